What follows belongs to an exercise in optimizing a design on an open flow for small area; a production flow would make more cautious choices.
At most, simulation tests tie the RTL to the original design; equivalence was not proved.
Runs are listed by start time; runs that overlapped did not see each other's results, and the first one shown may already differ from the original design.
Some runs may be left out. An edit can pass the tests and still lose a function that they never use.
Function not checked in runs 1, 8 and 9: the RTL went through the layout flow alone. The flow treats the clock pin as an ideal source, which a real chip does not have.

===== design/flow/config.mk =====
export PLATFORM = sky130hd
export DESIGN_NAME = FanController
export DESIGN_NICKNAME = FanController
export VERILOG_FILES = /design/flow/design.v
export SDC_FILE = /design/flow/constraint.sdc
export NUM_CORES = 4
export LEC_CHECK = 0
export CAP_MARGIN = 20
export CORE_MARGIN = 2
export CORE_UTILIZATION = 40
export PLACE_DENSITY = 0.6
export SLEW_MARGIN = 20

===== design/flow/constraint.sdc =====
create_clock -name core_clock -period 125.0 [get_ports {clk}]
set_input_delay 25.0000 -clock core_clock [delete_from_list [all_inputs] [get_ports {clk}]]
set_output_delay 25.0000 -clock core_clock [all_outputs]
set_load 0.01 [all_outputs]

===== design/flow/design.v =====
module Abs #(parameter WIDTH = 8) (
    input wire [WIDTH-1:0] in,
    output wire [WIDTH-1:0] out
);
    assign out = in[WIDTH-1] ? -in : in;
endmodule
module BetweenChecker #(parameter WIDTH = 8) (
    input wire signed [WIDTH-1:0] a,
    input wire signed [WIDTH-1:0] b,
    input wire signed [WIDTH-1:0] target,
    output wire result
);
    wire signed [WIDTH-1:0] lower = a > b ? b : a;
    wire signed [WIDTH-1:0] upper = a > b ? a : b;
    assign result = target > lower & target < upper;
endmodule
module Mux8To1 #(parameter WIDTH = 8) (
    input wire [WIDTH-1:0] a,
    input wire [WIDTH-1:0] b,
    input wire [WIDTH-1:0] c,
    input wire [WIDTH-1:0] d,
    input wire [WIDTH-1:0] e,
    input wire [WIDTH-1:0] f,
    input wire [WIDTH-1:0] g,
    input wire [WIDTH-1:0] h,
    input wire [2:0] select,
    output reg [WIDTH-1:0] out
);
    always @(*) begin
        case(select)
            3'b000: out = a;
            3'b001: out = b;
            3'b010: out = c;
            3'b011: out = d;
            3'b100: out = e;
            3'b101: out = f;
            3'b110: out = g;
            3'b111: out = h;
        endcase
    end
endmodule
module CounterWithMod #(parameter WIDTH = 8, parameter MOD = 100) (
    input wire clk,
    input wire clear,
    input wire enable,
    input wire mod_enable,
    output reg [WIDTH-1:0] out
);
    always @(posedge clk or posedge clear) begin
        if (clear)
            out <= 0;
        else if (enable) begin
            if (mod_enable)
                out <= (out + 1) % MOD;
            else
                out <= out + 1;
        end
    end
endmodule
module DFFWithLoad #(parameter WIDTH = 8) (
    input wire clk,
    input wire clear,
    input wire sclear,
    input wire load,
    input wire [WIDTH-1:0] in,
    output reg [WIDTH-1:0] out
);
    always @(posedge clk or posedge clear) begin
        if (clear)
            out <= 0;
        else if (sclear)
            out <= 0;
        else if (load)
            out <= in;
    end
endmodule
module SensorSumHolder #(parameter WIDTH = 16) (
    input wire clk,
    input wire reset,
    input wire sclear,  
    input wire enable,  
    input wire sub_sum_not,  
    input wire signed [WIDTH-1:0] in,
    output reg signed [WIDTH-1:0] out
);
    always @(posedge clk or posedge reset) begin
        if (reset)
            out <= 0;
        else if (sclear)
            out <= 0;
        else if (enable) begin
            if (sub_sum_not) begin
                out <= out - in;
            end else begin
                out <= out + in;
            end
        end
    end
endmodule
module FanStatusResultFinder (
    input wire clk,
    input wire reset,
    input wire signed [7:0] sensor1_60_average,
    input wire signed [7:0] sensor2_60_average,
    input wire signed [7:0] set_point,
    output reg [1:0] result
);
    wire [7:0] abs_diff;
    Abs #(8) abs(sensor2_60_average - sensor1_60_average, abs_diff);
    wire set_point_between_averages;
    BetweenChecker #(8) between_checker(sensor1_60_average, sensor2_60_average, set_point, set_point_between_averages);
    reg [1:0] result_held;
    always @(posedge clk or posedge reset) begin
        if (reset)
            result_held <= 0;
        else
            result_held <= result;
    end
    always @(*) begin
        result = result_held;
        if (sensor2_60_average < set_point)
            result = 0;
        else if (sensor2_60_average > set_point & sensor1_60_average > set_point)
            result = 1;
        else if (set_point_between_averages) begin
            if (abs_diff <= 3)
                result = 2;
            else
                result = 3;
        end
    end
endmodule
module Memory (
    input wire clk,
    input wire reset,           
    input wire clear,           
    input wire [7:0] addr,  
    input wire write_enable,
    input wire [7:0] write_data,
    output reg [7:0] read_data
);
    reg [1599:0] mem;  
    genvar i;
    generate
        for (i = 0; i < 200; i = i + 1) begin : word
            always @(posedge clk or posedge reset) begin
                if (reset)
                    mem[8*i +: 8] <= 0;
                else if (clear)
                    mem[8*i +: 8] <= 0;
                else if (write_enable && addr == i)
                    mem[8*i +: 8] <= write_data;
            end
        end
    endgenerate
    always @(posedge clk) begin
        if (!clear && !write_enable)
            read_data <= (addr < 200) ? mem[8*addr +: 8] : 8'd0;
    end
endmodule
module Datapath #(parameter CLOCK_FREQUENCY = 100) (
    input wire clk,
    input wire reset,
    input wire reset_clock_counter,
    input wire reset_sum_registers,
    output wire new_temp_ready,
    input wire [7:0] sensor1_in,
    input wire [7:0] sensor2_in,
    input wire sensor1_last_load,
    input wire sensor2_last_load,
    input wire [2:0] sensor1_average_enable,
    input wire [2:0] sensor2_average_enable,
    input wire [2:0] sensor1_average_mode,
    input wire [2:0] sensor2_average_mode,
    input wire [2:0] average_select,
    output wire signed [7:0] average_output,
    input wire memory_address_count_up,
    input wire memory_select,
    input wire [1:0] memory_old_select,  
    output wire [7:0] memory_address,
    input wire signed [7:0] set_point,
    output wire [1:0] fan_status_result
);
    wire [15:0] sensor1_in_sign_extend = {{8{sensor1_in[7]}}, sensor1_in[7:0]};
    wire [15:0] sensor2_in_sign_extend = {{8{sensor2_in[7]}}, sensor2_in[7:0]};
    wire signed [7:0] sensor1_last_out, sensor2_last_out;
    DFFWithLoad #(.WIDTH(8)) sensor1_last(clk, reset, reset_sum_registers, sensor1_last_load, sensor1_in, sensor1_last_out);
    DFFWithLoad #(.WIDTH(8)) sensor2_last(clk, reset, reset_sum_registers, sensor2_last_load, sensor2_in, sensor2_last_out);
    wire signed [15:0] sensor1_20_out, sensor2_20_out, sensor1_40_out, sensor2_40_out, sensor1_60_out, sensor2_60_out;
    SensorSumHolder #(.WIDTH(16)) sensor1_20(.clk(clk), .reset(reset), .sclear(reset_sum_registers), .enable(sensor1_average_enable[0]), .sub_sum_not(sensor1_average_mode[0]), .in(sensor1_in_sign_extend), .out(sensor1_20_out));
    SensorSumHolder #(.WIDTH(16)) sensor2_20(.clk(clk), .reset(reset), .sclear(reset_sum_registers), .enable(sensor2_average_enable[0]), .sub_sum_not(sensor2_average_mode[0]), .in(sensor2_in_sign_extend), .out(sensor2_20_out));
    SensorSumHolder #(.WIDTH(16)) sensor1_40(.clk(clk), .reset(reset), .sclear(reset_sum_registers), .enable(sensor1_average_enable[1]), .sub_sum_not(sensor1_average_mode[1]), .in(sensor1_in_sign_extend), .out(sensor1_40_out));
    SensorSumHolder #(.WIDTH(16)) sensor2_40(.clk(clk), .reset(reset), .sclear(reset_sum_registers), .enable(sensor2_average_enable[1]), .sub_sum_not(sensor2_average_mode[1]), .in(sensor2_in_sign_extend), .out(sensor2_40_out));
    SensorSumHolder #(.WIDTH(16)) sensor1_60(.clk(clk), .reset(reset), .sclear(reset_sum_registers), .enable(sensor1_average_enable[2]), .sub_sum_not(sensor1_average_mode[2]), .in(sensor1_in_sign_extend), .out(sensor1_60_out));
    SensorSumHolder #(.WIDTH(16)) sensor2_60(.clk(clk), .reset(reset), .sclear(reset_sum_registers), .enable(sensor2_average_enable[2]), .sub_sum_not(sensor2_average_mode[2]), .in(sensor2_in_sign_extend), .out(sensor2_60_out));
    wire signed [7:0] sensor1_20_average = sensor1_20_out / 20;
    wire signed [7:0] sensor2_20_average = sensor2_20_out / 20;
    wire signed [7:0] sensor1_40_average = sensor1_40_out / 40;
    wire signed [7:0] sensor2_40_average = sensor2_40_out / 40;
    wire signed [7:0] sensor1_60_average = sensor1_60_out / 60;
    wire signed [7:0] sensor2_60_average = sensor2_60_out / 60;
    Mux8To1 average_result_mux(
        .a(sensor1_last_out),
        .b(sensor2_last_out),
        .c(sensor1_20_average),
        .d(sensor2_20_average),
        .e(sensor1_40_average),
        .f(sensor2_40_average),
        .g(sensor1_60_average),
        .h(sensor2_60_average),
        .select(average_select),
        .out(average_output)
    );
    wire [31:0] clock_counter;
    CounterWithMod #(.WIDTH(32), .MOD(CLOCK_FREQUENCY)) clock_counter_part(.clk(clk), .clear(reset), .enable(1'b1), .mod_enable(reset_clock_counter), .out(clock_counter));
    assign new_temp_ready = clock_counter >= CLOCK_FREQUENCY;
    wire [7:0] mem_address;
    CounterWithMod #(.WIDTH(8), .MOD(100)) mem_address_counter(.clk(clk), .clear(reset), .enable(memory_address_count_up), .mod_enable(1'b1), .out(mem_address));
    wire [31:0] offset_memory_address = (mem_address + memory_old_select * 80) % 100;
    assign memory_address = memory_select ? offset_memory_address + 100 : offset_memory_address;
    FanStatusResultFinder fan_result_finder(.clk(clk), .reset(reset), .sensor1_60_average(sensor1_60_average), .sensor2_60_average(sensor2_60_average), .set_point(set_point), .result(fan_status_result));
endmodule
module ControlUnit(
    input wire clk,
    input wire reset,
    input wire [3:0] microupcode,
    input wire signed [7:0] sensor1_temp,
    input wire signed [7:0] sensor2_temp,
    output reg [1:0] fan_status,
    output reg cooler_status,
    output reg reset_clock_counter,
    output reg reset_sum_registers,
    input wire new_temp_ready,
    output reg [7:0] sensor1_in,
    output reg [7:0] sensor2_in,
    output reg sensor1_last_load,
    output reg sensor2_last_load,
    output reg [2:0] sensor1_average_enable,
    output reg [2:0] sensor2_average_enable,
    output reg [2:0] sensor1_average_mode,
    output reg [2:0] sensor2_average_mode,
    output reg [2:0] average_select,
    output reg datapath_memory_address_count_up,
    output reg datapath_memory_select,
    output reg [1:0] memory_old_select,
    input wire [1:0] fan_status_result,
    output reg ram_write_enable,
    output reg [7:0] ram_output,
    input wire [7:0] ram_inout,
    output reg ram_reset
);
    localparam [3:0] STATE_START = 0, STATE_STORE_SENSOR1 = 1, STATE_STORE_SENSOR2 = 2,
        STATE_UPDATE_SENSOR1_REG20 = 3, STATE_UPDATE_SENSOR2_REG20 = 4,
        STATE_UPDATE_SENSOR1_REG40 = 5, STATE_UPDATE_SENSOR2_REG40 = 6,
        STATE_UPDATE_SENSOR1_REG60 = 7, STATE_UPDATE_SENSOR2_REG60 = 8,
        STATE_CHECK_UPCODE = 9, STATE_UPDATE_COOLER = 10, STATE_AFTER_SENSOR_UPDATE = 11;
    reg [3:0] state, next_state;
    reg [2:0] average_select_held;
    reg [1:0] fan_status_held;
    reg cooler_status_held;
    always @(*) begin
        reset_clock_counter = 0;
        reset_sum_registers = 0;
        ram_write_enable = 0;
        ram_reset = 0;
        sensor1_last_load = 0;
        sensor2_last_load = 0;
        sensor1_average_enable = 0;
        sensor2_average_enable = 0;
        datapath_memory_address_count_up = 0;
        next_state = state;
        ram_output = 0;
        sensor1_in = 0;
        sensor2_in = 0;
        sensor1_average_mode = 0;
        sensor2_average_mode = 0;
        datapath_memory_select = 0;
        memory_old_select = 0;
        average_select = average_select_held;
        fan_status = fan_status_held;
        cooler_status = cooler_status_held;
        case(state)
            STATE_START: begin
                if (new_temp_ready) begin
                    next_state = STATE_STORE_SENSOR1;
                    reset_clock_counter = 1;
                end else begin
                    next_state = STATE_CHECK_UPCODE;
                end
            end
            STATE_STORE_SENSOR1: begin
                datapath_memory_select = 0;  
                memory_old_select = 0;  
                ram_output = sensor1_temp;  
                sensor1_in = sensor1_temp;
                ram_write_enable = 1;  
                sensor1_last_load = 1;
                sensor1_average_enable = 3'b111;  
                sensor1_average_mode = 3'b000;  
                next_state = STATE_STORE_SENSOR2;
            end
            STATE_STORE_SENSOR2: begin
                datapath_memory_select = 1;  
                memory_old_select = 0;  
                ram_output = sensor2_temp;  
                sensor2_in = sensor2_temp;
                ram_write_enable = 1;  
                sensor2_last_load = 1;
                sensor2_average_enable = 3'b111;  
                sensor2_average_mode = 3'b000;  
                next_state = STATE_UPDATE_SENSOR1_REG20;
            end
            STATE_UPDATE_SENSOR1_REG20: begin
                datapath_memory_select = 0;  
                memory_old_select = 1;  
                next_state = STATE_UPDATE_SENSOR2_REG20;
            end
            STATE_UPDATE_SENSOR2_REG20: begin
                sensor1_average_enable = 3'b001;  
                sensor1_average_mode = 3'b001;  
                sensor1_in = ram_inout;
                datapath_memory_select = 1;  
                memory_old_select = 1;  
                next_state = STATE_UPDATE_SENSOR1_REG40;
            end
            STATE_UPDATE_SENSOR1_REG40: begin
                sensor2_average_enable = 3'b001;  
                sensor2_average_mode = 3'b001;  
                sensor2_in = ram_inout;
                datapath_memory_select = 0;  
                memory_old_select = 2;  
                next_state = STATE_UPDATE_SENSOR2_REG40;
            end
            STATE_UPDATE_SENSOR2_REG40: begin
                sensor1_average_enable = 3'b010;
                sensor1_average_mode = 3'b010;  
                sensor1_in = ram_inout;
                datapath_memory_select = 1;  
                memory_old_select = 2;  
                next_state = STATE_UPDATE_SENSOR1_REG60;
            end
            STATE_UPDATE_SENSOR1_REG60: begin
                sensor2_average_enable = 3'b010;
                sensor2_average_mode = 3'b010;  
                sensor2_in = ram_inout;
                datapath_memory_select = 0;  
                memory_old_select = 3;  
                next_state = STATE_UPDATE_SENSOR2_REG60;
            end
            STATE_UPDATE_SENSOR2_REG60: begin
                sensor1_average_enable = 3'b100;
                sensor1_average_mode = 3'b100;  
                sensor1_in = ram_inout;
                datapath_memory_select = 1;  
                memory_old_select = 3;  
                next_state = STATE_AFTER_SENSOR_UPDATE;
            end
            STATE_AFTER_SENSOR_UPDATE: begin
                sensor2_average_enable = 3'b100;
                sensor2_average_mode = 3'b100;  
                sensor2_in = ram_inout;
                datapath_memory_address_count_up = 1;  
                next_state = STATE_CHECK_UPCODE;
            end
            STATE_CHECK_UPCODE: begin
                case (microupcode)
                4'b0000: begin
                    reset_sum_registers = 1;
                    ram_reset = 1;
                end
                4'b1000: average_select = 0;
                4'b1100: average_select = 1;
                4'b1001: average_select = 2;
                4'b1010: average_select = 4;
                4'b1011: average_select = 6;
                4'b1101: average_select = 3;
                4'b1110: average_select = 5;
                4'b1111: average_select = 7;
                endcase
                next_state = microupcode == 0 ? STATE_START : STATE_UPDATE_COOLER;
            end
            STATE_UPDATE_COOLER: begin
                case (fan_status_result)
                2'b00: begin
                    fan_status = 0;
                    cooler_status = 0;
                end
                2'b01: begin
                    fan_status = 2;
                    cooler_status = 1;
                end
                2'b10: begin
                    fan_status = 1;
                    cooler_status = 0;
                end
                2'b11: begin
                    fan_status = 2;
                    cooler_status = 0;
                end
                endcase
                next_state = STATE_START;
            end
        endcase
    end
    always @(posedge clk or posedge reset) begin
        if (reset) begin
            state <= STATE_START;
            average_select_held <= 0;
            fan_status_held <= 0;
            cooler_status_held <= 0;
        end else begin
            state <= next_state;
            average_select_held <= average_select;
            fan_status_held <= fan_status;
            cooler_status_held <= cooler_status;
        end
    end
endmodule
module FanController #(parameter CLOCK_FREQUENCY = 100) (
    input wire clk,
    input wire reset,
    input wire [3:0] microupcode,
    input wire signed [7:0] set_point,
    input wire signed [7:0] sensor1_temp,
    input wire signed [7:0] sensor2_temp,
    output wire [1:0] fan_status,
    output wire cooler_status,
    output wire [7:0] user_output
);
    wire [7:0] mem_address, mem_write_data, mem_read_data;
    wire mem_wire_enable, mem_reset;
    Memory ram (.clk(clk), .reset(reset), .clear(mem_reset), .addr(mem_address), .write_enable(mem_wire_enable), .write_data(mem_write_data), .read_data(mem_read_data));
    wire reset_clock_counter, reset_sum_registers, new_temp_ready, sensor1_last_load, sensor2_last_load, memory_address_count_up, memory_select;
    wire [7:0] sensor1_in, sensor2_in;
    wire [2:0] sensor1_average_enable, sensor2_average_enable, sensor1_average_mode, sensor2_average_mode, average_select;
    wire [1:0] fan_status_result, memory_old_select;
    Datapath #(CLOCK_FREQUENCY) datapath(
        .clk(clk),
        .reset(reset),
        .reset_clock_counter(reset_clock_counter),
        .reset_sum_registers(reset_sum_registers),
        .new_temp_ready(new_temp_ready),
        .sensor1_in(sensor1_in),
        .sensor2_in(sensor2_in),
        .sensor1_last_load(sensor1_last_load),
        .sensor2_last_load(sensor2_last_load),
        .sensor1_average_enable(sensor1_average_enable),
        .sensor2_average_enable(sensor2_average_enable),
        .sensor1_average_mode(sensor1_average_mode),
        .sensor2_average_mode(sensor2_average_mode),
        .average_select(average_select),
        .average_output(user_output),
        .memory_address_count_up(memory_address_count_up),
        .memory_select(memory_select),
        .memory_old_select(memory_old_select),
        .memory_address(mem_address),
        .set_point(set_point),
        .fan_status_result(fan_status_result)
    );
    ControlUnit cu(
        .clk(clk),
        .reset(reset),
        .microupcode(microupcode),
        .sensor1_temp(sensor1_temp),
        .sensor2_temp(sensor2_temp),
        .fan_status(fan_status),
        .cooler_status(cooler_status),
        .reset_clock_counter(reset_clock_counter),
        .reset_sum_registers(reset_sum_registers),
        .new_temp_ready(new_temp_ready),
        .sensor1_in(sensor1_in),
        .sensor2_in(sensor2_in),
        .sensor1_last_load(sensor1_last_load),
        .sensor2_last_load(sensor2_last_load),
        .sensor1_average_enable(sensor1_average_enable),
        .sensor2_average_enable(sensor2_average_enable),
        .sensor1_average_mode(sensor1_average_mode),
        .sensor2_average_mode(sensor2_average_mode),
        .average_select(average_select),
        .datapath_memory_address_count_up(memory_address_count_up),
        .datapath_memory_select(memory_select),
        .memory_old_select(memory_old_select),
        .fan_status_result(fan_status_result),
        .ram_write_enable(mem_wire_enable),
        .ram_output(mem_write_data),
        .ram_inout(mem_read_data),
        .ram_reset(mem_reset)
    );
endmodule

===== design/flow/run.sh =====
#!/bin/bash
# synth_recipe.tcl (not shown) runs the flow's synth.tcl, then flattens the netlist and writes it again
# the make line also repeats each setting of config.mk as NAME=value (left out here)
make -C /OpenROAD-flow-scripts/flow DESIGN_CONFIG=/design/flow/config.mk WORK_HOME=/design/flow/orfs CLKGATE_MAP_FILE= SYNTH_SCRIPT=/design/flow/synth_recipe.tcl finish

==> metrics.yaml, run 1 <==
hold_start: "datapath.sensor2_20.out[0]"
seq_area_frac_synth: 0.4554
wl_met1_mm: 127.6
firstDrtPassIters: 6
drive_gt1_frac: 0.1094
worstSkewPairLatency_ns: 0.88
crit_top_cell: "o21ai_0"
drcViolationCount: 0
cp.arrival_ns: 35.76
path_buf_inv: 5
routed.top_layer: "met4"
synthArstFlopShare: 0.9955
outcome: "timing/DRC/antenna clean"
fin_nets: 9787
antenna_found_initial: 1
drt-wirelength-per-cell_um: 22.10
start_util: 0.4014
r2r_end: "datapath.clock_counter_part.out[3]"
fp.dieH_um: 497.6
drtIter0Drc: 7373
max_freq_ghz: 0.01646
finalSetupViolations: 0
relSlewSlack: 0.1927
ys_ff_latch: 1772
place_congestion: 0.8693
yosysUniqueCellTypes: 154
timing.final.crit_period_ns: 60.76
post_cts_resized: 0
track_usage: 0.2270
hpwlAfterDp_mm: 175.6
crit_type: "input pin to primary output"
overflow: 0
start_kind: "input pin"
fin_skew_ns: 0.08385
netlist_area_um2: 97450
grt_max_degree: 249
synth_area_per_cell_um2: 9.643
rr_worst_depth: 65
min_path_cells: 2
cp_max_fo: 23
cts_tree: "built"
hold_viol_final: 0
die_area_um2: 247600
numCtsBuffers: 189
routed_wl_mm: 286.2
reg2reg_from: "datapath.clock_counter_part.out[4]"
max_slew.worst_pin.slew_ns: 1.211
syn-num-nets: 10300
vias_per_cell: 6.032
grt_pass1_wl_mm: 451.2
required_ns: 100.00
crit_slowest_cell: "mux2i_4"
die-width_um: 497.6
min_delay_worst_endpoint: "datapath.sensor2_20.out[0]"
ys.flop_type: "dfrtp_1"
vias: 78090
syn_inst: 10110
rsz0062_at_grt: "false"
timing.max_cap.violations: 0
ctsHoldBuffers: 0
synth_edf_count: 8
tns_ns: 0
clock-sinks: 1772
area_growth_pct: 9.284
cts.reportedPaths.clkPinSlew_ns: 0.06
final_max_slew_viol_count: 0
pin_count: 41
cts-root-buf: "clkbuf_16"
htree_levels: 4
cp_top_family: "compound AO/OA/AOI/OAI gates"
period_share: 0.4861
cp-end-kind: "primary output"
ff2ff_setup_slack_ns: 103.71
port_buffers: 40
hold_class: "register to register"
yosys_warnings: 8
final_antenna_net_count: 0
postCtsSetupBuffers: 0
max_stage_delay_ns: 0.64
wl_met2_mm: 133.5
grt_pass1_vias: 75840
final_util: 0.4387
cts_buffer_depth: 3
core_area_um2: 242800
rows: 181
met3_length_mm: 16.72
## worst register-to-register path, delay by kind of cell (launching register included)
family                   cells  cell delay (ns)
AO/OA/AOI/OAI               40            12.44
XOR/XNOR                     5             1.16
adder cells (fa/ha/maj)      4             1.52
flip-flops                   1             0.48
multiplexers                 4             1.47
AND/OR/NAND/NOR             12             4.07
## per-layer routing
metal,track usage,vias up
met5,0,-
met4,0.06780,0
met3,0.03629,451
met2,0.3622,2248
met1,0.3184,39300
li1,-,36090
## final cells by class
type                       count  area, µm²
fill                       23190     136300
multi-input combinational   7364      49560
sequential                  1772      44390
clock buffer                 259       5383
tap                         3202       4006
timing repair buffer         164       1685
clock inverter                81       1075
inverter                     103      394.1
antenna                        2      5.005
## worst max-delay path by stage
stage | startpoint | to | slack [ns] | depth (start not counted)
6_report | microupcode[3] | user_output[7] | 64.24 | 41
3_3_place_gp | microupcode[3] | user_output[7] | 64.06 | 41
5_1_grt | microupcode[3] | user_output[7] | 63.10 | 40
3_5_place_dp | microupcode[3] | user_output[7] | 63.82 | 42
4_1_cts | microupcode[3] | user_output[7] | 63.80 | 40
2_1_floorplan | reset | cu.average_select_held[0] | 50.20 | 1
## logic make-up (layout without fill, tap and decap cells)
logic type,count (synthesis),in the layout,synth area share
simple gates,3498,3498,0.1715
buf+inv,970,607,0.03893
fa+ha+maj,189,189,0.02427
mux,511,511,0.1049
compound gates,2821,2821,0.1730
xor+xnor,345,345,0.03200
other cells,0,2,0
flops,1772,1772,0.4554
## sequential cells by signal (all words and copies together), names as in the netlist
name	count
cu.state	4
datapath.clock_counter_part.out	32
datapath.sensor2_last.out	8
datapath.sensor1_40.out	16
datapath.sensor2_40.out	16
datapath.sensor1_last.out	8
datapath.fan_result_finder.result_held	2
datapath.sensor1_20.out	16
cu.average_select_held	3
cu.fan_status_held	2
cu.cooler_status_held	1
datapath.sensor1_60.out	16
datapath.mem_address_counter.out	8
datapath.sensor2_20.out	16
datapath.sensor2_60.out	16
ram.read_data	8
ram.mem	1600
## cells in the mapped netlist, types with 79 or more instances
cell,number,share of area
nand3_1,1809,0.093
o21ai_0,1775,0.091
dfrtp_1,1764,0.45
nand2_1,913,0.035
clkbuf_1,712,0.027
mux4_2,404,0.093
nor2_1,315,0.012
a21oi_1,236,0.012
xnor2_1,188,0.017
a21o_1,157,0.012
ha_1,155,0.020
xor2_1,148,0.013
buf_1,116,0.0045
inv_1,99,0.0038
nor3_1,86,0.0044
mux2i_1,85,0.0087
a22o_1,79,0.0071
## through the flow
| stage | cell area [µm²] | cells | hold slack, ns | setup WS [ns] |
|---|---|---|---|---|
| after detailed placement | 99950 | 12600 | 0.4677 | 63.82 |
| after floorplan | 97450 | 10110 | 0.4485 | 50.20 |
| after global placement | 99870 | 12600 | 0.4611 | 64.06 |
| final | 106500 | 12950 | 0.4799 | 64.24 |
| after global routing | 106500 | 12950 | 0.5117 | 63.10 |
| after CTS | 106400 | 12940 | 0.4812 | 63.80 |
## cell usage in the layout (no fill, tap or decap), drive strengths merged, types with 47 or more instances in the layout
| cell type | n |
|---|---|
| nand3 | 1810 |
| o21ai | 1806 |
| dfrtp | 1764 |
| nand2 | 917 |
| mux4 | 404 |
| nor2 | 321 |
| clkbuf | 259 |
| a21oi | 243 |
| xnor2 | 194 |
| a21o | 158 |
| ha | 155 |
| xor2 | 150 |
| buf | 124 |
| inv | 108 |
| mux2i | 89 |
| nor3 | 89 |
| and3 | 81 |
| a22o | 79 |
| a31oi | 76 |
| clkinv | 56 |
| a311oi | 55 |
| o31ai | 47 |
Power of run 1 is left out: the tool's default activity adds up to more than one toggle a clock period on the data nets, which glitch-free logic cannot reach.
==> run 2, diff against run 1 <==
==> design/flow/design.v (replaced) <==
module FanController #(parameter CLOCK_FREQUENCY = 100) (
    input wire clk,
    input wire reset,
    input wire [3:0] microupcode,
    input wire signed [7:0] set_point,
    input wire signed [7:0] sensor1_temp,
    input wire signed [7:0] sensor2_temp,
    output wire [1:0] fan_status,
    output wire cooler_status,
    output wire [7:0] user_output
);
    localparam [3:0] ST_START = 0, ST_S1 = 1, ST_S2 = 2, ST_P3 = 3, ST_P4 = 4, ST_P5 = 5,
        ST_P6 = 6, ST_P7 = 7, ST_P8 = 8, ST_P9 = 11, ST_CHECK = 9, ST_COOL = 10;
    localparam CW = 7;  
    localparam [CW-1:0] FM1 = CLOCK_FREQUENCY - 1;
    reg [3:0] state;
    reg [CW-1:0] ccnt;
    wire ready = ccnt >= CLOCK_FREQUENCY;
    wire take = (state == ST_START) && ready;
    wire op_zero = (microupcode == 4'b0000);
    wire clr = (state == ST_CHECK) && op_zero;
    wire st_s1 = (state == ST_S1), st_s2 = (state == ST_S2);
    wire [CW-1:0] ccnt_inc;
    Inc #(CW) ccnt_adder (.a(ccnt), .s(ccnt_inc));
    wire [CW-1:0] ccnt_wrap;
    AddC #(CW) ccnt_sub (.a(ccnt), .b(~FM1), .cin(1'b1), .s(ccnt_wrap));  
    always @(posedge clk or posedge reset) begin
        if (reset) begin
            state <= ST_START;
            ccnt <= 0;
        end else begin
            ccnt <= take ? ccnt_wrap : ccnt_inc;
            case (state)
                ST_START: state <= ready ? ST_S1 : ST_CHECK;
                ST_S1: state <= ST_S2;
                ST_S2: state <= ST_P3;
                ST_P3: state <= ST_P4;
                ST_P4: state <= ST_P5;
                ST_P5: state <= ST_P6;
                ST_P6: state <= ST_P7;
                ST_P7: state <= ST_P8;
                ST_P8: state <= ST_P9;
                ST_P9: state <= ST_CHECK;
                ST_CHECK: state <= op_zero ? ST_START : ST_COOL;
                default: state <= ST_START;
            endcase
        end
    end
    reg [8*61-1:0] h1, h2;
    always @(posedge clk) begin
        if (st_s1) h1 <= {h1[8*60-1:0], sensor1_temp};
        if (st_s2) h2 <= {h2[8*60-1:0], sensor2_temp};
    end
    reg [5:0] vcnt;
    wire [5:0] vcnt_inc;
    Inc #(6) vcnt_adder (.a(vcnt), .s(vcnt_inc));
    always @(posedge clk or posedge reset) begin
        if (reset) vcnt <= 0;
        else if (clr) vcnt <= 0;
        else if (st_s2 && vcnt != 61) vcnt <= vcnt_inc;
    end
    wire v20 = vcnt >= 21, v40 = vcnt >= 41, v60 = vcnt == 61;
    wire l1_valid = (vcnt != 0) || st_s2;
    wire l2_valid = (vcnt != 0);
    reg [7:0] opnd;
    reg sub, ss;
    always @(*) begin
        sub = 1'b1;
        ss = 1'b0;
        case (state)
            ST_S1: begin opnd = sensor1_temp; sub = 1'b0; end
            ST_S2: begin opnd = sensor2_temp; sub = 1'b0; ss = 1'b1; end
            ST_P4: opnd = ~h1[8*20 +: 8];
            ST_P5: begin opnd = ~h2[8*20 +: 8]; ss = 1'b1; end
            ST_P6: opnd = ~h1[8*40 +: 8];
            ST_P7: begin opnd = ~h2[8*40 +: 8]; ss = 1'b1; end
            ST_P8: opnd = ~h1[8*60 +: 8];
            default: begin opnd = ~h2[8*60 +: 8]; ss = 1'b1; end
        endcase
    end
    wire [8:0] y = {opnd[7], opnd};
    reg [8:0] q1_20, q2_20, q1_40, q2_40, q1_60, q2_60;
    reg [4:0] r1_20, r2_20;
    reg [5:0] r1_40, r2_40, r1_60, r2_60;
    wire [8:0] n_q20, n_q40, n_q60;
    wire [4:0] n_r20;
    wire [5:0] n_r40, n_r60;
    Upd20 u20 (.q(ss ? q2_20 : q1_20), .r(ss ? r2_20 : r1_20), .y(y), .cin(sub), .qn(n_q20), .rn(n_r20));
    Upd40 u40 (.q(ss ? q2_40 : q1_40), .r(ss ? r2_40 : r1_40), .y(y), .cin(sub), .qn(n_q40), .rn(n_r40));
    Upd60 u60 (.q(ss ? q2_60 : q1_60), .r(ss ? r2_60 : r1_60), .y(y), .cin(sub), .qn(n_q60), .rn(n_r60));
    wire ld1_20 = st_s1 || (state == ST_P4 && v20);
    wire ld2_20 = st_s2 || (state == ST_P5 && v20);
    wire ld1_40 = st_s1 || (state == ST_P6 && v40);
    wire ld2_40 = st_s2 || (state == ST_P7 && v40);
    wire ld1_60 = st_s1 || (state == ST_P8 && v60);
    wire ld2_60 = st_s2 || (state == ST_P9 && v60);
    always @(posedge clk or posedge reset) begin
        if (reset) begin
            q1_20 <= 0; q2_20 <= 0; q1_40 <= 0; q2_40 <= 0; q1_60 <= 0; q2_60 <= 0;
            r1_20 <= 0; r2_20 <= 0; r1_40 <= 0; r2_40 <= 0; r1_60 <= 0; r2_60 <= 0;
        end else if (clr) begin
            q1_20 <= 0; q2_20 <= 0; q1_40 <= 0; q2_40 <= 0; q1_60 <= 0; q2_60 <= 0;
            r1_20 <= 0; r2_20 <= 0; r1_40 <= 0; r2_40 <= 0; r1_60 <= 0; r2_60 <= 0;
        end else begin
            if (ld1_20) begin q1_20 <= n_q20; r1_20 <= n_r20; end
            if (ld2_20) begin q2_20 <= n_q20; r2_20 <= n_r20; end
            if (ld1_40) begin q1_40 <= n_q40; r1_40 <= n_r40; end
            if (ld2_40) begin q2_40 <= n_q40; r2_40 <= n_r40; end
            if (ld1_60) begin q1_60 <= n_q60; r1_60 <= n_r60; end
            if (ld2_60) begin q2_60 <= n_q60; r2_60 <= n_r60; end
        end
    end
    wire signed [7:0] a1, a2;
    Inc8If a1_inc (.a(q1_60[7:0]), .c(q1_60[8] && r1_60 != 0), .s(a1));
    Inc8If a2_inc (.a(q2_60[7:0]), .c(q2_60[8] && r2_60 != 0), .s(a2));
    reg [2:0] sel_held;
    wire [2:0] sel = (state == ST_CHECK && microupcode[3]) ? {microupcode[1:0], microupcode[2]} : sel_held;
    reg [7:0] dq;
    reg dc;
    always @(*) begin
        case (sel[1:0])
            2'd0: begin dq = q1_40[7:0]; dc = q1_40[8] && r1_40 != 0; end
            2'd1: begin dq = q2_40[7:0]; dc = q2_40[8] && r2_40 != 0; end
            2'd2: begin dq = q1_20[7:0]; dc = q1_20[8] && r1_20 != 0; end
            default: begin dq = q2_20[7:0]; dc = q2_20[8] && r2_20 != 0; end
        endcase
    end
    wire [7:0] avg_mid;
    Inc8If mid_inc (.a(dq), .c(dc), .s(avg_mid));
    reg [7:0] uo;
    always @(*) begin
        case (sel)
            3'd0: uo = l1_valid ? h1[7:0] : 8'd0;
            3'd1: uo = l2_valid ? h2[7:0] : 8'd0;
            3'd6: uo = a1;
            3'd7: uo = a2;
            default: uo = avg_mid;
        endcase
    end
    assign user_output = uo;
    wire a2_lt_s = SLt8(a2, set_point);
    wire a2_gt_s = SLt8(set_point, a2);
    wire a1_lt_s = SLt8(a1, set_point);
    wire a1_gt_s = SLt8(set_point, a1);
    wire [7:0] d;
    AddC #(8) dsub (.a(a2), .b(~a1), .cin(1'b1), .s(d));
    wire close = (d[7:2] == 6'b000000) || (d[7:2] == 6'b111111 && d[1:0] != 2'b00);
    reg [1:0] res_held;
    reg [1:0] res;
    always @(*) begin
        res = res_held;
        if (a2_lt_s) res = 0;
        else if (a2_gt_s && a1_gt_s) res = 1;
        else if (a2_gt_s && a1_lt_s) res = close ? 2 : 3;
    end
    reg [1:0] fan_held;
    reg cool_held;
    wire cool_state = (state == ST_COOL);
    assign fan_status = cool_state ? {res != 2'd2 && res != 2'd0, res == 2'd2} : fan_held;
    assign cooler_status = cool_state ? (res == 2'd1) : cool_held;
    always @(posedge clk or posedge reset) begin
        if (reset) begin
            sel_held <= 0; res_held <= 0; fan_held <= 0; cool_held <= 0;
        end else begin
            sel_held <= sel; res_held <= res; fan_held <= fan_status; cool_held <= cooler_status;
        end
    end
    function SLt8(input [7:0] a, input [7:0] b);
        integer i;
        reg c;
        begin
            c = 1'b1;
            for (i = 0; i < 7; i = i + 1)
                c = (a[i] & ~b[i]) | (a[i] & c) | (~b[i] & c);
            c = (~a[7] & b[7]) | (~a[7] & c) | (b[7] & c);
            SLt8 = ~c;
        end
    endfunction
endmodule
module AddC #(parameter W = 8) (
    input wire [W-1:0] a,
    input wire [W-1:0] b,
    input wire cin,
    output wire [W-1:0] s
);
    wire [W:0] c;
    assign c[0] = cin;
    genvar i;
    generate
        for (i = 0; i < W; i = i + 1) begin : bit_
            assign s[i] = a[i] ^ b[i] ^ c[i];
            assign c[i+1] = (a[i] & b[i]) | (c[i] & (a[i] ^ b[i]));
        end
    endgenerate
endmodule
module Inc #(parameter W = 8) (
    input wire [W-1:0] a,
    output wire [W-1:0] s
);
    wire [W:0] c;
    assign c[0] = 1'b1;
    genvar i;
    generate
        for (i = 0; i < W; i = i + 1) begin : bit_
            assign s[i] = a[i] ^ c[i];
            assign c[i+1] = a[i] & c[i];
        end
    endgenerate
endmodule
module Inc8If (
    input wire [7:0] a,
    input wire c,
    output wire [7:0] s
);
    wire [8:0] k;
    assign k[0] = c;
    genvar i;
    generate
        for (i = 0; i < 8; i = i + 1) begin : bit_
            assign s[i] = a[i] ^ k[i];
            assign k[i+1] = a[i] & k[i];
        end
    endgenerate
endmodule
module Upd20 (
    input wire [8:0] q,
    input wire [4:0] r,
    input wire [8:0] y,
    input wire cin,
    output wire [8:0] qn,
    output wire [4:0] rn
);
    wire [8:0] t;
    AddC #(9) add_r (.a({4'b0, r}), .b(y), .cin(cin), .s(t));
    wire signed [6:0] u = t[8:2];
    reg signed [3:0] k;
    reg [2:0] m;
    always @(*) begin
        if (u >= 35) begin k = 7; m = u - 35; end
        else if (u >= 30) begin k = 6; m = u - 30; end
        else if (u >= 25) begin k = 5; m = u - 25; end
        else if (u >= 20) begin k = 4; m = u - 20; end
        else if (u >= 15) begin k = 3; m = u - 15; end
        else if (u >= 10) begin k = 2; m = u - 10; end
        else if (u >= 5) begin k = 1; m = u - 5; end
        else if (u >= 0) begin k = 0; m = u; end
        else if (u >= -5) begin k = -1; m = u + 5; end
        else if (u >= -10) begin k = -2; m = u + 10; end
        else if (u >= -15) begin k = -3; m = u + 15; end
        else if (u >= -20) begin k = -4; m = u + 20; end
        else if (u >= -25) begin k = -5; m = u + 25; end
        else if (u >= -30) begin k = -6; m = u + 30; end
        else begin k = -7; m = u + 35; end
    end
    assign rn = {m, t[1:0]};
    AddC #(9) add_q (.a(q), .b({{5{k[3]}}, k}), .cin(1'b0), .s(qn));
endmodule
module Upd40 (
    input wire [8:0] q,
    input wire [5:0] r,
    input wire [8:0] y,
    input wire cin,
    output wire [8:0] qn,
    output wire [5:0] rn
);
    wire [8:0] t;
    AddC #(9) add_r (.a({3'b0, r}), .b(y), .cin(cin), .s(t));
    wire signed [5:0] u = t[8:3];
    reg signed [3:0] k;
    reg [2:0] m;
    always @(*) begin
        if (u >= 20) begin k = 4; m = u - 20; end
        else if (u >= 15) begin k = 3; m = u - 15; end
        else if (u >= 10) begin k = 2; m = u - 10; end
        else if (u >= 5) begin k = 1; m = u - 5; end
        else if (u >= 0) begin k = 0; m = u; end
        else if (u >= -5) begin k = -1; m = u + 5; end
        else if (u >= -10) begin k = -2; m = u + 10; end
        else if (u >= -15) begin k = -3; m = u + 15; end
        else begin k = -4; m = u + 20; end
    end
    assign rn = {m, t[2:0]};
    AddC #(9) add_q (.a(q), .b({{5{k[3]}}, k}), .cin(1'b0), .s(qn));
endmodule
module Upd60 (
    input wire [8:0] q,
    input wire [5:0] r,
    input wire [8:0] y,
    input wire cin,
    output wire [8:0] qn,
    output wire [5:0] rn
);
    wire [8:0] t;
    AddC #(9) add_r (.a({3'b0, r}), .b(y), .cin(cin), .s(t));
    wire signed [6:0] u = t[8:2];
    reg signed [3:0] k;
    reg [3:0] m;
    always @(*) begin
        if (u >= 45) begin k = 3; m = u - 45; end
        else if (u >= 30) begin k = 2; m = u - 30; end
        else if (u >= 15) begin k = 1; m = u - 15; end
        else if (u >= 0) begin k = 0; m = u; end
        else if (u >= -15) begin k = -1; m = u + 15; end
        else if (u >= -30) begin k = -2; m = u + 30; end
        else begin k = -3; m = u + 45; end
    end
    assign rn = {m, t[1:0]};
    AddC #(9) add_q (.a(q), .b({{5{k[3]}}, k}), .cin(1'b0), .s(qn));
endmodule
--- a/design/flow/config.mk
+++ b/design/flow/config.mk
@@ -6,7 +6,8 @@
 export NUM_CORES = 4
 export LEC_CHECK = 0
+export ABC_AREA = 1
 export CAP_MARGIN = 20
 export CORE_MARGIN = 2
-export CORE_UTILIZATION = 40
-export PLACE_DENSITY = 0.6
+export CORE_UTILIZATION = 60
+export PLACE_DENSITY = 0.7
 export SLEW_MARGIN = 20
==> metrics.yaml, run 2 <==
outcome: "timing/DRC/antenna clean"
ff2ff_setup_slack_ns: 114.20  # +10.49 ns
fin_nets: 2756  # -72%
netlist_area_um2: 39930  # -59%
grt_max_degree: 210  # -16%
min_path_cells: 0  # -2
clock-sinks: 1089  # -39%
cts-root-buf: "clkbuf_16"
rr_worst_depth: 42  # -35%
fin_ws_ns: 71.13  # +6.895 ns
syn-num-nets: 2635  # -74%
vias: 19520  # -75%
max_slew.worst_pin.slew_ns: 1.142  # -0.06878 ns
drcViolationCount: 0  # unchanged
yosys_warnings: 4  # -4
syn_inst: 2485  # -75%
cp-end-kind: "primary output"
antennaDiodeCount: 0  # -2
timing.final.crit_period_ns: 53.87  # -6.895 ns
max_freq_ghz: 0.01856  # +13%
drive_gt1_frac: 0.08773  # -0.02168
worstSkewPairLatency_ns: 0.67  # -0.21 ns
reg2reg_from: "state[3]"
place_congestion: 0.9614  # +11%
routed_wl_mm: 71.34  # -75%
yosys.area.top_type_share: 0.7339  # +0.2810
rows: 94  # -48%
postCtsSetupBuffers: 0  # unchanged
synth.most_common_cell: "edfxtp_1"
pin_count: 41  # unchanged
cts.reportedPaths.clkPinSlew_ns: 0.06  # about the same
period_share: 0.4309  # -0.05516
cp_max_fo: 10  # -57%
fin_skew_ns: 0.02987  # -0.05398 ns
overflow: 0  # unchanged
finalSetupViolations: 0  # unchanged
yosysUniqueCellTypes: 61  # -60%
place_ws_ns: 71.22  # +7.398 ns
synth_common_cells: "edfxtp_1, nand2_1, inv_1"
firstDrtPassIters: 5  # -1
vias_per_cell: 5.491  # -9.0%
min_delay_worst_endpoint: "h2[18]"
htree_levels: 3  # -1
post_cts_resized: 0  # unchanged
cts_buffer_depth: 3  # unchanged
final_antenna_net_count: 0  # unchanged
hpwlAfterDp_mm: 41.70  # -76%
antenna_found_initial: 0  # -1
seq_area_frac_synth: 0.8047  # +0.3493
start_kind: "input pin"
ys_ff_latch: 1089  # -39%
die-width_um: 262.0  # -47%
hold_class: "register to register"
ys_top_cells_by_area: "edfxtp_1, dfrtp_1, nand2_1"
cts_tree: "built"
cp.arrival_ns: 28.87  # -6.89 ns
final_max_slew_viol_count: 0  # unchanged
r2r_end: "q1_20[7]"
fp.dieH_um: 262.0  # -47%
hold_start: "h2[10]"
numCtsBuffers: 101  # -47%
core_area_um2: 65860  # -73%
layout_commonest_cell: "edfxtp_1"
port_buffers: 40  # unchanged
mostFrequentLayoutCells: "edfxtp_1, nand2_1, inv_1"
timing.max_cap.violations: 0  # unchanged
drt-wirelength-per-cell_um: 20.07  # -9.2%
crit_type: "input pin to primary output"
top_regs: "h1 x488, h2 x488"
synthArstFlopShare: 0.1038  # -0.8917
start_util: 0.6063  # +0.2049
tns_ns: 0  # unchanged
synth_area_per_cell_um2: 16.07  # +67%
yosysTopAreaCell: "edfxtp_1"
synth_edf_count: 976  # +968
required_ns: 100.00  # about the same
grt_pass1_wl_mm: 110.2  # -76%
fillCellCount: 4267  # -82%
hold_viol_final: 0  # unchanged
area_growth_pct: 11.97
ys.flop_type: "edfxtp_1"
die_area_um2: 68640  # -72%
drtIter0Drc: 2037  # -72%
ctsHoldBuffers: 0  # unchanged
rsz0062_at_grt: "false"
relSlewSlack: 0.2385  # +0.04585
track_usage: 0.2126  # -0.01438
grt_pass1_vias: 19310  # -75%
[run 2: worst max-delay path by stage]
| stage | startpoint | endpoint | cells after the start |
|---|---|---|---|
| floorplan | microupcode[3] | user_output[7] | 19 |
| global placement | microupcode[3] | user_output[7] | 21 |
| detailed placement | microupcode[3] | user_output[7] | 21 |
| CTS | microupcode[3] | user_output[7] | 21 |
| global route | microupcode[3] | user_output[7] | 20 |
| finish | microupcode[3] | user_output[7] | 20 |
[run 2: per-stage QoR]
step                utilization  cell area (µm²)  std cells  hold WS (ns)
CTS                      0.6787            44700       3554        0.3989
floorplan                     -            39930       2485        0.4003
global placement         0.6283            41380       3367        0.4003
global route             0.6789            44710       3554        0.4010
detailed placement       0.6283            41380       3367        0.4045
finish                   0.6789            44710       3554        0.3986
[run 2: layout make-up]
type	count	area, µm²	share of cell area
tap	864	1081	0.02418
clock inverter	68	681.9	0.01525
sequential	1089	32140	0.7187
inverter	261	996.0	0.02228
multi-input combinational	1096	6615	0.1480
timing repair buffer	57	564.3	0.01262
clock buffer	119	2638	0.05899
[run 2: layer usage]
metal	wire (µm)	track usage	up-vias
li1	-	-	9142
met5	0	0	-
met4	1706	0.06136	0
met2	33300	0.3294	578
met1	32790	0.3156	9675
met3	3548	0.03829	120
[run 2: logic make-up after synthesis]
| family | synth area share |
|---|---|
| buffers and inverters | 0.02998 |
| and+or+nand+nor | 0.06527 |
| AOI/OAI and AO/OA | 0.04954 |
| DFF | 0.8047 |
| xor gates and xnor gates | 0.003290 |
| muxes | 0.001316 |
| adders and majority gates | 0.04587 |
[run 2: critical path: stages]
cell             delay (ns)
clkdlybuf4s50_1        0.53
nand2_4                0.10
o21ai_4                0.25
inv_2                  0.14
nor2_1                 0.33
inv_1                  0.18
o221ai_1               0.20
o21ai_0                0.13
inv_1                  0.07
ha_1                   0.15
ha_1                   0.15
ha_1                   0.14
ha_1                   0.14
ha_1                   0.14
ha_1                   0.14
ha_1                   0.15
xor2_1                 0.16
nand2_1                0.08
o2111ai_1              0.10
clkdlybuf4s50_1        0.58
Power of run 2 is left out for the same reason.
==> run 3, diff against run 2 <==
--- a/design/flow/design.v
+++ b/design/flow/design.v
@@ -47,35 +47,64 @@
         end
     end
-    reg [8*61-1:0] h1, h2;
-    always @(posedge clk) begin
-        if (st_s1) h1 <= {h1[8*60-1:0], sensor1_temp};
-        if (st_s2) h2 <= {h2[8*60-1:0], sensor2_temp};
-    end
-    reg [5:0] vcnt;
-    wire [5:0] vcnt_inc;
-    Inc #(6) vcnt_adder (.a(vcnt), .s(vcnt_inc));
+    reg [7:0] l1, l2;
     always @(posedge clk or posedge reset) begin
-        if (reset) vcnt <= 0;
-        else if (clr) vcnt <= 0;
-        else if (st_s2 && vcnt != 61) vcnt <= vcnt_inc;
-    end
-    wire v20 = vcnt >= 21, v40 = vcnt >= 41, v60 = vcnt == 61;
-    wire l1_valid = (vcnt != 0) || st_s2;
-    wire l2_valid = (vcnt != 0);
+        if (reset) begin
+            l1 <= 0; l2 <= 0;
+        end else if (clr) begin
+            l1 <= 0; l2 <= 0;
+        end else begin
+            if (st_s1) l1 <= sensor1_temp;
+            if (st_s2) l2 <= sensor2_temp;
+        end
+    end
+    reg [8*122-1:0] ring;
+    wire wr1 = (ccnt == 50), wr2 = (ccnt == 51);
+    always @(posedge clk)
+        ring <= {ring[8*121-1:0], wr1 ? l1 : wr2 ? l2 : ring[8*121 +: 8]};
+    reg [5:0] wcnt;
+    wire [5:0] wcnt_inc;
+    Inc #(6) wcnt_adder (.a(wcnt), .s(wcnt_inc));
+    always @(posedge clk or posedge reset) begin
+        if (reset) wcnt <= 0;
+        else if (clr) wcnt <= 0;
+        else if (wr1 && wcnt != 60) wcnt <= wcnt_inc;
+    end
+    wire v20 = wcnt >= 20, v40 = wcnt >= 40, v60 = wcnt == 60;
     reg [7:0] opnd;
     reg sub, ss;
+    reg [1:0] grp, koff;
     always @(*) begin
         sub = 1'b1;
         ss = 1'b0;
+        grp = 2'd0;
+        koff = 2'd0;
         case (state)
-            ST_S1: begin opnd = sensor1_temp; sub = 1'b0; end
-            ST_S2: begin opnd = sensor2_temp; sub = 1'b0; ss = 1'b1; end
-            ST_P4: opnd = ~h1[8*20 +: 8];
-            ST_P5: begin opnd = ~h2[8*20 +: 8]; ss = 1'b1; end
-            ST_P6: opnd = ~h1[8*40 +: 8];
-            ST_P7: begin opnd = ~h2[8*40 +: 8]; ss = 1'b1; end
-            ST_P8: opnd = ~h1[8*60 +: 8];
-            default: begin opnd = ~h2[8*60 +: 8]; ss = 1'b1; end
+            ST_S1: sub = 1'b0;
+            ST_S2: begin sub = 1'b0; ss = 1'b1; end
+            ST_P4: begin grp = 2'd0; koff = 2'd0; end
+            ST_P5: begin grp = 2'd0; koff = 2'd1; ss = 1'b1; end
+            ST_P6: begin grp = 2'd1; koff = 2'd2; end
+            ST_P7: begin grp = 2'd1; koff = 2'd3; ss = 1'b1; end
+            ST_P8: begin grp = 2'd2; koff = 2'd0; end
+            default: begin grp = 2'd2; koff = 2'd1; ss = 1'b1; end
+        endcase
+    end
+    wire [1:0] jit = ccnt[1:0] - koff;
+    reg [7:0] tap;
+    always @(*) begin
+        case ({grp, jit})
+            4'b0000: tap = ring[8*1 +: 8];
+            4'b0001: tap = ring[8*2 +: 8];
+            4'b0010: tap = ring[8*3 +: 8];
+            4'b0100: tap = ring[8*51 +: 8];
+            4'b0101: tap = ring[8*52 +: 8];
+            4'b0110: tap = ring[8*53 +: 8];
+            4'b1000: tap = ring[8*101 +: 8];
+            4'b1001: tap = ring[8*102 +: 8];
+            default: tap = ring[8*103 +: 8];
         endcase
+        if (state == ST_S1) opnd = sensor1_temp;
+        else if (state == ST_S2) opnd = sensor2_temp;
+        else opnd = ~tap;
     end
     wire [8:0] y = {opnd[7], opnd};
@@ -131,6 +160,6 @@
     always @(*) begin
         case (sel)
-            3'd0: uo = l1_valid ? h1[7:0] : 8'd0;
-            3'd1: uo = l2_valid ? h2[7:0] : 8'd0;
+            3'd0: uo = l1;
+            3'd1: uo = l2;
             3'd6: uo = a1;
             3'd7: uo = a2;
==> metrics.yaml, run 3 <==
firstDrtPassIters: 5  # unchanged
ctsHoldBuffers: 0  # unchanged
drt-wirelength-per-cell_um: 18.16  # -9.6%
largest_reg_flops: 976
worstSetupStartpoint: "microupcode[3]"
cts-root-buf: "clkbuf_16"
drive_gt1_frac: 0.09260  # +0.004867
start_util: 0.6042  # -0.002082
placed_cell_area_um2: 31930  # -23%
final_util: 0.6927  # +0.01383
pin_count: 41  # unchanged
syn_inst: 2500  # +0.60%
track_usage: 0.2365  # +0.02387
period_share: 0.4288  # -0.002160
hpwlAfterDp_mm: 36.23  # -13%
relSlewSlack: 0.3148  # +0.07625
grt_pass1_vias: 17870  # -7.4%
synthArstFlopShare: 0.1167  # +0.01298
layout_commonest_cell: "dfxtp_1"
rows: 83  # -12%
finalSetupViolations: 0  # unchanged
core_area_um2: 50990  # -23%
r2r_end: "q1_20[7]"
cts.reportedPaths.clkPinSlew_ns: 0.07  # about the same
max_slew.worst_pin.slew_ns: 1.018  # -0.1238 ns
yosys_warnings: 4  # unchanged
worstSkewPairLatency_ns: 0.64  # -0.03 ns
grt_pass1_wl_mm: 98.37  # -11%
syn-num-nets: 2650  # +0.57%
synth_common_cells: "dfxtp_1, nand2_1, inv_1"
crit_end: "user_output[7]"
overflow: 0  # unchanged
place_ws_ns: 71.42  # +0.2064 ns
drcViolationCount: 0  # unchanged
fp.dieH_um: 230.6  # -12%
regMostFlops: "ring"
ys_top_cells_by_area: "dfxtp_1, dfrtp_1, nand2_1"
vias_per_cell: 5.123  # -6.7%
grt_max_degree: 78  # -63%
reg2reg_from: "state[0]"
fin_nets: 2758  # +0.073%
synth_area_per_cell_um2: 12.32  # -23%
max_freq_ghz: 0.01866  # +0.50%
netlist_area_um2: 30810  # -23%
ys_ff_latch: 1105  # +1.5%
drtIter0Drc: 1321  # -35%
timing.max_cap.violations: 0  # unchanged
yosys.area.top_type_share: 0.6342  # -0.09975
die-width_um: 230.6  # -12%
numCtsBuffers: 98  # -3.0%
cts_tree: "built"
final_cell_area_um2: 35320  # -21%
cts_buffer_depth: 3  # unchanged
cp.arrival_ns: 28.60  # -0.27 ns
rr_worst_depth: 44  # +4.8%
hold_class: "register to register"
ff2ff_setup_slack_ns: 113.21  # -0.99 ns
vias: 17260  # -12%
ys.flop_type: "dfxtp_1"
final_antenna_net_count: 0  # unchanged
cp_max_fo: 10  # unchanged
area_growth_pct: 14.64
yosysUniqueCellTypes: 56  # -8.2%
rsz0062_at_grt: "false"
antenna_found_initial: 2  # +2
die_area_um2: 53180  # -23%
synth.most_common_cell: "dfxtp_1"
post_cts_resized: 0  # unchanged
crit_type: "input pin to primary output"
cp-end-kind: "primary output"
clock-sinks: 1105  # +1.5%
postCtsSetupBuffers: 0  # unchanged
final_max_slew_viol_count: 0  # unchanged
hold_viol_final: 0  # unchanged
htree_levels: 3  # unchanged
seq_area_frac_synth: 0.7390  # -0.06578
fin_ws_ns: 71.40  # +0.2700 ns
port_buffers: 40  # unchanged
place_congestion: 0.9549  # -0.68%
timing.final.crit_period_ns: 53.60  # -0.2700 ns
routed_wl_mm: 61.18  # -14%
required_ns: 100.00  # about the same
fillCellCount: 3434  # -20%
mostFrequentLayoutCells: "dfxtp_1, nand2_1, inv_1"
start_kind: "input pin"
yosysTopAreaCell: "dfxtp_1"
tns_ns: 0  # unchanged
fin_skew_ns: 0.02292  # -0.006953 ns
outcome: "timing/DRC/antenna clean"
synth_edf_count: 0  # -100%
run 3: cell count changes after synthesis, sizes merged, moves of 15 or more:
cell,previous run,this run
dfxtp,0,976
edfxtp,976,0
nor2,161,117
inv,258,228
a221oi,7,24
dfrtp,113,129
nand3,63,78
run 3: final cells by class:
class,count,area [µm²],area share
Tap cell,680,850.8,0.02409
Clock buffer,146,2885,0.08169
Timing Repair Buffer,47,473.0,0.01339
Antenna cell,1,2.502,0.00007085
Sequential cell,1105,22770,0.6446
Clock inverter,35,467.9,0.01325
Inverter,230,865.8,0.02451
Multi-Input combinational cell,1126,7008,0.1984
run 3: metal layers:
layer | vias to the layer above | global-route usage | wire (µm)
li1 | 8318 | - | -
met1 | 8306 | 0.3232 | 27600
met2 | 511 | 0.3769 | 28430
met3 | 124 | 0.04335 | 3335
met4 | 4 | 0.09335 | 1792
met5 | - | 0 | 24
run 3: kinds of logic (layout without fill, tap and decap cells):
logic type | after synthesis | count (layout) | synth area share
and+or+nand+nor | 590 | 590 | 0.08142
xor gates and xnor gates | 19 | 19 | 0.005401
adders and majority gates | 120 | 120 | 0.05945
muxes | 25 | 25 | 0.008691
buffers and inverters | 269 | 458 | 0.03383
AOI/OAI and AO/OA | 372 | 372 | 0.07225
DFF | 1105 | 1105 | 0.7390
other | 0 | 1 | 0
run 3: how the worst min path moves through the flow:
stage | start | to | cells after the start
after floorplan | ring[92] | ring[100] | 0
after global placement | ring[930] | ring[938] | 0
after detailed placement | ring[145] | ring[153] | 0
after CTS | ring[399] | ring[407] | 0
after global routing | ring[845] | ring[853] | 0
final | ring[917] | ring[925] | 0
run 3: critical path, cell delays in order:
cell             delay, ns
clkdlybuf4s50_1       0.50
nand2_2               0.11
nand2_1               0.10
o21ai_2               0.09
inv_2                 0.18
nor2_1                0.14
o311ai_0              0.11
o2111ai_1             0.21
ha_1                  0.23
ha_1                  0.18
ha_1                  0.18
ha_1                  0.19
ha_1                  0.19
ha_1                  0.18
ha_1                  0.19
xor2_1                0.15
nand2_1               0.07
nand2_1               0.07
clkdlybuf4s50_1       0.53
run 3: through the flow:
step | instances | hold WS [ns]
finish | 3370 | 0.3143
global placement | 3187 | 0.3095
detailed placement | 3187 | 0.3121
floorplan | 2500 | 0.3096
global route | 3369 | 0.3226
CTS | 3368 | 0.3114
Power of run 3 is left out for the same reason.
==> run 4, diff against run 3 <==
--- a/design/flow/design.v
+++ b/design/flow/design.v
@@ -109,13 +109,11 @@
     end
     wire [8:0] y = {opnd[7], opnd};
-    reg [8:0] q1_20, q2_20, q1_40, q2_40, q1_60, q2_60;
-    reg [4:0] r1_20, r2_20;
-    reg [5:0] r1_40, r2_40, r1_60, r2_60;
-    wire [8:0] n_q20, n_q40, n_q60;
-    wire [4:0] n_r20;
-    wire [5:0] n_r40, n_r60;
-    Upd20 u20 (.q(ss ? q2_20 : q1_20), .r(ss ? r2_20 : r1_20), .y(y), .cin(sub), .qn(n_q20), .rn(n_r20));
-    Upd40 u40 (.q(ss ? q2_40 : q1_40), .r(ss ? r2_40 : r1_40), .y(y), .cin(sub), .qn(n_q40), .rn(n_r40));
-    Upd60 u60 (.q(ss ? q2_60 : q1_60), .r(ss ? r2_60 : r1_60), .y(y), .cin(sub), .qn(n_q60), .rn(n_r60));
+    reg [7:0] q1_20, q2_20, q1_40, q2_40, q1_60, q2_60;
+    reg [6:0] r1_20, r2_20, r1_40, r2_40, r1_60, r2_60;
+    wire [7:0] n_q20, n_q40, n_q60;
+    wire [6:0] n_r20, n_r40, n_r60;
+    Upd120 u20 (.q(ss ? q2_20 : q1_20), .r(ss ? r2_20 : r1_20), .y(y), .cin(sub), .qn(n_q20), .rn(n_r20));
+    Upd120 u40 (.q(ss ? q2_40 : q1_40), .r(ss ? r2_40 : r1_40), .y(y), .cin(sub), .qn(n_q40), .rn(n_r40));
+    Upd120 u60 (.q(ss ? q2_60 : q1_60), .r(ss ? r2_60 : r1_60), .y(y), .cin(sub), .qn(n_q60), .rn(n_r60));
     wire ld1_20 = st_s1 || (state == ST_P4 && v20);
     wire ld2_20 = st_s2 || (state == ST_P5 && v20);
@@ -141,20 +139,34 @@
     end
     wire signed [7:0] a1, a2;
-    Inc8If a1_inc (.a(q1_60[7:0]), .c(q1_60[8] && r1_60 != 0), .s(a1));
-    Inc8If a2_inc (.a(q2_60[7:0]), .c(q2_60[8] && r2_60 != 0), .s(a2));
+    Inc8If a1_inc (.a({q1_60[6:0], r1_60 >= 7'd60}), .c(q1_60[7] && r1_60 != 7'd0 && r1_60 != 7'd60), .s(a1));
+    Inc8If a2_inc (.a({q2_60[6:0], r2_60 >= 7'd60}), .c(q2_60[7] && r2_60 != 7'd0 && r2_60 != 7'd60), .s(a2));
     reg [2:0] sel_held;
     wire [2:0] sel = (state == ST_CHECK && microupcode[3]) ? {microupcode[1:0], microupcode[2]} : sel_held;
     reg [7:0] dq;
-    reg dc;
+    reg [6:0] dr;
     always @(*) begin
         case (sel[1:0])
-            2'd0: begin dq = q1_40[7:0]; dc = q1_40[8] && r1_40 != 0; end
-            2'd1: begin dq = q2_40[7:0]; dc = q2_40[8] && r2_40 != 0; end
-            2'd2: begin dq = q1_20[7:0]; dc = q1_20[8] && r1_20 != 0; end
-            default: begin dq = q2_20[7:0]; dc = q2_20[8] && r2_20 != 0; end
+            2'd0: begin dq = q1_40; dr = r1_40; end
+            2'd1: begin dq = q2_40; dr = r2_40; end
+            2'd2: begin dq = q1_20; dr = r1_20; end
+            default: begin dq = q2_20; dr = r2_20; end
         endcase
     end
+    wire is20 = sel[1];
+    reg [2:0] df;
+    reg dnz;
+    always @(*) begin
+        if (is20) begin
+            df = (dr >= 100) ? 3'd5 : (dr >= 80) ? 3'd4 : (dr >= 60) ? 3'd3 : (dr >= 40) ? 3'd2 : (dr >= 20) ? 3'd1 : 3'd0;
+            dnz = !(dr == 0 || dr == 20 || dr == 40 || dr == 60 || dr == 80 || dr == 100);
+        end else begin
+            df = (dr >= 80) ? 3'd2 : (dr >= 40) ? 3'd1 : 3'd0;
+            dnz = !(dr == 0 || dr == 40 || dr == 80);
+        end
+    end
+    wire [7:0] dq3;
+    AddC #(8) dq3_add (.a(dq), .b({dq[6:0], 1'b0}), .cin(1'b0), .s(dq3));
     wire [7:0] avg_mid;
-    Inc8If mid_inc (.a(dq), .c(dc), .s(avg_mid));
+    AddC #(8) mid_add (.a(is20 ? {dq3[6:0], 1'b0} : dq3), .b({5'd0, df}), .cin(dq[7] && dnz), .s(avg_mid));
     reg [7:0] uo;
     always @(*) begin
@@ -252,87 +264,29 @@
     endgenerate
 endmodule
-module Upd20 (
-    input wire [8:0] q,
-    input wire [4:0] r,
-    input wire [8:0] y,
-    input wire cin,
-    output wire [8:0] qn,
-    output wire [4:0] rn
-);
-    wire [8:0] t;
-    AddC #(9) add_r (.a({4'b0, r}), .b(y), .cin(cin), .s(t));
-    wire signed [6:0] u = t[8:2];
-    reg signed [3:0] k;
-    reg [2:0] m;
-    always @(*) begin
-        if (u >= 35) begin k = 7; m = u - 35; end
-        else if (u >= 30) begin k = 6; m = u - 30; end
-        else if (u >= 25) begin k = 5; m = u - 25; end
-        else if (u >= 20) begin k = 4; m = u - 20; end
-        else if (u >= 15) begin k = 3; m = u - 15; end
-        else if (u >= 10) begin k = 2; m = u - 10; end
-        else if (u >= 5) begin k = 1; m = u - 5; end
-        else if (u >= 0) begin k = 0; m = u; end
-        else if (u >= -5) begin k = -1; m = u + 5; end
-        else if (u >= -10) begin k = -2; m = u + 10; end
-        else if (u >= -15) begin k = -3; m = u + 15; end
-        else if (u >= -20) begin k = -4; m = u + 20; end
-        else if (u >= -25) begin k = -5; m = u + 25; end
-        else if (u >= -30) begin k = -6; m = u + 30; end
-        else begin k = -7; m = u + 35; end
-    end
-    assign rn = {m, t[1:0]};
-    AddC #(9) add_q (.a(q), .b({{5{k[3]}}, k}), .cin(1'b0), .s(qn));
-endmodule
-module Upd40 (
-    input wire [8:0] q,
-    input wire [5:0] r,
+module Upd120 (
+    input wire [7:0] q,
+    input wire [6:0] r,
     input wire [8:0] y,
     input wire cin,
-    output wire [8:0] qn,
-    output wire [5:0] rn
+    output wire [7:0] qn,
+    output wire [6:0] rn
 );
     wire [8:0] t;
-    AddC #(9) add_r (.a({3'b0, r}), .b(y), .cin(cin), .s(t));
-    wire signed [5:0] u = t[8:3];
-    reg signed [3:0] k;
-    reg [2:0] m;
-    always @(*) begin
-        if (u >= 20) begin k = 4; m = u - 20; end
-        else if (u >= 15) begin k = 3; m = u - 15; end
-        else if (u >= 10) begin k = 2; m = u - 10; end
-        else if (u >= 5) begin k = 1; m = u - 5; end
-        else if (u >= 0) begin k = 0; m = u; end
-        else if (u >= -5) begin k = -1; m = u + 5; end
-        else if (u >= -10) begin k = -2; m = u + 10; end
-        else if (u >= -15) begin k = -3; m = u + 15; end
-        else begin k = -4; m = u + 20; end
-    end
-    assign rn = {m, t[2:0]};
-    AddC #(9) add_q (.a(q), .b({{5{k[3]}}, k}), .cin(1'b0), .s(qn));
-endmodule
-module Upd60 (
-    input wire [8:0] q,
-    input wire [5:0] r,
-    input wire [8:0] y,
-    input wire cin,
-    output wire [8:0] qn,
-    output wire [5:0] rn
-);
-    wire [8:0] t;
-    AddC #(9) add_r (.a({3'b0, r}), .b(y), .cin(cin), .s(t));
-    wire signed [6:0] u = t[8:2];
-    reg signed [3:0] k;
-    reg [3:0] m;
-    always @(*) begin
-        if (u >= 45) begin k = 3; m = u - 45; end
-        else if (u >= 30) begin k = 2; m = u - 30; end
-        else if (u >= 15) begin k = 1; m = u - 15; end
-        else if (u >= 0) begin k = 0; m = u; end
-        else if (u >= -15) begin k = -1; m = u + 15; end
-        else if (u >= -30) begin k = -2; m = u + 30; end
-        else begin k = -3; m = u + 45; end
-    end
-    assign rn = {m, t[1:0]};
-    AddC #(9) add_q (.a(q), .b({{5{k[3]}}, k}), .cin(1'b0), .s(qn));
+    AddC #(9) add_r (.a({2'b0, r}), .b(y), .cin(cin), .s(t));
+    wire neg = t[8];
+    wire lt_m120 = (t[8:3] == 6'b110000);              
+    wire ge_120 = !neg && (t[7] || t[6:3] == 4'b1111);  
+    wire ge_240 = !neg && (t[7:4] == 4'b1111);          
+    reg [2:0] k;
+    always @(*) begin
+        if (lt_m120) k = 3'b110;
+        else if (neg) k = 3'b111;
+        else if (ge_240) k = 3'b010;
+        else if (ge_120) k = 3'b001;
+        else k = 3'b000;
+    end
+    wire [3:0] rh;
+    AddC #(4) add_rh (.a(t[6:3]), .b({k[2], k}), .cin(1'b0), .s(rh));
+    assign rn = {rh, t[2:0]};
+    AddC #(8) add_q (.a(q), .b({{5{k[2]}}, k}), .cin(1'b0), .s(qn));
 endmodule
--- a/design/flow/config.mk
+++ b/design/flow/config.mk
@@ -10,4 +10,7 @@
 export CORE_MARGIN = 2
 export CORE_UTILIZATION = 60
+export CTS_BUF_LIST = sky130_fd_sc_hd__clkbuf_16
+export CTS_CLUSTER_DIAMETER = 50
+export CTS_CLUSTER_SIZE = 30
 export PLACE_DENSITY = 0.7
 export SLEW_MARGIN = 20
==> metrics.yaml, run 4 <==
outcome: "timing/DRC/antenna clean"
final_max_slew_viol_count: 0  # unchanged
syn-num-nets: 2498  # -5.7%
seq_area_frac_synth: 0.7556  # +0.01669
synth.most_common_cell: "dfxtp_1"
drcViolationCount: 0  # unchanged
mostFrequentLayoutCells: "dfxtp_1, nand2_1, inv_1"
start_kind: "input pin"
yosysUniqueCellTypes: 57  # +1.8%
min_delay_worst_endpoint: "ring[470]"
vias_per_cell: 4.934  # -3.7%
numCtsBuffers: 60  # -39%
timing.max_cap.violations: 0  # unchanged
r2r_end: "q2_20[7]"
cp_max_fo: 27  # +17
max_freq_ghz: 0.01807  # -3.1%
largest_reg_flops: 976  # unchanged
cts.reportedPaths.clkPinSlew_ns: 0.10  # +0.03 ns
grt_pass1_vias: 15550  # -13%
layout_commonest_cell: "dfxtp_1"
drive_gt1_frac: 0.08205  # -0.01055
grt_pass1_wl_mm: 85.10  # -13%
synthArstFlopShare: 0.1183  # +0.001596
final_antenna_net_count: 0  # unchanged
synth_area_per_cell_um2: 12.76  # +3.5%
synth_edf_count: 0  # unchanged
ctsHoldBuffers: 0  # unchanged
required_ns: 100.00  # about the same
relSlewSlack: 0.3963  # +0.08155
path_buf_inv: 6  # +3
regMostFlops: "ring"
cts-root-buf: "clkbuf_16"
cp_cell_sequence: "clkdlybuf4s50_1 > nand3_2 > nand2_1 > nand2_4 > nand2_4 > inv_4 > nand2_1 > o2111ai_1 > ha_1 > fa_1 > inv_1 > fa_1 > inv_1 > fa_1 > fa_1 > fa_1 > inv_1 > o21ai_0 > ha_1 > nand3_1 > nand2_1 > nand2_1 > nand2_1 > clkdlybuf4s50_1"
grt_max_degree: 70  # -10%
start_util: 0.6043  # about the same
ys_top_cells_by_area: "dfxtp_1, dfrtp_1, nand2_1"
track_usage: 0.2082  # -0.02827
overflow: 0  # unchanged
yosys.area.top_type_share: 0.6471  # +0.01290
routed_wl_mm: 52.30  # -15%
synth_common_cells: "dfxtp_1, nand2_1, inv_1"
place_congestion: 0.8985  # -5.9%
port_buffers: 40  # unchanged
ff2ff_setup_slack_ns: 114.73  # +1.52 ns
cp-end-kind: "primary output"
hold_class: "register to register"
max_stage_delay_ns: 0.63  # +0.10 ns
crit_type: "input pin to primary output"
pin_count: 41  # unchanged
drt-wirelength-per-cell_um: 16.62  # -8.4%
htree_levels: 2  # -1
timing.final.crit_period_ns: 55.33  # +1.729 ns
area_growth_pct: 10.90
drtIter0Drc: 1089  # -18%
firstDrtPassIters: 6  # +1
fillCellCount: 3569  # +3.9%
post_cts_resized: 0  # unchanged
cp.arrival_ns: 30.33  # +1.73 ns
hpwlAfterDp_mm: 34.61  # -4.5%
min_path_cells: 0  # unchanged
hold_viol_final: 0  # unchanged
reg2reg_from: "state[0]"
regArea_um2: 22820  # +0.22%
crit_slowest_cell: "clkdlybuf4s50_1"
vias: 15520  # -10%
multi_input_area_um2: 6340  # -9.5%
postCtsSetupBuffers: 0  # unchanged
tns_ns: 0  # unchanged
cts_tree: "built"
fin_nets: 2561  # -7.1%
netlist_area_um2: 30200  # -2.0%
syn_inst: 2367  # -5.3%
antenna_found_initial: 0  # -2
die_area_um2: 52140  # -2.0%
antennaDiodeCount: 0  # -1
hold_start: "ring[462]"
rows: 82  # -1.2%
period_share: 0.4426  # +0.01383
rsz0062_at_grt: "false"
clock-sinks: 1107  # +0.18%
rr_worst_depth: 46  # +4.5%
ys.flop_type: "dfxtp_1"
ys_ff_latch: 1107  # +0.18%
die-width_um: 228.3  # -0.98%
cp_top_family: "adder cells"
yosysTopAreaCell: "dfxtp_1"
worstSkewPairLatency_ns: 0.66  # +0.02 ns
finalSetupViolations: 0  # unchanged
fp.dieH_um: 228.3  # -0.98%
max_slew.worst_pin.slew_ns: 0.9055  # -0.1129 ns
cts_buffer_depth: 3  # unchanged
fin_skew_ns: 0.03933  # +0.01641 ns
core_area_um2: 49970  # -2.0%
yosys_warnings: 2  # -2
-- run 4: final cells by class --
cell class,instances,share of cell area
sequential,1107,0.6814
multi-input combinational,1001,0.1893
clock buffer,60,0.04484
tap,672,0.02511
inverter,217,0.02455
clock inverter,46,0.02219
timing repair buffer,43,0.01263
-- run 4: worst max path at each step --
stage,startpoint,end,slack (ns),depth (start not counted)
final,microupcode[3],user_output[7],69.67,24
after global routing,microupcode[3],user_output[7],69.28,29
after CTS,microupcode[3],user_output[7],69.64,24
after detailed placement,microupcode[3],user_output[7],69.65,24
after global placement,microupcode[3],user_output[7],69.74,24
after floorplan,microupcode[3],user_output[7],71.22,23
-- run 4: through the flow --
step | instances | hold WS [ns] | worst slack [ns] | instance area (µm²) | utilization
after floorplan | 2367 | 0.3096 | 71.22 | 30200 | -
after global placement | 3040 | 0.3095 | 69.74 | 31240 | 0.6253
after detailed placement | 3040 | 0.3121 | 69.65 | 31240 | 0.6253
after CTS | 3146 | 0.3193 | 69.64 | 33490 | 0.6702
after global routing | 3146 | 0.3269 | 69.28 | 33490 | 0.6702
final | 3146 | 0.3229 | 69.67 | 33490 | 0.6702
-- run 4: cell families (layout without fill, tap and decap cells) --
group,count (synthesis),in the layout,synth area share
buffers and inverters,259,366,0.03448
and+or+nand+nor,594,594,0.08847
muxes,26,26,0.009365
DFF,1107,1107,0.7556
AOI/OAI and AO/OA,266,266,0.05146
adders and majority gates,101,101,0.05652
xor gates and xnor gates,14,14,0.004061
-- run 4: worst reg2reg max path, delay by kind of cell, from the launching register on --
family | cells | cell delay (ns)
flip-flops | 1 | 0.63
AO/OA/AOI/OAI | 4 | 0.71
XOR/XNOR | 2 | 0.35
buffers and inverters | 9 | 1.00
AND/OR/NAND/NOR | 15 | 2.11
adder cells (fa/ha/maj) | 16 | 5.27
-- run 4: layer usage --
layer / track usage / wire length, µm / up-vias / part of all wire
met4: 0.08190 / 1955 / 0 / 0.037
li1: - / - / 7635 / -
met3: 0.04454 / 3060 / 104 / 0.059
met5: 0 / 0 / - / 0
met2: 0.3146 / 22810 / 400 / 0.44
met1: 0.2968 / 24480 / 7383 / 0.47
Power of run 4 is not shown: the default activity estimate is doubtful for this run.
==> run 5, diff against run 4 <==
--- a/design/flow/config.mk
+++ b/design/flow/config.mk
@@ -11,6 +11,6 @@
 export CORE_UTILIZATION = 60
 export CTS_BUF_LIST = sky130_fd_sc_hd__clkbuf_16
-export CTS_CLUSTER_DIAMETER = 50
-export CTS_CLUSTER_SIZE = 30
+export CTS_CLUSTER_DIAMETER = 40
+export CTS_CLUSTER_SIZE = 22
 export PLACE_DENSITY = 0.7
 export SLEW_MARGIN = 20
==> metrics.yaml, run 5 <==
syn-num-nets: 2498  # unchanged
layout_commonest_cell: "dfxtp_1"
routed_wl_mm: 56.75  # +8.5%
synthSimpleGateAreaFrac: 0.08847  # unchanged
antenna_found_initial: 3  # +3
relSlewSlack: 0.3801  # -0.01618
area_growth_pct: 15.63
postCtsSetupBuffers: 0  # unchanged
vias: 15940  # +2.7%
ys.flop_type: "dfxtp_1"
synth_edf_count: 0  # unchanged
numCtsBuffers: 99  # +65%
synth_compound_area_frac: 0.05146  # unchanged
synth_common_cells: "dfxtp_1, nand2_1, inv_1"
port_buffers: 40  # unchanged
yosysUniqueCellTypes: 57  # unchanged
yosys_warnings: 2  # unchanged
synthArstFlopShare: 0.1183  # unchanged
die-width_um: 228.3  # unchanged
cts_tree: "built"
timing.final.crit_period_ns: 55.35  # +0.02460 ns
pin_count: 41  # unchanged
required_ns: 100.00  # about the same
cp.arrival_ns: 30.35  # +0.02 ns
timing.hold.ws_ns: 0.3131  # -0.009804 ns
synth_area_per_cell_um2: 12.76  # unchanged
synthXorXnorAreaFrac: 0.004061  # unchanged
fin_nets: 2600  # +1.5%
cts-root-buf: "clkbuf_16"
vias_per_cell: 4.938  # about the same
start_kind: "input pin"
rsz0062_at_grt: "false"
htree_levels: 3  # +1
drtIter0Drc: 1109  # +1.8%
seq_area_frac_synth: 0.7556  # unchanged
max_freq_ghz: 0.01807  # about the same
placed_cell_area_um2: 31240  # unchanged
cp-end-kind: "primary output"
final_max_slew_viol_count: 0  # unchanged
finalSetupViolations: 0  # unchanged
worstSkewPairLatency_ns: 0.65  # about the same
hold_class: "register to register"
yosys.area.top_type_share: 0.6471  # unchanged
outcome: "timing/DRC/antenna clean"
grt_pass1_vias: 16630  # +6.9%
rows: 82  # unchanged
fin_skew_ns: 0.02799  # -0.01134 ns
largest_reg_flops: 976  # unchanged
clock-sinks: 1107  # unchanged
start_util: 0.6043  # unchanged
grt_max_degree: 70  # unchanged
core_area_um2: 49970  # unchanged
drive_gt1_frac: 0.1095  # +0.02749
netlist_area_um2: 30200  # unchanged
mostFrequentLayoutCells: "dfxtp_1, nand2_1, inv_1"
place_congestion: 0.8985  # unchanged
final_cell_area_um2: 34920  # +4.3%
post_cts_resized: 0  # unchanged
ys_top_cells_by_area: "dfxtp_1, dfrtp_1, nand2_1"
synthMuxAreaShare: 0.009365  # unchanged
ctsHoldBuffers: 0  # unchanged
drcViolationCount: 0  # unchanged
hpwlAfterDp_mm: 34.61  # unchanged
die_area_um2: 52140  # unchanged
synth.most_common_cell: "dfxtp_1"
ys_ff_latch: 1107  # unchanged
track_usage: 0.2273  # +0.01904
antennaDiodeCount: 0  # unchanged
final_antenna_net_count: 0  # unchanged
cp_max_fo: 27  # unchanged
regMostFlops: "ring"
fillCellCount: 3363  # -5.8%
overflow: 0  # unchanged
grt_pass1_wl_mm: 92.02  # +8.1%
synth_top_family_by_area: "simple AND/OR/NAND/NOR gates"
period_share: 0.4428  # about the same
cts_buffer_depth: 3  # unchanged
max_slew.worst_pin.slew_ns: 0.9298  # +0.02427 ns
cts.reportedPaths.clkPinSlew_ns: 0.07  # -0.03 ns
crit_type: "input pin to primary output"
yosysTopAreaCell: "dfxtp_1"
synth_adder_area_share: 0.05652  # unchanged
timing.max_cap.violations: 0  # unchanged
fp.dieH_um: 228.3  # unchanged
tns_ns: 0  # unchanged
hold_viol_final: 0  # unchanged
drt-wirelength-per-cell_um: 17.58  # +5.7%
firstDrtPassIters: 5  # -1
syn_inst: 2367  # unchanged
==> run 5: cell types whose count changed in the layout (fill, tap and decap cells not counted), moves of 3 or more <==
cell	change
clkinv_4	+5
clkinvlp_4	+4
bufinv_16	+4
inv_6	+11
clkinv_1	+3
clkbuf_16	+43
clkinv_16	-7
inv_12	+8
inv_8	+6
==> run 5: logic make-up after synthesis <==
logic type	count (synthesis)
flip-flops	1107
AND/OR/NAND/NOR	594
AO/OA/AOI/OAI	266
buffers and inverters	259
adder cells (fa/ha/maj)	101
multiplexers	26
XOR/XNOR	14
==> run 5: per-stage QoR <==
stage	worst slack, ns	instances	util
2_1_floorplan	71.22	2367	-
3_3_place_gp	69.74	3040	0.6253
3_5_place_dp	69.65	3040	0.6253
4_1_cts	69.64	3228	0.6988
5_1_grt	69.28	3228	0.6988
6_report	69.65	3228	0.6988
==> run 5: worst paths after layout <==
check | start | end | slack (ns) | depth (start not counted)
worst max-delay path | microupcode[3] | user_output[7] | 69.65 | 24
min in group asynchronous | reset | r1_60[1] | 24.88 | 2
worst min-delay path | ring[444] | ring[452] | 0.31 | 0
max in group asynchronous | reset | r2_20[2] | 98.64 | 3
worst min register to register | ring[444] | ring[452] | 0.31 | 0
worst max register to register | state[0] | q2_20[7] | 114.76 | 46
==> run 5: cell type report <==
type | count | area, µm² | area share
sequential | 1107 | 22820 | 0.6535
inverter | 217 | 822.0 | 0.02354
clock buffer | 103 | 2577 | 0.07382
timing repair buffer | 43 | 422.9 | 0.01211
tap | 672 | 840.8 | 0.02408
multi-input combinational | 1001 | 6340 | 0.1816
clock inverter | 85 | 1096 | 0.03139
==> run 5: critical path: stages <==
cell,delay [ns]
clkdlybuf4s50_1,0.62
nand3_2,0.17
nand2_1,0.15
nand2_4,0.21
nand2_4,0.21
inv_4,0.08
nand2_1,0.06
o2111ai_1,0.16
ha_1,0.27
fa_1,0.41
inv_1,0.09
fa_1,0.17
inv_1,0.05
fa_1,0.44
fa_1,0.46
fa_1,0.55
inv_1,0.06
o21ai_0,0.17
ha_1,0.20
nand3_1,0.08
nand2_1,0.07
nand2_1,0.04
nand2_1,0.08
clkdlybuf4s50_1,0.54
==> run 5: metal layers <==
| metal | GRT usage | part of all wire | vias up |
|---|---|---|---|
| met5 | 0 | 0.00023 | - |
| li1 | - | - | 7768 |
| met3 | 0.05788 | 0.064 | 106 |
| met2 | 0.3645 | 0.47 | 453 |
| met4 | 0.08211 | 0.028 | 2 |
| met1 | 0.3017 | 0.44 | 7610 |
Power of run 5 is not shown: the default activity estimate is doubtful for this run.
==> run 6, diff against run 5 <==
--- a/design/flow/config.mk
+++ b/design/flow/config.mk
@@ -11,6 +11,6 @@
 export CORE_UTILIZATION = 60
 export CTS_BUF_LIST = sky130_fd_sc_hd__clkbuf_16
-export CTS_CLUSTER_DIAMETER = 40
-export CTS_CLUSTER_SIZE = 22
+export CTS_CLUSTER_DIAMETER = 100
+export CTS_CLUSTER_SIZE = 30
 export PLACE_DENSITY = 0.7
 export SLEW_MARGIN = 20
==> metrics.yaml, run 6 <==
rsz0062_at_grt: "false"
yosysUniqueCellTypes: 57  # unchanged
postCtsSetupBuffers: 0  # unchanged
cts-root-buf: "clkbuf_16"
tns_ns: 0  # unchanged
fp.dieH_um: 228.3  # unchanged
ys_top_cells_by_area: "dfxtp_1, dfrtp_1, nand2_1"
outcome: "timing/DRC/antenna clean"
synthArstFlopShare: 0.1183  # unchanged
place_congestion: 0.8985  # unchanged
yosys.area.top_type_share: 0.6471  # unchanged
mostFrequentLayoutCells: "dfxtp_1, nand2_1, inv_1"
cts_buffer_depth: 3  # unchanged
syn_inst: 2367  # unchanged
cp_max_fo: 27  # unchanged
ys_ff_latch: 1107  # unchanged
overflow: 0  # unchanged
vias: 15310  # -4.0%
period_share: 0.4426  # about the same
regArea_um2: 22820  # unchanged
wl_met2_mm: 22.40  # -16%
track_usage: 0.2042  # -0.02308
hpwlAfterDp_mm: 34.61  # unchanged
port_buffers: 40  # unchanged
grt_pass1_wl_mm: 83.59  # -9.2%
clock-sinks: 1107  # unchanged
cp.arrival_ns: 30.33  # -0.02 ns
core_area_um2: 49970  # unchanged
area_growth_pct: 7.380
start_kind: "input pin"
relSlewSlack: 0.3905  # +0.01040
cp_cell_sequence: "clkdlybuf4s50_1 > nand3_2 > nand2_1 > nand2_4 > nand2_4 > inv_4 > nand2_1 > o2111ai_1 > ha_1 > fa_1 > inv_1 > fa_1 > inv_1 > fa_1 > fa_1 > fa_1 > inv_1 > o21ai_0 > ha_1 > nand3_1 > nand2_1 > nand2_1 > nand2_1 > clkdlybuf4s50_1"
grt_max_degree: 70  # unchanged
seq_area_frac_synth: 0.7556  # unchanged
worstSkewPairLatency_ns: 0.62  # -0.03 ns
max_slew.worst_pin.slew_ns: 0.9142  # -0.01560 ns
vias_per_cell: 4.940  # about the same
required_ns: 100.00  # about the same
met3_length_mm: 2.925  # -19%
worstSetupStartpoint: "microupcode[3]"
ctsHoldBuffers: 0  # unchanged
max_stage_delay_ns: 0.63  # about the same
antennaDiodeCount: 0  # unchanged
antenna_found_initial: 1  # -2
netlist_area_um2: 30200  # unchanged
routed.top_layer: "met4"
final_antenna_net_count: 0  # unchanged
crit_slowest_cell: "clkdlybuf4s50_1"
hold_viol_final: 0  # unchanged
numCtsBuffers: 43  # -57%
drive_gt1_frac: 0.06224  # -0.04730
fin_nets: 2544  # -2.2%
crit_type: "input pin to primary output"
post_cts_resized: 0  # unchanged
cts_tree: "built"
pin_count: 41  # unchanged
final_max_slew_viol_count: 0  # unchanged
multi_input_area_um2: 6340  # unchanged
routed_wl_mm: 51.51  # -9.2%
yosys_warnings: 2  # unchanged
ys.flop_type: "dfxtp_1"
cp-end-kind: "primary output"
final_util: 0.6489  # -0.04988
reg2reg_from: "state[0]"
drt-wirelength-per-cell_um: 16.63  # -5.4%
htree_levels: 2  # -1
wl_met1_mm: 24.23  # -3.0%
cts.reportedPaths.clkPinSlew_ns: 0.11  # +0.04 ns
hold_class: "register to register"
die_area_um2: 52140  # unchanged
layout_commonest_cell: "dfxtp_1"
synth.most_common_cell: "dfxtp_1"
rows: 82  # unchanged
synth_edf_count: 0  # unchanged
fin_skew_ns: 0.03571  # +0.007716 ns
start_util: 0.6043  # unchanged
synth_common_cells: "dfxtp_1, nand2_1, inv_1"
hold_start: "ring[836]"
largest_reg_flops: 976  # unchanged
fillCellCount: 3712  # +10%
timing.final.crit_period_ns: 55.33  # -0.02290 ns
max_freq_ghz: 0.01807  # about the same
timing.max_cap.violations: 0  # unchanged
syn-num-nets: 2498  # unchanged
drtIter0Drc: 1076  # -3.0%
finalSetupViolations: 0  # unchanged
die-width_um: 228.3  # unchanged
regMostFlops: "ring"
grt_pass1_vias: 15230  # -8.5%
synth_area_per_cell_um2: 12.76  # unchanged
yosysTopAreaCell: "dfxtp_1"
firstDrtPassIters: 6  # +1
drcViolationCount: 0  # unchanged
[run 6: cell families (layout without fill, tap and decap cells)]
group	Yosys count	in the layout	synth area share
multiplexers	26	26	0.009365
buffers and inverters	259	318	0.03448
flip-flops	1107	1107	0.7556
AO/OA/AOI/OAI	266	266	0.05146
XOR/XNOR	14	14	0.004061
adder cells (fa/ha/maj)	101	101	0.05652
AND/OR/NAND/NOR	594	594	0.08847
[run 6: path summary, 6_finish.rpt]
kind / depth (start not counted) / slack [ns] / to
max: 24 / 69.67 / user_output[7]
max in group asynchronous: 3 / 98.64 / q2_20[0]
min in group asynchronous: 2 / 24.89 / r1_60[1]
min reg2reg: 0 / 0.31 / ring[844]
max reg2reg: 46 / 114.76 / q2_20[7]
min: 0 / 0.31 / ring[844]
[run 6: metrics by stage]
step / std cells / hold WS, ns / worst slack, ns / instance area (µm²)
3_3_place_gp: 3040 / 0.3095 / 69.74 / 31240
2_1_floorplan: 2367 / 0.3096 / 71.22 / 30200
4_1_cts: 3098 / 0.3241 / 69.64 / 32420
6_report: 3098 / 0.3148 / 69.67 / 32420
3_5_place_dp: 3040 / 0.3121 / 69.65 / 31240
5_1_grt: 3098 / 0.3294 / 69.27 / 32420
[run 6: final cells by class]
type / instances / share of cell area
well taps: 672 / 0.02593
inverters: 217 / 0.02535
clock inverters: 15 / 0.003241
repair buffers: 43 / 0.01304
flip-flops and latches: 1107 / 0.7037
multi-input cells: 1001 / 0.1955
clock buffers: 43 / 0.03319
[run 6: critical path, delay by kind of cell]
kind	cells	cell delay [ns]
adders and majority gates	7	2.49
buffers and inverters	6	1.43
and+or+nand+nor	9	1.08
AOI/OAI and AO/OA	2	0.32
[run 6: routing by layer]
layer	vias to the layer above	global-route usage
met5	-	0
li1	7555	-
met2	364	0.3086
met1	7273	0.2943
met4	0	0.07435
met3	113	0.04204
Power of run 6 is not shown: the default activity estimate is doubtful for this run.
==> run 7, diff against run 6 <==
==> design/flow/flow/run.sh (new file) <==
#!/bin/bash
# Own flow: the standard layout, except that Yosys's technology mapping step runs ABC
# with an area-oriented script (flow/abc_area.script: dc2, dch, amap) in place of ORFS's
# abc_area.script. Everything else, including the registers, is the standard synthesis.
set -euo pipefail
W=$PWD

# Synthesis script: synth_recipe.tcl sourcing a copy of ORFS's synth.tcl whose abc call uses
# our ABC script
sed 's|^  log_cmd abc {\*}\$abc_args$|  set abc_args [lreplace $abc_args 1 1 '"$W"'/flow/abc_area.script]\n  log_cmd abc {*}$abc_args|' \
    "$FLOW_HOME/scripts/synth.tcl" > "$W/abc_synth.tcl"
grep -q 'flow/abc_area.script' "$W/abc_synth.tcl"
sed 's|^source \$::env(SCRIPTS_DIR)/synth.tcl$|source '"$W"'/abc_synth.tcl|' "$W/synth_recipe.tcl" > "$W/own_synth.tcl"
grep -q 'abc_synth.tcl' "$W/own_synth.tcl"
sed "s|SYNTH_SCRIPT=[^ ]*|SYNTH_SCRIPT=$W/own_synth.tcl|" "$W/standard.sh" > "$W/own_standard.sh"
grep -q 'own_synth.tcl' "$W/own_standard.sh"

bash "$W/own_standard.sh" synth > "$W/synth.log" 2>&1
bash "$W/standard.sh" > "$W/layout.log" 2>&1
test -f "$W/out/final.def"
==> design/flow/flow/abc_area.script (new file) <==
strash
dc2
dch -f
amap
topo
dnsize -c
==> design/flow/standard.sh (new file) <==
#!/bin/bash
# synth_recipe.tcl (not shown) runs the flow's synth.tcl, then flattens the netlist and writes it again
# the make line also repeats each setting of config.mk as NAME=value (left out here)
make -C /OpenROAD-flow-scripts/flow DESIGN_CONFIG=/design/flow/config.mk WORK_HOME=/design/flow/orfs CLKGATE_MAP_FILE= SYNTH_SCRIPT=/design/flow/synth_recipe.tcl "${@:-finish}"
removed: design/flow/run.sh
==> metrics.yaml, run 7 <==
outcome: "timing/DRC/antenna clean"
required_ns: 100.00  # about the same
ctsHoldBuffers: 0  # unchanged
ff2ff_setup_slack_ns: 113.64  # -1.12 ns
seq_area_frac_synth: 0.7880  # +0.03232
grt_pass1_vias: 14780  # -2.9%
hold_class: "register to register"
die_area_um2: 50040  # -4.0%
final_max_slew_viol_count: 0  # unchanged
cp.arrival_ns: 32.16  # +1.83 ns
final_antenna_net_count: 0  # unchanged
syn-num-nets: 2188  # -12%
port_buffers: 40  # unchanged
regMostFlops: "ring"
cp-end-kind: "primary output"
hold_viol_final: 0  # unchanged
track_usage: 0.2113  # +0.007059
cp_max_fo: 21  # -22%
max_freq_ghz: 0.01749  # -3.2%
ys_ff_latch: 1107  # unchanged
routed_wl_mm: 51.46  # about the same
antenna_found_initial: 1  # unchanged
finalSetupViolations: 0  # unchanged
period_share: 0.4573  # +0.01465
rr_worst_depth: 41  # -11%
relSlewSlack: 0.2508  # -0.1397
reg2reg_from: "state[3]"
fin_skew_ns: 0.04010  # +0.004395 ns
crit_type: "input pin to primary output"
cts-root-buf: "clkbuf_16"
drive_gt1_frac: 0.03407  # -0.02817
r2r_end: "q1_20[7]"
crit_slowest_cell: "nor2_1"
antennaDiodeCount: 0  # unchanged
ys_top_cells_by_area: "dfxtp_1, dfrtp_1, fa_1"
yosysUniqueCellTypes: 44  # -23%
mostFrequentLayoutCells: "dfxtp_1, clkinv_1, o22ai_1"
hpwlAfterDp_mm: 33.73  # -2.5%
drcViolationCount: 0  # unchanged
grt_pass1_wl_mm: 82.26  # -1.6%
htree_levels: 2  # unchanged
layout_commonest_cell: "dfxtp_1"
overflow: 0  # unchanged
start_util: 0.6077  # +0.003425
numCtsBuffers: 43  # unchanged
vias_per_cell: 5.275  # +6.8%
post_cts_resized: 0  # unchanged
timing.final.crit_period_ns: 57.16  # +1.831 ns
drtIter0Drc: 1005  # -6.6%
synth.most_common_cell: "dfxtp_1"
min_delay_worst_endpoint: "ring[928]"
cts.reportedPaths.clkPinSlew_ns: 0.11  # about the same
synth_common_cells: "dfxtp_1, clkinv_1, o22ai_1"
cts_buffer_depth: 3  # unchanged
hold_start: "ring[920]"
core_area_um2: 47650  # -4.6%
area_growth_pct: 8.767
tns_ns: 0  # unchanged
vias: 14700  # -3.9%
max_stage_delay_ns: 0.72  # +0.09 ns
yosysTopAreaCell: "dfxtp_1"
firstDrtPassIters: 5  # -1
start_kind: "input pin"
fin_nets: 2290  # -10%
cts_tree: "built"
cp_top_family: "buffers and inverters"
grt_max_degree: 75  # +7.1%
netlist_area_um2: 28960  # -4.1%
worstSkewPairLatency_ns: 0.61  # about the same
yosys.area.top_type_share: 0.6748  # +0.02768
drt-wirelength-per-cell_um: 18.46  # +11%
min_path_cells: 0  # unchanged
pin_count: 41  # unchanged
die-width_um: 223.7  # -2.0%
max_slew.worst_pin.slew_ns: 1.113  # +0.1993 ns
fp.dieH_um: 223.7  # -2.0%
rsz0062_at_grt: "false"
postCtsSetupBuffers: 0  # unchanged
synth_area_per_cell_um2: 14.08  # +10%
synth_edf_count: 0  # unchanged
syn_inst: 2057  # -13%
timing.max_cap.violations: 0  # unchanged
clock-sinks: 1107  # unchanged
rows: 80  # -2.4%
synthArstFlopShare: 0.1183  # unchanged
yosys_warnings: 2  # unchanged
place_congestion: 0.9137  # +1.7%
largest_reg_flops: 976  # unchanged
ys.flop_type: "dfxtp_1"
path_buf_inv: 7  # +1
## run 7: cell types whose count changed after synthesis, sizes merged, moves of 17 or more
| cell | previous run | this run |
|---|---|---|
| a22oi | 5 | 22 |
| buf | 23 | 3 |
| clkbuf | 19 | 0 |
| clkinv | 2 | 183 |
| inv | 215 | 0 |
| mux2 | 18 | 0 |
| nand2 | 375 | 88 |
| nand3 | 76 | 13 |
| o21ai | 162 | 76 |
| o22ai | 8 | 144 |
## run 7: worst max path at each step
stage	from	endpoint	slack [ns]	depth (start not counted)
floorplan	microupcode[3]	user_output[7]	69.20	24
global placement	microupcode[3]	user_output[7]	68.22	27
detailed placement	microupcode[3]	user_output[7]	67.94	27
CTS	microupcode[3]	user_output[7]	67.92	27
global route	microupcode[3]	user_output[7]	67.24	27
finish	microupcode[3]	user_output[7]	67.84	27
## run 7: logic make-up (layout without fill, tap and decap cells)
kind of cell | after synthesis | after routing | synth area share
AO/OA/AOI/OAI | 385 | 385 | 0.08612
XOR/XNOR | 1 | 1 | 0.0003025
adder cells (fa/ha/maj) | 101 | 101 | 0.05894
buffers and inverters | 186 | 301 | 0.02411
flip-flops | 1107 | 1107 | 0.7880
AND/OR/NAND/NOR | 277 | 277 | 0.04256
## run 7: per-stage QoR
| step | utilization | cell area (µm²) | setup WS [ns] | std cells | hold WS [ns] |
|---|---|---|---|---|---|
| 2_1_floorplan | - | 28960 | 69.20 | 2057 | 0.3096 |
| 3_3_place_gp | 0.6357 | 30290 | 68.22 | 2729 | 0.3099 |
| 3_5_place_dp | 0.6357 | 30290 | 67.94 | 2729 | 0.3121 |
| 4_1_cts | 0.6609 | 31490 | 67.92 | 2787 | 0.3172 |
| 5_1_grt | 0.6610 | 31500 | 67.24 | 2787 | 0.3287 |
| 6_report | 0.6610 | 31500 | 67.84 | 2787 | 0.3123 |
## run 7: per-layer routing
metal | vias up | part of all wire | global-route usage
li1 | 7090 | - | -
met1 | 7101 | 0.45 | 0.2942
met2 | 413 | 0.46 | 0.3357
met3 | 98 | 0.055 | 0.03686
met4 | 0 | 0.035 | 0.07849
met5 | - | 0 | 0
## run 7: layout make-up
class,instances,area (µm²)
Fill cell,3448,16150
Tap cell,615,769.5
Clock inverter,14,101.3
Timing Repair Buffer,60,550.5
Sequential cell,1107,22820
Inverter,183,689.4
Clock buffer,44,1101
Multi-Input combinational cell,764,5466
Power of run 7 is not shown: default switching activity piles up to over one toggle a cycle in this logic, so the estimate is an artifact.
==> run 8, diff against run 7 <==
--- a/design/flow/design.v
+++ b/design/flow/design.v
@@ -109,11 +109,15 @@
     end
     wire [8:0] y = {opnd[7], opnd};
-    reg [7:0] q1_20, q2_20, q1_40, q2_40, q1_60, q2_60;
+    reg [5:0] q1_20, q2_20;
+    reg [6:0] q1_40, q2_40;
+    reg [7:0] q1_60, q2_60;
     reg [6:0] r1_20, r2_20, r1_40, r2_40, r1_60, r2_60;
-    wire [7:0] n_q20, n_q40, n_q60;
+    wire [5:0] n_q20;
+    wire [6:0] n_q40;
+    wire [7:0] n_q60;
     wire [6:0] n_r20, n_r40, n_r60;
-    Upd120 u20 (.q(ss ? q2_20 : q1_20), .r(ss ? r2_20 : r1_20), .y(y), .cin(sub), .qn(n_q20), .rn(n_r20));
-    Upd120 u40 (.q(ss ? q2_40 : q1_40), .r(ss ? r2_40 : r1_40), .y(y), .cin(sub), .qn(n_q40), .rn(n_r40));
-    Upd120 u60 (.q(ss ? q2_60 : q1_60), .r(ss ? r2_60 : r1_60), .y(y), .cin(sub), .qn(n_q60), .rn(n_r60));
+    Upd120 #(6) u20 (.q(ss ? q2_20 : q1_20), .r(ss ? r2_20 : r1_20), .y(y), .cin(sub), .qn(n_q20), .rn(n_r20));
+    Upd120 #(7) u40 (.q(ss ? q2_40 : q1_40), .r(ss ? r2_40 : r1_40), .y(y), .cin(sub), .qn(n_q40), .rn(n_r40));
+    Upd120 #(8) u60 (.q(ss ? q2_60 : q1_60), .r(ss ? r2_60 : r1_60), .y(y), .cin(sub), .qn(n_q60), .rn(n_r60));
     wire ld1_20 = st_s1 || (state == ST_P4 && v20);
     wire ld2_20 = st_s2 || (state == ST_P5 && v20);
@@ -147,8 +151,8 @@
     always @(*) begin
         case (sel[1:0])
-            2'd0: begin dq = q1_40; dr = r1_40; end
-            2'd1: begin dq = q2_40; dr = r2_40; end
-            2'd2: begin dq = q1_20; dr = r1_20; end
-            default: begin dq = q2_20; dr = r2_20; end
+            2'd0: begin dq = {q1_40[6], q1_40}; dr = r1_40; end
+            2'd1: begin dq = {q2_40[6], q2_40}; dr = r2_40; end
+            2'd2: begin dq = {{2{q1_20[5]}}, q1_20}; dr = r1_20; end
+            default: begin dq = {{2{q2_20[5]}}, q2_20}; dr = r2_20; end
         endcase
     end
@@ -264,10 +268,10 @@
     endgenerate
 endmodule
-module Upd120 (
-    input wire [7:0] q,
+module Upd120 #(parameter QW = 8) (
+    input wire [QW-1:0] q,
     input wire [6:0] r,
     input wire [8:0] y,
     input wire cin,
-    output wire [7:0] qn,
+    output wire [QW-1:0] qn,
     output wire [6:0] rn
 );
@@ -289,4 +293,4 @@
     AddC #(4) add_rh (.a(t[6:3]), .b({k[2], k}), .cin(1'b0), .s(rh));
     assign rn = {rh, t[2:0]};
-    AddC #(8) add_q (.a(q), .b({{5{k[2]}}, k}), .cin(1'b0), .s(qn));
-endmodule
+    AddC #(QW) add_q (.a(q), .b({{(QW-3){k[2]}}, k}), .cin(1'b0), .s(qn));
+endmodule
--- a/design/flow/flow/run.sh
+++ b/design/flow/flow/run.sh
@@ -17,4 +17,5 @@
 
 bash "$W/own_standard.sh" synth > "$W/synth.log" 2>&1
+export CTS_ARGS="-sink_clustering_enable -repair_clock_nets -buf_list sky130_fd_sc_hd__clkbuf_16 -sink_clustering_size 30 -sink_clustering_max_diameter 100 -dont_use_dummy_load"
 bash "$W/standard.sh" > "$W/layout.log" 2>&1
 test -f "$W/out/final.def"
==> design/flow/flow/abc_area.script (replaced) <==
strash
dc2
dch -f
amap -F 20 -A 20
topo
dnsize -c
==> metrics.yaml, run 8 <==
start_kind: "input pin"
routed_wl_mm: 51.24  # -0.42%
syn_inst: 2027  # -1.5%
relSlewSlack: 0.3285  # +0.07769
worstSetupStartpoint: "microupcode[3]"
required_ns: 100.00  # about the same
period_share: 0.4600  # +0.002707
rows: 80  # unchanged
dp_cells: 2697  # -1.2%
hold_class: "register to register"
use_met1: 0.3154  # +0.02116
yosysTopAreaCell: "dfxtp_1"
synthArstFlopShare: 0.1135  # -0.004805
seq_area_frac_synth: 0.7923  # +0.004367
die-width_um: 222.4  # -0.59%
drive_gt1_frac: 0.02963  # -0.004437
vias_per_cell: 5.267  # -0.16%
cp.arrival_ns: 32.50  # +0.34 ns
timing.max_cap.violations: 0  # unchanged
overflow: 0  # unchanged
yosysUniqueCellTypes: 43  # -2.3%
ff2ff_setup_slack_ns: 114.05  # +0.41 ns
place_congestion: 0.9093  # -0.48%
rsz0062_at_grt: "false"
core_area_um2: 47450  # -0.42%
drt-wirelength-per-cell_um: 18.68  # +1.2%
cp-end-kind: "primary output"
cts_buffer_depth: 3  # unchanged
area_growth_pct: 8.371
min_path_cells: 0  # unchanged
netlist_area_um2: 28610  # -1.2%
fin_skew_ns: 0.07299  # +0.03289 ns
use_met2: 0.3026  # -0.03319
ys.flop_type: "dfxtp_1"
antenna_found_initial: 3  # +2
pin_count: 41  # unchanged
port_buffers: 40  # unchanged
cts-root-buf: "clkbuf_16"
ys_ff_latch: 1101  # -0.54%
regMostFlops: "ring"
met3_usage: 0.04324  # +0.006385
yosys_warnings: 4  # +2
synth_edf_count: 0  # unchanged
drtIter0Drc: 1448  # +44%
largest_reg_flops: 976  # unchanged
timing.final.crit_period_ns: 57.50  # +0.3384 ns
grt_pass1_vias: 14230  # -3.7%
final_cells: 2743  # -1.6%
synth_area_per_cell_um2: 14.11  # +0.26%
outcome: "timing/DRC/antenna clean"
min_delay_worst_endpoint: "ring[868]"
cts_tree: "built"
finalSetupViolations: 0  # unchanged
hold_start: "ring[860]"
tns_ns: 0  # unchanged
drcViolationCount: 0  # unchanged
clock-sinks: 1101  # -0.54%
grt_pass1_wl_mm: 79.64  # -3.2%
syn-num-nets: 2156  # -1.5%
post_cts_resized: 0  # unchanged
synth.most_common_cell: "dfxtp_1"
yosys.area.top_type_share: 0.6830  # +0.008234
ctsHoldBuffers: 0  # unchanged
rr_worst_depth: 44  # +7.3%
cp_max_fo: 19  # -9.5%
fp.dieH_um: 222.4  # -0.59%
start_util: 0.6030  # -0.004793
firstDrtPassIters: 6  # +1
track_usage: 0.2092  # -0.002051
layout_commonest_cell: "dfxtp_1"
max_slew.worst_pin.slew_ns: 1.007  # -0.1063 ns
die_area_um2: 49440  # -1.2%
fin_nets: 2257  # -1.4%
cts.reportedPaths.clkPinSlew_ns: 0.10  # about the same
crit_type: "input pin to primary output"
vias: 14450  # -1.7%
reg2reg_from: "state[0]"
postCtsSetupBuffers: 0  # unchanged
mostFrequentLayoutCells: "dfxtp_1, clkinv_1, o22ai_1"
final_max_slew_viol_count: 0  # unchanged
numCtsBuffers: 43  # unchanged
htree_levels: 2  # unchanged
grt_busiest_layer: "met1"
ys_top_cells_by_area: "dfxtp_1, dfrtp_1, fa_1"
hold_viol_final: 0  # unchanged
final_antenna_net_count: 0  # unchanged
synth_common_cells: "dfxtp_1, clkinv_1, o22ai_1"
max_freq_ghz: 0.01739  # -0.59%
grt_max_degree: 71  # -5.3%
hpwlAfterDp_mm: 33.79  # +0.20%
r2r_end: "q1_60[7]"
worstSkewPairLatency_ns: 0.60  # about the same
run 8: cell types whose count changed in the layout (fill, tap and decap cells not counted), sizes merged, moves of 8 or more:
cell,delta
nor3,-11
a21oi,+8
nor2,-8
inv,-11
clkinv,+11
a211oi,-8
o21ai,+10
a222oi,+11
o21a,-8
run 8: layout make-up:
type,count,area (µm²)
Sequential cell,1101,22670
Tap cell,615,769.5
Timing Repair Buffer,58,543.0
Multi-Input combinational cell,727,5200
Clock buffer,43,1076
Inverter,197,742.0
Antenna cell,2,5.005
Fill cell,3456,16440
run 8: kinds of logic (layout without fill, tap and decap cells):
| family | Yosys count | count (layout) | synth area share |
|---|---|---|---|
| buffers and inverters | 199 | 298 | 0.02611 |
| and+or+nand+nor | 247 | 247 | 0.03735 |
| adders and majority gates | 99 | 99 | 0.05800 |
| xor gates and xnor gates | 1 | 1 | 0.0003062 |
| other | 0 | 2 | 0 |
| AOI/OAI and AO/OA | 380 | 380 | 0.08590 |
| DFF | 1101 | 1101 | 0.7923 |
run 8: worst max-delay path by stage:
stage,to,slack (ns),cells past startpoint
after detailed placement,user_output[7],67.58,24
after global placement,user_output[7],67.68,24
after floorplan,user_output[6],69.04,21
final,user_output[7],67.50,24
after global routing,user_output[7],66.99,24
after CTS,user_output[7],67.54,24
run 8: metrics by stage:
stage,util,setup slack (ns),hold slack (ns),instance area (µm²)
global route,0.6533,66.99,0.2924,31000
finish,0.6534,67.50,0.2956,31000
detailed placement,0.6303,67.58,0.3121,29910
global placement,0.6303,67.68,0.3097,29910
floorplan,-,69.04,0.3096,28610
CTS,0.6530,67.54,0.2897,30980
run 8: critical path, stage by stage:
cell,delay (ns)
clkdlybuf4s50_1,0.47
nor2b_1,0.26
clkinv_1,0.16
o22ai_1,0.14
buf_4,0.27
clkinv_1,0.43
nor2_1,0.59
a222oi_1,0.20
o22ai_1,0.54
clkinv_1,0.29
nor4_1,0.60
a311oi_1,0.17
o21ai_0,0.20
a31oi_1,0.09
fa_1,0.48
fa_1,0.47
fa_1,0.43
ha_1,0.21
ha_1,0.20
ha_1,0.19
ha_1,0.21
xnor2_1,0.14
o221ai_1,0.17
clkdlybuf4s50_1,0.59
run 8: metal layers:
metal | share of wire | vias to the layer above
li1 | - | 6970
met1 | 0.49 | 6939
met2 | 0.41 | 458
met3 | 0.070 | 80
met4 | 0.029 | 0
met5 | 0 | -
Power of run 8 is left out for the same reason.
==> run 9, diff against run 8 <==
--- a/design/flow/flow/run.sh
+++ b/design/flow/flow/run.sh
@@ -17,5 +17,4 @@
 
 bash "$W/own_standard.sh" synth > "$W/synth.log" 2>&1
-export CTS_ARGS="-sink_clustering_enable -repair_clock_nets -buf_list sky130_fd_sc_hd__clkbuf_16 -sink_clustering_size 30 -sink_clustering_max_diameter 100 -dont_use_dummy_load"
 bash "$W/standard.sh" > "$W/layout.log" 2>&1
 test -f "$W/out/final.def"
==> metrics.yaml, run 9 <==
cp-end-kind: "primary output"
cts.reportedPaths.clkPinSlew_ns: 0.10  # about the same
ys.flop_type: "dfxtp_1"
final_antenna_net_count: 0  # unchanged
yosysTopAreaCell: "dfxtp_1"
wl_met1_mm: 25.20  # +0.93%
overflow: 0  # unchanged
place_congestion: 0.9093  # unchanged
finalSetupViolations: 0  # unchanged
tns_ns: 0  # unchanged
seq_area_frac_synth: 0.7923  # unchanged
grt_max_degree: 71  # unchanged
drtIter0Drc: 1564  # +8.0%
outcome: "timing/DRC/antenna clean"
ctsHoldBuffers: 0  # unchanged
final_max_slew_viol_count: 0  # unchanged
start_util: 0.6030  # unchanged
fillCellCount: 3440  # -0.46%
drcViolationCount: 0  # unchanged
core_area_um2: 47450  # unchanged
place_ws_ns: 67.58  # unchanged
hpwlAfterDp_mm: 33.79  # unchanged
syn_inst: 2027  # unchanged
synth_top_family_by_area: "compound AO/OA/AOI/OAI gates"
vias: 14390  # -0.40%
ff2ff_setup_slack_ns: 114.07  # +0.02 ns
routed_wl_mm: 51.39  # +0.29%
max_slew.worst_pin.slew_ns: 1.027  # +0.02001 ns
synth_common_cells: "dfxtp_1, clkinv_1, o22ai_1"
period_share: 0.4598  # about the same
mostFrequentLayoutCells: "dfxtp_1, clkinv_1, o22ai_1"
die_area_um2: 49440  # unchanged
port_buffers: 40  # unchanged
synth_area_per_cell_um2: 14.11  # unchanged
pin_count: 41  # unchanged
synthArstFlopShare: 0.1135  # unchanged
rr_worst_depth: 44  # unchanged
r2r_end: "q1_60[7]"
synthSimpleGateAreaFrac: 0.03735  # unchanged
grt_pass1_vias: 14280  # +0.36%
yosys.area.top_type_share: 0.6830  # unchanged
ys_top_cells_by_area: "dfxtp_1, dfrtp_1, fa_1"
timing.final.crit_period_ns: 57.48  # -0.02220 ns
worstSkewPairLatency_ns: 0.61  # about the same
drt-wirelength-per-cell_um: 18.65  # -0.18%
fin_ws_ns: 67.52  # +0.02220 ns
ys_ff_latch: 1101  # unchanged
synthMuxAreaShare: 0  # unchanged
post_cts_resized: 0  # unchanged
area_growth_pct: 8.857
netlist_area_um2: 28610  # unchanged
reg2reg_from: "state[0]"
cts_tree: "built"
fin_skew_ns: 0.02131  # -0.05168 ns
synth_edf_count: 0  # unchanged
antenna_found_initial: 3  # unchanged
fp.dieH_um: 222.4  # unchanged
synthXorXnorAreaFrac: 0.0003062  # unchanged
synth_adder_area_share: 0.05800  # unchanged
rows: 80  # unchanged
min_delay_worst_endpoint: "ring[491]"
synth.most_common_cell: "dfxtp_1"
hold_class: "register to register"
fin_nets: 2257  # unchanged
firstDrtPassIters: 6  # unchanged
synth_compound_area_frac: 0.08590  # unchanged
drive_gt1_frac: 0.03226  # +0.002625
cp.arrival_ns: 32.48  # -0.02 ns
htree_levels: 2  # unchanged
die-width_um: 222.4  # unchanged
cp_max_fo: 19  # unchanged
layout_commonest_cell: "dfxtp_1"
rsz0062_at_grt: "false"
postCtsSetupBuffers: 0  # unchanged
min_path_cells: 0  # unchanged
wl_met2_mm: 21.56  # +1.5%
regMostFlops: "ring"
syn-num-nets: 2156  # unchanged
largest_reg_flops: 976  # unchanged
yosysUniqueCellTypes: 43  # unchanged
met3_length_mm: 3.253  # -8.7%
hold_viol_final: 0  # unchanged
crit_type: "input pin to primary output"
routed.top_layer: "met4"
yosys_warnings: 4  # unchanged
clock-sinks: 1101  # unchanged
track_usage: 0.2102  # +0.001036
required_ns: 100.00  # about the same
grt_pass1_wl_mm: 80.00  # +0.45%
cts_buffer_depth: 3  # unchanged
cts-root-buf: "clkbuf_16"
relSlewSlack: 0.3152  # -0.01334
timing.max_cap.violations: 0  # unchanged
max_freq_ghz: 0.01740  # about the same
start_kind: "input pin"
hold_start: "ring[483]"
vias_per_cell: 5.221  # -0.87%
numCtsBuffers: 43  # unchanged
run 9: layer usage:
metal,global-route usage,vias to the layer above
met5,0,-
met4,0.07058,0
met3,0.04192,80
met2,0.3073,414
met1,0.3164,6908
li1,-,6987
run 9: layout make-up:
cell class                 count  area, µm²  share of cell area
antenna                        2      5.005           0.0001607
sequential                  1101      22670              0.7279
tap                          615      769.5             0.02471
clock buffer                  44       1101             0.03536
clock inverter                12      101.3            0.003254
inverter                     197      742.0             0.02383
multi-input combinational    727       5200              0.1670
timing repair buffer          58      555.5             0.01784
run 9: worst max-delay path: stages:
cell             delay [ns]
clkdlybuf4s50_1        0.47
nor2b_1                0.26
clkinv_1               0.16
o22ai_1                0.14
buf_4                  0.27
clkinv_1               0.43
nor2_1                 0.60
a222oi_1               0.21
o22ai_1                0.52
clkinv_1               0.28
nor4_1                 0.58
a311oi_1               0.16
o21ai_0                0.20
a31oi_1                0.09
fa_1                   0.48
fa_1                   0.47
fa_1                   0.43
ha_1                   0.21
ha_1                   0.20
ha_1                   0.19
ha_1                   0.21
xnor2_1                0.14
o221ai_1               0.17
clkdlybuf4s50_1        0.59
run 9: worst max-delay path by stage:
stage                         from              to  slack, ns  cells after the start
floorplan           microupcode[3]  user_output[6]      69.04                     21
global route        microupcode[3]  user_output[7]      66.99                     24
global placement    microupcode[3]  user_output[7]      67.68                     24
detailed placement  microupcode[3]  user_output[7]      67.58                     24
CTS                 microupcode[3]  user_output[7]      67.54                     24
finish              microupcode[3]  user_output[7]      67.52                     24
run 9: cells by family (layout without fill, tap and decap cells):
family | count (synthesis) | after routing
AOI/OAI and AO/OA | 380 | 380
buffers and inverters | 199 | 311
and+or+nand+nor | 247 | 247
xor gates and xnor gates | 1 | 1
other | 0 | 2
adders and majority gates | 99 | 99
DFF | 1101 | 1101
run 9: stage by stage:
stage          instance area [µm²]    util  hold WS (ns)  instances
5_1_grt                      31140  0.6563        0.3304       2754
3_5_place_dp                 29910  0.6303        0.3121       2697
3_3_place_gp                 29910  0.6303        0.3097       2697
6_report                     31140  0.6564        0.3250       2756
2_1_floorplan                28610       -        0.3096       2027
4_1_cts                      31110  0.6557        0.3260       2753
Power of run 9 is left out for the same reason.
==> run 10, diff against run 9 <==
--- a/design/flow/design.v
+++ b/design/flow/design.v
@@ -11,5 +11,5 @@
 );
     localparam [3:0] ST_START = 0, ST_S1 = 1, ST_S2 = 2, ST_P3 = 3, ST_P4 = 4, ST_P5 = 5,
-        ST_P6 = 6, ST_P7 = 7, ST_P8 = 8, ST_P9 = 11, ST_CHECK = 9, ST_COOL = 10;
+        ST_P6 = 6, ST_P7 = 7, ST_P8 = 8, ST_P9 = 9, ST_CHECK = 10, ST_COOL = 11;
     localparam CW = 7;  
     localparam [CW-1:0] FM1 = CLOCK_FREQUENCY - 1;
--- a/design/flow/flow/run.sh
+++ b/design/flow/flow/run.sh
@@ -3,4 +3,5 @@
 # with an area-oriented script (flow/abc_area.script: dc2, dch, amap) in place of ORFS's
 # abc_area.script. Everything else, including the registers, is the standard synthesis.
+# Clock tree synthesis takes the same settings as config.mk gives it, without dummy loads.
 set -euo pipefail
 W=$PWD
@@ -17,4 +18,5 @@
 
 bash "$W/own_standard.sh" synth > "$W/synth.log" 2>&1
+export CTS_ARGS="-sink_clustering_enable -repair_clock_nets -buf_list sky130_fd_sc_hd__clkbuf_16 -sink_clustering_size 30 -sink_clustering_max_diameter 100 -dont_use_dummy_load"
 bash "$W/standard.sh" > "$W/layout.log" 2>&1
 test -f "$W/out/final.def"
==> metrics.yaml, run 10 <==
start_util: 0.6117  # +0.008709
ys_ff_latch: 1101  # unchanged
worstSkewPairLatency_ns: 0.63  # +0.02 ns
clock-sinks: 1101  # unchanged
core_area_um2: 46750  # -1.5%
fillCellCount: 3326  # -3.3%
htree_levels: 2  # unchanged
synth_area_per_cell_um2: 14.17  # +0.41%
worstSetupStartpoint: "microupcode[3]"
seq_area_frac_synth: 0.7926  # about the same
numCtsBuffers: 43  # unchanged
hold_viol_final: 0  # unchanged
grt_max_degree: 83  # +17%
vias_per_cell: 5.292  # +1.4%
rows: 79  # -1.3%
crit_end: "user_output[6]"
final_antenna_net_count: 0  # unchanged
grt_pass1_vias: 14630  # +2.4%
cp.arrival_ns: 32.10  # -0.38 ns
firstDrtPassIters: 7  # +1
netlist_area_um2: 28600  # about the same
timing.max_cap.violations: 0  # unchanged
postCtsSetupBuffers: 0  # unchanged
hold_class: "register to register"
drtIter0Drc: 992  # -37%
fin_nets: 2249  # -0.35%
cts.reportedPaths.clkPinSlew_ns: 0.10  # about the same
timing.final.crit_period_ns: 57.10  # -0.3719 ns
drcViolationCount: 0  # unchanged
track_usage: 0.2152  # +0.004940
die_area_um2: 49420  # about the same
post_cts_resized: 0  # unchanged
relSlewSlack: 0.3867  # +0.07147
die-width_um: 222.3  # about the same
fp.dieH_um: 222.3  # about the same
max_slew.worst_pin.slew_ns: 0.9200  # -0.1072 ns
drt-wirelength-per-cell_um: 19.08  # +2.3%
yosys.area.top_type_share: 0.6832  # about the same
finalSetupViolations: 0  # unchanged
crit_type: "input pin to primary output"
cts_tree: "built"
routed_wl_mm: 51.98  # +1.1%
max_freq_ghz: 0.01751  # +0.65%
grt_pass1_wl_mm: 82.53  # +3.2%
synth_common_cells: "dfxtp_1, clkinv_1, o22ai_1"
place_congestion: 0.8984  # -1.2%
hpwlAfterDp_mm: 34.35  # +1.6%
area_growth_pct: 8.313
synth.most_common_cell: "dfxtp_1"
vias: 14420  # +0.22%
required_ns: 100.00  # about the same
syn_inst: 2018  # -0.44%
synthArstFlopShare: 0.1135  # unchanged
ys.flop_type: "dfxtp_1"
drive_gt1_frac: 0.02975  # -0.002513
final_max_slew_viol_count: 0  # unchanged
reg2reg_from: "state[1]"
antenna_found_initial: 2  # -1
yosysTopAreaCell: "dfxtp_1"
start_kind: "input pin"
fin_skew_ns: 0.08320  # +0.06189 ns
regMostFlops: "ring"
overflow: 0  # unchanged
synth_edf_count: 0  # unchanged
ff2ff_setup_slack_ns: 113.28  # -0.79 ns
outcome: "timing/DRC/antenna clean"
pin_count: 41  # unchanged
r2r_end: "q2_60[7]"
period_share: 0.4568  # -0.002975
cp-end-kind: "primary output"
rr_worst_depth: 43  # -2.3%
yosysUniqueCellTypes: 41  # -4.7%
syn-num-nets: 2147  # -0.42%
antennaDiodeCount: 0  # -2
yosys_warnings: 4  # unchanged
cts-root-buf: "clkbuf_16"
cts_buffer_depth: 3  # unchanged
port_buffers: 40  # unchanged
tns_ns: 0  # unchanged
min_path_cells: 0  # unchanged
largest_reg_flops: 976  # unchanged
cp_max_fo: 19  # unchanged
ctsHoldBuffers: 0  # unchanged
ys_top_cells_by_area: "dfxtp_1, dfrtp_1, fa_1"
rsz0062_at_grt: "false"
mostFrequentLayoutCells: "dfxtp_1, clkinv_1, o22ai_1"
layout_commonest_cell: "dfxtp_1"
[run 10: layout make-up]
cell class              instances  area (µm²)  share of cell area
well taps                     607       759.5             0.02452
multi-input cells             721        5195              0.1677
inverters                     194       730.7             0.02359
clock buffers                  43        1076             0.03474
flip-flops and latches       1101       22670              0.7318
repair buffers                 59       546.8             0.01765
[run 10: routing by layer]
layer  wire length [µm]  part of all wire  global-route usage
met1              24790              0.48              0.3169
met2              23240              0.45              0.3326
met3               2526             0.049             0.03028
met4               1431             0.028             0.06866
met5                  0                 0                   0
[run 10: cell families after synthesis]
family	count (synthesis)	share of synthesized area
buffers and inverters	196	0.02573
adders and majority gates	99	0.05802
DFF	1101	0.7926
and+or+nand+nor	249	0.03798
AOI/OAI and AO/OA	373	0.08567
[run 10: per-stage QoR]
stage / setup WS, ns / util / instances / instance area, µm² / hold slack [ns]
6_report: 67.90 / 0.6625 / 2725 / 30970 / 0.2589
5_1_grt: 67.39 / 0.6625 / 2725 / 30970 / 0.2555
2_1_floorplan: 69.42 / - / 2018 / 28600 / 0.3096
3_3_place_gp: 68.01 / 0.6394 / 2682 / 29890 / 0.3095
3_5_place_dp: 67.87 / 0.6394 / 2682 / 29890 / 0.3121
4_1_cts: 67.88 / 0.6624 / 2725 / 30970 / 0.2628
[run 10: worst max-delay path, cell delays in order]
cell and delay [ns]:
clkdlybuf4s50_1 0.48, nand4_1 0.18, clkinv_1 0.14, o22ai_1 0.08, buf_4 0.21, nor2_1 0.65
clkinv_1 0.55, o21ai_0 0.74, clkinv_1 0.25, or2_0 0.28, nor2b_1 0.21, o21ai_0 0.13
o31ai_1 0.09, nor3_1 0.11, fa_1 0.49, fa_1 0.47, fa_1 0.43, ha_1 0.19
ha_1 0.18, ha_1 0.20, ha_1 0.31, a211o_1 0.26, clkdlybuf4s50_1 0.48
[run 10: worst min-delay path by stage]
stage,start,endpoint,slack [ns]
finish,ring[605],ring[613],0.26
global route,ring[605],ring[613],0.26
CTS,ring[605],ring[613],0.26
detailed placement,ring[282],ring[290],0.31
global placement,ring[927],ring[935],0.31
floorplan,ring[92],ring[100],0.31
Power of run 10 is not shown: the default activity estimate is doubtful for this run.
==> run 11, diff against run 10 <==
--- a/design/flow/flow/run.sh
+++ b/design/flow/flow/run.sh
@@ -3,5 +3,4 @@
 # with an area-oriented script (flow/abc_area.script: dc2, dch, amap) in place of ORFS's
 # abc_area.script. Everything else, including the registers, is the standard synthesis.
-# Clock tree synthesis takes the same settings as config.mk gives it, without dummy loads.
 set -euo pipefail
 W=$PWD
@@ -18,5 +17,4 @@
 
 bash "$W/own_standard.sh" synth > "$W/synth.log" 2>&1
-export CTS_ARGS="-sink_clustering_enable -repair_clock_nets -buf_list sky130_fd_sc_hd__clkbuf_16 -sink_clustering_size 30 -sink_clustering_max_diameter 100 -dont_use_dummy_load"
 bash "$W/standard.sh" > "$W/layout.log" 2>&1
 test -f "$W/out/final.def"
==> metrics.yaml, run 11 <==
htree_levels: 2  # unchanged
tns_ns: 0  # unchanged
synthSimpleGateAreaFrac: 0.03798  # unchanged
overflow: 0  # unchanged
drive_gt1_frac: 0.03238  # +0.002634
max_freq_ghz: 0.01751  # about the same
fin_ws_ns: 67.87  # -0.02140 ns
start_util: 0.6117  # unchanged
period_share: 0.4570  # about the same
yosys.area.top_type_share: 0.6832  # unchanged
timing.hold.ws_ns: 0.3034  # +0.04448 ns
pin_count: 41  # unchanged
synth.most_common_cell: "dfxtp_1"
max_stage_delay_ns: 0.74  # about the same
postCtsSetupBuffers: 0  # unchanged
drt-wirelength-per-cell_um: 19.32  # +1.3%
port_buffers: 40  # unchanged
rsz0062_at_grt: "false"
dp_cells: 2682  # unchanged
ys.flop_type: "dfxtp_1"
hold_class: "register to register"
mostFrequentLayoutCells: "dfxtp_1, clkinv_1, o22ai_1"
relSlewSlack: 0.4058  # +0.01918
post_cts_resized: 0  # unchanged
yosys_warnings: 4  # unchanged
clock-sinks: 1101  # unchanged
routed_wl_mm: 52.91  # +1.8%
regArea_um2: 22670  # unchanged
netlist_area_um2: 28600  # unchanged
multi_input_area_um2: 5195  # unchanged
final_max_slew_viol_count: 0  # unchanged
synthMuxAreaShare: 0  # unchanged
crit_type: "input pin to primary output"
finalSetupViolations: 0  # unchanged
drcViolationCount: 0  # unchanged
place_congestion: 0.8984  # unchanged
grt_pass1_wl_mm: 83.92  # +1.7%
syn-num-nets: 2147  # unchanged
firstDrtPassIters: 6  # -1
cp-end-kind: "primary output"
hpwlAfterDp_mm: 34.35  # unchanged
outcome: "timing/DRC/antenna clean"
seq_area_frac_synth: 0.7926  # unchanged
grt_pass1_vias: 14740  # +0.76%
die-width_um: 222.3  # unchanged
final_antenna_net_count: 0  # unchanged
synthArstFlopShare: 0.1135  # unchanged
yosysTopAreaCell: "dfxtp_1"
core_area_um2: 46750  # unchanged
largest_reg_flops: 976  # unchanged
cts-root-buf: "clkbuf_16"
place_ws_ns: 67.87  # unchanged
synth_edf_count: 0  # unchanged
cp_cell_sequence: "clkdlybuf4s50_1 > nand4_1 > clkinv_1 > o22ai_1 > buf_4 > nor2_1 > clkinv_1 > o21ai_0 > clkinv_1 > or2_0 > nor2b_1 > o21ai_0 > o31ai_1 > nor3_1 > fa_1 > fa_1 > fa_1 > ha_1 > ha_1 > ha_1 > ha_1 > a211o_1 > clkdlybuf4s50_1"
cp.arrival_ns: 32.13  # +0.03 ns
antennaDiodeCount: 0  # unchanged
track_usage: 0.2195  # +0.004306
area_growth_pct: 8.676
ys_top_cells_by_area: "dfxtp_1, dfrtp_1, fa_1"
timing.final.crit_period_ns: 57.13  # +0.02140 ns
crit_slowest_cell: "o21ai_0"
antenna_found_initial: 0  # -2
worstSkewPairLatency_ns: 0.63  # about the same
vias: 14490  # +0.50%
vias_per_cell: 5.293  # about the same
syn_inst: 2018  # unchanged
synth_adder_area_share: 0.05802  # unchanged
numCtsBuffers: 43  # unchanged
fin_skew_ns: 0.04853  # -0.03467 ns
ctsHoldBuffers: 0  # unchanged
cts.reportedPaths.clkPinSlew_ns: 0.11  # about the same
synth_top_family_by_area: "compound AO/OA/AOI/OAI gates"
required_ns: 100.00  # about the same
synth_area_per_cell_um2: 14.17  # unchanged
ys_ff_latch: 1101  # unchanged
hold_viol_final: 0  # unchanged
cts_buffer_depth: 3  # unchanged
fin_nets: 2249  # unchanged
die_area_um2: 49420  # unchanged
synth_compound_area_frac: 0.08567  # unchanged
grt_max_degree: 83  # unchanged
fp.dieH_um: 222.3  # unchanged
path_buf_inv: 6  # unchanged
final_cells: 2738  # +0.48%
rows: 79  # unchanged
yosysUniqueCellTypes: 41  # unchanged
synthXorXnorAreaFrac: 0  # unchanged
regMostFlops: "ring"
max_slew.worst_pin.slew_ns: 0.8880  # -0.03205 ns
crit_top_cell: "ha_1"
cp_top_family: "adder cells"
fillCellCount: 3326  # unchanged
start_kind: "input pin"
synth_common_cells: "dfxtp_1, clkinv_1, o22ai_1"
cp_max_fo: 19  # unchanged
drtIter0Drc: 990  # -0.20%
layout_commonest_cell: "dfxtp_1"
cts_tree: "built"
timing.max_cap.violations: 0  # unchanged
[run 11: worst paths after layout]
path | from | to | slack (ns) | depth (start not counted)
max in group asynchronous | reset | q2_60[4] | 98.93 | 3
setup / recovery | microupcode[3] | user_output[6] | 67.87 | 23
hold reg to reg | ring[580] | ring[588] | 0.30 | 0
min in group asynchronous | reset | sel_held[2] | 24.78 | 2
hold / removal | ring[580] | ring[588] | 0.30 | 0
setup reg to reg | state[1] | q2_60[7] | 113.35 | 43
[run 11: layout make-up]
type                       instances  share of cell area
tap                              607             0.02444
clock buffer                      43             0.03462
multi-input combinational        721              0.1672
timing repair buffer              59             0.01759
clock inverter                    13            0.003342
inverter                         194             0.02351
sequential                      1101              0.7293
[run 11: layer usage]
layer	share of wire	global-route usage	vias up
li1	-	-	6966
met2	0.45	0.3433	385
met4	0.028	0.06822	0
met3	0.051	0.02975	82
met5	0	0	-
met1	0.47	0.3211	7060
[run 11: cell families (layout without fill, tap and decap cells)]
logic type      after synthesis  count (layout)
fa+ha+maj                    99              99
simple gates                249             249
buf+inv                     196             309
flops                      1101            1101
compound gates              373             373
[run 11: per-stage QoR]
stage | utilization | area [µm²]
CTS | 0.6647 | 31070
floorplan | - | 28600
global route | 0.6647 | 31080
finish | 0.6647 | 31080
global placement | 0.6394 | 29890
detailed placement | 0.6394 | 29890
Power of run 11 is not shown: the default activity estimate is doubtful for this run.
==> run 12, diff against run 11 <==
--- a/design/flow/flow/run.sh
+++ b/design/flow/flow/run.sh
@@ -3,4 +3,5 @@
 # with an area-oriented script (flow/abc_area.script: dc2, dch, amap) in place of ORFS's
 # abc_area.script. Everything else, including the registers, is the standard synthesis.
+# Clock tree synthesis takes the same settings as config.mk gives it, without dummy loads.
 set -euo pipefail
 W=$PWD
@@ -17,4 +18,5 @@
 
 bash "$W/own_standard.sh" synth > "$W/synth.log" 2>&1
+export CTS_ARGS="-sink_clustering_enable -repair_clock_nets -buf_list sky130_fd_sc_hd__clkbuf_16 -sink_clustering_size 30 -sink_clustering_max_diameter 100 -dont_use_dummy_load"
 bash "$W/standard.sh" > "$W/layout.log" 2>&1
 test -f "$W/out/final.def"
--- a/design/flow/config.mk
+++ b/design/flow/config.mk
@@ -9,8 +9,8 @@
 export CAP_MARGIN = 20
 export CORE_MARGIN = 2
-export CORE_UTILIZATION = 60
+export CORE_UTILIZATION = 50
 export CTS_BUF_LIST = sky130_fd_sc_hd__clkbuf_16
 export CTS_CLUSTER_DIAMETER = 100
 export CTS_CLUSTER_SIZE = 30
-export PLACE_DENSITY = 0.7
+export PLACE_DENSITY = 0.6
 export SLEW_MARGIN = 20
==> metrics.yaml, run 12 <==
ys_top_cells_by_area: "dfxtp_1, dfrtp_1, fa_1"
hpwlAfterDp_mm: 32.62  # -5.0%
required_ns: 100.00  # about the same
area_growth_pct: 9.079
track_usage: 0.1654  # -0.05410
grt_max_degree: 64  # -23%
fin_nets: 2250  # +0.044%
port_buffers: 40  # unchanged
netlist_area_um2: 28600  # unchanged
antenna_found_initial: 1  # +1
die_area_um2: 59120  # +20%
routed_wl_mm: 48.60  # -8.1%
start_util: 0.5062  # -0.1055
synth_edf_count: 0  # unchanged
outcome: "timing/DRC/antenna clean"
largest_reg_flops: 976  # unchanged
antennaDiodeCount: 0  # unchanged
finalSetupViolations: 0  # unchanged
die-width_um: 243.2  # +9.4%
drtIter0Drc: 1185  # +20%
timing.max_cap.violations: 0  # unchanged
layout_commonest_cell: "dfxtp_1"
ys.flop_type: "dfxtp_1"
place_congestion: 0.8822  # -1.8%
drcViolationCount: 0  # unchanged
hold_class: "register to register"
core_area_um2: 56500  # +21%
rr_worst_depth: 42  # -2.3%
cts.reportedPaths.clkPinSlew_ns: 0.10  # about the same
dp_cells: 2831  # +5.6%
regMostFlops: "ring"
grt_pass1_wl_mm: 77.02  # -8.2%
cts_tree: "built"
fin_skew_ns: 0.08127  # +0.03274 ns
drive_gt1_frac: 0.03067  # -0.001704
max_freq_ghz: 0.01753  # +0.14%
final_max_slew_viol_count: 0  # unchanged
cp-end-kind: "primary output"
rows: 87  # +10%
overflow: 0  # unchanged
max_slew.worst_pin.slew_ns: 0.8982  # +0.01019 ns
htree_levels: 2  # unchanged
drt-wirelength-per-cell_um: 16.91  # -13%
start_kind: "input pin"
postCtsSetupBuffers: 0  # unchanged
tns_ns: 0  # unchanged
seq_area_frac_synth: 0.7926  # unchanged
final_cells: 2875  # +5.0%
syn-num-nets: 2147  # unchanged
vias_per_cell: 4.951  # -6.5%
yosysUniqueCellTypes: 41  # unchanged
synthArstFlopShare: 0.1135  # unchanged
hold_viol_final: 0  # unchanged
synth.most_common_cell: "dfxtp_1"
firstDrtPassIters: 8  # +2
vias: 14230  # -1.8%
relSlewSlack: 0.3957  # -0.01013
min_path_cells: 0  # unchanged
yosysTopAreaCell: "dfxtp_1"
mostFrequentLayoutCells: "dfxtp_1, clkinv_1, o22ai_1"
pin_count: 41  # unchanged
rsz0062_at_grt: "false"
post_cts_resized: 0  # unchanged
ys_ff_latch: 1101  # unchanged
fp.dieH_um: 243.2  # +9.4%
ctsHoldBuffers: 0  # unchanged
cp_max_fo: 19  # unchanged
numCtsBuffers: 44  # +2.3%
cp.arrival_ns: 32.04  # -0.09 ns
crit_type: "input pin to primary output"
timing.final.crit_period_ns: 57.04  # -0.08140 ns
grt_pass1_vias: 13870  # -5.9%
ff2ff_setup_slack_ns: 113.46  # +0.11 ns
yosys_warnings: 4  # unchanged
synth_common_cells: "dfxtp_1, clkinv_1, o22ai_1"
cts_buffer_depth: 3  # unchanged
worstSkewPairLatency_ns: 0.62  # about the same
final_antenna_net_count: 0  # unchanged
period_share: 0.4564  # -0.0006512
yosys.area.top_type_share: 0.6832  # unchanged
cts-root-buf: "clkbuf_16"
clock-sinks: 1101  # unchanged
synth_area_per_cell_um2: 14.17  # unchanged
syn_inst: 2018  # unchanged
-- run 12: cell counts after synthesis --
Identical to the previous run, type by type.
-- run 12: worst paths after layout --
kind / startpoint / end
setup reg to reg: state[1] / q2_60[7]
hold / removal: ring[931] / ring[939]
setup / recovery: microupcode[3] / user_output[7]
min in group asynchronous: reset / q2_20[5]
hold reg to reg: ring[931] / ring[939]
max in group asynchronous: reset / q2_60[2]
-- run 12: cell type report --
cell class / instances / area (µm²)
Fill cell: 4630 / 25300
Sequential cell: 1101 / 22670
Multi-Input combinational cell: 721 / 5206
Clock buffer: 44 / 1101
Tap cell: 756 / 945.9
Inverter: 194 / 730.7
Timing Repair Buffer: 59 / 543.0
-- run 12: kinds of logic (layout without fill, tap and decap cells) --
| kind of cell | Yosys count | after routing | synth area share |
|---|---|---|---|
| AO/OA/AOI/OAI | 373 | 373 | 0.08567 |
| buffers and inverters | 196 | 297 | 0.02573 |
| flip-flops | 1101 | 1101 | 0.7926 |
| AND/OR/NAND/NOR | 249 | 249 | 0.03798 |
| adder cells (fa/ha/maj) | 99 | 99 | 0.05802 |
-- run 12: metal layers --
| layer | track usage | part of all wire |
|---|---|---|
| met3 | 0.02963 | 0.056 |
| met4 | 0.06171 | 0.032 |
| met2 | 0.2427 | 0.42 |
| met5 | 0 | 0 |
| met1 | 0.2452 | 0.49 |
-- run 12: through the flow --
step	hold WS, ns	setup WS, ns	util	instance area (µm²)
5_1_grt	0.2819	67.51	0.5521	31190
4_1_cts	0.2786	67.98	0.5520	31190
6_report	0.2892	67.96	0.5521	31190
2_1_floorplan	0.3096	69.42	-	28600
3_5_place_dp	0.3121	67.99	0.5325	30090
3_3_place_gp	0.3098	68.22	0.5325	30090
-- run 12: worst max-delay path: stages --
cell and delay [ns]:
clkdlybuf4s50_1 0.48, nand4_1 0.19, clkinv_1 0.14, o22ai_1 0.08, buf_4 0.21, nor2_1 0.66, clkinv_1 0.57, o21ai_0 0.67
clkinv_1 0.25, or2_0 0.29, nor2b_1 0.20, o21ai_0 0.11, o31ai_1 0.08, nor3_1 0.11, fa_1 0.49, fa_1 0.46
fa_1 0.44, ha_1 0.19, ha_1 0.18, ha_1 0.19, ha_1 0.20, nand2_1 0.05, o21ai_0 0.07, a21oi_1 0.16
clkdlybuf4s50_1 0.55
Power of run 12 is not shown: the default activity estimate is doubtful for this run.
==> run 13, diff against run 12 <==
--- a/design/flow/flow/run.sh
+++ b/design/flow/flow/run.sh
@@ -3,5 +3,6 @@
 # with an area-oriented script (flow/abc_area.script: dc2, dch, amap) in place of ORFS's
 # abc_area.script. Everything else, including the registers, is the standard synthesis.
-# Clock tree synthesis takes the same settings as config.mk gives it, without dummy loads.
+# Clock tree synthesis takes the same settings as config.mk gives it, without dummy loads,
+# and the port buffers are the smallest buffer, buf_1.
 set -euo pipefail
 W=$PWD
@@ -19,4 +20,5 @@
 bash "$W/own_standard.sh" synth > "$W/synth.log" 2>&1
 export CTS_ARGS="-sink_clustering_enable -repair_clock_nets -buf_list sky130_fd_sc_hd__clkbuf_16 -sink_clustering_size 30 -sink_clustering_max_diameter 100 -dont_use_dummy_load"
+export BUFFER_PORTS_ARGS="-buffer_cell sky130_fd_sc_hd__buf_1"
 bash "$W/standard.sh" > "$W/layout.log" 2>&1
 test -f "$W/out/final.def"
--- a/design/flow/config.mk
+++ b/design/flow/config.mk
@@ -9,8 +9,8 @@
 export CAP_MARGIN = 20
 export CORE_MARGIN = 2
-export CORE_UTILIZATION = 50
+export CORE_UTILIZATION = 60
 export CTS_BUF_LIST = sky130_fd_sc_hd__clkbuf_16
 export CTS_CLUSTER_DIAMETER = 100
 export CTS_CLUSTER_SIZE = 30
-export PLACE_DENSITY = 0.6
+export PLACE_DENSITY = 0.7
 export SLEW_MARGIN = 20
==> metrics.yaml, run 13 <==
outcome: "timing/DRC/antenna clean"
fin_skew_ns: 0.07459  # -0.006687 ns
netlist_area_um2: 28600  # unchanged
cts-root-buf: "clkbuf_16"
path_buf_inv: 6  # unchanged
track_usage: 0.2115  # +0.04611
syn_inst: 2018  # unchanged
cts_buffer_depth: 3  # unchanged
place_congestion: 0.8563  # -2.9%
worstSkewPairLatency_ns: 0.60  # -0.02 ns
crit_slowest_cell: "nor2_1"
vias: 14280  # +0.34%
synth_common_cells: "dfxtp_1, clkinv_1, o22ai_1"
required_ns: 100.00  # about the same
drt-wirelength-per-cell_um: 18.70  # +11%
antenna_found_initial: 3  # +2
pin_count: 41  # unchanged
tns_ns: 0  # unchanged
vias_per_cell: 5.247  # +6.0%
core_area_um2: 46750  # -17%
hold_class: "register to register"
synth_area_per_cell_um2: 14.17  # unchanged
yosys.area.top_type_share: 0.6832  # unchanged
relSlewSlack: 0.2424  # -0.1534
die_area_um2: 49420  # -16%
post_cts_resized: 0  # unchanged
ys_ff_latch: 1101  # unchanged
synthArstFlopShare: 0.1135  # unchanged
postCtsSetupBuffers: 0  # unchanged
drive_gt1_frac: 0.02884  # -0.001833
final_antenna_net_count: 0  # unchanged
rsz0062_at_grt: "false"
numCtsBuffers: 43  # -2.3%
max_slew.worst_pin.slew_ns: 1.128  # +0.2296 ns
ctsHoldBuffers: 0  # unchanged
cp-end-kind: "primary output"
ys_top_cells_by_area: "dfxtp_1, dfrtp_1, fa_1"
max_freq_ghz: 0.01774  # +1.2%
drtIter0Drc: 1266  # +6.8%
fp.dieH_um: 222.3  # -8.6%
rows: 79  # -9.2%
clock-sinks: 1101  # unchanged
mostFrequentLayoutCells: "dfxtp_1, clkinv_1, o22ai_1"
cts_tree: "built"
port_buffers: 40  # unchanged
crit_type: "input pin to primary output"
finalSetupViolations: 0  # unchanged
grt_max_degree: 77  # +20%
synth.most_common_cell: "dfxtp_1"
seq_area_frac_synth: 0.7926  # unchanged
start_kind: "input pin"
timing.final.crit_period_ns: 56.37  # -0.6738 ns
cp.arrival_ns: 31.37  # -0.67 ns
overflow: 0  # unchanged
htree_levels: 2  # unchanged
yosysUniqueCellTypes: 41  # unchanged
yosysTopAreaCell: "dfxtp_1"
cp_max_fo: 19  # unchanged
cts.reportedPaths.clkPinSlew_ns: 0.10  # about the same
period_share: 0.4510  # -0.005390
hold_viol_final: 0  # unchanged
drcViolationCount: 0  # unchanged
crit_top_cell: "ha_1"
die-width_um: 222.3  # -8.6%
fillCellCount: 3341  # -28%
fin_nets: 2246  # -0.18%
area_growth_pct: 7.372
regMostFlops: "ring"
grt_pass1_vias: 14490  # +4.4%
grt_pass1_wl_mm: 81.18  # +5.4%
syn-num-nets: 2147  # unchanged
largest_reg_flops: 976  # unchanged
cp_top_family: "adder cells"
cp_cell_sequence: "buf_1 > nand4_1 > clkinv_1 > o22ai_1 > buf_4 > nor2_1 > clkinv_1 > o21ai_0 > clkinv_1 > or2_0 > nor2b_1 > o21ai_0 > o31ai_1 > nor3_1 > fa_1 > fa_1 > fa_1 > ha_1 > ha_1 > ha_1 > ha_1 > a211o_1 > buf_1"
synth_edf_count: 0  # unchanged
firstDrtPassIters: 8  # unchanged
final_max_slew_viol_count: 0  # unchanged
ys.flop_type: "dfxtp_1"
routed_wl_mm: 50.90  # +4.7%
max_stage_delay_ns: 0.71  # +0.04 ns
yosys_warnings: 4  # unchanged
start_util: 0.6117  # +0.1055
timing.max_cap.violations: 0  # unchanged
layout_commonest_cell: "dfxtp_1"
hpwlAfterDp_mm: 33.35  # +2.2%
antennaDiodeCount: 0  # unchanged
[run 13: final timing paths]
path                                start              to  slack [ns]  cells past startpoint
setup / recovery           microupcode[3]  user_output[6]       68.63                     23
hold / removal                  ring[886]       ring[894]        0.30                      0
max in group asynchronous           reset        q1_60[3]       99.25                      3
setup reg to reg                 state[1]        q2_60[7]      113.05                     42
hold reg to reg                 ring[886]       ring[894]        0.30                      0
min in group asynchronous           reset     sel_held[2]       24.47                      2
[run 13: stage by stage]
step | instance area (µm²) | std cells | hold WS (ns) | util | setup slack, ns
2_1_floorplan | 28600 | 2018 | 0.3096 | - | 69.42
3_5_place_dp | 29630 | 2679 | 0.3121 | 0.6337 | 68.64
4_1_cts | 30700 | 2722 | 0.2989 | 0.6567 | 68.63
6_report | 30710 | 2722 | 0.3029 | 0.6568 | 68.63
3_3_place_gp | 29630 | 2679 | 0.3098 | 0.6337 | 68.72
5_1_grt | 30710 | 2722 | 0.2892 | 0.6568 | 67.96
[run 13: cells by family after synthesis]
group / Yosys count / share of synthesized area
buffers and inverters: 196 / 0.02573
AO/OA/AOI/OAI: 373 / 0.08567
AND/OR/NAND/NOR: 249 / 0.03798
flip-flops: 1101 / 0.7926
adder cells (fa/ha/maj): 99 / 0.05802
[run 13: cell type report]
type | instances | area, µm² | area share
Clock buffer | 43 | 1076 | 0.03504
Inverter | 194 | 730.7 | 0.02380
Multi-Input combinational cell | 721 | 5199 | 0.1693
Sequential cell | 1101 | 22670 | 0.7382
Tap cell | 607 | 759.5 | 0.02473
Timing Repair Buffer | 56 | 274.0 | 0.008924
[run 13: per-layer routing]
metal | up-vias | global-route usage | wire (µm)
met2 | 377 | 0.3241 | 22600
met5 | - | 0 | 0
met4 | 0 | 0.06604 | 1321
li1 | 6936 | - | -
met3 | 85 | 0.03835 | 2933
met1 | 6884 | 0.3087 | 24050
Power of run 13 is not shown: the default activity estimate is doubtful for this run.
==> run 14, diff against run 13 <==
--- a/design/flow/config.mk
+++ b/design/flow/config.mk
@@ -13,4 +13,5 @@
 export CTS_CLUSTER_DIAMETER = 100
 export CTS_CLUSTER_SIZE = 30
+export GPL_TIMING_DRIVEN = 0
 export PLACE_DENSITY = 0.7
 export SLEW_MARGIN = 20
==> metrics.yaml, run 14 <==
outcome: "timing/DRC/antenna clean"
hold_viol_final: 0  # unchanged
synthArstFlopShare: 0.1135  # unchanged
ys.flop_type: "dfxtp_1"
drive_gt1_frac: 0.02986  # +0.001016
max_slew.worst_pin.slew_ns: 1.121  # -0.007138 ns
tns_ns: 0  # unchanged
cts.reportedPaths.clkPinSlew_ns: 0.10  # about the same
hold_class: "register to register"
fp.dieH_um: 222.3  # unchanged
pin_count: 41  # unchanged
min_path_cells: 0  # unchanged
drtIter0Drc: 1189  # -6.1%
fin_skew_ns: 0.04932  # -0.02527 ns
mostFrequentLayoutCells: "dfxtp_1, clkinv_1, o22ai_1"
relSlewSlack: 0.2501  # +0.007784
finalSetupViolations: 0  # unchanged
synth_area_per_cell_um2: 14.17  # unchanged
postCtsSetupBuffers: 0  # unchanged
syn_inst: 2018  # unchanged
cts_tree: "built"
yosysUniqueCellTypes: 41  # unchanged
syn-num-nets: 2147  # unchanged
grt_pass1_wl_mm: 76.00  # -6.4%
cp_max_fo: 19  # unchanged
yosysTopAreaCell: "dfxtp_1"
met3_usage: 0.03597  # -0.002380
crit_top_cell: "ha_1"
fillCellCount: 3367  # +0.78%
max_freq_ghz: 0.01751  # -1.3%
synth_common_cells: "dfxtp_1, clkinv_1, o22ai_1"
synth.most_common_cell: "dfxtp_1"
hpwlAfterDp_mm: 31.61  # -5.2%
numCtsBuffers: 42  # -2.3%
ys_top_cells_by_area: "dfxtp_1, dfrtp_1, fa_1"
crit_slowest_cell: "nor2_1"
netlist_area_um2: 28600  # unchanged
use_met1: 0.2937  # -0.01506
final_antenna_net_count: 0  # unchanged
start_util: 0.6117  # unchanged
die-width_um: 222.3  # unchanged
cp.arrival_ns: 32.12  # +0.75 ns
worstSkewPairLatency_ns: 0.59  # about the same
core_area_um2: 46750  # unchanged
yosys_warnings: 4  # unchanged
grt_pass1_vias: 14100  # -2.7%
use_met2: 0.2856  # -0.03853
timing.final.crit_period_ns: 57.12  # +0.7470 ns
routed_wl_mm: 47.55  # -6.6%
cp_cell_sequence: "buf_1 > nand4_1 > clkinv_1 > o22ai_2 > nor2_1 > clkinv_1 > o21ai_0 > clkinv_1 > or2_0 > nor2b_1 > o21ai_0 > o31ai_1 > nor3_1 > fa_1 > fa_1 > fa_1 > ha_1 > ha_1 > ha_1 > ha_1 > a211o_1 > buf_1"
final_max_slew_viol_count: 0  # unchanged
antennaDiodeCount: 0  # unchanged
timing.max_cap.violations: 0  # unchanged
cts_buffer_depth: 3  # unchanged
rows: 79  # unchanged
drcViolationCount: 0  # unchanged
vias: 14350  # +0.46%
ys_ff_latch: 1101  # unchanged
area_growth_pct: 7.538
post_cts_resized: 0  # unchanged
firstDrtPassIters: 5  # -3
grt_max_degree: 83  # +7.8%
seq_area_frac_synth: 0.7926  # unchanged
layout_commonest_cell: "dfxtp_1"
synth_edf_count: 0  # unchanged
crit_type: "input pin to primary output"
regMostFlops: "ring"
clock-sinks: 1101  # unchanged
start_kind: "input pin"
grt_busiest_layer: "met1"
htree_levels: 2  # unchanged
fin_nets: 2241  # -0.22%
yosys.area.top_type_share: 0.6832  # unchanged
rsz0062_at_grt: "false"
overflow: 0  # unchanged
max_stage_delay_ns: 0.94  # +0.23 ns
antenna_found_initial: 1  # -2
track_usage: 0.1954  # -0.01612
die_area_um2: 49420  # unchanged
cts-root-buf: "clkbuf_16"
vias_per_cell: 5.280  # +0.64%
cp-end-kind: "primary output"
place_congestion: 0.9122  # +6.5%
timing.hold.ws_ns: 0.2948  # -0.008132 ns
ctsHoldBuffers: 0  # unchanged
drt-wirelength-per-cell_um: 17.50  # -6.4%
rr_worst_depth: 42  # unchanged
period_share: 0.4569  # +0.005976
port_buffers: 40  # unchanged
largest_reg_flops: 976  # unchanged
required_ns: 100.00  # about the same
[run 14: cell count changes in the layout (fill, tap and decap cells not counted), sizes merged]
cell,before,now
buf,56,52
clkbuf,43,42
clkinv,193,194
inv,1,0
[run 14: per-stage QoR]
step           instance area, µm²    util  instances  setup slack (ns)
2_1_floorplan               28600       -       2018             69.42
4_1_cts                     30750  0.6576       2717             68.02
6_report                    30750  0.6578       2717             67.88
5_1_grt                     30750  0.6578       2717             67.51
3_3_place_gp                29510  0.6311       2665             67.64
3_5_place_dp                29700  0.6352       2675             68.02
[run 14: layer usage]
layer,up-vias,wire [µm]
met5,-,0
met3,85,2936
met1,6885,23210
met4,0,1536
li1,6954,-
met2,423,19870
[run 14: critical path: cells and delay by family]
family / cells / cell delay, ns
fa+ha+maj: 7 / 2.32
simple gates: 5 / 1.80
buf+inv: 5 / 1.50
compound gates: 5 / 1.48
[run 14: worst paths after layout]
check,startpoint,endpoint,slack (ns)
max,microupcode[3],user_output[6],67.88
min,ring[891],ring[899],0.29
max reg2reg,state[1],q2_60[7],113.14
min reg2reg,ring[891],ring[899],0.29
max in group asynchronous,reset,q1_60[3],99.81
min in group asynchronous,reset,q2_20[5],24.40
[run 14: kinds of logic (layout without fill, tap and decap cells)]
group | Yosys count | in the layout | synth area share
fa+ha+maj | 99 | 99 | 0.05802
flops | 1101 | 1101 | 0.7926
compound gates | 373 | 373 | 0.08567
buf+inv | 196 | 288 | 0.02573
simple gates | 249 | 249 | 0.03798
[run 14: final cells by class]
type,count,area [µm²],area share
buffer,2,7.507,0.0002441
clock buffer,42,1051,0.03418
inverter,194,734.5,0.02388
multi-input combinational,721,5259,0.1710
sequential,1101,22670,0.7371
tap,607,759.5,0.02470
timing repair buffer,50,275.3,0.008951
Power of run 14 is not shown: the default activity estimate is doubtful for this run.
==> run 15, diff against run 14 <==
--- a/design/flow/flow/run.sh
+++ b/design/flow/flow/run.sh
@@ -19,5 +19,5 @@
 
 bash "$W/own_standard.sh" synth > "$W/synth.log" 2>&1
-export CTS_ARGS="-sink_clustering_enable -repair_clock_nets -buf_list sky130_fd_sc_hd__clkbuf_16 -sink_clustering_size 30 -sink_clustering_max_diameter 100 -dont_use_dummy_load"
+export CTS_ARGS="-sink_clustering_enable -repair_clock_nets -buf_list sky130_fd_sc_hd__clkbuf_8 -sink_clustering_size 20 -sink_clustering_max_diameter 80 -dont_use_dummy_load"
 export BUFFER_PORTS_ARGS="-buffer_cell sky130_fd_sc_hd__buf_1"
 bash "$W/standard.sh" > "$W/layout.log" 2>&1
--- a/design/flow/config.mk
+++ b/design/flow/config.mk
@@ -13,5 +13,4 @@
 export CTS_CLUSTER_DIAMETER = 100
 export CTS_CLUSTER_SIZE = 30
-export GPL_TIMING_DRIVEN = 0
 export PLACE_DENSITY = 0.7
 export SLEW_MARGIN = 20
==> metrics.yaml, run 15 <==
cts_tree: "built"
finalSetupViolations: 0  # unchanged
tns_ns: 0  # unchanged
overflow: 0  # unchanged
final_antenna_net_count: 0  # unchanged
max_slew.worst_pin.slew_ns: 1.120  # -0.0008196 ns
yosysUniqueCellTypes: 41  # unchanged
synth_adder_area_share: 0.05802  # unchanged
hold_viol_final: 0  # unchanged
max_freq_ghz: 0.01772  # +1.2%
timing.final.crit_period_ns: 56.43  # -0.6887 ns
final_max_slew_viol_count: 0  # unchanged
regMostFlops: "ring"
synthMuxAreaShare: 0  # unchanged
seq_area_frac_synth: 0.7926  # unchanged
firstDrtPassIters: 6  # +1
rr_worst_depth: 42  # unchanged
relSlewSlack: 0.2477  # -0.002438
antenna_found_initial: 3  # +2
fin_nets: 2271  # +1.3%
htree_levels: 3  # +1
vias_per_cell: 5.261  # -0.37%
cts-root-buf: "clkbuf_8"
postCtsSetupBuffers: 0  # unchanged
min_delay_worst_endpoint: "ring[372]"
cts_buffer_depth: 3  # unchanged
post_cts_resized: 0  # unchanged
crit_type: "input pin to primary output"
largest_reg_flops: 976  # unchanged
mostFrequentLayoutCells: "dfxtp_1, clkinv_1, o22ai_1"
ys.flop_type: "dfxtp_1"
cp-end-kind: "primary output"
reg2reg_from: "state[1]"
numCtsBuffers: 68  # +62%
yosys.area.top_type_share: 0.6832  # unchanged
fillCellCount: 3402  # +1.0%
port_buffers: 40  # unchanged
vias: 14460  # +0.77%
period_share: 0.4514  # -0.005510
hpwlAfterDp_mm: 33.35  # +5.5%
cp_max_fo: 19  # unchanged
start_util: 0.6117  # unchanged
fp.dieH_um: 222.3  # unchanged
synth.most_common_cell: "dfxtp_1"
outcome: "timing/DRC/antenna clean"
ys_top_cells_by_area: "dfxtp_1, dfrtp_1, fa_1"
yosysTopAreaCell: "dfxtp_1"
drtIter0Drc: 1220  # +2.6%
pin_count: 41  # unchanged
worstSkewPairLatency_ns: 0.71  # +0.12 ns
ctsHoldBuffers: 0  # unchanged
hold_start: "ring[364]"
required_ns: 100.00  # about the same
clock-sinks: 1101  # unchanged
core_area_um2: 46750  # unchanged
synth_common_cells: "dfxtp_1, clkinv_1, o22ai_1"
layout_commonest_cell: "dfxtp_1"
hold_class: "register to register"
netlist_area_um2: 28600  # unchanged
synth_area_per_cell_um2: 14.17  # unchanged
cts.reportedPaths.clkPinSlew_ns: 0.11  # about the same
yosys_warnings: 4  # unchanged
syn-num-nets: 2147  # unchanged
synth_compound_area_frac: 0.08567  # unchanged
syn_inst: 2018  # unchanged
place_congestion: 0.8563  # -6.1%
drcViolationCount: 0  # unchanged
drt-wirelength-per-cell_um: 18.18  # +3.9%
timing.max_cap.violations: 0  # unchanged
rows: 79  # unchanged
r2r_end: "q1_60[7]"
grt_max_degree: 77  # -7.2%
track_usage: 0.2085  # +0.01315
start_kind: "input pin"
ys_ff_latch: 1101  # unchanged
fin_skew_ns: 0.1047  # +0.05533 ns
die-width_um: 222.3  # unchanged
min_path_cells: 0  # unchanged
synth_top_family_by_area: "compound AO/OA/AOI/OAI gates"
drive_gt1_frac: 0.04019  # +0.01033
cp.arrival_ns: 31.43  # -0.69 ns
grt_pass1_wl_mm: 79.74  # +4.9%
synthArstFlopShare: 0.1135  # unchanged
synthSimpleGateAreaFrac: 0.03798  # unchanged
area_growth_pct: 6.891
synth_edf_count: 0  # unchanged
synthXorXnorAreaFrac: 0  # unchanged
rsz0062_at_grt: "false"
ff2ff_setup_slack_ns: 113.14  # about the same
grt_pass1_vias: 14550  # +3.2%
die_area_um2: 49420  # unchanged
routed_wl_mm: 49.97  # +5.1%
## run 15: logic make-up (layout without fill, tap and decap cells)
family / after synthesis / in the layout
adder cells (fa/ha/maj): 99 / 99
buffers and inverters: 196 / 318
AND/OR/NAND/NOR: 249 / 249
flip-flops: 1101 / 1101
other: 0 / 1
AO/OA/AOI/OAI: 373 / 373
## run 15: how the worst max path moves through the flow
stage                    from             end  slack [ns]  cells past startpoint
2_1_floorplan  microupcode[3]  user_output[6]       69.42                     21
3_5_place_dp   microupcode[3]  user_output[6]       68.64                     23
5_1_grt        microupcode[3]  user_output[7]       67.93                     25
4_1_cts        microupcode[3]  user_output[6]       68.63                     23
6_report       microupcode[3]  user_output[6]       68.57                     23
3_3_place_gp   microupcode[3]  user_output[6]       68.72                     23
## run 15: cell type report
| class | instances | area (µm²) | share of cell area |
|---|---|---|---|
| Antenna cell | 1 | 2.502 | 0.00008186 |
| Inverter | 194 | 730.7 | 0.02390 |
| Tap cell | 607 | 759.5 | 0.02485 |
| Multi-Input combinational cell | 721 | 5199 | 0.1701 |
| Clock buffer | 68 | 935.9 | 0.03062 |
| Sequential cell | 1101 | 22670 | 0.7415 |
| Timing Repair Buffer | 56 | 274.0 | 0.008964 |
## run 15: metal layers
metal / track usage / routed length (µm) / vias up
li1: - / - / 6981
met1: 0.3073 / 23960 / 7002
met2: 0.3078 / 21630 / 375
met3: 0.04523 / 2918 / 99
met4: 0.07105 / 1468 / 0
met5: 0 / 0 / -
## run 15: worst max-delay path, stage by stage
cell and delay, ns:
buf_1 0.10, nand4_1 0.18, clkinv_1 0.13, o22ai_1 0.08
buf_4 0.21, nor2_1 0.71, clkinv_1 0.59, o21ai_0 0.75
clkinv_1 0.24, or2_0 0.28, nor2b_1 0.21, o21ai_0 0.13
o31ai_1 0.09, nor3_1 0.11, fa_1 0.48, fa_1 0.46
fa_1 0.43, ha_1 0.19, ha_1 0.18, ha_1 0.20
ha_1 0.30, a211o_1 0.25, buf_1 0.13
## run 15: stage by stage
step	hold slack [ns]	setup slack (ns)	cell area [µm²]	std cells	utilization
6_report	0.2751	68.57	30570	2748	0.6538
5_1_grt	0.2766	67.93	30570	2748	0.6538
3_5_place_dp	0.3121	68.64	29630	2679	0.6337
3_3_place_gp	0.3098	68.72	29630	2679	0.6337
4_1_cts	0.2734	68.63	30560	2747	0.6537
2_1_floorplan	0.3096	69.42	28600	2018	-
Power of run 15 is not shown: the default activity estimate is doubtful for this run.
==> run 16, diff against run 15 <==
--- a/design/flow/design.v
+++ b/design/flow/design.v
@@ -109,13 +109,15 @@
     end
     wire [8:0] y = {opnd[7], opnd};
-    reg [5:0] q1_20, q2_20;
+    reg [6:0] q1_20, q2_20;
     reg [6:0] q1_40, q2_40;
     reg [7:0] q1_60, q2_60;
-    reg [6:0] r1_20, r2_20, r1_40, r2_40, r1_60, r2_60;
-    wire [5:0] n_q20;
+    reg [5:0] r1_20, r2_20;
+    reg [6:0] r1_40, r2_40, r1_60, r2_60;
+    wire [6:0] n_q20;
     wire [6:0] n_q40;
     wire [7:0] n_q60;
-    wire [6:0] n_r20, n_r40, n_r60;
-    Upd120 #(6) u20 (.q(ss ? q2_20 : q1_20), .r(ss ? r2_20 : r1_20), .y(y), .cin(sub), .qn(n_q20), .rn(n_r20));
+    wire [5:0] n_r20;
+    wire [6:0] n_r40, n_r60;
+    Upd60 u20 (.q(ss ? q2_20 : q1_20), .r(ss ? r2_20 : r1_20), .y(y), .cin(sub), .qn(n_q20), .rn(n_r20));
     Upd120 #(7) u40 (.q(ss ? q2_40 : q1_40), .r(ss ? r2_40 : r1_40), .y(y), .cin(sub), .qn(n_q40), .rn(n_r40));
     Upd120 #(8) u60 (.q(ss ? q2_60 : q1_60), .r(ss ? r2_60 : r1_60), .y(y), .cin(sub), .qn(n_q60), .rn(n_r60));
@@ -147,30 +149,31 @@
     reg [2:0] sel_held;
     wire [2:0] sel = (state == ST_CHECK && microupcode[3]) ? {microupcode[1:0], microupcode[2]} : sel_held;
-    reg [7:0] dq;
+    reg [6:0] dq;
     reg [6:0] dr;
     always @(*) begin
         case (sel[1:0])
-            2'd0: begin dq = {q1_40[6], q1_40}; dr = r1_40; end
-            2'd1: begin dq = {q2_40[6], q2_40}; dr = r2_40; end
-            2'd2: begin dq = {{2{q1_20[5]}}, q1_20}; dr = r1_20; end
-            default: begin dq = {{2{q2_20[5]}}, q2_20}; dr = r2_20; end
+            2'd0: begin dq = q1_40; dr = r1_40; end
+            2'd1: begin dq = q2_40; dr = r2_40; end
+            2'd2: begin dq = q1_20; dr = {1'b0, r1_20}; end
+            default: begin dq = q2_20; dr = {1'b0, r2_20}; end
         endcase
     end
     wire is20 = sel[1];
-    reg [2:0] df;
+    reg [1:0] df;
     reg dnz;
     always @(*) begin
         if (is20) begin
-            df = (dr >= 100) ? 3'd5 : (dr >= 80) ? 3'd4 : (dr >= 60) ? 3'd3 : (dr >= 40) ? 3'd2 : (dr >= 20) ? 3'd1 : 3'd0;
-            dnz = !(dr == 0 || dr == 20 || dr == 40 || dr == 60 || dr == 80 || dr == 100);
+            df = (dr >= 40) ? 2'd2 : (dr >= 20) ? 2'd1 : 2'd0;
+            dnz = !(dr == 0 || dr == 20 || dr == 40);
         end else begin
-            df = (dr >= 80) ? 3'd2 : (dr >= 40) ? 3'd1 : 3'd0;
+            df = (dr >= 80) ? 2'd2 : (dr >= 40) ? 2'd1 : 2'd0;
             dnz = !(dr == 0 || dr == 40 || dr == 80);
         end
     end
+    wire [7:0] dqx = {dq[6], dq};
     wire [7:0] dq3;
-    AddC #(8) dq3_add (.a(dq), .b({dq[6:0], 1'b0}), .cin(1'b0), .s(dq3));
+    AddC #(8) dq3_add (.a(dqx), .b({dqx[6:0], 1'b0}), .cin(1'b0), .s(dq3));
     wire [7:0] avg_mid;
-    AddC #(8) mid_add (.a(is20 ? {dq3[6:0], 1'b0} : dq3), .b({5'd0, df}), .cin(dq[7] && dnz), .s(avg_mid));
+    AddC #(8) mid_add (.a(dq3), .b({6'd0, df}), .cin(dq[6] && dnz), .s(avg_mid));
     reg [7:0] uo;
     always @(*) begin
@@ -295,2 +298,31 @@
     AddC #(QW) add_q (.a(q), .b({{(QW-3){k[2]}}, k}), .cin(1'b0), .s(qn));
 endmodule
+module Upd60 #(parameter QW = 7) (
+    input wire [QW-1:0] q,
+    input wire [5:0] r,
+    input wire [8:0] y,
+    input wire cin,
+    output wire [QW-1:0] qn,
+    output wire [5:0] rn
+);
+    wire [8:0] t;
+    AddC #(9) add_r (.a({3'b0, r}), .b(y), .cin(cin), .s(t));
+    wire neg = t[8];
+    reg [2:0] k;
+    always @(*) begin
+        if (neg) begin
+            if (t[7:0] < 8'd136) k = 3'b101;         
+            else if (t[7:0] < 8'd196) k = 3'b110;    
+            else k = 3'b111;
+        end else begin
+            if (t[7:0] >= 8'd180) k = 3'b011;
+            else if (t[7:0] >= 8'd120) k = 3'b010;
+            else if (t[7:0] >= 8'd60) k = 3'b001;
+            else k = 3'b000;
+        end
+    end
+    wire [3:0] rh;
+    AddC #(4) add_rh (.a(t[5:2]), .b({k[2], k}), .cin(1'b0), .s(rh));
+    assign rn = {rh, t[1:0]};
+    AddC #(QW) add_q (.a(q), .b({{(QW-3){k[2]}}, k}), .cin(1'b0), .s(qn));
+endmodule
--- a/design/flow/flow/run.sh
+++ b/design/flow/flow/run.sh
@@ -1,5 +1,5 @@
 #!/bin/bash
 # Own flow: the standard layout, except that Yosys's technology mapping step runs ABC
-# with an area-oriented script (flow/abc_area.script: dc2, dch, amap) in place of ORFS's
+# with an area-oriented script (flow/abc_area.script: ifraig, dc2, dch, amap) in place of ORFS's
 # abc_area.script. Everything else, including the registers, is the standard synthesis.
 # Clock tree synthesis takes the same settings as config.mk gives it, without dummy loads,
@@ -19,5 +19,5 @@
 
 bash "$W/own_standard.sh" synth > "$W/synth.log" 2>&1
-export CTS_ARGS="-sink_clustering_enable -repair_clock_nets -buf_list sky130_fd_sc_hd__clkbuf_8 -sink_clustering_size 20 -sink_clustering_max_diameter 80 -dont_use_dummy_load"
+export CTS_ARGS="-sink_clustering_enable -repair_clock_nets -buf_list sky130_fd_sc_hd__clkbuf_16 -sink_clustering_size 30 -sink_clustering_max_diameter 100 -dont_use_dummy_load"
 export BUFFER_PORTS_ARGS="-buffer_cell sky130_fd_sc_hd__buf_1"
 bash "$W/standard.sh" > "$W/layout.log" 2>&1
==> design/flow/flow/abc_area.script (replaced) <==
strash
ifraig
dc2
dch -f
amap -F 40 -A 40 -C 5000
topo
dnsize -c
==> metrics.yaml, run 16 <==
outcome: "timing/DRC/antenna clean"
largest_reg_flops: 976  # unchanged
rsz0062_at_grt: "false"
grt_pass1_vias: 14440  # -0.77%
synth_area_per_cell_um2: 14.31  # +0.97%
die-width_um: 221.8  # -0.24%
ys.flop_type: "dfxtp_1"
cts_buffer_depth: 3  # unchanged
seq_area_frac_synth: 0.7964  # +0.003833
overflow: 0  # unchanged
tns_ns: 0  # unchanged
grt_pass1_wl_mm: 79.81  # about the same
drive_gt1_frac: 0.03207  # -0.008114
max_slew.worst_pin.slew_ns: 0.8727  # -0.2472 ns
cts.reportedPaths.clkPinSlew_ns: 0.10  # about the same
fin_skew_ns: 0.03326  # -0.07139 ns
fin_nets: 2221  # -2.2%
synth_common_cells: "dfxtp_1, clkinv_1, o22ai_1"
dp_cells: 2653  # -0.97%
die_area_um2: 49190  # -0.47%
final_antenna_net_count: 0  # unchanged
yosysUniqueCellTypes: 41  # unchanged
syn-num-nets: 2119  # -1.3%
worstSkewPairLatency_ns: 0.59  # -0.12 ns
max_freq_ghz: 0.01790  # +1.0%
firstDrtPassIters: 19  # +13
cts_tree: "built"
clock-sinks: 1101  # unchanged
hold_viol_final: 0  # unchanged
post_cts_resized: 0  # unchanged
synth.most_common_cell: "dfxtp_1"
grt_max_degree: 77  # unchanged
postCtsSetupBuffers: 0  # unchanged
numCtsBuffers: 43  # -37%
mostFrequentLayoutCells: "dfxtp_1, clkinv_1, o22ai_1"
period_share: 0.4469  # -0.004527
vias_per_cell: 5.286  # +0.47%
required_ns: 100.00  # about the same
cp_max_fo: 9  # -10
start_kind: "input pin"
ys_top_cells_by_area: "dfxtp_1, dfrtp_1, fa_1"
syn_inst: 1989  # -1.4%
netlist_area_um2: 28460  # -0.48%
regMostFlops: "ring"
antennaDiodeCount: 0  # -1
crit_type: "input pin to primary output"
yosys_warnings: 4  # unchanged
rows: 79  # unchanged
finalSetupViolations: 0  # unchanged
routed_wl_mm: 49.64  # -0.66%
final_max_slew_viol_count: 0  # unchanged
timing.final.crit_period_ns: 55.86  # -0.5659 ns
core_area_um2: 46650  # -0.21%
layout_commonest_cell: "dfxtp_1"
track_usage: 0.2070  # -0.001508
synth_edf_count: 0  # unchanged
port_buffers: 40  # unchanged
final_cells: 2696  # -1.9%
fillCellCount: 3367  # -1.0%
area_growth_pct: 7.562
cp.arrival_ns: 30.86  # -0.57 ns
timing.max_cap.violations: 0  # unchanged
yosys.area.top_type_share: 0.6865  # +0.003304
antenna_found_initial: 1  # -2
fp.dieH_um: 221.8  # -0.24%
hold_class: "register to register"
htree_levels: 2  # -1
drt-wirelength-per-cell_um: 18.41  # +1.3%
start_util: 0.6100  # -0.001654
pin_count: 41  # unchanged
yosysTopAreaCell: "dfxtp_1"
cts-root-buf: "clkbuf_16"
place_congestion: 0.9595  # +12%
drcViolationCount: 0  # unchanged
relSlewSlack: 0.4129  # +0.1652
drtIter0Drc: 981  # -20%
placed_cell_area_um2: 29520  # -0.35%
hpwlAfterDp_mm: 32.71  # -1.9%
vias: 14250  # -1.4%
synthArstFlopShare: 0.1135  # unchanged
ff2ff_setup_slack_ns: 114.72  # +1.58 ns
cp-end-kind: "primary output"
ctsHoldBuffers: 0  # unchanged
final_cell_area_um2: 30610  # +0.14%
ys_ff_latch: 1101  # unchanged
==> run 16: cell count changes after synthesis, sizes merged, moves of 3 or more <==
cell	change
a211o	-5
o21ai	-4
a21oi	+7
o22ai	-10
a221oi	-4
a31oi	+3
nand2	-6
nor2	-18
a22oi	+3
nand3	-3
o221ai	+5
==> run 16: cells by family after synthesis <==
family	Yosys count	synth area share
AOI/OAI and AO/OA	370	0.08481
and+or+nand+nor	223	0.03456
adders and majority gates	100	0.05847
buffers and inverters	195	0.02572
DFF	1101	0.7964
==> run 16: final timing paths <==
kind / end / depth (start not counted) / start
setup / recovery: user_output[6] / 25 / microupcode[3]
hold / removal: ring[694] / 0 / ring[686]
setup reg to reg: q2_20[6] / 41 / state[0]
hold reg to reg: ring[694] / 0 / ring[686]
max in group asynchronous: r2_20[2] / 3 / reset
min in group asynchronous: q1_60[6] / 2 / reset
==> run 16: routing by layer <==
layer,routed length [µm],track usage,vias to the layer above
li1,-,-,6866
met1,23070,0.2975,6853
met2,22150,0.3257,429
met3,2819,0.03326,102
met4,1598,0.06604,0
met5,0,0,-
==> run 16: worst max-delay path, cell delays in order <==
cell and delay, ns:
buf_1 0.09, nor2b_1 0.27, clkinv_1 0.16, o22ai_1 0.52, clkinv_1 0.47, nor2_1 0.55, clkinv_1 0.37, o22ai_1 0.24
o22ai_1 0.19, nor2_1 0.15, nor2_1 0.05, a2111oi_0 0.33, a31oi_1 0.10, o21ai_0 0.27, fa_1 0.25, fa_1 0.18
clkinv_1 0.06, ha_1 0.20, ha_1 0.20, ha_1 0.19, ha_1 0.19, ha_1 0.30, a222oi_1 0.25, o211ai_1 0.14
buf_1 0.16
==> run 16: stage by stage <==
stage / utilization / hold WS, ns / setup slack [ns]
2_1_floorplan: - / 0.3096 / 70.64
6_report: 0.6561 / 0.3200 / 69.14
3_5_place_dp: 0.6328 / 0.3121 / 69.23
3_3_place_gp: 0.6328 / 0.3095 / 69.25
5_1_grt: 0.6561 / 0.3259 / 68.65
4_1_cts: 0.6559 / 0.3217 / 69.24
==> run 16: layout make-up <==
class	count	area, µm²	share of cell area
Inverter	194	730.7	0.02387
Tap cell	607	759.5	0.02481
Clock buffer	43	1076	0.03515
Sequential cell	1101	22670	0.7405
Multi-Input combinational cell	693	5090	0.1663
Timing Repair Buffer	58	289.0	0.009442
Power of run 16 is not shown: the default activity estimate is doubtful for this run.
==> run 17, diff against run 16 <==
--- a/design/flow/flow/run.sh
+++ b/design/flow/flow/run.sh
@@ -19,5 +19,5 @@
 
 bash "$W/own_standard.sh" synth > "$W/synth.log" 2>&1
-export CTS_ARGS="-sink_clustering_enable -repair_clock_nets -buf_list sky130_fd_sc_hd__clkbuf_16 -sink_clustering_size 30 -sink_clustering_max_diameter 100 -dont_use_dummy_load"
+export CTS_ARGS="-sink_clustering_enable -repair_clock_nets -buf_list sky130_fd_sc_hd__clkbuf_8 -sink_clustering_size 18 -sink_clustering_max_diameter 80 -dont_use_dummy_load"
 export BUFFER_PORTS_ARGS="-buffer_cell sky130_fd_sc_hd__buf_1"
 bash "$W/standard.sh" > "$W/layout.log" 2>&1
==> metrics.yaml, run 17 <==
vias: 14350  # +0.67%
layout_commonest_cell: "dfxtp_1"
ys_top_cells_by_area: "dfxtp_1, dfrtp_1, fa_1"
rows: 79  # unchanged
outcome: "timing/DRC/antenna clean"
cts.reportedPaths.clkPinSlew_ns: 0.09  # about the same
firstDrtPassIters: 19  # unchanged
grt_max_degree: 77  # unchanged
grt_pass1_vias: 14600  # +1.2%
antennaDiodeCount: 0  # unchanged
cp.arrival_ns: 30.79  # -0.07 ns
port_buffers: 40  # unchanged
finalSetupViolations: 0  # unchanged
largest_reg_flops: 976  # unchanged
grt_pass1_wl_mm: 79.19  # -0.77%
crit_type: "input pin to primary output"
die-width_um: 221.8  # unchanged
clock-sinks: 1101  # unchanged
max_stage_delay_ns: 0.55  # about the same
synth_edf_count: 0  # unchanged
yosys_warnings: 4  # unchanged
hold_class: "register to register"
relSlewSlack: 0.3846  # -0.02829
cts_tree: "built"
routed_wl_mm: 48.76  # -1.8%
synth_area_per_cell_um2: 14.31  # unchanged
syn_inst: 1989  # unchanged
place_congestion: 0.9595  # unchanged
netlist_area_um2: 28460  # unchanged
syn-num-nets: 2119  # unchanged
cts_buffer_depth: 3  # unchanged
regMostFlops: "ring"
drcViolationCount: 0  # unchanged
hpwlAfterDp_mm: 32.71  # unchanged
ys.flop_type: "dfxtp_1"
postCtsSetupBuffers: 0  # unchanged
track_usage: 0.2056  # -0.001446
start_kind: "input pin"
max_freq_ghz: 0.01792  # +0.12%
drt-wirelength-per-cell_um: 17.89  # -2.8%
post_cts_resized: 0  # unchanged
antenna_found_initial: 1  # unchanged
ys_ff_latch: 1101  # unchanged
cts-root-buf: "clkbuf_8"
max_slew.worst_pin.slew_ns: 0.9147  # +0.04205 ns
rsz0062_at_grt: "false"
overflow: 0  # unchanged
cp_cell_sequence: "buf_1 > nor2b_1 > clkinv_1 > o22ai_1 > clkinv_1 > nor2_1 > clkinv_1 > o22ai_1 > nor2_1 > a2111oi_0 > a31oi_1 > o21ai_0 > fa_1 > fa_1 > clkinv_1 > ha_1 > ha_1 > ha_1 > ha_1 > ha_1 > a222oi_1 > o211ai_1 > buf_1"
yosysTopAreaCell: "dfxtp_1"
final_max_slew_viol_count: 0  # unchanged
tns_ns: 0  # unchanged
fp.dieH_um: 221.8  # unchanged
drtIter0Drc: 1002  # +2.1%
pin_count: 41  # unchanged
cp-end-kind: "primary output"
synth_common_cells: "dfxtp_1, clkinv_1, o22ai_1"
yosysUniqueCellTypes: 41  # unchanged
crit_slowest_cell: "nor2_1"
yosys.area.top_type_share: 0.6865  # unchanged
numCtsBuffers: 72  # +67%
start_util: 0.6100  # unchanged
mostFrequentLayoutCells: "dfxtp_1, clkinv_1, o22ai_1"
ctsHoldBuffers: 0  # unchanged
core_area_um2: 46650  # unchanged
die_area_um2: 49190  # unchanged
drive_gt1_frac: 0.04533  # +0.01325
timing.max_cap.violations: 0  # unchanged
seq_area_frac_synth: 0.7964  # unchanged
crit_top_cell: "ha_1"
htree_levels: 3  # +1
period_share: 0.4463  # -0.0005520
hold_viol_final: 0  # unchanged
synthArstFlopShare: 0.1135  # unchanged
timing.final.crit_period_ns: 55.79  # -0.06900 ns
area_growth_pct: 7.263
fin_skew_ns: 0.06354  # +0.03028 ns
fin_nets: 2250  # +1.3%
cp_max_fo: 9  # unchanged
worstSkewPairLatency_ns: 0.66  # +0.07 ns
vias_per_cell: 5.265  # -0.40%
required_ns: 100.00  # about the same
final_antenna_net_count: 0  # unchanged
synth.most_common_cell: "dfxtp_1"
## run 17: cell types whose count changed in the layout (fill, tap and decap cells not counted)
cell	delta
clkbuf_8	+72
clkbuf_16	-43
## run 17: final timing paths
check	from	to	slack, ns	cells after the start
min in group asynchronous	reset	q2_60[4]	24.45	2
max	microupcode[3]	user_output[6]	69.21	23
max reg2reg	state[0]	q2_20[6]	114.71	41
min	ring[650]	ring[658]	0.30	0
min reg2reg	ring[650]	ring[658]	0.30	0
max in group asynchronous	reset	q2_40[6]	99.33	3
## run 17: critical path, delay by kind of cell
family          cells  cell delay (ns)
simple gates        3             0.90
buf+inv             6             1.30
fa+ha+maj           7             1.51
compound gates      7             2.08
## run 17: area by class of cell
class	count	area, µm²
sequential	1101	22670
multi-input combinational	693	5090
fill	3390	16130
inverter	194	730.7
timing repair buffer	58	289.0
clock buffer	72	991.0
tap	607	759.5
## run 17: cell families after synthesis
family	after synthesis	share of synthesized area
compound gates	370	0.08481
simple gates	223	0.03456
fa+ha+maj	100	0.05847
buf+inv	195	0.02572
flops	1101	0.7964
## run 17: metal layers
metal  up-vias  global-route usage  share of wire
met2       432              0.3119           0.44
met3       101             0.03989          0.059
met4         0             0.07956          0.032
met5         -                   0              0
li1       6918                   -              -
met1      6895              0.2951           0.47
## run 17: metrics by stage
step	setup slack, ns	utilization	std cells	area (µm²)	hold slack [ns]
2_1_floorplan	70.64	-	1989	28460	0.3096
3_3_place_gp	69.25	0.6328	2653	29520	0.3095
3_5_place_dp	69.23	0.6328	2653	29520	0.3121
4_1_cts	69.24	0.6540	2725	30510	0.3012
5_1_grt	68.65	0.6543	2725	30530	0.3063
6_report	69.21	0.6543	2725	30530	0.2993
Power of run 17 is not shown: the default activity estimate is doubtful for this run.
==> run 18, diff against run 17 <==
--- a/design/flow/config.mk
+++ b/design/flow/config.mk
@@ -10,7 +10,7 @@
 export CORE_MARGIN = 2
 export CORE_UTILIZATION = 60
-export CTS_BUF_LIST = sky130_fd_sc_hd__clkbuf_16
-export CTS_CLUSTER_DIAMETER = 100
-export CTS_CLUSTER_SIZE = 30
+export CTS_BUF_LIST = sky130_fd_sc_hd__clkbuf_8
+export CTS_CLUSTER_DIAMETER = 80
+export CTS_CLUSTER_SIZE = 18
 export PLACE_DENSITY = 0.7
 export SLEW_MARGIN = 20
==> metrics.yaml, run 18 <==
wl_met1_mm: 22.84  # unchanged
htree_levels: 3  # unchanged
fin_nets: 2250  # unchanged
fillCellCount: 3390  # unchanged
cts_buffer_depth: 3  # unchanged
hold_class: "register to register"
firstDrtPassIters: 19  # unchanged
cts_tree: "built"
drcViolationCount: 0  # unchanged
vias: 14350  # unchanged
fp.dieH_um: 221.8  # unchanged
numCtsBuffers: 72  # unchanged
final_max_slew_viol_count: 0  # unchanged
synth_edf_count: 0  # unchanged
grt_max_degree: 77  # unchanged
routed_wl_mm: 48.76  # unchanged
drt-wirelength-per-cell_um: 17.89  # unchanged
largest_reg_flops: 976  # unchanged
finalSetupViolations: 0  # unchanged
seq_area_frac_synth: 0.7964  # unchanged
start_util: 0.6100  # unchanged
cp.arrival_ns: 30.79  # about the same
antennaDiodeCount: 0  # unchanged
netlist_area_um2: 28460  # unchanged
yosysUniqueCellTypes: 41  # unchanged
timing.max_cap.violations: 0  # unchanged
yosys_warnings: 4  # unchanged
post_cts_resized: 0  # unchanged
cp-end-kind: "primary output"
routed.top_layer: "met4"
period_share: 0.4463  # unchanged
synthArstFlopShare: 0.1135  # unchanged
hpwlAfterDp_mm: 32.71  # unchanged
die-width_um: 221.8  # unchanged
ys_ff_latch: 1101  # unchanged
postCtsSetupBuffers: 0  # unchanged
relSlewSlack: 0.3846  # unchanged
antenna_found_initial: 1  # unchanged
yosys.area.top_type_share: 0.6865  # unchanged
cts-root-buf: "clkbuf_8"
rows: 79  # unchanged
ys_top_cells_by_area: "dfxtp_1, dfrtp_1, fa_1"
core_area_um2: 46650  # unchanged
timing.final.crit_period_ns: 55.79  # unchanged
die_area_um2: 49190  # unchanged
ys.flop_type: "dfxtp_1"
yosysTopAreaCell: "dfxtp_1"
rsz0062_at_grt: "false"
grt_pass1_wl_mm: 79.19  # unchanged
max_stage_delay_ns: 0.55  # about the same
layout_commonest_cell: "dfxtp_1"
drive_gt1_frac: 0.04533  # unchanged
pin_count: 41  # unchanged
crit_top_cell: "ha_1"
cp_max_fo: 9  # unchanged
synth_common_cells: "dfxtp_1, clkinv_1, o22ai_1"
area_growth_pct: 7.263  # unchanged
syn_inst: 1989  # unchanged
cts.reportedPaths.clkPinSlew_ns: 0.09  # about the same
track_usage: 0.2056  # unchanged
clock-sinks: 1101  # unchanged
wl_met2_mm: 21.45  # unchanged
required_ns: 100.00  # about the same
max_freq_ghz: 0.01792  # unchanged
overflow: 0  # unchanged
port_buffers: 40  # unchanged
hold_viol_final: 0  # unchanged
ctsHoldBuffers: 0  # unchanged
fin_skew_ns: 0.06354  # unchanged
grt_pass1_vias: 14600  # unchanged
synth.most_common_cell: "dfxtp_1"
mostFrequentLayoutCells: "dfxtp_1, clkinv_1, o22ai_1"
vias_per_cell: 5.265  # unchanged
syn-num-nets: 2119  # unchanged
regMostFlops: "ring"
tns_ns: 0  # unchanged
start_kind: "input pin"
max_slew.worst_pin.slew_ns: 0.9147  # unchanged
cp_cell_sequence: "buf_1 > nor2b_1 > clkinv_1 > o22ai_1 > clkinv_1 > nor2_1 > clkinv_1 > o22ai_1 > nor2_1 > a2111oi_0 > a31oi_1 > o21ai_0 > fa_1 > fa_1 > clkinv_1 > ha_1 > ha_1 > ha_1 > ha_1 > ha_1 > a222oi_1 > o211ai_1 > buf_1"
drtIter0Drc: 1002  # unchanged
synth_area_per_cell_um2: 14.31  # unchanged
crit_slowest_cell: "nor2_1"
crit_type: "input pin to primary output"
place_congestion: 0.9595  # unchanged
worstSkewPairLatency_ns: 0.66  # about the same
met3_length_mm: 2.894  # unchanged
outcome: "timing/DRC/antenna clean"
final_antenna_net_count: 0  # unchanged
## run 18: cell counts after synthesis
No cell type changed its count.
## run 18: per-stage QoR
stage	setup WS [ns]	utilization	hold WS (ns)	cells	cell area [µm²]
after floorplan	70.64	-	0.3096	1989	28460
after global placement	69.25	0.6328	0.3095	2653	29520
after detailed placement	69.23	0.6328	0.3121	2653	29520
after CTS	69.24	0.6540	0.3012	2725	30510
after global routing	68.65	0.6543	0.3063	2725	30530
final	69.21	0.6543	0.2993	2725	30530
## run 18: metal layers
metal | global-route usage | vias to the layer above
met5 | 0 | -
met4 | 0.07956 | 0
met3 | 0.03989 | 101
met2 | 0.3119 | 432
met1 | 0.2951 | 6895
li1 | - | 6918
## run 18: cells by family after synthesis
logic type,count (synthesis),synth area share
DFF,1101,0.7964
AOI/OAI and AO/OA,370,0.08481
and+or+nand+nor,223,0.03456
buffers and inverters,195,0.02572
adders and majority gates,100,0.05847
## run 18: final timing paths
check / from / depth (start not counted) / slack, ns / end
max in group asynchronous: reset / 3 / 99.33 / q2_40[6]
min reg2reg: ring[650] / 0 / 0.30 / ring[658]
min in group asynchronous: reset / 2 / 24.45 / q2_60[4]
min: ring[650] / 0 / 0.30 / ring[658]
max reg2reg: state[0] / 41 / 114.71 / q2_20[6]
max: microupcode[3] / 23 / 69.21 / user_output[6]
## run 18: cell type report
| class | count | area (µm²) | share of cell area |
|---|---|---|---|
| Tap cell | 607 | 759.5 | 0.02488 |
| Inverter | 194 | 730.7 | 0.02394 |
| Sequential cell | 1101 | 22670 | 0.7425 |
| Clock buffer | 72 | 991.0 | 0.03246 |
| Multi-Input combinational cell | 693 | 5090 | 0.1667 |
| Timing Repair Buffer | 58 | 289.0 | 0.009468 |
## run 18: critical path, delay by kind of cell
kind | cells | cell delay, ns
buffers and inverters | 6 | 1.30
and+or+nand+nor | 3 | 0.90
adders and majority gates | 7 | 1.51
AOI/OAI and AO/OA | 7 | 2.08
Power of run 18 is not shown: the default activity estimate is doubtful for this run.

## static timing again, ports no longer ideal
The flow's constraints put no driver on any port. The routed layouts listed below were extracted and timed again, unchanged, in two steps. Step 1 sets driving cells, clkbuf_16 on the clock port and buf_2 on the other inputs (assumed; they add their load-dependent delay and slew). Step 2 times the ports against the registers' clock, not the clock port: input delays grow and output delays shrink by t, the midpoint of the rising clock arrivals with the driver on. Three values: ideal ports, drivers, drivers and shift; two values: the first two.
run	t (ns)	slack for setup (ns)	worst slew at a driven data input, ns	pins driven straight from the clock port
run 1	0.937	64.236 / 64.204 / 64.204	0.04	1
run 2	0.714	71.132 / 71.108 / 71.108	0.05	1
run 3	0.686	71.402 / 71.377 / 71.377	0.09	1
run 4	0.695	69.673 / 69.646 / 69.646	0.05	1
run 5	0.699	69.648 / 69.621 / 69.621	0.05	1
run 6	0.655	69.671 / 69.644 / 69.644	0.05	1
run 7	0.648	67.840 / 67.817 / 67.817	0.04	1
run 8	0.625	67.502 / 67.474 / 67.474	0.04	1
run 9	0.659	67.524 / 67.496 / 67.496	0.04	1
run 10	0.633	67.896 / 67.871 / 67.871	0.05	1
run 11	0.649	67.875 / 67.850 / 67.850	0.04	1
run 12	0.637	67.956 / 67.922 / 67.922	0.04	1
run 13	0.623	68.630 / 68.606 / 68.606	0.04	1
run 14	0.618	67.883 / 67.859 / 67.859	0.05	1
run 15	0.697	68.572 / 68.547 / 68.547	0.04	1
run 16	0.628	69.138 / 69.113 / 69.113	0.05	1
run 17	0.683	69.206 / 69.181 / 69.181	0.05	1
run 18	0.683	69.206 / 69.181 / 69.181	0.05	1
After both steps every run listed still meets setup and hold. The setup slack of run 12, which loses most, moves by -0.034 ns with the drivers and by -0.034 ns with both steps.
